Source: an optimization exercise on an open RTL-to-GDS flow (aim: small area). Production flows keep margins and buffers that such runs may drop. At most, simulation tests tie the RTL to the original design; equivalence was not proved. Runs are listed by start time; runs that overlapped did not see each other's results, and the first one shown may already differ from the original design. The series may have gaps, and a smaller design here may also do less where the tests do not look. The RTL of run 3 was laid out without a check of its function. The clock cells of runs 10 to 20 come from the design's own scripts or RTL, not from TritonCTS. The clock input has no modelled driver; a real chip could not lean on it and would need a root buffer or a full tree.

### run.sh
#!/bin/bash
# synth_recipe.tcl (not shown) runs the flow's synth.tcl, then flattens the netlist and writes it again
# the make line also repeats each setting of config.mk as NAME=value (left out here)
make -C /OpenROAD-flow-scripts/flow DESIGN_CONFIG=/design/flow/config.mk WORK_HOME=/design/flow/orfs CLKGATE_MAP_FILE= SYNTH_SCRIPT=/design/flow/synth_recipe.tcl finish
### config.mk
export PLATFORM = sky130hd
export DESIGN_NAME = latency
export DESIGN_NICKNAME = latency
export VERILOG_FILES = /design/flow/design.v
export SDC_FILE = /design/flow/constraint.sdc
export NUM_CORES = 4
export LEC_CHECK = 0
export CAP_MARGIN = 20
export CORE_MARGIN = 2
export CORE_UTILIZATION = 40
export SLEW_MARGIN = 20
### constraint.sdc
create_clock -name core_clock -period 10.0 [get_ports {clk}]
set_input_delay 2.0000 -clock core_clock [delete_from_list [all_inputs] [get_ports {clk}]]
set_output_delay 2.0000 -clock core_clock [all_outputs]
set_load 0.01 [all_outputs]
### design.v
`timescale 1ns / 1ps
module single_pulse(clk, rst_l, ub, ubsing);
input clk, rst_l;
input ub;
output ubsing;
reg next_state, state;
reg ubsing_reg, next_ubsing_reg;
assign ubsing = ubsing_reg;
always @(posedge clk or negedge rst_l)
begin
	if (~rst_l) begin
			state <= 0;
			ubsing_reg <= 0;
	end else begin
			state <= next_state;
			ubsing_reg <= next_ubsing_reg;
	end
end
always @(*)
begin
		next_state = state;
		next_ubsing_reg = 0;
		case (state)
		0: if (ub == 1) begin
				next_state = 1;
				next_ubsing_reg = 1;
			end
		1: if (ub == 0)
				next_state = 0;
		endcase
end
endmodule
`timescale 1ns / 1ps
module spi_slave_lcd(clk, rst, SCK, SSEL, MOSI, MISO, output_valid, byte_data_received, byte_data_send);
input clk, rst, SCK, SSEL, MOSI;
output MISO;
output [7:0] byte_data_received;
input [7:0] byte_data_send;
output output_valid;
reg MISO;
reg [2:0] i;
reg output_valid;
reg [7:0]  
	byte_data_received;
reg [2:0] SCK_vec;
always @(posedge clk or posedge rst)
	if (rst)
		SCK_vec <= 3'b000;
	else
		SCK_vec <= {SCK_vec[1:0], SCK};
wire SCK_rise=(SCK_vec[2:1]==2'b01);
always @(posedge clk or posedge rst) begin
	if (rst) begin
		MISO <= 0;
		i <= 7;
		output_valid <= 0;
		byte_data_received <= 0;
	end else if (~SSEL) begin
		if(SCK_rise) begin
			byte_data_received[i] <= MOSI;
			if(i == 0) begin
				i <= 7;
				output_valid <= 1;
			end
			else begin
				output_valid <= 0;
				i <= i-1;
			end
		end
		if (SCK_vec[1] == 0) begin
			MISO <= byte_data_send[i];
		end
	end else begin
		i <= 7;
		output_valid <= 0;
	end
end
endmodule
`timescale 1ns / 1ps
module latency(clk, rst, SCK, SSEL, MOSI, MISO, leds, interrupt, interrupt_ack, btn2);  
input clk, rst, btn2;
input SCK, SSEL, MOSI;
output MISO;
output [7:0] leds;
output interrupt;
input interrupt_ack;
wire spi_output_valid, spi_output_valid_sing;
wire [7:0] byte_data_received;
reg [7:0] byte_data_send, next_byte_data_send;
reg [31:0] int_ack_latency_cnt, next_int_ack_latency_cnt,
	spi_latency_cnt, next_spi_latency_cnt;
reg [3:0] state, next_state;
reg interrupt, next_interrupt;
reg [31:0] cnt, next_cnt;
parameter delay=(2*5*10*1000);  
reg sck_deb;
reg [10-1:0] sck_pipe;
always @(posedge clk or posedge rst) begin
  if (rst) begin
    sck_pipe <= {10{1'b0}};
    sck_deb <= 1'b0;
  end else begin
    sck_pipe <= {sck_pipe[10-2:0], SCK};
    if (&sck_pipe[10-1:1] == 1'b1)
      sck_deb <= 1'b1;
    else if (|sck_pipe[10-1:1] == 1'b0)
      sck_deb <= 1'b0;
  end
end
reg ssel_deb;
reg [10-1:0] ssel_pipe;
always @(posedge clk or posedge rst) begin
  if (rst) begin
    ssel_pipe <= {10{1'b1}};
    ssel_deb <= 1'b1;
  end else begin
    ssel_pipe <= {ssel_pipe[10-2:0], SSEL};
    if (&ssel_pipe[10-1:1] == 1'b1)
      ssel_deb <= 1'b1;
    else if (|ssel_pipe[10-1:1] == 1'b0)
      ssel_deb <= 1'b0;
  end
end
reg int_ack_deb;
reg [10-1:0] int_ack_pipe;
always @(posedge clk or posedge rst) begin
  if (rst) begin
    int_ack_pipe <= {10{1'b1}};
    int_ack_deb <= 1'b1;
  end else begin
    int_ack_pipe <= {int_ack_pipe[10-2:0], interrupt_ack};
    if (&int_ack_pipe[10-1:1] == 1'b1)
      int_ack_deb <= 1'b1;
    else if (|int_ack_pipe[10-1:1] == 1'b0)
      int_ack_deb <= 1'b0;
  end
end
spi_slave_lcd si (.clk(clk), .rst(rst), .SCK(sck_deb), .SSEL(ssel_deb), .MOSI(MOSI), .MISO(MISO), 
	.output_valid(spi_output_valid), .byte_data_received(byte_data_received), .byte_data_send(byte_data_send));
single_pulse sp (.clk(clk), .rst_l(!rst), .ub(spi_output_valid), .ubsing(spi_output_valid_sing));
assign leds=
	(btn2 == 0)
		? {sck_deb, interrupt, int_ack_deb, ssel_deb, state[3], state[2], state[1], state[0]}
		: {^byte_data_received, cnt[6:0]};
always @(posedge clk or posedge rst)
	if(rst) begin
		state <= 7;
		int_ack_latency_cnt <= 0;
		spi_latency_cnt <= 0;
		interrupt <= 0;
		cnt <= 0;
		byte_data_send <= 0;
	end else begin
		state <= next_state;
		int_ack_latency_cnt <= next_int_ack_latency_cnt;
		spi_latency_cnt <= next_spi_latency_cnt;
		interrupt <= next_interrupt;
		cnt <= next_cnt;
		byte_data_send <= next_byte_data_send;
	end
always @(*) begin
	next_cnt = cnt;
	next_int_ack_latency_cnt = int_ack_latency_cnt;
	next_spi_latency_cnt = spi_latency_cnt;
	next_state = state;
	next_byte_data_send = byte_data_send;
	next_interrupt = interrupt;
	case(state)
	7: begin
		if(spi_output_valid_sing)
			next_state = 0;
	end
	0: begin
		if(!int_ack_deb) begin
			if (cnt >= delay) begin
				next_interrupt = 1;
				next_state = 1;
				next_int_ack_latency_cnt = 0;
				next_cnt = 0;
			end else
				next_cnt = cnt + 1;
		end
	end
	1: begin
		if(!int_ack_deb) begin
			next_int_ack_latency_cnt = int_ack_latency_cnt + 1;
		end else begin
			next_int_ack_latency_cnt = int_ack_latency_cnt - (10 - 1);
			next_spi_latency_cnt = 0;
			next_interrupt = 0;
			next_state = 2;
		end
	end
	2: begin
		if(ssel_deb) begin
			next_spi_latency_cnt = spi_latency_cnt + 1;
		end else begin
			next_byte_data_send = int_ack_latency_cnt[7:0];
			next_state = 3;
			next_cnt = 1;
		end
	end
	3: begin
		if(spi_output_valid_sing) begin
			if(cnt == 1)
				next_byte_data_send = int_ack_latency_cnt[15:8];
			else if(cnt == 2)
				next_byte_data_send = int_ack_latency_cnt[23:16];
			else if(cnt == 3)
				next_byte_data_send = int_ack_latency_cnt[31:24];
			else if(cnt == 4)
				next_byte_data_send = spi_latency_cnt[7:0];
			else if(cnt == 5)
				next_byte_data_send = spi_latency_cnt[15:8];
			else if(cnt == 6)
				next_byte_data_send = spi_latency_cnt[23:16];
			else if(cnt == 7)
				next_byte_data_send = spi_latency_cnt[31:24];
			if(cnt < 9)
				next_cnt = cnt + 1;
		end else if((cnt >= 9) && (sck_deb == 0)) begin
			next_cnt = 0;
			next_state = 0;
		end
	end
	endcase
end
endmodule
==> results.py, run 1 <==
metrics = {
    "timing": {
        "max_slew_margin_pct": 33.3,
        "post-route-min-period_ns": 5.57,
        "slew_violations": 0,
        "worstMarginPinSlew_ns": 0.998,
        "fmax_mhz": 180,
        "rsz0062_at_grt": "no",
        "finClkSkew_ns": 0.0163,
        "setup_violations": 0,
        "final.period_utilization_pct": 55.7,
        "finalSetupTns_ns": 0,
        "hold_violations": 0,
    },
    "synth": {
        "synth_nets": 1026,
        "synth_warnings": 3,
        "synth_top_area_cell": "dfrtp_1",
        "synth.area.top_cells": "dfrtp_1 (36%), dfstp_2 (8.2%), o21ai_0 (5.7%)",
        "avgSynthCellArea_sq_um": 9.18,
        "synth-seq-cells": 159,
        "yosys.cell_types.count": 67,
        "synthCells": 979,
        "ys_dominant_reg_cell": "dfrtp_1",
        "ys_top_cells_by_count": "dfrtp_1 (131), nand2_1 (110), o21ai_0 (103), nor2_1 (93), a21oi_1 (49)",
        "async_flop_share_pct": 100,
        "ys_seq_area_share_pct": 44.6,
        "synth_area_sq_um": 8990,
        "yosys.cell_count.top_type": "dfrtp_1",
        "synth_edf_count": 0,
        "yosysTopAreaCellShare_pct": 36.5,
    },
    "floorplan": {
        "dieArea_sq_um": 23700,
        "ios": 17,
        "die_width_um": 154,
        "row_count": 54,
        "core-area_sq_um": 22000,
        "start_util_pct": 40.9,
        "die_y_um": 154,
    },
    "routing": {
        "route.detailed.drc": 0,
        "routed_wl_um": 20600,
        "final_antenna_net_count": 0,
        "highest_layer": "met4",
        "first_pass_iters": 5,
        "drtIter0Drc": 471,
        "wl_met3_um": 473,
        "wire_per_inst_um": 16.2,
        "num_vias": 7126,
        "viasPerCell": 5.61,
        "met1Wirelength_um": 10700,
        "wl_met2_um": 9210,
    },
    "clocking": {
        "cts_hold_buf": 0,
        "cts.sinks": 159,
        "cts_setup_buffers": 0,
        "cts_max_level": 4,
        "worst_skew_pair.late_latency_ns": 0.43,
        "clk_pin_slew_ns": 0.07,
        "cts_made_buffers": 17,
        "cts-root-buf": "clkbuf_16",
        "cts_tree": "yes",
        "clockBufferDepth": 2,
        "post_cts_resized": 0,
    },
    "setup_path": {
        "crit_type": "in2out",
        "critPathCaptureType": "output pin",
        "cp_max_fo": 13,
        "crit_arrival_ns": 3.57,
        "crit_path_start_kind": "primary input",
        "critPathRequiredTime_ns": 8.00,
    },
    "min_path": {
        "hold_path_class": "reg2reg",
    },
    "placement": {
        "hpwl_um": 14200,
        "finalWeightedCongestion": 0.817,
        "io_buffers": 16,
    },
    "final_layout": {
        "drive_gt1_share_pct": 8.79,
        "fin_nets": 1024,
        "area_growth_syn_to_layout_pct": 10.7,
        "largestRegisters": "cnt: 32 flops, int_ack_latency_cnt: 32 flops, spi_latency_cnt: 32 flops",
        "n_antenna_cell": 0,
        "nFillCells": 2074,
    },
    "global_route": {
        "grtUsageTotal_pct": 18.3,
        "grt_pass1_wl_um": 35200,
        "grt_max_degree": 89,
        "grt_overflow": 0,
        "antenna_found_initial": 0,
        "grt_pass1_vias": 6835,
    },
    "run_status": {
        "outcome": "timing/DRC/antenna clean",
    },
    "flow_run": {
        "drv_cap": 0,
    },
}
-- path summary, 6_finish.rpt --
| check | from | to | slack [ns] | depth (start not counted) |
|---|---|---|---|---|
| max reg2reg | int_ack_deb | int_ack_latency_cnt[31] | 6.20 | 9 |
| max in group asynchronous | rst | spi_latency_cnt[31] | 6.45 | 3 |
| min in group asynchronous | rst | sck_pipe[0] | 2.10 | 2 |
| max | btn2 | leds[0] | 4.43 | 3 |
| min | sck_pipe[0] | sck_pipe[1] | 0.35 | 0 |
| min reg2reg | sck_pipe[0] | sck_pipe[1] | 0.35 | 0 |
-- cell families after synthesis --
logic type | after synthesis | synth area share [%]
buffers and inverters | 66 | 2.80
adder cells (fa/ha/maj) | 40 | 5.65
XOR/XNOR | 53 | 5.16
AND/OR/NAND/NOR | 370 | 20.4
multiplexers | 13 | 1.81
flip-flops | 159 | 44.6
AO/OA/AOI/OAI | 278 | 19.5
-- layer usage --
layer  up-vias  GRT usage, %
li1       3553             -
met1      3471          26.6
met2        85          28.5
met3        17          3.18
met4         0          4.27
met5         -             0
-- per-stage QoR --
step                cell area [sq um]  hold slack (ns)  cells  worst slack, ns  utilization, %
finish                           9950            0.355   1270             4.43            45.3
global route                     9950            0.359   1270             4.36            45.3
CTS                              9950            0.352   1270             4.42            45.3
detailed placement               9390            0.336   1238             4.42            42.8
global placement                 9390            0.335   1238             4.47            42.8
floorplan                        8990            0.331    979             3.75               -
-- cell type report --
class | instances | area (sq um) | area share (%)
Sequential cell | 159 | 4010 | 40.3
Inverter | 25 | 98.8 | 0.993
Clock buffer | 20 | 467 | 4.69
Clock inverter | 12 | 97.6 | 0.981
Tap cell | 280 | 350 | 3.52
Timing Repair Buffer | 20 | 190 | 1.91
Multi-Input combinational cell | 754 | 4740 | 47.6
-- critical path, cell delays in order --
cell             delay, ns
clkdlybuf4s50_1       0.70
mux2_2                0.39
clkdlybuf4s50_1       0.48
-- cell usage in the layout, fill, tap and decap left out, types with 9 or more instances in the layout --
cell,netlist,routed
a211oi_1,19,19
a21o_1,15,15
a21oi_1,49,49
and2_1,10,10
and3_1,21,21
clkbuf_16,0,17
clkdlybuf4s50_1,0,16
dfrtp_1,131,131
dfstp_2,28,28
ha_1,39,39
inv_1,25,24
nand2_1,110,110
nand3_1,27,27
nand4_1,19,19
nor2_1,93,93
nor2b_1,16,16
nor3_1,15,15
nor4_1,14,14
o21ai_0,103,103
or3_1,9,9
xnor2_1,25,25
xor2_1,28,28
Power of run 1 is not shown: the default activity estimate is doubtful for this run.
==> run 2: changes to the inputs <==
==> design.v (replaced) <==
`timescale 1ns / 1ps
module single_pulse(clk, rst, x, deb);
parameter INIT = 1'b0;
input clk, rst, x;
output deb;
reg deb;
reg p0;
reg [3:0] c;
wire flip = (c == 4'd9);
wire deb_n = deb ^ flip;
wire d = p0 ^ deb_n;
always @(posedge clk or posedge rst)
	if (rst) begin
		p0 <= INIT;
		c <= 4'd0;
		deb <= INIT;
	end else begin
		p0 <= x;
		deb <= deb_n;
		c <= d ? (flip ? 4'd1 : c + 4'd1) : 4'd0;
	end
endmodule
`timescale 1ns / 1ps
module spi_slave_lcd(clk, rst, SCK, SSEL, MOSI, MISO, pulse, parity, byte_data_send);
input clk, rst, SCK, SSEL, MOSI;
output MISO;
output pulse;
output parity;
input [7:0] byte_data_send;
reg MISO;
reg [2:0] i;
reg [7:0] byte_data_received;
reg [2:0] SCK_vec;
reg done, pulse;
wire SCK_rise = ~SCK_vec[2] & SCK_vec[1];
assign parity = ^byte_data_received;
always @(posedge clk or posedge rst)
	if (rst) begin
		SCK_vec <= 3'b000;
		MISO <= 1'b0;
		i <= 3'd7;
		byte_data_received <= 8'd0;
		done <= 1'b0;
		pulse <= 1'b0;
	end else begin
		SCK_vec <= {SCK_vec[1:0], SCK};
		done <= ~SSEL & SCK_rise & (i == 3'd0);
		pulse <= done;
		if (~SSEL) begin
			if (SCK_rise) begin
				byte_data_received[i] <= MOSI;
				i <= i - 3'd1;
			end
			if (~SCK_vec[1])
				MISO <= byte_data_send[i];
		end else
			i <= 3'd7;
	end
endmodule
`timescale 1ns / 1ps
module latency(clk, rst, SCK, SSEL, MOSI, MISO, leds, interrupt, interrupt_ack, btn2);
input clk, rst, btn2;
input SCK, SSEL, MOSI;
output MISO;
output [7:0] leds;
output interrupt;
input interrupt_ack;
wire sck_deb, ssel_deb, int_ack_deb;
wire pulse, parity;
reg [7:0] byte_data_send;
reg [2:0] state;
reg [31:0] a, b;
single_pulse #(.INIT(1'b0)) db_sck (.clk(clk), .rst(rst), .x(SCK), .deb(sck_deb));
single_pulse #(.INIT(1'b1)) db_ssel (.clk(clk), .rst(rst), .x(SSEL), .deb(ssel_deb));
single_pulse #(.INIT(1'b1)) db_ack (.clk(clk), .rst(rst), .x(interrupt_ack), .deb(int_ack_deb));
spi_slave_lcd si (.clk(clk), .rst(rst), .SCK(sck_deb), .SSEL(ssel_deb), .MOSI(MOSI), .MISO(MISO),
	.pulse(pulse), .parity(parity), .byte_data_send(byte_data_send));
wire st7 = (state == 3'd7);
wire st0 = (state == 3'd0);
wire st1 = (state == 3'd1);
wire st2 = (state == 3'd2);
wire st3 = (state == 3'd3);
assign interrupt = st1;
wire delay_done = b[16] & b[15] & b[10] & b[9] & b[7] & b[5];  
wire [3:0] bc = a[3:0];
wire bc_ge9 = bc[3] & bc[0];
wire [6:0] cnt7 = st0 ? b[6:0] : st3 ? a[6:0] : 7'd0;
assign leds = btn2 ? {parity, cnt7}
                   : {sck_deb, interrupt, int_ack_deb, ssel_deb, 1'b0, state};
always @(posedge clk or posedge rst)
	if (rst) begin
		state <= 3'd7;
		byte_data_send <= 8'd0;
	end else begin
		case (state)
		3'd7: if (pulse) state <= 3'd0;
		3'd0: if (~int_ack_deb & delay_done) state <= 3'd1;
		3'd1: if (int_ack_deb) state <= 3'd2;
		3'd2: if (~ssel_deb) begin
			state <= 3'd3;
			byte_data_send <= a[7:0];
		end
		3'd3: if (pulse) begin
			if (~bc[3])
				case (bc[2:0])
				3'd1: byte_data_send <= a[15:8];
				3'd2: byte_data_send <= a[23:16];
				3'd3: byte_data_send <= a[31:24];
				3'd4: byte_data_send <= b[7:0];
				3'd5: byte_data_send <= b[15:8];
				3'd6: byte_data_send <= b[23:16];
				3'd7: byte_data_send <= b[31:24];
				default: ;
				endcase
		end else if (bc_ge9 & ~sck_deb)
			state <= 3'd0;
		default: ;
		endcase
	end
always @(posedge clk) begin
	case (state)
	3'd7, 3'd0: a <= 32'hFFFFFFF7;
	3'd1: if (~int_ack_deb) a <= a + 32'd1;
	3'd2: if (~ssel_deb) a[7:0] <= 8'd1;
	3'd3: if (pulse & ~bc_ge9) a[3:0] <= bc + 4'd1;
	default: ;
	endcase
	case (state)
	3'd7, 3'd1: b <= 32'd0;
	3'd0: if (~int_ack_deb) b <= b + 32'd1;
	3'd2: if (ssel_deb) b <= b + 32'd1;
	3'd3: if (bc[3]) b <= 32'd0;
	default: ;
	endcase
end
endmodule
==> run 2 against run 1 <==
Worst setup slack got worse by 0.15 ns. Synthesized cell count down 30%. Highest routed layer unchanged. Critical path depth up 3. Hold slack improved by 0.011 ns. Routed wire length shrank 22%. Clock-buffer cell count is 11 lower. First-iteration DRC count down 16%. Critical endpoint is now leds[6]. Synthesized area shrank 26%.
==> results.py, run 2 <==
metrics = {
    "timing": {
        "finalSetupTns_ns": 0,
        "final.period_utilization_pct": 57.2,
        "rsz0062_at_grt": "no",
        "fin_ws_ns": 4.28,
        "fmax_mhz": 175,
        "post-route-min-period_ns": 5.72,
        "setup_violations": 0,
        "finClkSkew_ns": 0.00964,
        "max_slew_margin_pct": 40.5,
        "hold_violations": 0,
        "worstMarginPinSlew_ns": 0.891,
        "whs_ns": 0.366,
        "slew_violations": 0,
    },
    "synth": {
        "synth_warnings": 4,
        "ys_top_cells_by_count": "nand2_1 (70), edfxtp_1 (64), nor2_1 (55), nand3_1 (45)",
        "synth_edf_count": 64,
        "synthCells": 689,
        "synth_area_sq_um": 6680,
        "avgSynthCellArea_sq_um": 9.70,
        "synth_nets": 708,
        "yosysTopAreaCellShare_pct": 28.8,
        "synth.area.top_cells": "edfxtp_1 (29%), dfrtp_1 (13%), dfstp_2 (3.9%)",
        "ys_dominant_reg_cell": "edfxtp_1",
        "async_flop_share_pct": 41.8,
        "yosys.cell_count.top_type": "nand2_1",
        "synth_top_area_cell": "edfxtp_1",
        "yosys.cell_types.count": 60,
        "ys_seq_area_share_pct": 46.2,
        "synth-seq-cells": 110,
    },
    "floorplan": {
        "core-area_sq_um": 16500,
        "die_width_um": 133,
        "die_y_um": 133,
        "start_util_pct": 40.6,
        "ios": 17,
        "row_count": 47,
        "dieArea_sq_um": 17800,
    },
    "setup_path": {
        "critPathCaptureType": "output pin",
        "crit_type": "in2out",
        "path_delay_family": "buffers and inverters",
        "cp_slowest_stage_delay_ns": 0.77,
        "crit_top_cell": "clkdlybuf4s50_1",
        "crit_path_start_kind": "primary input",
        "critPathBufInv": 2,
        "cp_max_fo": 15,
        "critPathRequiredTime_ns": 8.00,
        "crit_slowest_cell": "clkdlybuf4s50_1",
        "crit_arrival_ns": 3.72,
        "path_cells": "clkdlybuf4s50_1, nand3_1, o21ai_0, a32oi_1, nor2_1, clkdlybuf4s50_1",
    },
    "placement": {
        "hpwl_um": 11600,
        "dp_cells": 885,
        "finalWeightedCongestion": 0.902,
        "dp_slack_ns": 4.29,
        "io_buffers": 16,
    },
    "final_layout": {
        "drive_gt1_share_pct": 8.37,
        "fin_nets": 695,
        "n_antenna_cell": 0,
        "fin_cells": 901,
        "mostFrequentLayoutCell": "nand2_1",
        "most-common-layout-cells": "nand2_1 (69), edfxtp_1 (64), nor2_1 (55), nand3_1 (45), dfrtp_1 (36)",
        "area_growth_syn_to_layout_pct": 9.04,
        "largestRegisters": "a: 32 flops, b: 32 flops",
    },
    "global_route": {
        "grt_overflow": 0,
        "antenna_found_initial": 0,
        "grt_pass1_vias": 5111,
        "grt_pass1_wl_um": 26500,
        "grt_max_degree": 47,
        "grtUsageTotal_pct": 18.6,
    },
    "clocking": {
        "cts_made_buffers": 9,
        "cts_setup_buffers": 0,
        "clk_pin_slew_ns": 0.08,
        "cts.sinks": 110,
        "cts_hold_buf": 0,
        "cts-root-buf": "clkbuf_16",
        "clockBufferDepth": 2,
        "worst_skew_pair.late_latency_ns": 0.36,
        "cts_max_level": 3,
        "cts_tree": "yes",
        "post_cts_resized": 0,
    },
    "routing": {
        "route.detailed.drc": 0,
        "drtIter0Drc": 395,
        "routed_wl_um": 16100,
        "first_pass_iters": 5,
        "final_antenna_net_count": 0,
        "num_vias": 5357,
        "wire_per_inst_um": 17.9,
        "viasPerCell": 5.95,
    },
    "run_status": {
        "outcome": "timing/DRC/antenna clean",
    },
    "flow_run": {
        "drv_cap": 0,
    },
    "min_path": {
        "hold_path_class": "reg2reg",
    },
}
[run 2: worst reg2reg max path, stage by stage (launching register included)]
cell and delay (ns):
edfxtp_1 0.66, clkinv_1 0.41, ha_1 0.45, nor3_2 0.48, a2111oi_0 0.26, a21oi_2 0.40
mux2_2 0.39
[run 2: worst paths after layout]
kind | from | endpoint | slack, ns | depth (start not counted)
worst max-delay path | btn2 | leds[6] | 4.28 | 6
worst min register to register | si.SCK_vec[0] | si.SCK_vec[1] | 0.37 | 0
min in group asynchronous | rst | si.byte_data_received[4] | 2.15 | 2
worst max register to register | a[2] | byte_data_send[7] | 6.84 | 6
max in group asynchronous | rst | db_ack.c[0] | 7.30 | 2
worst min-delay path | si.SCK_vec[0] | si.SCK_vec[1] | 0.37 | 0
[run 2: final cells by class]
type	instances	area [sq um]
Timing Repair Buffer	17	168
Clock buffer	9	225
Fill cell	1610	9180
Sequential cell	110	3090
Tap cell	220	275
Clock inverter	7	91.3
Inverter	21	78.8
Multi-Input combinational cell	517	3360
[run 2: per-stage QoR]
stage / area [sq um] / util, %
CTS: 7280 / 44.2
global placement: 6970 / 42.3
finish: 7290 / 44.3
global route: 7290 / 44.3
detailed placement: 6970 / 42.3
floorplan: 6680 / -
[run 2: cells by family after synthesis]
family,Yosys count,synth area share (%)
DFF,110,46.2
buffers and inverters,62,3.59
and+or+nand+nor,298,23.6
AOI/OAI and AO/OA,138,14.0
muxes,30,5.20
adders and majority gates,12,2.25
xor gates and xnor gates,39,5.11
[run 2: metal layers]
metal | global-route usage, % | vias to the layer above | part of all wire, %
met5 | 0 | - | 0
met2 | 31.2 | 134 | 49
met3 | 3.50 | 21 | 4.2
li1 | - | 2571 | -
met4 | 5.67 | 0 | 1.8
met1 | 24.7 | 2631 | 45
Power of run 2 is not shown: the default activity estimate is doubtful for this run.
==> run 3: changes to the inputs <==
--- a/design.v
+++ b/design.v
@@ -119,17 +119,16 @@
 	end
 always @(posedge clk) begin
 	case (state)
-	3'd7, 3'd0: a <= 32'hFFFFFFF7;
-	3'd1: if (~int_ack_deb) a <= a + 32'd1;
-	3'd2: if (~ssel_deb) a[7:0] <= 8'd1;
-	3'd3: if (pulse & ~bc_ge9) a[3:0] <= bc + 4'd1;
-	default: ;
-	endcase
-	case (state)
-	3'd7, 3'd1: b <= 32'd0;
-	3'd0: if (~int_ack_deb) b <= b + 32'd1;
+	3'd7: b <= 32'd0;
+	3'd0: if (~int_ack_deb) b <= delay_done ? 32'hFFFFFFF7 : b + 32'd1;
+	3'd1: if (~int_ack_deb) b <= b + 32'd1;
+	      else begin b <= 32'd0; a <= b; end
 	3'd2: if (ssel_deb) b <= b + 32'd1;
-	3'd3: if (bc[3]) b <= 32'd0;
+	      else a[7:0] <= 8'd1;
+	3'd3: begin
+		if (bc[3]) b <= 32'd0;
+		if (pulse & ~bc_ge9) a[3:0] <= bc + 4'd1;
+	end
 	default: ;
 	endcase
 end
--- a/config.mk
+++ b/config.mk
@@ -8,4 +8,5 @@
 export CAP_MARGIN = 20
 export CORE_MARGIN = 2
 export CORE_UTILIZATION = 40
+export CTS_BUF_LIST = sky130_fd_sc_hd__clkbuf_8
 export SLEW_MARGIN = 20
==> run 3 against run 2 <==
Via count down 23%. Non-clock buffer count up 4. Routed wire length down 20%. Critical path depth down 2. Critical path type unchanged. Largest cell class is now flip-flops and latches.
==> results.py, run 3 <==
metrics = {
    "run_status": {
        "outcome": "timing/DRC/antenna clean",
    },
    "final_layout": {
        "n_antenna_cell": 0,
        "multi_input_area_sq_um": 2560,
        "nFillCells": 1328,
        "fin_nets": 566,
        "area_growth_syn_to_layout_pct": 7.87,
        "mostFrequentLayoutCell": "edfxtp_1",
        "most-common-layout-cells": "edfxtp_1 (64), nand2_1 (52), nor2_1 (48), a21oi_1 (40)",
        "largestRegisters": "a: 32 flops, b: 32 flops",
        "drive_gt1_share_pct": 10.4,
        "seq_area_sq_um": 3090,
        "fin_util_pct": 43.8,
    },
    "clocking": {
        "worst_skew_pair.late_latency_ns": 0.39,
        "clockBufferDepth": 2,
        "cts_tree": "yes",
        "cts_max_level": 3,
        "cts_setup_buffers": 0,
        "cts.sinks": 110,
        "cts-root-buf": "clkbuf_8",
        "post_cts_resized": 0,
        "cts_hold_buf": 0,
        "cts_made_buffers": 9,
        "clk_pin_slew_ns": 0.10,
    },
    "setup_path": {
        "critPathCaptureType": "output pin",
        "crit_type": "in2out",
        "timing.rr.start": "a[0]",
        "startpoint": "btn2",
        "critPathRequiredTime_ns": 8.00,
        "cp_max_fo": 16,
        "crit_arrival_ns": 3.82,
        "crit_path_start_kind": "primary input",
    },
    "synth": {
        "synthCells": 545,
        "yosys.cell_types.count": 62,
        "synth_nets": 564,
        "yosysTopAreaCellShare_pct": 32.9,
        "avgSynthCellArea_sq_um": 10.7,
        "ys_dominant_reg_cell": "edfxtp_1",
        "async_flop_share_pct": 41.8,
        "synth_area_sq_um": 5830,
        "synth_edf_count": 64,
        "ys_top_cells_by_count": "edfxtp_1 (64), nand2_1 (52), nor2_1 (49), a21oi_1 (40)",
        "synth_top_area_cell": "edfxtp_1",
        "yosys.cell_count.top_type": "edfxtp_1",
        "synth_warnings": 4,
        "ys_seq_area_share_pct": 52.9,
        "synth-seq-cells": 110,
        "synth.area.top_cells": "edfxtp_1 (33%), dfrtp_1 (15%), dfstp_2 (4.5%)",
    },
    "timing": {
        "post-route-min-period_ns": 5.82,
        "hold_violations": 0,
        "finClkSkew_ns": 0.0118,
        "finalSetupTns_ns": 0,
        "slew_violations": 0,
        "setup_violations": 0,
        "rsz0062_at_grt": "no",
        "whs_ns": 0.369,
        "fmax_mhz": 172,
        "worstMarginPinSlew_ns": 0.926,
        "fin_ws_ns": 4.18,
        "final.period_utilization_pct": 58.2,
        "max_slew_margin_pct": 38.0,
    },
    "routing": {
        "drtIter0Drc": 336,
        "route.detailed.drc": 0,
        "wire_per_inst_um": 17.6,
        "viasPerCell": 5.59,
        "routed_wl_um": 12900,
        "final_antenna_net_count": 0,
        "first_pass_iters": 6,
        "num_vias": 4101,
    },
    "global_route": {
        "grt_pass1_vias": 4028,
        "grt_overflow": 0,
        "grtUsageTotal_pct": 17.0,
        "grt_pass1_wl_um": 21100,
        "grt_max_degree": 47,
        "antenna_found_initial": 0,
    },
    "floorplan": {
        "core-area_sq_um": 14400,
        "die_y_um": 125,
        "die_width_um": 125,
        "row_count": 44,
        "ios": 17,
        "start_util_pct": 40.6,
        "dieArea_sq_um": 15600,
    },
    "min_path": {
        "worstHoldStart": "si.SCK_vec[0]",
        "hold_path_class": "reg2reg",
    },
    "placement": {
        "hpwl_um": 8770,
        "finalWeightedCongestion": 0.840,
        "io_buffers": 16,
        "dp_slack_ns": 4.21,
    },
    "flow_run": {
        "drv_cap": 0,
    },
}
[run 3: cell count changes in the layout (fill, tap and decap cells not counted), sizes merged, moves of 6 or more]
cell	previous run	this run
nand2	70	52
or4	18	0
nand3	45	21
xor2	13	23
mux2	18	10
and2	11	5
and4	12	4
or3	11	0
o21ai	26	37
o31ai	17	1
nor4	12	5
a221oi	8	0
[run 3: through the flow]
step / cells / area [sq um]
5_1_grt: 734 / 6290
2_1_floorplan: 545 / 5830
6_report: 734 / 6290
3_5_place_dp: 720 / 6140
3_3_place_gp: 720 / 6140
4_1_cts: 734 / 6290
[run 3: cells by family (layout without fill, tap and decap cells)]
kind of cell               after synthesis  count (layout)  share of synthesized area (%)
and+or+nand+nor                        186             186                           16.7
AOI/OAI and AO/OA                      127             127                           14.0
DFF                                    110             110                           52.9
buffers and inverters                   48              53                           3.50
xor gates and xnor gates                44              44                           6.61
muxes                                   18              18                           3.73
adders and majority gates               12              12                           2.57
[run 3: worst max-delay path: stages]
cell and delay (ns):
clkdlybuf4s50_1 0.83, o21ai_0 0.24, a32o_1 0.27, clkdlybuf4s50_1 0.48
[run 3: per-layer routing]
metal	track usage [%]	vias to the layer above	wire, um
met1	23.1	2000	5950
met2	26.8	92	6210
met3	3.87	17	514
met4	6.28	0	244
met5	0	-	0
li1	-	1992	-
[run 3: layout make-up]
class / count / area share [%]
repair buffers: 21 / 3.14
well taps: 184 / 3.66
multi-input cells: 387 / 40.7
clock inverters: 5 / 0.457
flip-flops and latches: 110 / 49.0
clock buffers: 9 / 1.97
inverters: 18 / 1.07
[run 3: final timing paths]
| path | to | slack [ns] | cells past startpoint |
|---|---|---|---|
| setup / recovery | leds[1] | 4.18 | 4 |
| hold / removal | si.SCK_vec[1] | 0.37 | 0 |
| hold reg to reg | si.SCK_vec[1] | 0.37 | 0 |
| setup reg to reg | byte_data_send[5] | 7.32 | 6 |
| max in group asynchronous | si.byte_data_received[3] | 7.29 | 2 |
| min in group asynchronous | db_ack.c[1] | 2.14 | 2 |
Power of run 3 is not shown: the default activity estimate is doubtful for this run.
==> run 4: changes to the inputs <==
--- a/design.v
+++ b/design.v
@@ -5,19 +5,20 @@
 output deb;
 reg deb;
 reg p0;
-reg [3:0] c;
-wire flip = (c == 4'd9);
+reg [3:0] s;
+wire flip = s[3] & ~s[2] & ~s[0];            
 wire deb_n = deb ^ flip;
 wire d = p0 ^ deb_n;
+wire f = s[0] ? (s[2] ^ s[3]) : ~s[2];
 always @(posedge clk or posedge rst)
 	if (rst) begin
 		p0 <= INIT;
-		c <= 4'd0;
+		s <= 4'b0000;
 		deb <= INIT;
 	end else begin
 		p0 <= x;
 		deb <= deb_n;
-		c <= d ? (flip ? 4'd1 : c + 4'd1) : 4'd0;
+		s <= d ? {s[2:0], f} : 4'b0000;
 	end
 endmodule
 `timescale 1ns / 1ps
@@ -34,27 +35,29 @@
 reg done, pulse;
 wire SCK_rise = ~SCK_vec[2] & SCK_vec[1];
 assign parity = ^byte_data_received;
+always @(posedge clk) begin
+	SCK_vec <= {SCK_vec[1:0], SCK};
+	if (~SSEL) begin
+		if (SCK_rise)
+			i <= i - 3'd1;
+	end else
+		i <= 3'd7;
+end
 always @(posedge clk or posedge rst)
 	if (rst) begin
-		SCK_vec <= 3'b000;
 		MISO <= 1'b0;
-		i <= 3'd7;
 		byte_data_received <= 8'd0;
 		done <= 1'b0;
 		pulse <= 1'b0;
 	end else begin
-		SCK_vec <= {SCK_vec[1:0], SCK};
 		done <= ~SSEL & SCK_rise & (i == 3'd0);
 		pulse <= done;
 		if (~SSEL) begin
-			if (SCK_rise) begin
+			if (SCK_rise)
 				byte_data_received[i] <= MOSI;
-				i <= i - 3'd1;
-			end
 			if (~SCK_vec[1])
 				MISO <= byte_data_send[i];
-		end else
-			i <= 3'd7;
+		end
 	end
 endmodule
 `timescale 1ns / 1ps
@@ -117,18 +120,22 @@
 		default: ;
 		endcase
 	end
+wire b_inc = ~st3 & ((~state[1] & ~int_ack_deb) | (st2 & ssel_deb));
+wire b_clr = st7 | (st1 & int_ack_deb) | (st3 & bc[3]);
+wire b_ld9 = st0 & ~int_ack_deb & delay_done;
+wire [32:0] b_cy;
+assign b_cy[0] = b_inc;
+genvar g;
+generate for (g = 0; g < 32; g = g + 1) begin : inc
+	assign b_cy[g+1] = b_cy[g] & b[g];
+end endgenerate
+wire [31:0] b_sum = b ^ b_cy[31:0];
 always @(posedge clk) begin
+	b <= b_clr ? 32'd0 : b_ld9 ? 32'hFFFFFFF7 : b_sum;
 	case (state)
-	3'd7: b <= 32'd0;
-	3'd0: if (~int_ack_deb) b <= delay_done ? 32'hFFFFFFF7 : b + 32'd1;
-	3'd1: if (~int_ack_deb) b <= b + 32'd1;
-	      else begin b <= 32'd0; a <= b; end
-	3'd2: if (ssel_deb) b <= b + 32'd1;
-	      else a[7:0] <= 8'd1;
-	3'd3: begin
-		if (bc[3]) b <= 32'd0;
-		if (pulse & ~bc_ge9) a[3:0] <= bc + 4'd1;
-	end
+	3'd1: if (int_ack_deb) a <= b;
+	3'd2: if (~ssel_deb) a[7:0] <= 8'd1;
+	3'd3: if (pulse & ~bc_ge9) a[3:0] <= bc + 4'd1;
 	default: ;
 	endcase
 end
--- a/config.mk
+++ b/config.mk
@@ -7,6 +7,7 @@
 export LEC_CHECK = 0
 export CAP_MARGIN = 20
 export CORE_MARGIN = 2
-export CORE_UTILIZATION = 40
-export CTS_BUF_LIST = sky130_fd_sc_hd__clkbuf_8
+export CORE_UTILIZATION = 60
+export CTS_BUF_LIST = sky130_fd_sc_hd__clkbuf_4 sky130_fd_sc_hd__clkbuf_8
+export PLACE_DENSITY = 0.75
 export SLEW_MARGIN = 20
==> run 4 against run 3 <==
Still clean. Utilization rose by 21 points. Design area fell by 11%. Global-route usage rose by 5.6 points. Critical path depth rose by 32. Flip-flop and latch count did not move. Non-clock buffer count fell by 3. Hold slack got worse by 0.023 ns. Synthesized area fell by 9.8%. Clock skew rose by 0.00086 ns. Synthesized cell count fell by 17%. Largest cell class unchanged.
==> results.py, run 4 <==
metrics = {
    "synth": {
        "ys_dominant_reg_cell": "dfxtp_1",
        "synth_nets": 502,
        "ys_seq_area_share_pct": 51.9,
        "synth_area_sq_um": 5260,
        "async_flop_share_pct": 36.4,
        "avgSynthCellArea_sq_um": 11.7,
        "yosys.cell_count.top_type": "ha_1",
        "synthCells": 450,
        "synth_edf_count": 32,
        "synth-seq-cells": 110,
        "synth_top_area_cell": "edfxtp_1",
        "ys_top_cells_by_count": "ha_1 (45), dfxtp_1 (38), nor2_1 (36), dfrtp_1 (33), edfxtp_1 (32)",
        "yosysTopAreaCellShare_pct": 18.3,
        "synth.area.top_cells": "edfxtp_1 (18%), dfrtp_1 (16%), dfxtp_1 (14%)",
        "yosys.cell_types.count": 56,
        "synth_warnings": 4,
    },
    "setup_path": {
        "crit_top_cell": "ha_1",
        "cp_slowest_stage_delay_ns": 0.67,
        "critPathBufInv": 0,
        "crit_path_start_kind": "flop",
        "critPathRequiredTime_ns": 10.27,
        "crit_type": "reg2reg",
        "crit_arrival_ns": 7.48,
        "cp_max_fo": 14,
        "crit_slowest_cell": "dfstp_2",
        "path_delay_family": "adder cells",
        "regToRegSetupSlack_ns": 2.79,
        "critPathCaptureType": "flop",
    },
    "timing": {
        "finClkSkew_ns": 0.0127,
        "setup_violations": 0,
        "final.period_utilization_pct": 72.1,
        "post-route-min-period_ns": 7.21,
        "finalSetupTns_ns": 0,
        "fmax_mhz": 139,
        "rsz0062_at_grt": "no",
        "hold_violations": 0,
        "slew_violations": 0,
        "max_slew_margin_pct": 39.9,
        "worstMarginPinSlew_ns": 0.889,
    },
    "global_route": {
        "grt_pass1_wl_um": 17100,
        "grt_pass1_vias": 3395,
        "grt_max_degree": 41,
        "antenna_found_initial": 0,
        "grt_overflow": 0,
        "grtUsageTotal_pct": 22.6,
    },
    "clocking": {
        "cts_hold_buf": 0,
        "cts_tree": "yes",
        "cts-root-buf": "clkbuf_8",
        "worst_skew_pair.late_latency_ns": 0.37,
        "cts.sinks": 110,
        "clk_pin_slew_ns": 0.10,
        "cts_made_buffers": 9,
        "clockBufferDepth": 2,
        "cts_setup_buffers": 0,
        "post_cts_resized": 0,
        "cts_max_level": 3,
    },
    "final_layout": {
        "largestRegisters": "a: 32 flops, b: 32 flops",
        "drive_gt1_share_pct": 9.87,
        "mostFrequentLayoutCell": "ha_1",
        "area_growth_syn_to_layout_pct": 6.59,
        "n_antenna_cell": 0,
        "fin_nets": 503,
        "nFillCells": 673,
        "most-common-layout-cells": "ha_1 (45), dfxtp_1 (38), nor2_1 (36), dfrtp_1 (33), edfxtp_1 (32)",
    },
    "flow_run": {
        "drv_cap": 0,
    },
    "placement": {
        "finalWeightedCongestion": 0.889,
        "hpwl_um": 7220,
        "io_buffers": 16,
    },
    "min_path": {
        "hold_path_class": "reg2reg",
    },
    "floorplan": {
        "die_width_um": 97.6,
        "start_util_pct": 61.2,
        "core-area_sq_um": 8590,
        "die_y_um": 97.6,
        "ios": 17,
        "dieArea_sq_um": 9530,
        "row_count": 34,
    },
    "routing": {
        "route.detailed.drc": 0,
        "routed_wl_um": 10000,
        "final_antenna_net_count": 0,
        "wire_per_inst_um": 17.7,
        "num_vias": 3405,
        "viasPerCell": 6.04,
        "first_pass_iters": 5,
        "drtIter0Drc": 196,
    },
    "run_status": {
        "outcome": "timing/DRC/antenna clean",
    },
}
[run 4: cell types whose count changed after synthesis, sizes merged, moves of 14 or more]
cell    previous run  this run
nor2              50        36
nand4             17         1
a21oi             40         8
xor2              23         5
o21ai             37        20
nand2             52        17
o21a               1        31
dfxtp              0        38
nand3             21         6
ha                12        45
edfxtp            64        32
[run 4: kinds of logic (layout without fill, tap and decap cells)]
kind of cell | Yosys count | count (layout) | synth area share, %
flip-flops | 110 | 110 | 51.9
XOR/XNOR | 19 | 19 | 3.16
multiplexers | 10 | 10 | 2.52
adder cells (fa/ha/maj) | 45 | 45 | 10.7
buffers and inverters | 44 | 50 | 3.83
AND/OR/NAND/NOR | 99 | 99 | 9.70
AO/OA/AOI/OAI | 123 | 123 | 18.2
[run 4: cell type report]
type	instances	area, sq um	share of cell area [%]
flip-flops and latches	110	2730	48.7
multi-input cells	296	2330	41.5
repair buffers	18	175	3.12
well taps	108	135	2.41
clock buffers	10	131	2.34
inverters	16	60.1	1.07
clock inverters	6	45.0	0.803
[run 4: worst paths after layout]
path | from | endpoint | depth (start not counted)
setup / recovery | state[2] | b[31] | 36
hold / removal | si.SCK_vec[0] | si.SCK_vec[1] | 0
setup reg to reg | state[2] | b[31] | 36
hold reg to reg | si.SCK_vec[0] | si.SCK_vec[1] | 0
max in group asynchronous | rst | state[2] | 3
min in group asynchronous | rst | db_ssel.s[2] | 3
[run 4: layer usage]
metal / global-route usage [%] / share of wire (%) / routed length [um] / vias up
met5: 0 / 0 / 0 / -
met1: 29.5 / 44 / 4420 / 1657
met2: 36.9 / 49 / 4900 / 91
li1: - / - / - / 1641
met4: 8.55 / 2.3 / 232 / 0
met3: 5.25 / 4.5 / 452 / 16
[run 4: per-stage QoR]
step	hold WS [ns]	instance area, sq um	worst slack [ns]	util [%]	std cells
2_1_floorplan	0.310	5260	3.01	-	450
3_3_place_gp	0.311	5430	2.94	63.2	548
3_5_place_dp	0.325	5430	2.79	63.2	548
4_1_cts	0.350	5610	2.77	65.2	564
5_1_grt	0.351	5610	2.32	65.3	564
6_report	0.346	5610	2.79	65.3	564
Power of run 4 is not shown: the default activity estimate is doubtful for this run.
==> run 5: changes to the inputs <==
--- a/config.mk
+++ b/config.mk
@@ -7,7 +7,8 @@
 export LEC_CHECK = 0
 export CAP_MARGIN = 20
 export CORE_MARGIN = 2
-export CORE_UTILIZATION = 60
-export CTS_BUF_LIST = sky130_fd_sc_hd__clkbuf_4 sky130_fd_sc_hd__clkbuf_8
-export PLACE_DENSITY = 0.75
+export CORE_UTILIZATION = 40
+export CTS_BUF_LIST = sky130_fd_sc_hd__clkbuf_8
+export CTS_CLUSTER_DIAMETER = 100
+export CTS_CLUSTER_SIZE = 30
 export SLEW_MARGIN = 20
==> run 5 against run 4 <==
Non-clock buffer count is 1 lower. Still clean. Largest cell class unchanged. Sequential share of layout area decreased by 0.66 points. Synthesized cell count is the same. Cell count up 11%. Clock skew down 0.0056 ns. Utilization is 21 points lower. Hold slack lost 0.0077 ns. Maximum frequency up 0.50%. Routed wire length increased by 3.9%. Via count decreased by 1.2%. First-iteration DRC count is 56% higher. Die area rose by 48%.
==> results.py, run 5 <==
metrics = {
    "synth": {
        "avgSynthCellArea_sq_um": 11.7,
        "synth_top_area_cell": "edfxtp_1",
        "synth-seq-cells": 110,
        "yosys.cell_count.top_type": "ha_1",
        "ys_seq_area_share_pct": 51.9,
        "synth_edf_count": 32,
        "yosysTopAreaCellShare_pct": 18.3,
        "synth_nets": 502,
        "synth.area.top_cells": "edfxtp_1 (18%), dfrtp_1 (16%), dfxtp_1 (14%)",
        "synthCells": 450,
        "ys_dominant_reg_cell": "dfxtp_1",
        "synth_warnings": 4,
        "yosys.cell_types.count": 56,
        "async_flop_share_pct": 36.4,
        "synth_area_sq_um": 5260,
        "ys_top_cells_by_count": "ha_1 (45), dfxtp_1 (38), nor2_1 (36), dfrtp_1 (33), edfxtp_1 (32)",
    },
    "timing": {
        "final.period_utilization_pct": 71.7,
        "fmax_mhz": 139,
        "slew_violations": 0,
        "hold_violations": 0,
        "rsz0062_at_grt": "no",
        "setup_violations": 0,
        "finalSetupTns_ns": 0,
        "max_slew_margin_pct": 40.3,
        "finClkSkew_ns": 0.00708,
        "post-route-min-period_ns": 7.17,
        "worstMarginPinSlew_ns": 0.883,
    },
    "routing": {
        "first_pass_iters": 4,
        "drtIter0Drc": 306,
        "num_vias": 3365,
        "viasPerCell": 5.37,
        "route.detailed.drc": 0,
        "routed_wl_um": 10400,
        "wire_per_inst_um": 16.6,
        "final_antenna_net_count": 0,
    },
    "setup_path": {
        "timing.rr.start": "state[2]",
        "path_delay_family": "adder cells",
        "regToRegSetupSlack_ns": 2.83,
        "crit_path_start_kind": "flop",
        "crit_top_cell": "ha_1",
        "critPathRequiredTime_ns": 10.29,
        "cp_slowest_stage_delay_ns": 0.66,
        "cp.depth": 36,
        "crit_type": "reg2reg",
        "crit_slowest_cell": "dfstp_2",
        "cp_max_fo": 14,
        "critPathCaptureType": "flop",
        "critPathBufInv": 0,
        "crit_arrival_ns": 7.46,
        "reg2regPathDepth": 36,
        "reg2reg_to": "b[31]",
    },
    "clocking": {
        "cts.sinks": 110,
        "cts_setup_buffers": 0,
        "post_cts_resized": 0,
        "cts_hold_buf": 0,
        "cts_max_level": 3,
        "worst_skew_pair.late_latency_ns": 0.38,
        "cts-root-buf": "clkbuf_8",
        "cts_tree": "yes",
        "clockBufferDepth": 2,
        "clk_pin_slew_ns": 0.11,
        "cts_made_buffers": 9,
    },
    "global_route": {
        "grt_overflow": 0,
        "grt_pass1_vias": 3381,
        "antenna_found_initial": 0,
        "grt_max_degree": 41,
        "grtUsageTotal_pct": 15.7,
        "grt_pass1_wl_um": 17500,
    },
    "run_status": {
        "outcome": "timing/DRC/antenna clean",
    },
    "floorplan": {
        "ios": 17,
        "dieArea_sq_um": 14100,
        "die_width_um": 119,
        "row_count": 41,
        "die_y_um": 119,
        "core-area_sq_um": 12700,
        "start_util_pct": 41.4,
    },
    "final_layout": {
        "mostFrequentLayoutCell": "ha_1",
        "nFillCells": 1233,
        "n_antenna_cell": 0,
        "area_growth_syn_to_layout_pct": 8.06,
        "drive_gt1_share_pct": 9.89,
        "fin_nets": 502,
        "most-common-layout-cells": "ha_1 (45), dfxtp_1 (38), nor2_1 (36), dfrtp_1 (33), edfxtp_1 (32)",
        "largestRegisters": "a: 32 flops, b: 32 flops",
    },
    "placement": {
        "hpwl_um": 7510,
        "io_buffers": 16,
        "finalWeightedCongestion": 0.826,
    },
    "flow_run": {
        "drv_cap": 0,
    },
    "min_path": {
        "hold_path_class": "reg2reg",
        "hold_path_depth": 0,
        "worstHoldStart": "si.SCK_vec[0]",
        "min_to": "si.SCK_vec[1]",
    },
}
## run 5: cell counts after synthesis
No cell type changed its count.
## run 5: worst register-to-register path: cells and delay by family (launching register included)
kind            cells  cell delay (ns)
flops               1             0.66
xor+xnor            1             0.14
simple gates        2             0.36
compound gates      2             0.38
fa+ha+maj          31             5.54
## run 5: layout make-up
| type | instances | area, sq um | area share, % |
|---|---|---|---|
| well taps | 172 | 215 | 3.79 |
| flip-flops and latches | 110 | 2730 | 48.0 |
| clock inverters | 7 | 56.3 | 0.990 |
| inverters | 16 | 60.1 | 1.06 |
| repair buffers | 17 | 168 | 2.95 |
| multi-input cells | 296 | 2330 | 41.0 |
| clock buffers | 9 | 124 | 2.18 |
## run 5: worst max path at each step
stage / startpoint / endpoint / slack [ns]
finish: state[2] / b[31] / 2.83
global route: state[2] / b[31] / 2.36
CTS: state[2] / b[31] / 2.77
detailed placement: state[2] / b[31] / 2.78
global placement: state[2] / b[31] / 2.91
floorplan: state[2] / b[31] / 3.01
## run 5: logic make-up after synthesis
family | after synthesis | share of synthesized area (%)
compound gates | 123 | 18.2
xor+xnor | 19 | 3.16
fa+ha+maj | 45 | 10.7
buf+inv | 44 | 3.83
flops | 110 | 51.9
mux | 10 | 2.52
simple gates | 99 | 9.70
## run 5: per-layer routing
metal	track usage (%)	up-vias	wire, um
met4	2.68	0	70
met2	25.6	53	5060
met3	4.49	7	462
li1	-	1645	-
met5	0	-	0
met1	21.1	1660	4790
## run 5: per-stage QoR
step                      util, %  cells  hold slack [ns]  instance area (sq um)  setup slack (ns)
after floorplan                 -    450            0.310                   5260              3.01
after global placement       43.3    611            0.314                   5500              2.91
after detailed placement     43.3    611            0.312                   5500              2.78
after CTS                    44.7    627            0.341                   5680              2.77
after global routing         44.7    627            0.354                   5690              2.36
final                        44.7    627            0.338                   5690              2.83
Power of run 5 is not shown: the default activity estimate is doubtful for this run.
==> run 6: changes to the inputs <==
==> flow/run.sh (new file) <==
#!/bin/bash
# Standard layout with smaller port buffers and no CTS dummy loads.
bash standard.sh \
  'BUFFER_PORTS_ARGS=-buffer_cell sky130_fd_sc_hd__buf_1' \
  'CTS_ARGS=-sink_clustering_enable -repair_clock_nets -buf_list sky130_fd_sc_hd__clkbuf_8 -sink_clustering_size 30 -sink_clustering_max_diameter 100 -dont_use_dummy_load' \
  finish > standard.log 2>&1
==> standard.sh (new file) <==
#!/bin/bash
# synth_recipe.tcl (not shown) runs the flow's synth.tcl, then flattens the netlist and writes it again
# the make line also repeats each setting of config.mk as NAME=value (left out here)
make -C /OpenROAD-flow-scripts/flow DESIGN_CONFIG=/design/flow/config.mk WORK_HOME=/design/flow/orfs CLKGATE_MAP_FILE= SYNTH_SCRIPT=/design/flow/synth_recipe.tcl "${@:-finish}"
removed: run.sh
==> run 6 against run 5 <==
Clock skew rose by 0.018 ns. Utilization fell by 1.2 points. Via count fell by 0.48%. Critical path depth did not move. Synthesized cell count did not move. Hold slack got worse by 0.0034 ns. Maximum frequency fell by 0.64%. Design area fell by 2.8%. Cell count fell by 1.1%. Flip-flop and latch count did not move. Global-route usage fell by 0.59 points. Routed wire length fell by 1.6%. Critical endpoint unchanged.
==> results.py, run 6 <==
metrics = {
    "min_path": {
        "min_to": "si.SCK_vec[1]",
        "hold_path_class": "reg2reg",
        "hold_path_depth": 0,
        "worstHoldStart": "si.SCK_vec[0]",
    },
    "clocking": {
        "cts_hold_buf": 0,
        "cts_tree": "yes",
        "cts_setup_buffers": 0,
        "cts.sinks": 110,
        "cts_max_level": 3,
        "clk_pin_slew_ns": 0.09,
        "cts_made_buffers": 9,
        "worst_skew_pair.late_latency_ns": 0.38,
        "post_cts_resized": 0,
        "cts-root-buf": "clkbuf_8",
        "clockBufferDepth": 2,
    },
    "routing": {
        "num_vias": 3349,
        "final_antenna_net_count": 0,
        "viasPerCell": 5.40,
        "wire_per_inst_um": 16.5,
        "routed_wl_um": 10200,
        "drtIter0Drc": 315,
        "route.detailed.drc": 0,
        "first_pass_iters": 5,
    },
    "floorplan": {
        "ios": 17,
        "dieArea_sq_um": 14100,
        "core-area_sq_um": 12700,
        "start_util_pct": 41.4,
        "row_count": 41,
        "die_width_um": 119,
        "die_y_um": 119,
    },
    "global_route": {
        "grt_overflow": 0,
        "antenna_found_initial": 0,
        "grtUsageTotal_pct": 15.1,
        "grt_pass1_vias": 3239,
        "grt_pass1_wl_um": 16900,
        "grt_max_degree": 41,
    },
    "timing": {
        "slew_violations": 0,
        "finalSetupTns_ns": 0,
        "rsz0062_at_grt": "no",
        "hold_violations": 0,
        "post-route-min-period_ns": 7.22,
        "fmax_mhz": 138,
        "max_slew_margin_pct": 42.9,
        "fin_ws_ns": 2.78,
        "finClkSkew_ns": 0.0247,
        "setup_violations": 0,
        "final.period_utilization_pct": 72.2,
        "worstMarginPinSlew_ns": 0.845,
    },
    "synth": {
        "yosys.cell_count.top_type": "ha_1",
        "synth_warnings": 4,
        "synth_top_area_cell": "edfxtp_1",
        "async_flop_share_pct": 36.4,
        "synthCells": 450,
        "synth_nets": 502,
        "synth-seq-cells": 110,
        "yosysTopAreaCellShare_pct": 18.3,
        "ys_dominant_reg_cell": "dfxtp_1",
        "synth_area_sq_um": 5260,
        "synth.area.top_cells": "edfxtp_1 (18%), dfrtp_1 (16%), dfxtp_1 (14%)",
        "avgSynthCellArea_sq_um": 11.7,
        "yosys.cell_types.count": 56,
        "ys_top_cells_by_count": "ha_1 (45), dfxtp_1 (38), nor2_1 (36), dfrtp_1 (33), edfxtp_1 (32)",
        "synth_edf_count": 32,
        "ys_seq_area_share_pct": 51.9,
    },
    "placement": {
        "dp_slack_ns": 2.78,
        "io_buffers": 16,
        "finalWeightedCongestion": 0.893,
        "hpwl_um": 7400,
        "dpl_cell_area_sq_um": 5400,
    },
    "setup_path": {
        "crit_top_cell": "ha_1",
        "critPathCaptureType": "flop",
        "reg2reg_to": "b[31]",
        "timing.rr.start": "state[2]",
        "reg2regPathDepth": 36,
        "crit_arrival_ns": 7.49,
        "cp_slowest_stage_delay_ns": 0.66,
        "regToRegSetupSlack_ns": 2.78,
        "crit_type": "reg2reg",
        "critPathRequiredTime_ns": 10.27,
        "crit_path_start_kind": "flop",
        "crit_slowest_cell": "dfstp_2",
        "cp_max_fo": 14,
    },
    "final_layout": {
        "nFillCells": 1250,
        "n_antenna_cell": 0,
        "fin_nets": 502,
        "area_growth_syn_to_layout_pct": 5.09,
        "most-common-layout-cells": "ha_1 (45), dfxtp_1 (38), nor2_1 (36), dfrtp_1 (33), edfxtp_1 (32)",
        "final_cell_area_sq_um": 5530,
        "mostFrequentLayoutCell": "ha_1",
        "seq_area_sq_um": 2730,
        "largestRegisters": "a: 32 flops, b: 32 flops",
        "multi_input_area_sq_um": 2330,
        "drive_gt1_share_pct": 8.48,
    },
    "flow_run": {
        "drv_cap": 0,
    },
    "run_status": {
        "outcome": "timing/DRC/antenna clean",
    },
}
[run 6: cell types whose count changed in the layout (fill, tap and decap cells not counted), sizes merged]
cell	delta
inv	-4
clkinvlp	-1
clkinv	-2
clkdlybuf4s50	-16
buf	+16
[run 6: worst max-delay path by stage]
| stage | slack, ns | from | cells past startpoint | to |
|---|---|---|---|---|
| final | 2.78 | state[2] | 36 | b[31] |
| after global routing | 2.39 | state[2] | 36 | b[31] |
| after detailed placement | 2.78 | state[2] | 36 | b[31] |
| after global placement | 2.91 | state[2] | 36 | b[31] |
| after CTS | 2.78 | state[2] | 36 | b[31] |
| after floorplan | 3.01 | state[2] | 37 | b[31] |
[run 6: per-layer routing]
layer / global-route usage (%) / wire length [um] / vias up
met5: 0 / 0 / -
met4: 4.32 / 129 / 0
met3: 3.47 / 364 / 13
met2: 24.0 / 4970 / 61
met1: 20.7 / 4760 / 1643
li1: - / - / 1632
[run 6: cell families (layout without fill, tap and decap cells)]
group,after synthesis,after routing,share of synthesized area (%)
AOI/OAI and AO/OA,123,123,18.2
DFF,110,110,51.9
and+or+nand+nor,99,99,9.70
adders and majority gates,45,45,10.7
buffers and inverters,44,42,3.83
xor gates and xnor gates,19,19,3.16
muxes,10,10,2.52
[run 6: critical path: cells and delay by family (launching register included)]
family	cells	cell delay [ns]
fa+ha+maj	31	5.58
compound gates	2	0.38
simple gates	2	0.36
xor+xnor	1	0.14
flops	1	0.66
[run 6: layout make-up]
class / count / share of cell area [%]
well taps: 172 / 3.89
inverters: 16 / 1.09
clock buffers: 9 / 2.24
repair buffers: 17 / 1.22
multi-input cells: 296 / 42.2
flip-flops and latches: 110 / 49.4
[run 6: metrics by stage]
step / hold WS (ns) / utilization [%] / cells
final: 0.334 / 43.5 / 620
after global routing: 0.355 / 43.5 / 620
after CTS: 0.343 / 43.4 / 620
after global placement: 0.312 / 42.5 / 611
after floorplan: 0.310 / - / 450
after detailed placement: 0.326 / 42.5 / 611
Power of run 6 is not shown: the default activity estimate is doubtful for this run.
==> run 7: changes to the inputs <==
--- a/design.v
+++ b/design.v
@@ -30,34 +30,34 @@
 input [7:0] byte_data_send;
 reg MISO;
 reg [2:0] i;
-reg [7:0] byte_data_received;
+reg [7:0] rxr;
+reg parity;
 reg [2:0] SCK_vec;
 reg done, pulse;
 wire SCK_rise = ~SCK_vec[2] & SCK_vec[1];
-assign parity = ^byte_data_received;
+wire step = SSEL ? (i != 3'd7) : SCK_rise;
+wire rx_in = SSEL ? rxr[0] : MOSI;
 always @(posedge clk) begin
 	SCK_vec <= {SCK_vec[1:0], SCK};
-	if (~SSEL) begin
-		if (SCK_rise)
-			i <= i - 3'd1;
-	end else
-		i <= 3'd7;
+	if (step)
+		i <= i - 3'd1;
 end
 always @(posedge clk or posedge rst)
 	if (rst) begin
 		MISO <= 1'b0;
-		byte_data_received <= 8'd0;
+		rxr <= 8'd0;
+		parity <= 1'b0;
 		done <= 1'b0;
 		pulse <= 1'b0;
 	end else begin
 		done <= ~SSEL & SCK_rise & (i == 3'd0);
 		pulse <= done;
-		if (~SSEL) begin
-			if (SCK_rise)
-				byte_data_received[i] <= MOSI;
-			if (~SCK_vec[1])
-				MISO <= byte_data_send[i];
+		if (step) begin
+			rxr <= {rx_in, rxr[7:1]};
+			parity <= parity ^ rxr[0] ^ rx_in;
 		end
+		if (~SSEL & ~SCK_vec[1])
+			MISO <= byte_data_send[i];
 	end
 endmodule
 `timescale 1ns / 1ps
@@ -72,6 +72,7 @@
 wire pulse, parity;
 reg [7:0] byte_data_send;
 reg [2:0] state;
+reg [3:0] cnt;         
 reg [31:0] a, b;
 single_pulse #(.INIT(1'b0)) db_sck (.clk(clk), .rst(rst), .x(SCK), .deb(sck_deb));
 single_pulse #(.INIT(1'b1)) db_ssel (.clk(clk), .rst(rst), .x(SSEL), .deb(ssel_deb));
@@ -85,43 +86,41 @@
 wire st3 = (state == 3'd3);
 assign interrupt = st1;
 wire delay_done = b[16] & b[15] & b[10] & b[9] & b[7] & b[5];  
-wire [3:0] bc = a[3:0];
-wire bc_ge9 = bc[3] & bc[0];
-wire [6:0] cnt7 = st0 ? b[6:0] : st3 ? a[6:0] : 7'd0;
+wire cnt_ge9 = cnt[3] & cnt[0];
+wire byte_pulse = st3 & pulse & ~cnt[3];       
+wire [6:0] cnt7 = st0 ? b[6:0] : {3'd0, cnt};
 assign leds = btn2 ? {parity, cnt7}
                    : {sck_deb, interrupt, int_ack_deb, ssel_deb, 1'b0, state};
 always @(posedge clk or posedge rst)
 	if (rst) begin
 		state <= 3'd7;
 		byte_data_send <= 8'd0;
+		cnt <= 4'd0;
 	end else begin
 		case (state)
 		3'd7: if (pulse) state <= 3'd0;
 		3'd0: if (~int_ack_deb & delay_done) state <= 3'd1;
 		3'd1: if (int_ack_deb) state <= 3'd2;
-		3'd2: if (~ssel_deb) begin
-			state <= 3'd3;
-			byte_data_send <= a[7:0];
-		end
-		3'd3: if (pulse) begin
-			if (~bc[3])
-				case (bc[2:0])
-				3'd1: byte_data_send <= a[15:8];
-				3'd2: byte_data_send <= a[23:16];
-				3'd3: byte_data_send <= a[31:24];
-				3'd4: byte_data_send <= b[7:0];
-				3'd5: byte_data_send <= b[15:8];
-				3'd6: byte_data_send <= b[23:16];
-				3'd7: byte_data_send <= b[31:24];
-				default: ;
-				endcase
-		end else if (bc_ge9 & ~sck_deb)
-			state <= 3'd0;
+		3'd2: if (~ssel_deb) state <= 3'd3;
+		3'd3: if (~pulse & cnt_ge9 & ~sck_deb) state <= 3'd0;
 		default: ;
 		endcase
+		if (st3) begin
+			if (pulse & ~cnt_ge9)
+				cnt <= cnt + 4'd1;
+		end else
+			cnt <= {3'd0, st2 & ~ssel_deb};
+		if ((st2 & ~ssel_deb) | byte_pulse)
+			case (cnt[1:0])
+			2'd0: byte_data_send <= a[7:0];
+			2'd1: byte_data_send <= a[15:8];
+			2'd2: byte_data_send <= a[23:16];
+			2'd3: byte_data_send <= a[31:24];
+			endcase
 	end
+wire a_ld = (st1 & int_ack_deb) | (byte_pulse & (cnt[1:0] == 2'd3));
 wire b_inc = ~st3 & ((~state[1] & ~int_ack_deb) | (st2 & ssel_deb));
-wire b_clr = st7 | (st1 & int_ack_deb) | (st3 & bc[3]);
+wire b_clr = st7 | a_ld;
 wire b_ld9 = st0 & ~int_ack_deb & delay_done;
 wire [32:0] b_cy;
 assign b_cy[0] = b_inc;
@@ -132,11 +131,7 @@
 wire [31:0] b_sum = b ^ b_cy[31:0];
 always @(posedge clk) begin
 	b <= b_clr ? 32'd0 : b_ld9 ? 32'hFFFFFFF7 : b_sum;
-	case (state)
-	3'd1: if (int_ack_deb) a <= b;
-	3'd2: if (~ssel_deb) a[7:0] <= 8'd1;
-	3'd3: if (pulse & ~bc_ge9) a[3:0] <= bc + 4'd1;
-	default: ;
-	endcase
+	if (a_ld)
+		a <= b;
 end
 endmodule
==> run.sh (new file) <==
#!/bin/bash
# synth_recipe.tcl (not shown) runs the flow's synth.tcl, then flattens the netlist and writes it again
# the make line also repeats each setting of config.mk as NAME=value (left out here)
make -C /OpenROAD-flow-scripts/flow DESIGN_CONFIG=/design/flow/config.mk WORK_HOME=/design/flow/orfs CLKGATE_MAP_FILE= SYNTH_SCRIPT=/design/flow/synth_recipe.tcl finish
removed: flow/run.sh
removed: standard.sh
==> run 7 against run 6 <==
Register-to-register slack gained 0.28 ns. Sequential share of layout area is 2.4 points higher. Critical path depth unchanged. Synthesized area shrank 8.1%. Cell count fell by 12%. Die area fell by 7.8%. Routed wire length shrank 22%. Non-clock buffer count grew 1. Via count decreased by 19%. Highest routed layer unchanged.
==> results.py, run 7 <==
metrics = {
    "timing": {
        "slew_violations": 0,
        "hold_violations": 0,
        "rsz0062_at_grt": "no",
        "post-route-min-period_ns": 6.94,
        "setup_violations": 0,
        "worstMarginPinSlew_ns": 0.715,
        "finalSetupTns_ns": 0,
        "final.period_utilization_pct": 69.4,
        "fmax_mhz": 144,
        "max_slew_margin_pct": 52.2,
        "finClkSkew_ns": 0.00798,
    },
    "run_status": {
        "outcome": "timing/DRC/antenna clean",
    },
    "placement": {
        "finalWeightedCongestion": 0.820,
        "io_buffers": 16,
        "hpwl_um": 5550,
    },
    "setup_path": {
        "crit_type": "reg2reg",
        "critPathRequiredTime_ns": 10.32,
        "cp_slowest_stage_delay_ns": 0.67,
        "critPathCaptureType": "flop",
        "crit_slowest_cell": "dfstp_2",
        "crit_top_cell": "ha_1",
        "crit_arrival_ns": 7.26,
        "timing.rr.start": "state[0]",
        "crit_path_start_kind": "flop",
        "cp_max_fo": 13,
        "startpoint": "state[0]",
    },
    "global_route": {
        "busiest_layer": "met2",
        "grt_max_degree": 46,
        "grt_pass1_wl_um": 13400,
        "grtUsageTotal_pct": 13.7,
        "grtUsageMet1_pct": 17.6,
        "grt_overflow": 0,
        "grtUsageMet3_pct": 5.42,
        "use_met2_pct": 20.8,
        "antenna_found_initial": 0,
        "grt_pass1_vias": 2749,
    },
    "synth": {
        "synth_nets": 415,
        "synth_warnings": 4,
        "ys_dominant_reg_cell": "dfrtp_1",
        "avgSynthCellArea_sq_um": 13.2,
        "ys_top_cells_by_count": "ha_1 (41), dfrtp_1 (38), dfxtp_1 (35), edfxtp_1 (35), o21a_1 (32)",
        "yosysTopAreaCellShare_pct": 21.7,
        "synthCells": 367,
        "synth_edf_count": 35,
        "synth_area_sq_um": 4840,
        "synth-seq-cells": 115,
        "yosys.cell_types.count": 50,
        "yosys.cell_count.top_type": "ha_1",
        "synth_top_area_cell": "edfxtp_1",
        "synth.area.top_cells": "edfxtp_1 (22%), dfrtp_1 (20%), dfxtp_1 (14%)",
        "ys_seq_area_share_pct": 59.7,
        "async_flop_share_pct": 39.1,
    },
    "routing": {
        "route.detailed.drc": 0,
        "num_vias": 2713,
        "routed_wl_um": 7970,
        "final_antenna_net_count": 0,
        "wire_per_inst_um": 14.5,
        "drtIter0Drc": 217,
        "first_pass_iters": 5,
        "viasPerCell": 4.95,
    },
    "floorplan": {
        "row_count": 40,
        "die_y_um": 114,
        "ios": 17,
        "start_util_pct": 40.6,
        "dieArea_sq_um": 13000,
        "die_width_um": 114,
        "core-area_sq_um": 11900,
    },
    "final_layout": {
        "most-common-layout-cells": "ha_1 (41), dfrtp_1 (38), edfxtp_1 (35), dfxtp_1 (35), o21a_1 (32)",
        "largestRegisters": "a: 32 flops, b: 32 flops",
        "seq_area_sq_um": 2890,
        "drive_gt1_share_pct": 15.5,
        "mostFrequentLayoutCell": "ha_1",
        "n_antenna_cell": 0,
        "area_growth_syn_to_layout_pct": 15.1,
        "multi_input_area_sq_um": 1820,
        "fin_nets": 436,
        "nFillCells": 1068,
    },
    "clocking": {
        "cts_hold_buf": 0,
        "cts-root-buf": "clkbuf_8",
        "worst_skew_pair.late_latency_ns": 0.43,
        "cts_setup_buffers": 0,
        "clk_pin_slew_ns": 0.07,
        "post_cts_resized": 0,
        "cts.sinks": 115,
        "cts_made_buffers": 17,
        "cts_tree": "yes",
        "cts_max_level": 4,
        "clockBufferDepth": 2,
    },
    "min_path": {
        "hold_path_class": "reg2reg",
        "worstHoldStart": "si.SCK_vec[0]",
    },
    "flow_run": {
        "drv_cap": 0,
    },
}
run 7: cells by family (layout without fill, tap and decap cells):
logic type	after synthesis	after routing	share of synthesized area, %
xor+xnor	14	14	2.53
compound gates	72	72	10.7
fa+ha+maj	41	41	10.6
simple gates	68	68	7.01
mux	24	24	6.52
flops	115	115	59.7
buf+inv	33	67	2.95
run 7: worst max-delay path, delay by kind of cell (launching register included):
kind / cells / cell delay (ns)
compound gates: 2 / 0.25
fa+ha+maj: 31 / 5.55
xor+xnor: 1 / 0.16
simple gates: 2 / 0.20
flops: 1 / 0.67
run 7: final cells by class:
type | count | area share (%)
flip-flops and latches | 115 | 51.8
multi-input cells | 219 | 32.7
clock buffers | 20 | 4.94
well taps | 147 | 3.30
repair buffers | 18 | 3.15
clock inverters | 12 | 2.92
inverters | 17 | 1.15
run 7: routing by layer:
layer	wire, um	vias to the layer above
met5	0	-
li1	-	1368
met2	3670	55
met3	323	11
met1	3850	1279
met4	130	0
run 7: worst paths after layout:
check / endpoint / slack, ns / depth (start not counted)
setup / recovery: b[31] / 3.06 / 36
hold / removal: si.SCK_vec[1] / 0.34 / 0
setup reg to reg: b[31] / 3.06 / 36
hold reg to reg: si.SCK_vec[1] / 0.34 / 0
max in group asynchronous: cnt[0] / 7.61 / 3
min in group asynchronous: si.parity / 2.01 / 3
run 7: through the flow:
step                hold WS [ns]  util [%]  area [sq um]  setup WS [ns]  cells
floorplan                  0.310         -          4840           3.19    367
global placement           0.313      43.0          5130           3.16    516
detailed placement         0.314      43.1          5130           3.07    516
CTS                        0.330      46.8          5570           3.03    548
global route               0.351      46.8          5570           2.70    548
finish                     0.335      46.8          5570           3.06    548
Power of run 7 is not shown: the default activity estimate is doubtful for this run.
==> run 8: changes to the inputs <==
==> design.v: back to that of run 4 <==
==> flow/run.sh (new file) <==
#!/bin/bash
# Standard layout with smaller port buffers and a flat clock tree of big buffers.
bash standard.sh \
  'BUFFER_PORTS_ARGS=-buffer_cell sky130_fd_sc_hd__buf_1' \
  'CTS_ARGS=-sink_clustering_enable -repair_clock_nets -buf_list sky130_fd_sc_hd__clkbuf_16 -root_buf sky130_fd_sc_hd__clkbuf_16 -sink_clustering_size 60 -sink_clustering_max_diameter 300 -dont_use_dummy_load' \
  finish > standard.log 2>&1
==> standard.sh (new file) <==
#!/bin/bash
# synth_recipe.tcl (not shown) runs the flow's synth.tcl, then flattens the netlist and writes it again
# the make line also repeats each setting of config.mk as NAME=value (left out here)
make -C /OpenROAD-flow-scripts/flow DESIGN_CONFIG=/design/flow/config.mk WORK_HOME=/design/flow/orfs CLKGATE_MAP_FILE= SYNTH_SCRIPT=/design/flow/synth_recipe.tcl "${@:-finish}"
removed: run.sh
==> run 8 against run 7 <==
Hold slack got worse by 0.0044 ns. Utilization fell by 2.5 points. Maximum frequency fell by 3.9%. Via count rose by 23%. Design area rose by 1.1%. Flip-flop and latch count fell by 5. Critical path depth did not move.
==> results.py, run 8 <==
metrics = {
    "setup_path": {
        "crit_arrival_ns": 7.45,
        "path_delay_family": "adder cells",
        "critPathRequiredTime_ns": 10.23,
        "crit_slowest_cell": "dfstp_2",
        "crit_path_start_kind": "flop",
        "crit_top_cell": "ha_1",
        "critPathCaptureType": "flop",
        "cp_max_fo": 14,
        "cp_slowest_stage_delay_ns": 0.65,
        "critPathBufInv": 0,
        "crit_type": "reg2reg",
    },
    "routing": {
        "wire_per_inst_um": 16.5,
        "first_pass_iters": 4,
        "viasPerCell": 5.37,
        "routed_wl_um": 10200,
        "route.detailed.drc": 0,
        "drtIter0Drc": 278,
        "num_vias": 3331,
        "final_antenna_net_count": 0,
    },
    "floorplan": {
        "dieArea_sq_um": 14100,
        "core-area_sq_um": 12700,
        "die_width_um": 119,
        "start_util_pct": 41.4,
        "ios": 17,
        "row_count": 41,
        "die_y_um": 119,
    },
    "timing": {
        "worstMarginPinSlew_ns": 0.854,
        "setup_violations": 0,
        "hold_violations": 0,
        "whs_ns": 0.331,
        "slew_violations": 0,
        "fmax_mhz": 139,
        "finClkSkew_ns": 0.0157,
        "post-route-min-period_ns": 7.22,
        "final.period_utilization_pct": 72.2,
        "rsz0062_at_grt": "no",
        "finalSetupTns_ns": 0,
        "max_slew_margin_pct": 42.3,
    },
    "synth": {
        "synth_warnings": 4,
        "yosysTopAreaCellShare_pct": 18.3,
        "avgSynthCellArea_sq_um": 11.7,
        "synth_area_sq_um": 5260,
        "ys_top_cells_by_count": "ha_1 (45), dfxtp_1 (38), nor2_1 (36), dfrtp_1 (33), edfxtp_1 (32)",
        "yosys.cell_count.top_type": "ha_1",
        "yosys.cell_types.count": 56,
        "synth.area.top_cells": "edfxtp_1 (18%), dfrtp_1 (16%), dfxtp_1 (14%)",
        "ys_seq_area_share_pct": 51.9,
        "synthCells": 450,
        "synth_nets": 502,
        "ys_dominant_reg_cell": "dfxtp_1",
        "synth-seq-cells": 110,
        "synth_edf_count": 32,
        "async_flop_share_pct": 36.4,
        "synth_top_area_cell": "edfxtp_1",
    },
    "clocking": {
        "cts_setup_buffers": 0,
        "cts_made_buffers": 9,
        "cts-root-buf": "clkbuf_16",
        "worst_skew_pair.late_latency_ns": 0.35,
        "cts_tree": "yes",
        "cts_hold_buf": 0,
        "post_cts_resized": 0,
        "clk_pin_slew_ns": 0.06,
        "cts.sinks": 110,
        "cts_max_level": 3,
        "clockBufferDepth": 2,
    },
    "run_status": {
        "outcome": "timing/DRC/antenna clean",
    },
    "final_layout": {
        "n_antenna_cell": 0,
        "nFillCells": 1234,
        "drive_gt1_share_pct": 8.48,
        "mostFrequentLayoutCell": "ha_1",
        "area_growth_syn_to_layout_pct": 7.02,
        "most-common-layout-cells": "ha_1 (45), dfxtp_1 (38), nor2_1 (36), dfrtp_1 (33), edfxtp_1 (32)",
        "fin_nets": 502,
        "largestRegisters": "a: 32 flops, b: 32 flops",
    },
    "placement": {
        "hpwl_um": 7400,
        "finalWeightedCongestion": 0.893,
        "io_buffers": 16,
    },
    "flow_run": {
        "drv_cap": 0,
    },
    "global_route": {
        "grtUsageTotal_pct": 15.2,
        "grt_pass1_wl_um": 17000,
        "grt_pass1_vias": 3231,
        "grt_overflow": 0,
        "antenna_found_initial": 0,
        "grt_max_degree": 41,
    },
    "min_path": {
        "hold_path_class": "reg2reg",
    },
}
-- run 8: changes by cell type in the layout (fill, tap and decap cells not counted), sizes merged, moves of 5 or more --
cell and change:
nand3b +5, mux2 -10, nor2 +14, a22oi +9, a22o +8, buf +15
nand2b +5, o31ai +7, xnor2 +7, clkbuf -11, dfrtp -5, clkdlybuf4s50 -16
-- run 8: worst paths after layout --
kind	startpoint	endpoint	slack, ns	depth (start not counted)
min in group asynchronous	rst	si.MISO	1.76	3
max in group asynchronous	rst	state[1]	7.87	3
worst max-delay path	state[2]	b[31]	2.78	36
worst min-delay path	si.SCK_vec[0]	si.SCK_vec[1]	0.33	0
worst max register to register	state[2]	b[31]	2.78	36
worst min register to register	si.SCK_vec[0]	si.SCK_vec[1]	0.33	0
-- run 8: layout make-up --
class | count | area, sq um | area share [%]
well taps | 172 | 215 | 3.82
multi-input cells | 296 | 2330 | 41.4
flip-flops and latches | 110 | 2730 | 48.5
clock buffers | 9 | 225 | 4.00
inverters | 16 | 60.1 | 1.07
repair buffers | 17 | 67.6 | 1.20
-- run 8: kinds of logic after synthesis --
logic type | after synthesis | synth area share [%]
xor gates and xnor gates | 19 | 3.16
AOI/OAI and AO/OA | 123 | 18.2
DFF | 110 | 51.9
and+or+nand+nor | 99 | 9.70
buffers and inverters | 44 | 3.83
adders and majority gates | 45 | 10.7
muxes | 10 | 2.52
-- run 8: per-stage QoR --
| stage | std cells | setup slack (ns) | utilization [%] | area, sq um |
|---|---|---|---|---|
| after floorplan | 450 | 3.01 | - | 5260 |
| after global placement | 611 | 2.91 | 42.5 | 5400 |
| after detailed placement | 611 | 2.78 | 42.5 | 5400 |
| after CTS | 620 | 2.77 | 44.2 | 5630 |
| after global routing | 620 | 2.39 | 44.3 | 5630 |
| final | 620 | 2.78 | 44.3 | 5630 |
-- run 8: routing by layer --
layer | share of wire, % | global-route usage [%]
met1 | 46 | 20.8
met2 | 50 | 24.1
met4 | 0.65 | 4.09
met5 | 0 | 0
met3 | 3.6 | 3.47
Power of run 8 is not shown: the default activity estimate is doubtful for this run.
==> run 9: changes to the inputs <==
==> design.v: back to that of run 7 <==
==> flow/run.sh (replaced) <==
#!/bin/bash
# Standard layout with smaller port buffers and no CTS dummy loads.
bash standard.sh \
  'BUFFER_PORTS_ARGS=-buffer_cell sky130_fd_sc_hd__buf_1' \
  'CTS_ARGS=-sink_clustering_enable -repair_clock_nets -buf_list sky130_fd_sc_hd__clkbuf_8 -sink_clustering_size 30 -sink_clustering_max_diameter 100 -dont_use_dummy_load' \
  finish > standard.log 2>&1
--- a/config.mk
+++ b/config.mk
@@ -8,7 +8,4 @@
 export CAP_MARGIN = 20
 export CORE_MARGIN = 2
 export CORE_UTILIZATION = 40
-export CTS_BUF_LIST = sky130_fd_sc_hd__clkbuf_8
-export CTS_CLUSTER_DIAMETER = 100
-export CTS_CLUSTER_SIZE = 30
 export SLEW_MARGIN = 20
==> run 9 against run 8 <==
Non-clock buffer count grew 1. Global-route usage shrank 1.4 points. Utilization shrank 0.055 points. Sequential share of layout area grew 6.3 points.
==> results.py, run 9 <==
metrics = {
    "setup_path": {
        "critPathCaptureType": "flop",
        "startpoint": "state[0]",
        "crit_top_cell": "ha_1",
        "cp_slowest_stage_delay_ns": 0.67,
        "reg2regPathDepth": 36,
        "reg2reg_to": "b[31]",
        "crit_slowest_cell": "dfstp_2",
        "crit_path_start_kind": "flop",
        "crit_type": "reg2reg",
        "timing.rr.start": "state[0]",
        "regToRegSetupSlack_ns": 3.12,
        "crit_arrival_ns": 7.18,
        "critPathRequiredTime_ns": 10.30,
        "cp_max_fo": 13,
    },
    "synth": {
        "yosys.cell_count.top_type": "ha_1",
        "synth_nets": 415,
        "yosysTopAreaCellShare_pct": 21.7,
        "ys_top_cells_by_count": "ha_1 (41), dfrtp_1 (38), dfxtp_1 (35), edfxtp_1 (35), o21a_1 (32)",
        "ys_seq_area_share_pct": 59.7,
        "synth_edf_count": 35,
        "synth_top_area_cell": "edfxtp_1",
        "synth_area_sq_um": 4840,
        "yosys.cell_types.count": 50,
        "avgSynthCellArea_sq_um": 13.2,
        "ys_dominant_reg_cell": "dfrtp_1",
        "synth.area.top_cells": "edfxtp_1 (22%), dfrtp_1 (20%), dfxtp_1 (14%)",
        "async_flop_share_pct": 39.1,
        "synth_warnings": 4,
        "synth-seq-cells": 115,
        "synthCells": 367,
    },
    "floorplan": {
        "ios": 17,
        "die_width_um": 114,
        "start_util_pct": 40.6,
        "die_y_um": 114,
        "dieArea_sq_um": 13000,
        "core-area_sq_um": 11900,
        "row_count": 40,
    },
    "flow_run": {
        "drv_cap": 0,
    },
    "placement": {
        "hpwl_um": 5700,
        "dp_slack_ns": 3.09,
        "dp_cells": 516,
        "finalWeightedCongestion": 0.830,
        "io_buffers": 16,
    },
    "min_path": {
        "min_to": "si.SCK_vec[1]",
        "worstHoldStart": "si.SCK_vec[0]",
        "hold_path_depth": 0,
        "hold_path_class": "reg2reg",
    },
    "global_route": {
        "grt_overflow": 0,
        "grtUsageTotal_pct": 13.7,
        "grt_pass1_wl_um": 13500,
        "antenna_found_initial": 0,
        "grt_pass1_vias": 2658,
        "grt_max_degree": 46,
    },
    "timing": {
        "hold_violations": 0,
        "worstMarginPinSlew_ns": 0.682,
        "fmax_mhz": 145,
        "slew_violations": 0,
        "rsz0062_at_grt": "no",
        "setup_violations": 0,
        "post-route-min-period_ns": 6.88,
        "finClkSkew_ns": 0.0222,
        "max_slew_margin_pct": 54.5,
        "final.period_utilization_pct": 68.8,
        "finalSetupTns_ns": 0,
        "fin_ws_ns": 3.12,
    },
    "clocking": {
        "clockBufferDepth": 2,
        "cts-root-buf": "clkbuf_8",
        "cts_setup_buffers": 0,
        "worst_skew_pair.late_latency_ns": 0.42,
        "post_cts_resized": 0,
        "cts_max_level": 4,
        "clk_pin_slew_ns": 0.06,
        "cts_tree": "yes",
        "cts_made_buffers": 17,
        "cts.sinks": 115,
        "cts_hold_buf": 0,
    },
    "routing": {
        "route.detailed.drc": 0,
        "final_antenna_net_count": 0,
        "num_vias": 2706,
        "first_pass_iters": 4,
        "wire_per_inst_um": 15.0,
        "routed_wl_um": 7990,
        "drtIter0Drc": 169,
        "viasPerCell": 5.08,
    },
    "final_layout": {
        "fin_cells": 533,
        "n_antenna_cell": 0,
        "largestRegisters": "a: 32 flops, b: 32 flops",
        "mostFrequentLayoutCell": "ha_1",
        "fin_nets": 436,
        "fin_util_pct": 44.2,
        "nFillCells": 1118,
        "area_growth_syn_to_layout_pct": 8.85,
        "drive_gt1_share_pct": 13.0,
        "most-common-layout-cells": "ha_1 (41), dfrtp_1 (38), edfxtp_1 (35), dfxtp_1 (35), o21a_1 (32)",
    },
    "run_status": {
        "outcome": "timing/DRC/antenna clean",
    },
}
-- run 9: cell count changes after synthesis, moves of 5 or more --
cell	change
a22o_1	-8
a22oi_1	-9
clkbuf_1	-8
dfrtp_1	+5
mux2_4	+8
nand2b_1	-5
nand3b_1	-5
nor2_1	-14
o21ai_0	-5
o31ai_2	-7
xnor2_1	-7
-- run 9: through the flow --
stage	hold WS [ns]	area, sq um
after floorplan	0.310	4840
after global placement	0.312	5030
after detailed placement	0.314	5030
after CTS	0.329	5270
after global routing	0.331	5270
final	0.326	5270
-- run 9: routing by layer --
layer / GRT usage, % / vias to the layer above / wire (um)
met5: 0 / - / 0
met1: 18.4 / 1293 / 3950
met3: 4.46 / 13 / 286
li1: - / 1353 / -
met4: 6.10 / 0 / 112
met2: 20.4 / 47 / 3640
-- run 9: cells by family after synthesis --
family          Yosys count  synth area share (%)
buf+inv                  33                  2.95
mux                      24                  6.52
xor+xnor                 14                  2.53
fa+ha+maj                41                  10.6
flops                   115                  59.7
simple gates             68                  7.01
compound gates           72                  10.7
-- run 9: area by class of cell --
cell class / count / area [sq um] / share of cell area (%)
Multi-Input combinational cell: 219 / 1820 / 34.6
Timing Repair Buffer: 18 / 75.1 / 1.43
Clock buffer: 17 / 234 / 4.44
Tap cell: 147 / 184 / 3.49
Sequential cell: 115 / 2890 / 54.8
Inverter: 17 / 63.8 / 1.21
-- run 9: worst max-delay path by stage --
stage	end	slack [ns]	depth (start not counted)
6_report	b[31]	3.12	36
5_1_grt	b[31]	2.67	36
4_1_cts	b[31]	3.07	36
3_5_place_dp	b[31]	3.09	36
3_3_place_gp	b[31]	3.17	36
2_1_floorplan	b[31]	3.19	37
-- run 9: worst max-delay path: cells and delay by family, from the launching register on --
| kind | cells | cell delay, ns |
|---|---|---|
| AND/OR/NAND/NOR | 2 | 0.20 |
| XOR/XNOR | 1 | 0.16 |
| adder cells (fa/ha/maj) | 31 | 5.48 |
| AO/OA/AOI/OAI | 2 | 0.25 |
| flip-flops | 1 | 0.67 |
Power of run 9 is not shown: the default activity estimate is doubtful for this run.
==> run 10: changes to the inputs <==
==> flow/run.sh (replaced) <==
#!/bin/bash
# Standard layout, except: port buffers are buf_1 cells, and the clock tree
# is a fixed root buffer plus 8 leaf buffers (flow/mycts.tcl).
export MYCTS_NBUF=8
export MYCTS_LEAF=sky130_fd_sc_hd__clkbuf_8
export MYCTS_ROOT=sky130_fd_sc_hd__clkbuf_8
bash standard.sh \
  'BUFFER_PORTS_ARGS=-buffer_cell sky130_fd_sc_hd__buf_1' \
  "PRE_CTS_TCL=$(pwd)/flow/mycts.tcl" \
  finish > standard.log 2>&1
==> flow/mycts.tcl (new file) <==
# Sourced by ORFS's cts.tcl before clock tree synthesis (PRE_CTS_TCL). It
# replaces clock_tree_synthesis with a fixed two-level tree: the clock port
# drives one root buffer, which drives MYCTS_NBUF leaf buffers, each placed
# at the centre of the group of registers it drives. The groups are formed by
# splitting the registers in half at the median y, then each half at the
# median x, and so on. All registers see the same two buffers, so the tree
# is balanced; cts.tcl then legalises the placement and repairs timing.
proc mytree_build {nbuf bufcell rootcell} {
  set block [ord::get_db_block]
  set master [[ord::get_db] findMaster $bufcell]
  set rm [[ord::get_db] findMaster $rootcell]
  set clk [$block findNet clk]
  set sinks {}
  foreach it [$clk getITerms] {
    set inst [$it getInst]
    set loc [$inst getLocation]
    set m [$inst getMaster]
    set cx [expr {[lindex $loc 0] + [$m getWidth] / 2}]
    set cy [expr {[lindex $loc 1] + [$m getHeight] / 2}]
    lappend sinks [list $it $cx $cy]
  }
  set groups [list $sinks]
  set axis 2
  while {[llength $groups] < $nbuf} {
    set ng {}
    foreach g $groups {
      set s [lsort -integer -index $axis $g]
      set h [expr {[llength $s] / 2}]
      lappend ng [lrange $s 0 [expr {$h - 1}]] [lrange $s $h end]
    }
    set groups $ng
    set axis [expr {3 - $axis}]
  }
  set sx 0; set sy 0
  foreach s $sinks { incr sx [lindex $s 1]; incr sy [lindex $s 2] }
  set n [llength $sinks]
  set rinst [odb::dbInst_create $block $rm "clkbuf_root"]
  set drv [odb::dbNet_create $block "clk_root"]
  $drv setSigType CLOCK
  $clk setSigType CLOCK
  [$rinst findITerm A] connect $clk
  [$rinst findITerm X] connect $drv
  $rinst setLocation [expr {$sx / $n - [$rm getWidth] / 2}] [expr {$sy / $n - [$rm getHeight] / 2}]
  $rinst setPlacementStatus PLACED
  set k 0
  foreach g $groups {
    set sx 0; set sy 0
    foreach s $g { incr sx [lindex $s 1]; incr sy [lindex $s 2] }
    set n [llength $g]
    set inst [odb::dbInst_create $block $master "clkbuf_leaf_$k"]
    set net [odb::dbNet_create $block "clk_leaf_$k"]
    $net setSigType CLOCK
    foreach s $g {
      set it [lindex $s 0]
      $it disconnect
      $it connect $net
    }
    [$inst findITerm A] connect $drv
    [$inst findITerm X] connect $net
    $inst setLocation [expr {$sx / $n - [$master getWidth] / 2}] [expr {$sy / $n - [$master getHeight] / 2}]
    $inst setPlacementStatus PLACED
    incr k
  }
  puts "mycts: root $rootcell, $nbuf leaves of $bufcell"
}

rename clock_tree_synthesis orfs_clock_tree_synthesis
proc clock_tree_synthesis {args} {
  mytree_build $::env(MYCTS_NBUF) $::env(MYCTS_LEAF) $::env(MYCTS_ROOT)
}
==> run 10 against run 9 <==
Synthesized area unchanged. Critical endpoint unchanged. Worst setup slack got worse by 0.026 ns. Die area unchanged. Flip-flop and latch count unchanged. First-iteration DRC count increased by 17%. Maximum frequency decreased by 0.38%. Still clean. Register-to-register slack got worse by 0.03 ns. Synthesized cell count unchanged. Critical path type unchanged. Utilization decreased by 0.92 points. Sequential share of layout area increased by 1.2 points. Critical path depth unchanged.
==> results.py, run 10 <==
metrics = {
    "routing": {
        "route.detailed.drc": 0,
        "wl_met2_um": 3590,
        "routed_wl_um": 7960,
        "final_antenna_net_count": 0,
        "met1Wirelength_um": 3880,
        "num_vias": 2679,
        "highest_layer": "met4",
        "wl_met3_um": 304,
        "viasPerCell": 5.10,
        "drtIter0Drc": 198,
        "wire_per_inst_um": 15.2,
        "first_pass_iters": 4,
    },
    "synth": {
        "ys_top_cells_by_count": "ha_1 (41), dfrtp_1 (38), dfxtp_1 (35), edfxtp_1 (35), o21a_1 (32)",
        "synth.area.top_cells": "edfxtp_1 (22%), dfrtp_1 (20%), dfxtp_1 (14%)",
        "yosys.cell_types.count": 50,
        "synth_area_sq_um": 4840,
        "synth_top_area_cell": "edfxtp_1",
        "async_flop_share_pct": 39.1,
        "yosysTopAreaCellShare_pct": 21.7,
        "synthCells": 367,
        "synth_warnings": 4,
        "yosys.cell_count.top_type": "ha_1",
        "avgSynthCellArea_sq_um": 13.2,
        "ys_dominant_reg_cell": "dfrtp_1",
        "synth-seq-cells": 115,
        "synth_nets": 415,
        "synth_edf_count": 35,
        "ys_seq_area_share_pct": 59.7,
    },
    "min_path": {
        "hold_path_class": "reg2reg",
        "hold_path_depth": 0,
    },
    "final_layout": {
        "drive_gt1_share_pct": 11.1,
        "n_antenna_cell": 0,
        "final_cell_area_sq_um": 5150,
        "most-common-layout-cells": "ha_1 (41), dfrtp_1 (38), edfxtp_1 (35), dfxtp_1 (35), o21a_1 (32)",
        "mostFrequentLayoutCell": "ha_1",
        "fin_nets": 428,
        "seq_area_sq_um": 2890,
        "nFillCells": 1130,
        "multi_input_area_sq_um": 1820,
        "area_growth_syn_to_layout_pct": 6.57,
        "largestRegisters": "a: 32 flops, b: 32 flops",
    },
    "global_route": {
        "grt_pass1_vias": 2604,
        "grt_pass1_wl_um": 13400,
        "grtUsageTotal_pct": 12.5,
        "grt_max_degree": 46,
        "grt_overflow": 0,
        "antenna_found_initial": 0,
    },
    "setup_path": {
        "regToRegSetupSlack_ns": 3.09,
        "crit_arrival_ns": 7.18,
        "startpoint": "state[0]",
        "reg2reg_to": "b[31]",
        "crit_top_cell": "ha_1",
        "critPathRequiredTime_ns": 10.27,
        "crit_path_start_kind": "flop",
        "cp_slowest_stage_delay_ns": 0.68,
        "timing.rr.start": "state[0]",
        "critPathCapture": "b[31]",
        "cp_max_fo": 13,
        "crit_type": "reg2reg",
        "reg2regPathDepth": 36,
        "critPathCaptureType": "flop",
        "crit_slowest_cell": "dfstp_2",
    },
    "timing": {
        "worstMarginPinSlew_ns": 0.680,
        "final.period_utilization_pct": 69.1,
        "finalSetupTns_ns": 0,
        "finClkSkew_ns": 0.0106,
        "max_slew_margin_pct": 54.6,
        "hold_violations": 0,
        "setup_violations": 0,
        "post-route-min-period_ns": 6.91,
        "fmax_mhz": 145,
        "slew_violations": 0,
        "rsz0062_at_grt": "no",
    },
    "floorplan": {
        "row_count": 40,
        "die_y_um": 114,
        "die_width_um": 114,
        "start_util_pct": 40.6,
        "ios": 17,
        "dieArea_sq_um": 13000,
        "core-area_sq_um": 11900,
    },
    "clocking": {
        "post_cts_resized": 0,
        "worst_skew_pair.late_latency_ns": 0.37,
        "cts_hold_buf": 0,
        "clk_pin_slew_ns": 0.09,
        "cts_setup_buffers": 0,
    },
    "flow_run": {
        "drv_cap": 0,
    },
    "placement": {
        "dpl_cell_area_sq_um": 5030,
        "hpwl_um": 5700,
        "finalWeightedCongestion": 0.830,
        "io_buffers": 16,
    },
    "run_status": {
        "outcome": "timing/DRC/antenna clean",
    },
}
## run 10: cell counts after synthesis
Identical to the previous run, type by type.
## run 10: cells by family (layout without fill, tap and decap cells)
family	Yosys count	in the layout	synth area share (%)
AO/OA/AOI/OAI	72	72	10.7
XOR/XNOR	14	14	2.53
adder cells (fa/ha/maj)	41	41	10.6
buffers and inverters	33	44	2.95
flip-flops	115	115	59.7
multiplexers	24	24	6.52
AND/OR/NAND/NOR	68	68	7.01
## run 10: metrics by stage
stage	std cells	hold WS (ns)	util [%]	setup WS, ns
3_3_place_gp	516	0.312	42.2	3.17
4_1_cts	525	0.314	43.3	3.06
6_report	525	0.335	43.3	3.09
3_5_place_dp	516	0.314	42.2	3.09
2_1_floorplan	367	0.310	-	3.19
5_1_grt	525	0.341	43.3	2.64
## run 10: worst min-delay path by stage
stage	startpoint	endpoint	slack (ns)
floorplan	si.SCK_vec[0]	si.SCK_vec[1]	0.31
global placement	si.SCK_vec[0]	si.SCK_vec[1]	0.31
detailed placement	si.SCK_vec[0]	si.SCK_vec[1]	0.31
CTS	si.SCK_vec[0]	si.SCK_vec[1]	0.31
global route	si.SCK_vec[0]	si.SCK_vec[1]	0.34
finish	si.SCK_vec[0]	si.SCK_vec[1]	0.34
## run 10: final cells by class
type                       count  area share (%)
sequential                   115            56.0
multi-input combinational    219            35.3
tap                          147            3.57
buffer                         9            2.40
timing repair buffer          18            1.46
inverter                      17            1.24
## run 10: layer usage
metal	global-route usage, %	up-vias
met1	18.9	1274
met2	20.2	51
met4	2.20	0
met3	0.903	12
li1	-	1342
met5	0	-
## run 10: critical path: cells and delay by family (launching register included)
kind | cells | cell delay (ns)
flops | 1 | 0.68
simple gates | 2 | 0.20
xor+xnor | 1 | 0.16
fa+ha+maj | 31 | 5.50
compound gates | 2 | 0.25
Power of run 10 is not shown: the default activity estimate is doubtful for this run.
==> run 11: changes to the inputs <==
--- a/flow/run.sh
+++ b/flow/run.sh
@@ -7,4 +7,5 @@
 bash standard.sh \
   'BUFFER_PORTS_ARGS=-buffer_cell sky130_fd_sc_hd__buf_1' \
   "PRE_CTS_TCL=$(pwd)/flow/mycts.tcl" \
+  RECOVER_POWER=100 \
   finish > standard.log 2>&1
--- a/config.mk
+++ b/config.mk
@@ -7,5 +7,6 @@
 export LEC_CHECK = 0
 export CAP_MARGIN = 20
 export CORE_MARGIN = 2
-export CORE_UTILIZATION = 40
+export CORE_UTILIZATION = 65
+export PLACE_DENSITY = 0.8
 export SLEW_MARGIN = 20
==> run 11 against run 10 <==
Design area down 1.9%. Now fails the layout checks on capacitance limit, slew limit. Cell count fell by 9.1%. Worst setup slack lost 0.24 ns. First-iteration DRC count rose by 16%. Synthesized area is the same. Highest routed layer unchanged.
==> results.py, run 11 <==
metrics = {
    "run_status": {
        "outcome": "failed layout checks",
        "violations": "capacitance limit, slew limit",
    },
    "global_route": {
        "grt_overflow": 0,
        "grt_pass1_vias": 2740,
        "antenna_found_initial": 0,
        "grt_max_degree": 46,
        "grtUsageTotal_pct": 19.7,
        "grt_pass1_wl_um": 13200,
    },
    "placement": {
        "io_buffers": 16,
        "finalWeightedCongestion": 0.840,
        "hpwl_um": 5630,
        "dp_slack_ns": 3.01,
        "dpl_cell_area_sq_um": 4970,
    },
    "floorplan": {
        "start_util_pct": 67.0,
        "die_y_um": 90.3,
        "die_width_um": 90.3,
        "core-area_sq_um": 7210,
        "ios": 17,
        "dieArea_sq_um": 8150,
        "row_count": 31,
    },
    "routing": {
        "num_vias": 2697,
        "final_antenna_net_count": 0,
        "viasPerCell": 5.65,
        "routed_wl_um": 7760,
        "route.detailed.drc": 0,
        "drtIter0Drc": 229,
        "first_pass_iters": 8,
        "wire_per_inst_um": 16.3,
    },
    "synth": {
        "synthCells": 367,
        "async_flop_share_pct": 39.1,
        "synth-seq-cells": 115,
        "synth_edf_count": 35,
        "yosys.cell_count.top_type": "ha_1",
        "ys_seq_area_share_pct": 59.7,
        "synth_top_area_cell": "edfxtp_1",
        "ys_dominant_reg_cell": "dfrtp_1",
        "avgSynthCellArea_sq_um": 13.2,
        "yosysTopAreaCellShare_pct": 21.7,
        "yosys.cell_types.count": 50,
        "synth_area_sq_um": 4840,
        "ys_top_cells_by_count": "ha_1 (41), dfrtp_1 (38), dfxtp_1 (35), edfxtp_1 (35), o21a_1 (32)",
        "synth_warnings": 4,
        "synth.area.top_cells": "edfxtp_1 (22%), dfrtp_1 (20%), dfxtp_1 (14%)",
        "synth_nets": 415,
    },
    "final_layout": {
        "area_growth_syn_to_layout_pct": 4.53,
        "fin_nets": 428,
        "mostFrequentLayoutCell": "ha_1",
        "nFillCells": 531,
        "largestRegisters": "a: 32 flops, b: 32 flops",
        "final_cell_area_sq_um": 5060,
        "n_antenna_cell": 0,
        "most-common-layout-cells": "ha_1 (41), dfrtp_1 (38), edfxtp_1 (35), dfxtp_1 (35), o21a_1 (32)",
        "drive_gt1_share_pct": 6.88,
    },
    "timing": {
        "max_slew_margin_pct": -10.0,
        "slew_violations": 79,
        "final.period_utilization_pct": 71.5,
        "whs_ns": 0.333,
        "fmax_mhz": 140,
        "post-route-min-period_ns": 7.15,
        "finalSetupTns_ns": 0,
        "worstMarginPinSlew_ns": 1.65,
        "rsz0062_at_grt": "no",
        "finClkSkew_ns": 0.00822,
        "fin_ws_ns": 2.85,
        "setup_violations": 0,
        "hold_violations": 0,
    },
    "setup_path": {
        "crit_arrival_ns": 7.41,
        "crit_type": "reg2reg",
        "critPathRequiredTime_ns": 10.27,
        "crit_top_cell": "ha_1",
        "path_delay_family": "adder cells",
        "crit_slowest_cell": "dfstp_1",
        "cp_slowest_stage_delay_ns": 0.79,
        "critPathBufInv": 0,
        "critPathCaptureType": "flop",
        "cp_max_fo": 13,
        "crit_path_start_kind": "flop",
    },
    "clocking": {
        "clk_pin_slew_ns": 0.09,
        "post_cts_resized": 0,
        "cts_setup_buffers": 0,
        "cts_hold_buf": 0,
        "worst_skew_pair.late_latency_ns": 0.37,
    },
    "min_path": {
        "hold_path_class": "reg2reg",
    },
    "flow_run": {
        "drv_cap": 2,
    },
}
==> run 11: changes by cell type in the layout (fill, tap and decap cells not counted), moves of 2 or more <==
cell	delta
mux2_1	+8
mux2_4	-8
dfstp_1	+4
dfstp_2	-4
o21ai_0	+3
buf_4	-2
clkbuf_1	+2
inv_1	+2
o21ai_1	-2
==> run 11: worst paths after layout <==
kind                       depth (start not counted)           from            end  slack [ns]
setup / recovery                                  36       state[0]          b[31]        2.85
hold / removal                                     0  si.SCK_vec[0]  si.SCK_vec[1]        0.33
setup reg to reg                                  36       state[0]          b[31]        2.85
hold reg to reg                                    0  si.SCK_vec[0]  si.SCK_vec[1]        0.33
max in group asynchronous                          2            rst      si.rxr[2]        6.95
min in group asynchronous                          2            rst   db_ssel.s[0]        2.10
==> run 11: worst register-to-register path, delay by kind of cell (launching register included) <==
kind / cells / cell delay, ns
xor+xnor: 1 / 0.15
fa+ha+maj: 31 / 5.63
flops: 1 / 0.79
compound gates: 2 / 0.25
simple gates: 2 / 0.23
==> run 11: kinds of logic after synthesis <==
kind of cell | count (synthesis) | share of synthesized area [%]
AOI/OAI and AO/OA | 72 | 10.7
muxes | 24 | 6.52
buffers and inverters | 33 | 2.95
DFF | 115 | 59.7
xor gates and xnor gates | 14 | 2.53
and+or+nand+nor | 68 | 7.01
adders and majority gates | 41 | 10.6
==> run 11: metrics by stage <==
stage / util (%) / cells
floorplan: - / 367
global placement: 68.7 / 467
detailed placement: 68.9 / 468
CTS: 70.6 / 477
global route: 70.1 / 477
finish: 70.1 / 477
==> run 11: area by class of cell <==
| type | count | area (sq um) | share of cell area [%] |
|---|---|---|---|
| sequential | 115 | 2890 | 57.1 |
| buffer | 9 | 124 | 2.45 |
| inverter | 17 | 63.8 | 1.26 |
| tap | 99 | 124 | 2.45 |
| multi-input combinational | 219 | 1780 | 35.3 |
| timing repair buffer | 18 | 75.1 | 1.48 |
==> run 11: routing by layer <==
| layer | GRT usage, % | wire length (um) |
|---|---|---|
| met5 | 0 | 0 |
| met4 | 4.10 | 153 |
| met3 | 1.42 | 257 |
| met2 | 32.7 | 3710 |
| met1 | 29.1 | 3650 |
Power of run 11 is not shown: the default activity estimate is doubtful for this run.
==> run 12: changes to the inputs <==
==> design.v (replaced) <==
`timescale 1ns / 1ps
module single_pulse(clk, rst, x, deb, deb_n);
parameter INIT = 1'b0;
input clk, rst, x;
output deb;
output deb_n;     
reg deb;
reg p0;
reg [3:0] s;
wire flip = s[3] & ~s[2] & ~s[0];            
wire deb_n = deb ^ flip;
wire d = p0 ^ deb_n;
wire f = s[0] ? (s[2] ^ s[3]) : ~s[2];
always @(posedge clk or posedge rst)
	if (rst) begin
		p0 <= INIT;
		s <= 4'b0000;
		deb <= INIT;
	end else begin
		p0 <= x;
		deb <= deb_n;
		s <= d ? {s[2:0], f} : 4'b0000;
	end
endmodule
`timescale 1ns / 1ps
module spi_slave_lcd(clk, rst, SCK, SSEL, SSEL_n, MOSI, MISO, pulse, parity, byte_data_send, a_top, keep, keep_old);
input clk, rst, SCK, SSEL, MOSI;
input SSEL_n;      
input keep;        
input keep_old;    
output MISO;
output pulse;
output parity;
input [7:0] byte_data_send;
input [7:0] a_top;       
reg MISO;
reg [2:0] i;
reg [7:0] rxr;
reg parity;
reg [2:0] SCK_vec;
reg done, pulse;
reg old_bit;
wire SCK_rise = ~SCK_vec[2] & SCK_vec[1];
wire step = SSEL ? (i != 3'd7) : SCK_rise;
wire rx_in = SSEL ? rxr[0] : MOSI;
wire [2:0] i_n = step ? i - 3'd1 : i;
wire [2:0] i_keep = SSEL_n ? 3'd7 : i_n;
always @(posedge clk) begin
	SCK_vec <= {SCK_vec[1:0], SCK};
	if (keep)
		old_bit <= a_top[i_keep];
end
always @(posedge clk or posedge rst)
	if (rst) begin
		MISO <= 1'b0;
		i <= 3'd7;
		rxr <= 8'd0;
		parity <= 1'b0;
		done <= 1'b0;
		pulse <= 1'b0;
	end else begin
		i <= i_n;
		done <= ~SSEL & SCK_rise & (i == 3'd0);
		pulse <= done;
		if (step) begin
			rxr <= {rx_in, rxr[7:1]};
			parity <= parity ^ rxr[0] ^ rx_in;
		end
		if (~SSEL & ~SCK_vec[1])
			MISO <= keep_old ? old_bit : byte_data_send[i];
	end
endmodule
`timescale 1ns / 1ps
module latency(clk, rst, SCK, SSEL, MOSI, MISO, leds, interrupt, interrupt_ack, btn2);
input clk, rst, btn2;
input SCK, SSEL, MOSI;
output MISO;
output [7:0] leds;
output interrupt;
input interrupt_ack;
wire sck_deb, ssel_deb, int_ack_deb, ssel_deb_n;
wire pulse, parity;
reg [2:0] state;
reg [3:0] cnt;         
reg [31:0] a;
reg [31:0] b;
single_pulse #(.INIT(1'b0)) db_sck (.clk(clk), .rst(rst), .x(SCK), .deb(sck_deb), .deb_n());
single_pulse #(.INIT(1'b1)) db_ssel (.clk(clk), .rst(rst), .x(SSEL), .deb(ssel_deb), .deb_n(ssel_deb_n));
single_pulse #(.INIT(1'b1)) db_ack (.clk(clk), .rst(rst), .x(interrupt_ack), .deb(int_ack_deb), .deb_n());
wire st7 = (state == 3'd7);
wire st0 = (state == 3'd0);
wire st1 = (state == 3'd1);
wire st2 = (state == 3'd2);
wire st3 = (state == 3'd3);
assign interrupt = st1;
wire delay_done = b[16] & b[15] & b[10] & b[9] & b[7] & b[5];  
wire cnt_ge9 = cnt[3] & cnt[0];
wire ack_in = st1 & int_ack_deb;
wire [1:0] idx = cnt_ge9 ? 2'd3 : cnt[1:0] - 2'd1;
wire [3:0] sel = {idx == 2'd3, idx == 2'd2, idx == 2'd1, idx == 2'd0};
wire [7:0] byte_data_send = (a[7:0] & {8{sel[0]}}) | (a[15:8] & {8{sel[1]}})
                          | (a[23:16] & {8{sel[2]}}) | (a[31:24] & {8{sel[3]}});
spi_slave_lcd si (.clk(clk), .rst(rst), .SCK(sck_deb), .SSEL(ssel_deb), .SSEL_n(ssel_deb_n), .MOSI(MOSI), .MISO(MISO),
	.pulse(pulse), .parity(parity), .byte_data_send(byte_data_send), .a_top(a[31:24]),
	.keep(ack_in), .keep_old(st2));
wire [6:0] cnt7 = st0 ? b[6:0] : {3'd0, cnt};
assign leds = btn2 ? {parity, cnt7}
                   : {sck_deb, interrupt, int_ack_deb, ssel_deb, 1'b0, state};
always @(posedge clk or posedge rst)
	if (rst) begin
		state <= 3'd7;
		cnt <= 4'd0;
	end else begin
		case (state)
		3'd7: if (pulse) state <= 3'd0;
		3'd0: if (~int_ack_deb & delay_done) state <= 3'd1;
		3'd1: if (int_ack_deb) state <= 3'd2;
		3'd2: if (~ssel_deb) state <= 3'd3;
		3'd3: if (~pulse & cnt_ge9 & ~sck_deb) state <= 3'd0;
		default: ;
		endcase
		if (st3) begin
			if (pulse & ~cnt_ge9)
				cnt <= cnt + 4'd1;
		end else
			cnt <= {3'd0, st2 & ~ssel_deb};
	end
wire a_ld = st7 | ack_in | (st3 & pulse & (cnt == 4'd4));
wire b_inc = ~st3 & ((~state[1] & ~int_ack_deb) | (st2 & ssel_deb));
wire b_clr = a_ld;
wire b_ld9 = st0 & ~int_ack_deb & delay_done;
wire [32:0] b_cy;
assign b_cy[0] = b_inc;
genvar g;
generate for (g = 0; g < 32; g = g + 1) begin : inc
	assign b_cy[g+1] = b_cy[g] & b[g];
end endgenerate
wire [31:0] b_sum = b ^ b_cy[31:0];
always @(posedge clk) begin
	b <= b_clr ? 32'd0 : b_ld9 ? 32'hFFFFFFF7 : b_sum;
	if (a_ld)
		a <= b;
end
endmodule
--- a/flow/run.sh
+++ b/flow/run.sh
@@ -7,5 +7,4 @@
 bash standard.sh \
   'BUFFER_PORTS_ARGS=-buffer_cell sky130_fd_sc_hd__buf_1' \
   "PRE_CTS_TCL=$(pwd)/flow/mycts.tcl" \
-  RECOVER_POWER=100 \
   finish > standard.log 2>&1
--- a/config.mk
+++ b/config.mk
@@ -7,6 +7,5 @@
 export LEC_CHECK = 0
 export CAP_MARGIN = 20
 export CORE_MARGIN = 2
-export CORE_UTILIZATION = 65
-export PLACE_DENSITY = 0.8
+export CORE_UTILIZATION = 40
 export SLEW_MARGIN = 20
==> run 12 against run 11 <==
The run now finishes clean. Hold slack hardly changed. Routed wire length grew 3.7%. Worst setup slack better by 0.15 ns. Global-route usage shrank 6.8 points. Flip-flop and latch count shrank 7. Register-to-register slack gained 0.15 ns. Synthesized area decreased by 1.8%. Clock skew rose by 0.0080 ns. Via count up 6.7%. Cell count up 19%. Sequential share of layout area fell by 3.4 points. Critical path type unchanged. Largest cell class unchanged. Highest routed layer unchanged.
==> results.py, run 12 <==
metrics = {
    "global_route": {
        "antenna_found_initial": 0,
        "grt_pass1_wl_um": 13900,
        "grt_max_degree": 65,
        "grt_pass1_vias": 2822,
        "grtUsageMet1_pct": 18.9,
        "grtUsageTotal_pct": 12.9,
        "grtUsageMet3_pct": 0.911,
        "busiest_layer": "met2",
        "grt_overflow": 0,
        "use_met2_pct": 21.4,
    },
    "clocking": {
        "worst_skew_pair.late_latency_ns": 0.37,
        "cts_setup_buffers": 0,
        "cts_hold_buf": 0,
        "post_cts_resized": 0,
        "clk_pin_slew_ns": 0.10,
    },
    "placement": {
        "finalWeightedCongestion": 0.865,
        "io_buffers": 16,
        "dp_slack_ns": 2.99,
        "hpwl_um": 5880,
    },
    "final_layout": {
        "drive_gt1_share_pct": 10.6,
        "seq_area_sq_um": 2710,
        "mostFrequentLayoutCell": "nor2_1",
        "largestRegisters": "a: 32 flops, b: 32 flops, si.rxr: 8 flops",
        "fin_nets": 474,
        "area_growth_syn_to_layout_pct": 6.11,
        "n_antenna_cell": 0,
        "multi_input_area_sq_um": 1890,
        "nFillCells": 1118,
        "most-common-layout-cells": "nor2_1 (90), ha_1 (39), dfxtp_1 (35), edfxtp_1 (33), dfrtp_1 (30)",
    },
    "setup_path": {
        "crit_slowest_cell": "dfstp_2",
        "timing.rr.start": "state[0]",
        "critPathRequiredTime_ns": 10.22,
        "crit_top_cell": "ha_1",
        "cp_slowest_stage_delay_ns": 0.64,
        "crit_arrival_ns": 7.22,
        "reg2regPathDepth": 37,
        "crit_path_start_kind": "flop",
        "regToRegSetupSlack_ns": 3.00,
        "cp_max_fo": 10,
        "critPathCaptureType": "flop",
        "startpoint": "state[0]",
        "crit_type": "reg2reg",
    },
    "synth": {
        "synthCells": 420,
        "synth_area_sq_um": 4750,
        "yosysTopAreaCellShare_pct": 20.9,
        "yosys.cell_types.count": 55,
        "avgSynthCellArea_sq_um": 11.3,
        "ys_seq_area_share_pct": 56.9,
        "synth.area.top_cells": "edfxtp_1 (21%), dfrtp_1 (16%), dfxtp_1 (15%)",
        "synth_edf_count": 33,
        "synth_top_area_cell": "edfxtp_1",
        "yosys.cell_count.top_type": "nor2_1",
        "synth_warnings": 4,
        "async_flop_share_pct": 37.0,
        "synth_nets": 466,
        "ys_top_cells_by_count": "nor2_1 (90), ha_1 (39), dfxtp_1 (35), edfxtp_1 (33), dfrtp_1 (30)",
        "ys_dominant_reg_cell": "dfxtp_1",
        "synth-seq-cells": 108,
    },
    "floorplan": {
        "start_util_pct": 41.3,
        "ios": 17,
        "dieArea_sq_um": 12800,
        "die_y_um": 113,
        "die_width_um": 113,
        "core-area_sq_um": 11500,
        "row_count": 39,
    },
    "min_path": {
        "hold_path_class": "reg2reg",
        "worstHoldStart": "si.SCK_vec[0]",
        "hold_path_depth": 0,
    },
    "routing": {
        "first_pass_iters": 16,
        "routed_wl_um": 8050,
        "route.detailed.drc": 0,
        "final_antenna_net_count": 0,
        "wire_per_inst_um": 14.1,
        "viasPerCell": 5.06,
        "num_vias": 2879,
        "drtIter0Drc": 166,
    },
    "timing": {
        "hold_violations": 0,
        "fin_ws_ns": 3.00,
        "slew_violations": 0,
        "setup_violations": 0,
        "rsz0062_at_grt": "no",
        "finalSetupTns_ns": 0,
        "fmax_mhz": 143,
        "post-route-min-period_ns": 7.00,
        "worstMarginPinSlew_ns": 0.920,
        "max_slew_margin_pct": 38.7,
        "final.period_utilization_pct": 70.0,
        "finClkSkew_ns": 0.0162,
    },
    "run_status": {
        "outcome": "timing/DRC/antenna clean",
    },
    "flow_run": {
        "drv_cap": 0,
    },
}
## run 12: changes by cell type after synthesis, moves of 4 or more
cell / change
nor3_1: +4
a222oi_1: -8
nor2_1: +68
o21ai_0: -4
o21a_1: -32
mux2_4: -6
a21oi_1: +10
clkbuf_1: +4
dfrtp_1: -8
## run 12: cells by family (layout without fill, tap and decap cells)
kind of cell	after synthesis	in the layout	share of synthesized area, %
AO/OA/AOI/OAI	55	55	8.08
XOR/XNOR	14	14	2.74
adder cells (fa/ha/maj)	39	39	10.3
buffers and inverters	39	45	3.42
flip-flops	108	108	56.9
multiplexers	24	24	5.61
AND/OR/NAND/NOR	141	141	13.0
## run 12: routing by layer
| layer | part of all wire, % | wire length (um) |
|---|---|---|
| met1 | 49 | 3940 |
| met2 | 46 | 3730 |
| met3 | 2.9 | 235 |
| met4 | 1.7 | 137 |
| met5 | 0 | 0 |
## run 12: cell type report
cell class,count,area share (%)
plain buffers,9,2.46
inverters,19,1.44
multi-input cells,273,37.6
flip-flops and latches,108,53.6
well taps,143,3.55
repair buffers,17,1.34
## run 12: final timing paths
kind / end
min in group asynchronous: si.rxr[1]
max reg2reg: b[31]
min reg2reg: si.SCK_vec[1]
min: si.SCK_vec[1]
max in group asynchronous: db_ack.deb
max: b[31]
## run 12: through the flow
step / instances / instance area [sq um] / hold slack (ns) / utilization [%]
6_report: 569 / 5040 / 0.333 / 43.8
2_1_floorplan: 420 / 4750 / 0.310 / -
3_3_place_gp: 560 / 4910 / 0.317 / 42.6
4_1_cts: 569 / 5030 / 0.314 / 43.7
5_1_grt: 569 / 5040 / 0.341 / 43.8
3_5_place_dp: 560 / 4910 / 0.320 / 42.6
## run 12: critical path, delay by kind of cell (launching register included)
| family | cells | cell delay [ns] |
|---|---|---|
| AOI/OAI and AO/OA | 1 | 0.12 |
| adders and majority gates | 31 | 5.62 |
| xor gates and xnor gates | 1 | 0.16 |
| and+or+nand+nor | 4 | 0.32 |
| DFF | 1 | 0.64 |
Power of run 12 is not shown: the default activity estimate is doubtful for this run.
==> run 13: changes to the inputs <==
==> flow/run.sh (replaced) <==
#!/bin/bash
# Standard layout, except: port buffers are buf_1 cells, and the clock tree
# is a fixed root buffer plus 4 leaf buffers (flow/mycts.tcl).
export MYCTS_NBUF=4
export MYCTS_LEAF=sky130_fd_sc_hd__clkbuf_16
export MYCTS_ROOT=sky130_fd_sc_hd__clkbuf_4
bash standard.sh \
  'BUFFER_PORTS_ARGS=-buffer_cell sky130_fd_sc_hd__buf_1' \
  "PRE_CTS_TCL=$(pwd)/flow/mycts.tcl" \
  finish > standard.log 2>&1
==> run 13 against run 12 <==
Still clean. Via count decreased by 0.73%. Utilization decreased by 0.12 points. First-iteration DRC count decreased by 6.6%. Global-route usage decreased by 0.13 points. Sequential share of layout area increased by 0.15 points. Design area decreased by 0.27%. Synthesized area unchanged. Worst setup slack improved by 0.0036 ns. Flip-flop and latch count unchanged. Critical path type unchanged. Largest cell class unchanged.
==> results.py, run 13 <==
metrics = {
    "routing": {
        "final_antenna_net_count": 0,
        "routed_wl_um": 7920,
        "route.detailed.drc": 0,
        "drtIter0Drc": 155,
        "viasPerCell": 5.05,
        "first_pass_iters": 16,
        "wire_per_inst_um": 14.0,
        "num_vias": 2858,
    },
    "setup_path": {
        "reg2regPathDepth": 37,
        "reg2reg_to": "b[31]",
        "crit_type": "reg2reg",
        "crit_top_cell": "ha_1",
        "regToRegSetupSlack_ns": 3.00,
        "crit_path_start_kind": "flop",
        "timing.rr.start": "state[0]",
        "path_delay_family": "adder cells",
        "critPathRequiredTime_ns": 10.30,
        "critPathBufInv": 0,
        "cp_max_fo": 10,
        "crit_arrival_ns": 7.30,
        "cp_slowest_stage_delay_ns": 0.65,
        "crit_slowest_cell": "dfstp_2",
        "critPathCaptureType": "flop",
    },
    "synth": {
        "avgSynthCellArea_sq_um": 11.3,
        "yosysTopAreaCellShare_pct": 20.9,
        "synthCells": 420,
        "yosys.cell_count.top_type": "nor2_1",
        "ys_top_cells_by_count": "nor2_1 (90), ha_1 (39), dfxtp_1 (35), edfxtp_1 (33), dfrtp_1 (30)",
        "synth_warnings": 4,
        "synth_top_area_cell": "edfxtp_1",
        "synth_area_sq_um": 4750,
        "synth.area.top_cells": "edfxtp_1 (21%), dfrtp_1 (16%), dfxtp_1 (15%)",
        "synth_edf_count": 33,
        "ys_dominant_reg_cell": "dfxtp_1",
        "synth_nets": 466,
        "synth-seq-cells": 108,
        "ys_seq_area_share_pct": 56.9,
        "async_flop_share_pct": 37.0,
        "yosys.cell_types.count": 55,
    },
    "final_layout": {
        "seq_area_sq_um": 2710,
        "drive_gt1_share_pct": 9.72,
        "mostFrequentLayoutCell": "nor2_1",
        "fin_cells": 566,
        "largestRegisters": "a: 32 flops, b: 32 flops, si.rxr: 8 flops",
        "final_cell_area_sq_um": 5030,
        "fin_nets": 470,
        "fin_util_pct": 43.7,
        "most-common-layout-cells": "nor2_1 (90), ha_1 (39), dfxtp_1 (35), edfxtp_1 (33), dfrtp_1 (30)",
        "area_growth_syn_to_layout_pct": 5.82,
        "nFillCells": 1122,
        "multi_input_area_sq_um": 1890,
    },
    "global_route": {
        "antenna_found_initial": 0,
        "grt_max_degree": 65,
        "grtUsageTotal_pct": 12.7,
        "grt_pass1_vias": 2785,
        "grt_pass1_wl_um": 13800,
        "grt_overflow": 0,
    },
    "floorplan": {
        "dieArea_sq_um": 12800,
        "core-area_sq_um": 11500,
        "row_count": 39,
        "start_util_pct": 41.3,
        "die_width_um": 113,
        "ios": 17,
        "die_y_um": 113,
    },
    "flow_run": {
        "drv_cap": 0,
    },
    "clocking": {
        "cts_hold_buf": 0,
        "worst_skew_pair.late_latency_ns": 0.44,
        "post_cts_resized": 0,
        "clk_pin_slew_ns": 0.11,
        "cts_setup_buffers": 0,
    },
    "timing": {
        "post-route-min-period_ns": 7.00,
        "setup_violations": 0,
        "worstMarginPinSlew_ns": 0.908,
        "rsz0062_at_grt": "no",
        "fmax_mhz": 143,
        "final.period_utilization_pct": 70.0,
        "finClkSkew_ns": 0.0149,
        "hold_violations": 0,
        "slew_violations": 0,
        "max_slew_margin_pct": 39.5,
        "finalSetupTns_ns": 0,
    },
    "run_status": {
        "outcome": "timing/DRC/antenna clean",
    },
    "min_path": {
        "hold_path_depth": 0,
        "hold_path_class": "reg2reg",
        "worstHoldStart": "si.SCK_vec[0]",
        "min_to": "si.SCK_vec[1]",
    },
    "placement": {
        "hpwl_um": 5880,
        "finalWeightedCongestion": 0.865,
        "io_buffers": 16,
        "dp_cells": 560,
        "dpl_cell_area_sq_um": 4910,
    },
}
run 13: cell types whose count changed in the layout (fill, tap and decap cells not counted):
| cell | change |
|---|---|
| diode_2 | +1 |
| clkbuf_4 | +1 |
| clkbuf_8 | -9 |
| clkbuf_16 | +4 |
run 13: worst max path at each step:
stage | start | end | depth (start not counted)
5_1_grt | state[0] | b[31] | 37
6_report | state[0] | b[31] | 37
3_3_place_gp | state[0] | b[31] | 37
2_1_floorplan | state[0] | b[30] | 37
3_5_place_dp | state[0] | b[31] | 37
4_1_cts | state[0] | b[31] | 37
run 13: final cells by class:
| type | count | share of cell area [%] |
|---|---|---|
| inverter | 19 | 1.44 |
| buffer | 5 | 2.14 |
| tap | 143 | 3.56 |
| timing repair buffer | 17 | 1.34 |
| antenna | 1 | 0.0498 |
| multi-input combinational | 273 | 37.7 |
| sequential | 108 | 53.8 |
run 13: cell families after synthesis:
group                    share of synthesized area (%)
buffers and inverters                             3.42
flip-flops                                        56.9
AND/OR/NAND/NOR                                   13.0
adder cells (fa/ha/maj)                           10.3
AO/OA/AOI/OAI                                     8.08
multiplexers                                      5.61
XOR/XNOR                                          2.74
run 13: worst reg2reg max path, delay by kind of cell (launching register included):
kind                     cells  cell delay, ns
adder cells (fa/ha/maj)     31            5.62
AO/OA/AOI/OAI                1            0.12
flip-flops                   1            0.65
AND/OR/NAND/NOR              4            0.32
XOR/XNOR                     1            0.16
run 13: routing by layer:
layer  wire, um  GRT usage (%)  vias up
met2       3740           21.4       35
met1       3790           18.7     1360
met3        241          0.803       11
met4        148           1.95        0
met5          0              0        -
li1           -              -     1452
run 13: through the flow:
| step | hold WS (ns) | worst slack, ns |
|---|---|---|
| 6_report | 0.339 | 3.00 |
| 5_1_grt | 0.346 | 2.49 |
| 4_1_cts | 0.314 | 2.98 |
| 3_5_place_dp | 0.320 | 2.99 |
| 3_3_place_gp | 0.317 | 3.13 |
| 2_1_floorplan | 0.310 | 3.27 |
Power of run 13 is not shown: the default activity estimate is doubtful for this run.
==> run 14: changes to the inputs <==
--- a/design.v
+++ b/design.v
@@ -5,21 +5,24 @@
 output deb;
 output deb_n;     
 reg deb;
-reg p0;
 reg [3:0] s;
-wire flip = s[3] & ~s[2] & ~s[0];            
-wire deb_n = deb ^ flip;
-wire d = p0 ^ deb_n;
-wire f = s[0] ? (s[2] ^ s[3]) : ~s[2];
+wire u = x ^ deb;
+wire flip = s[3] & ~s[2] & ~s[1];            
+wire [3:0] sn;
+assign sn[0] = (u & s[0] & ~s[1] & s[2]) | (u & s[2] & ~s[3]) | (~u & ~s[0] & ~s[1] & s[2])
+             | (u & s[1] & ~s[2] & s[3]) | (~u & ~s[1] & ~s[2] & s[3]) | (u & ~s[1] & ~s[3]);
+assign sn[1] = (u & s[0] & s[2]) | (u & s[0] & ~s[3]) | (~u & s[0] & ~s[1] & ~s[2] & s[3])
+             | (u & s[0] & s[1]);
+assign sn[2] = u & s[1];
+assign sn[3] = (~s[0] & ~s[1] & s[2]) | (u & s[2]);
+assign deb_n = deb ^ flip;
 always @(posedge clk or posedge rst)
 	if (rst) begin
-		p0 <= INIT;
 		s <= 4'b0000;
 		deb <= INIT;
 	end else begin
-		p0 <= x;
+		s <= sn;
 		deb <= deb_n;
-		s <= d ? {s[2:0], f} : 4'b0000;
 	end
 endmodule
 `timescale 1ns / 1ps
==> run 14 against run 13 <==
First-iteration DRC count up 48%. Maximum frequency shrank 0.24%. Routed wire length is 4.9% higher. Cell count increased by 0.71%. Synthesized area rose by 0.11%.
==> results.py, run 14 <==
metrics = {
    "min_path": {
        "worstHoldStart": "si.SCK_vec[0]",
        "hold_path_depth": 0,
        "hold_path_class": "reg2reg",
        "min_to": "si.SCK_vec[1]",
    },
    "floorplan": {
        "die_y_um": 113,
        "die_width_um": 113,
        "core-area_sq_um": 11500,
        "dieArea_sq_um": 12800,
        "start_util_pct": 41.3,
        "ios": 17,
        "row_count": 39,
    },
    "global_route": {
        "antenna_found_initial": 0,
        "grt_max_degree": 65,
        "grt_pass1_vias": 2848,
        "grtUsageMet3_pct": 0.857,
        "grt_pass1_wl_um": 14500,
        "grtUsageTotal_pct": 13.4,
        "grt_overflow": 0,
        "use_met2_pct": 22.8,
        "grtUsageMet1_pct": 19.6,
        "busiest_layer": "met2",
    },
    "timing": {
        "fmax_mhz": 143,
        "post-route-min-period_ns": 7.01,
        "slew_violations": 0,
        "hold_violations": 0,
        "setup_violations": 0,
        "max_slew_margin_pct": 39.1,
        "finalSetupTns_ns": 0,
        "final.period_utilization_pct": 70.1,
        "rsz0062_at_grt": "no",
        "worstMarginPinSlew_ns": 0.913,
        "finClkSkew_ns": 0.00966,
    },
    "synth": {
        "synth_warnings": 4,
        "synth_area_sq_um": 4760,
        "ys_dominant_reg_cell": "dfxtp_1",
        "synth.area.top_cells": "edfxtp_1 (21%), dfrtp_1 (15%), dfxtp_1 (15%)",
        "avgSynthCellArea_sq_um": 11.2,
        "ys_seq_area_share_pct": 55.2,
        "synth_simple_gate_area_share_pct": 14.4,
        "synthCells": 423,
        "synth_top_family_by_area": "simple AND/OR/NAND/NOR gates",
        "synth_nets": 466,
        "yosys.cell_count.top_type": "nor2_1",
        "synth_compound_area_share_pct": 10.6,
        "synthAdderAreaFrac_pct": 9.47,
        "yosysTopAreaCellShare_pct": 20.8,
        "yosys.cell_types.count": 58,
        "synth-seq-cells": 105,
        "ys_top_cells_by_count": "nor2_1 (78), ha_1 (36), dfxtp_1 (35), edfxtp_1 (33), dfrtp_1 (29)",
        "muxShareOfSynthArea_pct": 4.13,
        "synth_edf_count": 33,
        "async_flop_share_pct": 35.2,
        "synth_top_area_cell": "edfxtp_1",
        "synthXorXnorAreaFrac_pct": 3.08,
    },
    "routing": {
        "first_pass_iters": 16,
        "viasPerCell": 5.26,
        "wire_per_inst_um": 14.6,
        "route.detailed.drc": 0,
        "final_antenna_net_count": 0,
        "drtIter0Drc": 230,
        "routed_wl_um": 8300,
        "num_vias": 2996,
    },
    "clocking": {
        "worst_skew_pair.late_latency_ns": 0.43,
        "clk_pin_slew_ns": 0.10,
        "cts_setup_buffers": 0,
        "cts_hold_buf": 0,
        "post_cts_resized": 0,
    },
    "setup_path": {
        "reg2reg_to": "b[31]",
        "critPathRequiredTime_ns": 10.29,
        "cp_slowest_stage_delay_ns": 0.66,
        "startpoint": "state[0]",
        "critPathCaptureType": "flop",
        "crit_arrival_ns": 7.31,
        "crit_slowest_cell": "dfstp_2",
        "crit_top_cell": "ha_1",
        "reg2regPathDepth": 37,
        "critPathBufInv": 0,
        "timing.rr.start": "state[0]",
        "path_delay_family": "adder cells",
        "regToRegSetupSlack_ns": 2.99,
        "crit_type": "reg2reg",
        "cp_max_fo": 12,
        "crit_path_start_kind": "flop",
    },
    "run_status": {
        "outcome": "timing/DRC/antenna clean",
    },
    "placement": {
        "io_buffers": 16,
        "hpwl_um": 5950,
        "finalWeightedCongestion": 0.792,
        "dp_cells": 565,
    },
    "flow_run": {
        "drv_cap": 0,
    },
    "final_layout": {
        "seq_area_sq_um": 2630,
        "mostFrequentLayoutCell": "nor2_1",
        "drive_gt1_share_pct": 9.37,
        "fin_nets": 472,
        "multi_input_area_sq_um": 1980,
        "most-common-layout-cells": "nor2_1 (78), ha_1 (36), dfxtp_1 (35), edfxtp_1 (33), dfrtp_1 (29)",
        "fin_cells": 570,
        "n_antenna_cell": 0,
        "largestRegisters": "a: 32 flops, b: 32 flops, si.rxr: 8 flops",
        "area_growth_syn_to_layout_pct": 5.58,
        "nFillCells": 1079,
    },
}
run 14: cell families after synthesis:
group | count (synthesis)
compound gates | 71
xor+xnor | 15
fa+ha+maj | 36
buf+inv | 32
flops | 105
mux | 17
simple gates | 147
run 14: worst max-delay path by stage:
stage | slack, ns | to | depth (start not counted)
after global placement | 3.05 | b[31] | 37
after floorplan | 3.19 | b[30] | 37
after global routing | 2.54 | b[31] | 37
after CTS | 2.94 | b[31] | 37
final | 2.99 | b[31] | 37
after detailed placement | 2.96 | b[31] | 37
run 14: metrics by stage:
stage               hold WS (ns)  instance area, sq um  util [%]  setup slack [ns]
floorplan                  0.310                  4760         -              3.19
global placement           0.314                  4910      42.7              3.05
detailed placement         0.315                  4910      42.7              2.96
CTS                        0.315                  5020      43.6              2.94
global route               0.347                  5020      43.6              2.54
finish                     0.340                  5020      43.6              2.99
run 14: final cells by class:
| class | instances | area share [%] |
|---|---|---|
| buffer | 5 | 2.14 |
| inverter | 13 | 0.997 |
| multi-input combinational | 286 | 39.5 |
| sequential | 105 | 52.3 |
| tap | 143 | 3.56 |
| timing repair buffer | 18 | 1.49 |
run 14: metal layers:
| layer | share of wire [%] | up-vias |
|---|---|---|
| met2 | 48 | 43 |
| met4 | 1.1 | 0 |
| met3 | 2.9 | 8 |
| met5 | 0 | - |
| met1 | 48 | 1436 |
| li1 | - | 1509 |
run 14: worst register-to-register path: cells and delay by family, from the launching register on:
| family | cells | cell delay (ns) |
|---|---|---|
| compound gates | 1 | 0.10 |
| fa+ha+maj | 31 | 5.61 |
| flops | 1 | 0.66 |
| xor+xnor | 1 | 0.15 |
| simple gates | 4 | 0.37 |
Power of run 14 is not shown: the default activity estimate is doubtful for this run.
==> run 15: changes to the inputs <==
--- a/design.v
+++ b/design.v
@@ -5,24 +5,21 @@
 output deb;
 output deb_n;     
 reg deb;
+reg p0;
 reg [3:0] s;
-wire u = x ^ deb;
-wire flip = s[3] & ~s[2] & ~s[1];            
-wire [3:0] sn;
-assign sn[0] = (u & s[0] & ~s[1] & s[2]) | (u & s[2] & ~s[3]) | (~u & ~s[0] & ~s[1] & s[2])
-             | (u & s[1] & ~s[2] & s[3]) | (~u & ~s[1] & ~s[2] & s[3]) | (u & ~s[1] & ~s[3]);
-assign sn[1] = (u & s[0] & s[2]) | (u & s[0] & ~s[3]) | (~u & s[0] & ~s[1] & ~s[2] & s[3])
-             | (u & s[0] & s[1]);
-assign sn[2] = u & s[1];
-assign sn[3] = (~s[0] & ~s[1] & s[2]) | (u & s[2]);
-assign deb_n = deb ^ flip;
+wire flip = s[3] & ~s[2] & ~s[0];            
+wire deb_n = deb ^ flip;
+wire d = p0 ^ deb_n;
+wire f = s[0] ? (s[2] ^ s[3]) : ~s[2];
 always @(posedge clk or posedge rst)
 	if (rst) begin
+		p0 <= INIT;
 		s <= 4'b0000;
 		deb <= INIT;
 	end else begin
-		s <= sn;
+		p0 <= x;
 		deb <= deb_n;
+		s <= d ? {s[2:0], f} : 4'b0000;
 	end
 endmodule
 `timescale 1ns / 1ps
--- a/config.mk
+++ b/config.mk
@@ -7,5 +7,6 @@
 export LEC_CHECK = 0
 export CAP_MARGIN = 20
 export CORE_MARGIN = 2
-export CORE_UTILIZATION = 40
+export CORE_UTILIZATION = 65
+export PLACE_DENSITY = 0.8
 export SLEW_MARGIN = 20
==> run 15 against run 14 <==
Synthesized area decreased by 0.11%. Maximum frequency decreased by 0.70%. Flip-flop and latch count increased by 3. Still clean on timing, DRC and antenna. Worst setup slack got worse by 0.049 ns. Critical path depth unchanged.
==> results.py, run 15 <==
metrics = {
    "routing": {
        "wire_per_inst_um": 15.3,
        "routed_wl_um": 7970,
        "wl_met3_um": 256,
        "viasPerCell": 5.59,
        "final_antenna_net_count": 0,
        "highest_layer": "met4",
        "first_pass_iters": 4,
        "drtIter0Drc": 240,
        "wl_met2_um": 3920,
        "num_vias": 2913,
        "route.detailed.drc": 0,
        "met1Wirelength_um": 3610,
    },
    "final_layout": {
        "drive_gt1_share_pct": 9.72,
        "final_cell_area_sq_um": 4970,
        "fin_cells": 521,
        "mostFrequentLayoutCell": "nor2_1",
        "fin_nets": 470,
        "largestRegisters": "a: 32 flops, b: 32 flops, si.rxr: 8 flops",
        "most-common-layout-cells": "nor2_1 (90), ha_1 (39), dfxtp_1 (35), edfxtp_1 (33), dfrtp_1 (30)",
        "area_growth_syn_to_layout_pct": 4.61,
        "n_antenna_cell": 0,
    },
    "timing": {
        "hold_violations": 0,
        "post-route-min-period_ns": 7.06,
        "fin_ws_ns": 2.94,
        "fmax_mhz": 142,
        "finClkSkew_ns": 0.00999,
        "slew_violations": 0,
        "worstMarginPinSlew_ns": 0.889,
        "final.period_utilization_pct": 70.6,
        "setup_violations": 0,
        "max_slew_margin_pct": 40.7,
        "rsz0062_at_grt": "no",
        "finalSetupTns_ns": 0,
    },
    "min_path": {
        "hold_path_depth": 0,
        "hold_path_class": "reg2reg",
    },
    "setup_path": {
        "reg2regPathDepth": 37,
        "critPathBufInv": 0,
        "cp_slowest_stage_delay_ns": 0.64,
        "path_delay_family": "adder cells",
        "crit_arrival_ns": 7.36,
        "crit_top_cell": "ha_1",
        "crit_type": "reg2reg",
        "crit_slowest_cell": "dfstp_2",
        "crit_path_start_kind": "flop",
        "cp.depth": 37,
        "critPathRequiredTime_ns": 10.30,
        "cp_max_fo": 10,
        "critPathCaptureType": "flop",
    },
    "clocking": {
        "cts_setup_buffers": 0,
        "worst_skew_pair.late_latency_ns": 0.44,
        "cts_hold_buf": 0,
        "clk_pin_slew_ns": 0.10,
        "post_cts_resized": 0,
    },
    "synth": {
        "synth_edf_count": 33,
        "ys_top_cells_by_count": "nor2_1 (90), ha_1 (39), dfxtp_1 (35), edfxtp_1 (33), dfrtp_1 (30)",
        "avgSynthCellArea_sq_um": 11.3,
        "synth.area.top_cells": "edfxtp_1 (21%), dfrtp_1 (16%), dfxtp_1 (15%)",
        "synth_top_area_cell": "edfxtp_1",
        "ys_dominant_reg_cell": "dfxtp_1",
        "synth-seq-cells": 108,
        "yosys.cell_count.top_type": "nor2_1",
        "synthCells": 420,
        "yosys.cell_types.count": 55,
        "synth_area_sq_um": 4750,
        "async_flop_share_pct": 37.0,
        "synth_warnings": 4,
        "yosysTopAreaCellShare_pct": 20.9,
        "ys_seq_area_share_pct": 56.9,
        "synth_nets": 466,
    },
    "floorplan": {
        "core-area_sq_um": 7180,
        "start_util_pct": 66.2,
        "dieArea_sq_um": 8010,
        "ios": 17,
        "die_y_um": 89.5,
        "die_width_um": 89.5,
        "row_count": 31,
    },
    "placement": {
        "dpl_cell_area_sq_um": 4850,
        "io_buffers": 16,
        "dp_cells": 516,
        "hpwl_um": 5790,
        "dp_slack_ns": 2.94,
        "finalWeightedCongestion": 0.936,
    },
    "flow_run": {
        "drv_cap": 0,
    },
    "global_route": {
        "grt_pass1_vias": 2646,
        "grtUsageTotal_pct": 20.0,
        "grt_max_degree": 65,
        "grt_pass1_wl_um": 12600,
        "grt_overflow": 0,
        "antenna_found_initial": 0,
    },
    "run_status": {
        "outcome": "timing/DRC/antenna clean",
    },
}
-- run 15: metal layers --
metal / GRT usage, % / vias up
met5: 0 / -
met4: 4.21 / 0
met3: 2.03 / 13
met2: 34.9 / 48
met1: 27.3 / 1395
li1: - / 1457
-- run 15: worst register-to-register path, delay by kind of cell, from the launching register on --
| kind | cells | cell delay [ns] |
|---|---|---|
| DFF | 1 | 0.64 |
| xor gates and xnor gates | 1 | 0.16 |
| adders and majority gates | 31 | 5.67 |
| AOI/OAI and AO/OA | 1 | 0.13 |
| and+or+nand+nor | 4 | 0.32 |
-- run 15: cells by family after synthesis --
| logic type | after synthesis | share of synthesized area (%) |
|---|---|---|
| AO/OA/AOI/OAI | 55 | 8.08 |
| XOR/XNOR | 14 | 2.74 |
| adder cells (fa/ha/maj) | 39 | 10.3 |
| buffers and inverters | 39 | 3.42 |
| flip-flops | 108 | 56.9 |
| multiplexers | 24 | 5.61 |
| AND/OR/NAND/NOR | 141 | 13.0 |
-- run 15: through the flow --
step / utilization (%) / hold slack (ns)
finish: 69.3 / 0.340
global route: 69.3 / 0.354
CTS: 69.1 / 0.318
detailed placement: 67.6 / 0.318
global placement: 67.6 / 0.315
floorplan: - / 0.310
-- run 15: final timing paths --
path                          startpoint             to  slack (ns)
hold / removal             si.SCK_vec[0]  si.SCK_vec[1]        0.34
setup / recovery                state[0]          b[31]        2.94
max in group asynchronous            rst        si.i[2]        7.99
setup reg to reg                state[0]          b[31]        2.94
hold reg to reg            si.SCK_vec[0]  si.SCK_vec[1]        0.34
min in group asynchronous            rst    db_ack.s[2]        1.64
-- run 15: layout make-up --
cell class | instances | area, sq um
multi-input combinational | 273 | 1890
fill | 535 | 2200
tap | 99 | 124
buffer | 5 | 108
sequential | 108 | 2710
timing repair buffer | 17 | 67.6
inverter | 19 | 72.6
Power of run 15 is not shown: the default activity estimate is doubtful for this run.
==> run 16: changes to the inputs <==
--- a/design.v
+++ b/design.v
@@ -5,21 +5,24 @@
 output deb;
 output deb_n;     
 reg deb;
-reg p0;
 reg [3:0] s;
-wire flip = s[3] & ~s[2] & ~s[0];            
-wire deb_n = deb ^ flip;
-wire d = p0 ^ deb_n;
-wire f = s[0] ? (s[2] ^ s[3]) : ~s[2];
+wire u = x ^ deb;
+wire flip = s[3] & ~s[2] & ~s[1];            
+wire [3:0] sn;
+assign sn[0] = (u & s[0] & ~s[1] & s[2]) | (u & s[2] & ~s[3]) | (~u & ~s[0] & ~s[1] & s[2])
+             | (u & s[1] & ~s[2] & s[3]) | (~u & ~s[1] & ~s[2] & s[3]) | (u & ~s[1] & ~s[3]);
+assign sn[1] = (u & s[0] & s[2]) | (u & s[0] & ~s[3]) | (~u & s[0] & ~s[1] & ~s[2] & s[3])
+             | (u & s[0] & s[1]);
+assign sn[2] = u & s[1];
+assign sn[3] = (~s[0] & ~s[1] & s[2]) | (u & s[2]);
+assign deb_n = deb ^ flip;
 always @(posedge clk or posedge rst)
 	if (rst) begin
-		p0 <= INIT;
 		s <= 4'b0000;
 		deb <= INIT;
 	end else begin
-		p0 <= x;
+		s <= sn;
 		deb <= deb_n;
-		s <= d ? {s[2:0], f} : 4'b0000;
 	end
 endmodule
 `timescale 1ns / 1ps
==> flow/run.sh (replaced) <==
#!/bin/bash
# Standard layout (bash standard.sh, standard synthesis), except:
#  - port buffers are buf_1 cells;
#  - before repair_design, combinational cells go back to their smallest
#    drive strength (flow/downsize.tcl);
#  - the clock tree is a fixed root buffer plus 4 leaf buffers, each driving
#    a quarter of the registers (flow/mycts.tcl).
export MYCTS_NBUF=4
export MYCTS_LEAF=sky130_fd_sc_hd__clkbuf_16
export MYCTS_ROOT=sky130_fd_sc_hd__clkbuf_4
bash standard.sh \
  'BUFFER_PORTS_ARGS=-buffer_cell sky130_fd_sc_hd__buf_1' \
  "PRE_RESIZE_TCL=$(pwd)/flow/downsize.tcl" \
  "PRE_CTS_TCL=$(pwd)/flow/mycts.tcl" \
  finish > standard.log 2>&1
==> flow/downsize.tcl (new file) <==
# Sourced by ORFS's resize.tcl before repair_design (PRE_RESIZE_TCL). It puts
# every combinational cell that synthesis gave more than the smallest drive
# strength back to the smallest variant of the same cell; repair_design, which
# follows, upsizes again only where slew or capacitance needs it, and the
# later timing repairs only where timing needs it.
set n_downsized 0
foreach inst [get_cells *] {
  set ref [get_property $inst ref_name]
  if {![regexp {^(sky130_fd_sc_hd__[a-z0-9]+)_([0-9]+)$} $ref -> base drv]} { continue }
  if {[regexp {clk|dly|__buf|__inv|__df|__edf|__sdf|conb|tap|fill|decap|diode} $base]} { continue }
  foreach d {0 1} {
    if {$d >= $drv} { break }
    set cand "${base}_$d"
    if {[get_lib_cells -quiet */$cand] eq ""} { continue }
    replace_cell $inst $cand
    incr n_downsized
    break
  }
}
puts "downsize: $n_downsized cells set to their smallest drive strength"
==> run 16 against run 15 <==
Routed wire length is 2.1% higher. Synthesized area is 0.11% higher. Flip-flop and latch count fell by 3. Critical path depth unchanged. Utilization shrank 0.44 points. Worst setup slack better by 0.0082 ns. Register-to-register slack is essentially flat. Synthesized cell count grew 0.71%. Hold slack improved by 0.0015 ns. Die area increased by 0.10%. Global-route usage up 0.76 points. Sequential share of layout area shrank 1.2 points. Highest routed layer unchanged.
==> results.py, run 16 <==
metrics = {
    "run_status": {
        "outcome": "timing/DRC/antenna clean",
    },
    "setup_path": {
        "crit_slowest_cell": "dfstp_2",
        "critPathCaptureType": "flop",
        "reg2regPathDepth": 37,
        "regToRegSetupSlack_ns": 2.95,
        "crit_arrival_ns": 7.37,
        "path_delay_family": "adder cells",
        "timing.rr.start": "state[0]",
        "critPathCapture": "b[31]",
        "cp_slowest_stage_delay_ns": 0.66,
        "startpoint": "state[0]",
        "critPathBufInv": 0,
        "cp.depth": 37,
        "crit_path_start_kind": "flop",
        "crit_type": "reg2reg",
        "reg2reg_to": "b[31]",
        "critPathRequiredTime_ns": 10.31,
        "crit_top_cell": "ha_1",
        "cp_max_fo": 12,
    },
    "clocking": {
        "worst_skew_pair.late_latency_ns": 0.45,
        "cts_hold_buf": 0,
        "post_cts_resized": 0,
        "cts_setup_buffers": 0,
        "clk_pin_slew_ns": 0.10,
    },
    "final_layout": {
        "largestRegisters": "a: 32 flops, b: 32 flops, si.rxr: 8 flops",
        "mostFrequentLayoutCell": "nor2_1",
        "area_growth_syn_to_layout_pct": 3.84,
        "n_antenna_cell": 0,
        "drive_gt1_share_pct": 4.44,
        "nFillCells": 560,
        "most-common-layout-cells": "nor2_1 (79), ha_1 (36), dfxtp_1 (35), edfxtp_1 (33), dfrtp_1 (29)",
        "fin_nets": 473,
    },
    "routing": {
        "viasPerCell": 5.78,
        "first_pass_iters": 4,
        "num_vias": 3044,
        "wire_per_inst_um": 15.4,
        "route.detailed.drc": 0,
        "drtIter0Drc": 177,
        "final_antenna_net_count": 0,
        "routed_wl_um": 8140,
    },
    "synth": {
        "synth_edf_count": 33,
        "synth.area.top_cells": "edfxtp_1 (21%), dfrtp_1 (15%), dfxtp_1 (15%)",
        "ys_top_cells_by_count": "nor2_1 (78), ha_1 (36), dfxtp_1 (35), edfxtp_1 (33), dfrtp_1 (29)",
        "synth_top_area_cell": "edfxtp_1",
        "synth_nets": 466,
        "ys_seq_area_share_pct": 55.2,
        "avgSynthCellArea_sq_um": 11.2,
        "ys_dominant_reg_cell": "dfxtp_1",
        "synthCells": 423,
        "yosys.cell_count.top_type": "nor2_1",
        "async_flop_share_pct": 35.2,
        "yosys.cell_types.count": 58,
        "synth_warnings": 4,
        "synth-seq-cells": 105,
        "yosysTopAreaCellShare_pct": 20.8,
        "synth_area_sq_um": 4760,
    },
    "floorplan": {
        "core-area_sq_um": 7180,
        "die_y_um": 89.6,
        "start_util_pct": 66.3,
        "row_count": 31,
        "ios": 17,
        "die_width_um": 89.6,
        "dieArea_sq_um": 8020,
    },
    "timing": {
        "post-route-min-period_ns": 7.05,
        "max_slew_margin_pct": 27.5,
        "rsz0062_at_grt": "no",
        "slew_violations": 0,
        "hold_violations": 0,
        "worstMarginPinSlew_ns": 1.08,
        "finClkSkew_ns": 0.0135,
        "fmax_mhz": 142,
        "finalSetupTns_ns": 0,
        "final.period_utilization_pct": 70.5,
        "setup_violations": 0,
    },
    "global_route": {
        "grt_overflow": 0,
        "grt_pass1_wl_um": 13200,
        "grtUsageTotal_pct": 20.8,
        "grt_pass1_vias": 2755,
        "antenna_found_initial": 0,
        "grt_max_degree": 65,
    },
    "flow_run": {
        "drv_cap": 0,
    },
    "placement": {
        "io_buffers": 16,
        "finalWeightedCongestion": 0.918,
        "hpwl_um": 5720,
    },
    "min_path": {
        "worstHoldStart": "si.SCK_vec[0]",
        "hold_path_class": "reg2reg",
    },
}
## run 16: cells by family after synthesis
logic type	share of synthesized area (%)
AND/OR/NAND/NOR	14.4
flip-flops	55.2
AO/OA/AOI/OAI	10.6
adder cells (fa/ha/maj)	9.47
buffers and inverters	3.08
multiplexers	4.13
XOR/XNOR	3.08
## run 16: area by class of cell
cell class	count	area, sq um	share of cell area, %
multi-input combinational	286	1950	39.4
timing repair buffer	19	82.6	1.67
buffer	5	108	2.18
tap	99	124	2.51
sequential	105	2630	53.2
inverter	13	50.0	1.01
## run 16: worst reg2reg max path: cells and delay by family (launching register included)
kind | cells | cell delay (ns)
compound gates | 1 | 0.10
xor+xnor | 1 | 0.16
fa+ha+maj | 31 | 5.63
flops | 1 | 0.66
simple gates | 4 | 0.37
## run 16: stage by stage
stage	setup WS (ns)	util, %	hold WS, ns	area [sq um]	instances
6_report	2.95	68.8	0.342	4940	527
5_1_grt	2.47	68.8	0.350	4940	527
3_3_place_gp	3.07	67.7	0.315	4860	521
2_1_floorplan	3.19	-	0.310	4760	423
3_5_place_dp	2.98	67.3	0.328	4830	522
4_1_cts	2.93	68.8	0.321	4940	527
## run 16: metal layers
metal | wire (um) | track usage (%) | part of all wire [%] | vias to the layer above
li1 | - | - | - | 1508
met1 | 3640 | 30.4 | 45 | 1465
met2 | 3980 | 34.0 | 49 | 56
met3 | 326 | 1.94 | 4.0 | 15
met4 | 189 | 4.34 | 2.3 | 0
met5 | 0 | 0 | 0 | -
## run 16: how the worst min path moves through the flow
stage	endpoint	slack, ns	cells after the start
6_report	si.SCK_vec[1]	0.34	0
5_1_grt	si.SCK_vec[1]	0.35	0
4_1_cts	si.SCK_vec[1]	0.32	0
3_5_place_dp	si.SCK_vec[1]	0.33	0
3_3_place_gp	si.SCK_vec[1]	0.32	0
2_1_floorplan	si.SCK_vec[1]	0.31	0
Power of run 16 is not shown: the default activity estimate is doubtful for this run.
==> run 17: changes to the inputs <==
--- a/config.mk
+++ b/config.mk
@@ -8,5 +8,6 @@
 export CAP_MARGIN = 20
 export CORE_MARGIN = 2
 export CORE_UTILIZATION = 65
+export GPL_TIMING_DRIVEN = 0
 export PLACE_DENSITY = 0.8
 export SLEW_MARGIN = 20
==> run 17 against run 16 <==
Flip-flop and latch count unchanged. Critical path depth up 1. Maximum frequency down 5.0%. Cell count up 3.4%. Worst setup slack worse by 0.37 ns. Clock skew down 0.0033 ns. Critical endpoint unchanged.
==> results.py, run 17 <==
metrics = {
    "run_status": {
        "outcome": "timing/DRC/antenna clean",
    },
    "timing": {
        "hold_violations": 0,
        "max_slew_margin_pct": 49.5,
        "fmax_mhz": 135,
        "setup_violations": 0,
        "final.period_utilization_pct": 74.2,
        "worstMarginPinSlew_ns": 0.756,
        "finalSetupTns_ns": 0,
        "post-route-min-period_ns": 7.42,
        "rsz0062_at_grt": "no",
        "finClkSkew_ns": 0.0102,
        "slew_violations": 0,
    },
    "final_layout": {
        "most-common-layout-cells": "nor2_1 (79), ha_1 (36), dfxtp_1 (35), edfxtp_1 (33), dfrtp_1 (29)",
        "largestRegisters": "a: 32 flops, b: 32 flops, si.rxr: 8 flops",
        "nFillCells": 527,
        "multi_input_area_sq_um": 1950,
        "drive_gt1_share_pct": 6.50,
        "area_growth_syn_to_layout_pct": 6.10,
        "seq_area_sq_um": 2630,
        "n_antenna_cell": 0,
        "fin_cells": 545,
        "fin_nets": 491,
        "mostFrequentLayoutCell": "nor2_1",
    },
    "routing": {
        "routed_wl_um": 8600,
        "final_antenna_net_count": 0,
        "num_vias": 3133,
        "viasPerCell": 5.75,
        "first_pass_iters": 5,
        "route.detailed.drc": 0,
        "drtIter0Drc": 175,
        "wire_per_inst_um": 15.8,
    },
    "synth": {
        "ys_seq_area_share_pct": 55.2,
        "synth_nets": 466,
        "avgSynthCellArea_sq_um": 11.2,
        "synth.area.top_cells": "edfxtp_1 (21%), dfrtp_1 (15%), dfxtp_1 (15%)",
        "ys_top_cells_by_count": "nor2_1 (78), ha_1 (36), dfxtp_1 (35), edfxtp_1 (33), dfrtp_1 (29)",
        "async_flop_share_pct": 35.2,
        "synth-seq-cells": 105,
        "ys_dominant_reg_cell": "dfxtp_1",
        "yosysTopAreaCellShare_pct": 20.8,
        "synth_warnings": 4,
        "yosys.cell_types.count": 58,
        "synth_edf_count": 33,
        "synth_top_area_cell": "edfxtp_1",
        "synthCells": 423,
        "synth_area_sq_um": 4760,
        "yosys.cell_count.top_type": "nor2_1",
    },
    "setup_path": {
        "crit_arrival_ns": 7.76,
        "critPathCaptureType": "flop",
        "crit_path_start_kind": "flop",
        "cp_max_fo": 10,
        "regToRegSetupSlack_ns": 2.58,
        "crit_slowest_cell": "dfstp_2",
        "timing.rr.start": "state[0]",
        "critPathRequiredTime_ns": 10.34,
        "crit_top_cell": "ha_1",
        "cp_slowest_stage_delay_ns": 0.56,
        "crit_type": "reg2reg",
        "reg2regPathDepth": 38,
        "reg2reg_to": "b[31]",
    },
    "min_path": {
        "hold_path_depth": 0,
        "worstHoldStart": "si.SCK_vec[0]",
        "hold_path_class": "reg2reg",
        "min_to": "si.SCK_vec[1]",
    },
    "placement": {
        "io_buffers": 16,
        "dp_cells": 539,
        "finalWeightedCongestion": 0.870,
        "hpwl_um": 6250,
    },
    "floorplan": {
        "core-area_sq_um": 7180,
        "start_util_pct": 66.3,
        "die_width_um": 89.6,
        "dieArea_sq_um": 8020,
        "row_count": 31,
        "die_y_um": 89.6,
        "ios": 17,
    },
    "clocking": {
        "cts_setup_buffers": 0,
        "cts_hold_buf": 0,
        "clk_pin_slew_ns": 0.10,
        "post_cts_resized": 0,
        "worst_skew_pair.late_latency_ns": 0.44,
    },
    "flow_run": {
        "drv_cap": 0,
    },
    "global_route": {
        "grtUsageTotal_pct": 21.7,
        "grt_max_degree": 38,
        "grt_overflow": 0,
        "grt_pass1_wl_um": 13700,
        "antenna_found_initial": 0,
        "grt_pass1_vias": 2813,
    },
}
## run 17: cell counts after synthesis
Identical to the previous run, type by type.
## run 17: how the worst max path moves through the flow
stage	from	end	slack, ns	cells past startpoint
global route	state[0]	b[31]	2.14	38
floorplan	state[0]	b[30]	3.19	37
CTS	state[0]	b[31]	2.55	38
global placement	state[0]	b[31]	2.68	38
finish	state[0]	b[31]	2.58	38
detailed placement	state[0]	b[31]	2.58	38
## run 17: area by class of cell
class / instances / share of cell area, %
inverters: 13 / 0.967
repair buffers: 18 / 1.83
multi-input cells: 286 / 38.6
well taps: 99 / 2.45
plain buffers: 24 / 4.09
flip-flops and latches: 105 / 52.1
## run 17: routing by layer
| layer | vias up | share of wire (%) | global-route usage, % |
|---|---|---|---|
| met3 | 16 | 4.4 | 1.48 |
| met2 | 75 | 48 | 35.6 |
| met4 | 0 | 2.3 | 4.48 |
| li1 | 1548 | - | - |
| met5 | - | 0 | 0 |
| met1 | 1494 | 46 | 32.0 |
## run 17: critical path: cells and delay by family (launching register included)
kind	cells	cell delay, ns
simple gates	4	0.43
compound gates	1	0.10
fa+ha+maj	31	5.73
flops	1	0.56
buf+inv	1	0.31
xor+xnor	1	0.17
## run 17: stage by stage
stage	instance area [sq um]	setup WS [ns]	util (%)	hold WS (ns)
2_1_floorplan	4760	3.19	-	0.310
3_3_place_gp	4940	2.68	68.9	0.313
3_5_place_dp	4930	2.58	68.8	0.313
4_1_cts	5040	2.55	70.3	0.313
5_1_grt	5050	2.14	70.3	0.341
6_report	5050	2.58	70.3	0.336
## run 17: cells by family (layout without fill, tap and decap cells)
group	after synthesis	count (layout)	synth area share (%)
simple gates	147	147	14.4
buf+inv	32	55	3.08
fa+ha+maj	36	36	9.47
xor+xnor	15	15	3.08
flops	105	105	55.2
compound gates	71	71	10.6
mux	17	17	4.13
Power of run 17 is not shown: the default activity estimate is doubtful for this run.
==> run 18: changes to the inputs <==
--- a/flow/run.sh
+++ b/flow/run.sh
@@ -1,5 +1,7 @@
 #!/bin/bash
 # Standard layout (bash standard.sh, standard synthesis), except:
+#  - after floorplanning, the combinational logic is re-mapped for area with
+#    OpenROAD's restructure (flow/restructure.tcl); registers are untouched;
 #  - port buffers are buf_1 cells;
 #  - before repair_design, combinational cells go back to their smallest
 #    drive strength (flow/downsize.tcl);
@@ -9,6 +11,7 @@
 export MYCTS_LEAF=sky130_fd_sc_hd__clkbuf_16
 export MYCTS_ROOT=sky130_fd_sc_hd__clkbuf_4
 bash standard.sh \
+  "POST_FLOORPLAN_TCL=$(pwd)/flow/restructure.tcl" \
   'BUFFER_PORTS_ARGS=-buffer_cell sky130_fd_sc_hd__buf_1' \
   "PRE_RESIZE_TCL=$(pwd)/flow/downsize.tcl" \
   "PRE_CTS_TCL=$(pwd)/flow/mycts.tcl" \
==> flow/restructure.tcl (new file) <==
# Sourced by ORFS's floorplan.tcl at its end (POST_FLOORPLAN_TCL), before
# placement. It re-maps the combinational logic between the registers and
# ports for area with OpenROAD's restructure (ABC); registers are untouched.
set rs_dir [file join $::env(RESULTS_DIR) restructure]
file mkdir $rs_dir
set rs_lib [lindex $::env(LIB_FILES) 0]
set tielo [lindex $::env(TIELO_CELL_AND_PORT) 0]/[lindex $::env(TIELO_CELL_AND_PORT) 1]
set tiehi [lindex $::env(TIEHI_CELL_AND_PORT) 0]/[lindex $::env(TIEHI_CELL_AND_PORT) 1]
log_cmd restructure -liberty_file $rs_lib -target area \
  -tielo_port $tielo -tiehi_port $tiehi -work_dir $rs_dir
--- a/config.mk
+++ b/config.mk
@@ -8,6 +8,5 @@
 export CAP_MARGIN = 20
 export CORE_MARGIN = 2
 export CORE_UTILIZATION = 65
-export GPL_TIMING_DRIVEN = 0
 export PLACE_DENSITY = 0.8
 export SLEW_MARGIN = 20
==> run 18 against run 17 <==
Critical path type unchanged. Hold slack better by 0.010 ns. Maximum frequency is 29% higher. Sequential share of layout area is 2.1 points higher.
==> results.py, run 18 <==
metrics = {
    "routing": {
        "viasPerCell": 5.99,
        "routed_wl_um": 9010,
        "first_pass_iters": 4,
        "drtIter0Drc": 247,
        "num_vias": 3363,
        "route.detailed.drc": 0,
        "final_antenna_net_count": 0,
        "wire_per_inst_um": 16.1,
    },
    "global_route": {
        "grt_pass1_wl_um": 14200,
        "grtUsageTotal_pct": 22.2,
        "antenna_found_initial": 0,
        "grt_pass1_vias": 2993,
        "grt_max_degree": 38,
        "grt_overflow": 0,
    },
    "final_layout": {
        "drive_gt1_share_pct": 3.68,
        "area_growth_syn_to_layout_pct": 2.03,
        "fin_nets": 471,
        "largestRegisters": "a: 32 flops, b: 32 flops, si.rxr: 8 flops",
        "fin_util_pct": 67.6,
        "n_antenna_cell": 0,
        "nFillCells": 553,
        "mostFrequentLayoutCell": "nor2_1",
        "most-common-layout-cells": "nor2_1 (70), clkinv_1 (56), o21a_1 (41), dfxtp_1 (35), edfxtp_1 (33)",
    },
    "run_status": {
        "outcome": "timing/DRC/antenna clean",
    },
    "min_path": {
        "worstHoldStart": "si.SCK_vec[0]",
        "hold_path_class": "reg2reg",
    },
    "placement": {
        "finalWeightedCongestion": 0.905,
        "io_buffers": 16,
        "hpwl_um": 6430,
    },
    "synth": {
        "synth_edf_count": 33,
        "avgSynthCellArea_sq_um": 11.2,
        "ys_dominant_reg_cell": "dfxtp_1",
        "async_flop_share_pct": 35.2,
        "synth-seq-cells": 105,
        "synth_warnings": 4,
        "ys_top_cells_by_count": "nor2_1 (78), ha_1 (36), dfxtp_1 (35), edfxtp_1 (33), dfrtp_1 (29)",
        "synth.area.top_cells": "edfxtp_1 (21%), dfrtp_1 (15%), dfxtp_1 (15%)",
        "synthCells": 423,
        "yosys.cell_count.top_type": "nor2_1",
        "yosys.cell_types.count": 58,
        "synth_nets": 466,
        "synth_top_area_cell": "edfxtp_1",
        "synth_area_sq_um": 4760,
        "ys_seq_area_share_pct": 55.2,
        "yosysTopAreaCellShare_pct": 20.8,
    },
    "timing": {
        "rsz0062_at_grt": "no",
        "post-route-min-period_ns": 5.74,
        "hold_violations": 0,
        "finalSetupTns_ns": 0,
        "max_slew_margin_pct": 45.6,
        "fmax_mhz": 174,
        "worstMarginPinSlew_ns": 0.811,
        "slew_violations": 0,
        "setup_violations": 0,
        "finClkSkew_ns": 0.0141,
        "final.period_utilization_pct": 57.4,
    },
    "clocking": {
        "cts_setup_buffers": 0,
        "worst_skew_pair.late_latency_ns": 0.43,
        "clk_pin_slew_ns": 0.10,
        "cts_hold_buf": 0,
        "post_cts_resized": 0,
    },
    "setup_path": {
        "cp_slowest_stage_delay_ns": 0.58,
        "crit_arrival_ns": 6.10,
        "path_delay_family": "simple AND/OR/NAND/NOR gates",
        "crit_slowest_cell": "dfstp_2",
        "timing.rr.start": "db_ssel.deb",
        "crit_top_cell": "and3_1",
        "startpoint": "db_ssel.deb",
        "crit_path_start_kind": "flop",
        "cp_max_fo": 9,
        "critPathCaptureType": "flop",
        "critPathRequiredTime_ns": 10.36,
        "critPathBufInv": 4,
        "crit_type": "reg2reg",
    },
    "floorplan": {
        "ios": 17,
        "start_util_pct": 66.3,
        "die_width_um": 89.6,
        "die_y_um": 89.6,
        "dieArea_sq_um": 8020,
        "core-area_sq_um": 7180,
        "row_count": 31,
    },
    "flow_run": {
        "drv_cap": 0,
    },
}
==> run 18: cell counts after synthesis <==
No cell type changed its count.
==> run 18: metal layers <==
| layer | routed length (um) | GRT usage (%) |
|---|---|---|
| met1 | 4050 | 30.7 |
| met2 | 4480 | 37.8 |
| met3 | 321 | 1.85 |
| met4 | 167 | 5.83 |
| met5 | 0 | 0 |
==> run 18: final timing paths <==
| check | cells after the start | slack [ns] | endpoint |
|---|---|---|---|
| setup reg to reg | 29 | 4.26 | b[31] |
| hold reg to reg | 0 | 0.35 | si.SCK_vec[1] |
| min in group asynchronous | 3 | 1.63 | db_sck.s[2] |
| max in group asynchronous | 3 | 8.00 | si.i[0] |
| setup / recovery | 29 | 4.26 | b[31] |
| hold / removal | 0 | 0.35 | si.SCK_vec[1] |
==> run 18: kinds of logic (layout without fill, tap and decap cells) <==
| kind of cell | Yosys count | count (layout) | synth area share, % |
|---|---|---|---|
| AND/OR/NAND/NOR | 147 | 119 | 14.4 |
| AO/OA/AOI/OAI | 71 | 156 | 10.6 |
| XOR/XNOR | 15 | 1 | 3.08 |
| flip-flops | 105 | 105 | 55.2 |
| adder cells (fa/ha/maj) | 36 | 0 | 9.47 |
| multiplexers | 17 | 0 | 4.13 |
| buffers and inverters | 32 | 81 | 3.08 |
==> run 18: cell type report <==
class                      instances  area [sq um]  area share [%]
buffer                             5           108            2.22
multi-input combinational        276          1700            35.0
sequential                       105          2630            54.1
tap                               99           124            2.55
timing repair buffer              19          82.6            1.70
inverter                          57           214            4.41
==> run 18: per-stage QoR <==
| stage | setup WS, ns | hold WS (ns) | instances | instance area [sq um] |
|---|---|---|---|---|
| floorplan | 3.19 | 0.310 | 423 | 4760 |
| finish | 4.26 | 0.347 | 561 | 4850 |
| detailed placement | 4.37 | 0.325 | 556 | 4750 |
| CTS | 4.32 | 0.325 | 561 | 4850 |
| global placement | 4.65 | 0.315 | 556 | 4750 |
| global route | 3.64 | 0.361 | 561 | 4850 |
Power of run 18 is not shown: the default activity estimate is doubtful for this run.
==> run 19: changes to the inputs <==
==> flow/run.sh (replaced) <==
#!/bin/bash
# Standard layout (bash standard.sh, standard synthesis), except:
#  - the combinational logic of the standard synthesis netlist is mapped again
#    for area (flow/remap.sh, ABC script flow/remap.abc); the registers stay
#    exactly as the standard synthesis made them;
#  - port buffers are buf_1 cells;
#  - before repair_design, combinational cells go back to their smallest
#    drive strength (flow/downsize.tcl);
#  - the clock tree is a fixed root buffer plus 4 leaf buffers, each driving
#    a quarter of the registers (flow/mycts.tcl).
set -e
export MYCTS_NBUF=4
export MYCTS_LEAF=sky130_fd_sc_hd__clkbuf_16
export MYCTS_ROOT=sky130_fd_sc_hd__clkbuf_4
ARGS=(
  'BUFFER_PORTS_ARGS=-buffer_cell sky130_fd_sc_hd__buf_1'
  "PRE_RESIZE_TCL=$(pwd)/flow/downsize.tcl"
  "PRE_CTS_TCL=$(pwd)/flow/mycts.tcl"
)
RES=$(pwd)/orfs/results/sky130hd/latency/base
LIB=$FLOW_HOME/platforms/sky130hd/lib/sky130_fd_sc_hd__tt_025C_1v80.lib
bash standard.sh "${ARGS[@]}" "$RES/1_2_yosys.v" > synth.log 2>&1
cp "$RES/1_2_yosys.v" "$RES/1_2_yosys_standard.v"
bash flow/remap.sh "$RES/1_2_yosys_standard.v" "$RES/1_2_yosys.v" "$LIB" "$(pwd)/flow/remap.abc" > remap.log 2>&1
bash standard.sh "${ARGS[@]}" finish > standard.log 2>&1
==> flow/remap.abc (new file) <==
strash
&get -n
&st
&dc2
&dch
&nf -R 1000
&put
==> flow/remap.sh (new file) <==
#!/bin/bash
# Re-map the combinational logic of the standard synthesis netlist for area.
# usage: remap.sh NETLIST_IN NETLIST_OUT LIBERTY ABC_SCRIPT
# The registers stay as they are (the same instances, names and cells): the
# flip-flop cells are kept as black boxes, every other cell is read as its
# liberty function, and ABC maps that logic again with ABC_SCRIPT.
set -euo pipefail
IN=$1; OUT=$2; LIB=$3; SCRIPT=$4
cat > remap.ys <<EOT
read_liberty -ignore_miss_func $LIB
setattr -mod -set blackbox 1 sky130_fd_sc_hd__*df* sky130_fd_sc_hd__*dl*
read_verilog $IN
hierarchy -top latency
flatten
opt_clean -purge
abc -liberty $LIB -dont_use *probe* -dont_use *lpflow* -dont_use *clk* -dont_use *dlygate* -script $SCRIPT
splitnets
opt_clean -purge
hilomap -singleton -hicell sky130_fd_sc_hd__conb_1 HI -locell sky130_fd_sc_hd__conb_1 LO
insbuf -buf sky130_fd_sc_hd__buf_1 A X
opt_clean -purge
read_liberty -lib -overwrite -ignore_miss_func $LIB
check -assert
stat -liberty $LIB
write_verilog -noattr -nohex -nodec $OUT
EOT
yosys -s remap.ys
removed: flow/restructure.tcl
==> run 19 against run 18 <==
Synthesized cell count down 5.9%. Hold slack worse by 0.012 ns. Die area down 8.0%. Critical path type unchanged. Design area down 4.1%. Worst setup slack better by 0.32 ns. First-iteration DRC count up 13%. Via count down 8.2%. Synthesized area down 8.3%. Register-to-register slack better by 0.32 ns. Critical endpoint unchanged. Maximum frequency up 5.9%.
==> results.py, run 19 <==
metrics = {
    "setup_path": {
        "cp_slowest_stage_delay_ns": 0.67,
        "critPathBufInv": 0,
        "cp_max_fo": 14,
        "timing.rr.start": "state[1]",
        "path_cells": "nand2_1, o22a_1, nor2b_1, and4_1, nand3_1, nor2_1, nand3_1, nor2_1, nand3_1, nor2_1, nand3_1, nor2_1, nand3_1, nor2_1, nand3_1, nor2_1, nand3_1, nor2_1, nand3_1, nor2_1, nand4_1, xor2_1, a21oi_1",
        "crit_type": "reg2reg",
        "crit_path_start_kind": "flop",
        "reg2regPathDepth": 23,
        "regToRegSetupSlack_ns": 4.58,
        "path_delay_family": "simple AND/OR/NAND/NOR gates",
        "cp.depth": 23,
        "crit_slowest_cell": "dfstp_2",
        "crit_arrival_ns": 5.70,
        "critPathRequiredTime_ns": 10.28,
        "reg2reg_to": "b[31]",
        "critPathCaptureType": "flop",
    },
    "final_layout": {
        "mostFrequentLayoutCell": "a21oi_1",
        "n_antenna_cell": 0,
        "final_cell_area_sq_um": 4650,
        "most-common-layout-cells": "a21oi_1 (50), nand2_1 (35), dfxtp_1 (35), edfxtp_1 (33), dfrtp_1 (29)",
        "largestRegisters": "a: 32 flops, b: 32 flops, si.rxr: 8 flops",
        "area_growth_syn_to_layout_pct": 6.74,
        "nFillCells": 473,
        "drive_gt1_share_pct": 3.79,
        "fin_cells": 499,
        "fin_nets": 431,
    },
    "floorplan": {
        "start_util_pct": 67.9,
        "die_y_um": 85.9,
        "die_width_um": 85.9,
        "ios": 17,
        "dieArea_sq_um": 7380,
        "row_count": 29,
        "core-area_sq_um": 6420,
    },
    "routing": {
        "viasPerCell": 6.19,
        "num_vias": 3087,
        "final_antenna_net_count": 0,
        "route.detailed.drc": 0,
        "drtIter0Drc": 278,
        "routed_wl_um": 7850,
        "wl_met2_um": 3870,
        "wire_per_inst_um": 15.7,
        "wl_met3_um": 373,
        "met1Wirelength_um": 3480,
        "highest_layer": "met4",
        "first_pass_iters": 5,
    },
    "min_path": {
        "worstHoldStart": "si.SCK_vec[0]",
        "hold_path_depth": 0,
        "hold_path_class": "reg2reg",
        "min_to": "si.SCK_vec[1]",
    },
    "clocking": {
        "worst_skew_pair.late_latency_ns": 0.42,
        "post_cts_resized": 0,
        "clk_pin_slew_ns": 0.10,
        "cts_hold_buf": 0,
        "cts_setup_buffers": 0,
    },
    "placement": {
        "finalWeightedCongestion": 0.896,
        "io_buffers": 16,
        "dpl_cell_area_sq_um": 4530,
        "dp_cells": 493,
        "hpwl_um": 5570,
    },
    "timing": {
        "hold_violations": 0,
        "finClkSkew_ns": 0.0141,
        "setup_violations": 0,
        "post-route-min-period_ns": 5.42,
        "slew_violations": 0,
        "fmax_mhz": 184,
        "worstMarginPinSlew_ns": 0.998,
        "max_slew_margin_pct": 33.4,
        "final.period_utilization_pct": 54.2,
        "rsz0062_at_grt": "no",
        "finalSetupTns_ns": 0,
    },
    "run_status": {
        "outcome": "timing/DRC/antenna clean",
    },
    "global_route": {
        "grtUsageTotal_pct": 21.8,
        "grt_max_degree": 65,
        "antenna_found_initial": 0,
        "grt_pass1_vias": 2956,
        "grt_overflow": 0,
        "grt_pass1_wl_um": 13400,
    },
    "synth": {
        "synth_warnings": 4,
        "avgSynthCellArea_sq_um": 11.0,
        "synth_area_sq_um": 4360,
        "synthCells": 398,
        "synth_nets": 405,
    },
    "flow_run": {
        "drv_cap": 0,
    },
}
==> run 19: worst max-delay path by stage <==
stage | slack (ns) | start | endpoint
final | 4.58 | state[1] | b[31]
after global placement | 4.90 | state[1] | b[31]
after global routing | 3.97 | state[1] | b[31]
after detailed placement | 4.63 | state[1] | b[31]
after floorplan | 4.71 | cnt[0] | a[0]
after CTS | 4.62 | state[1] | b[31]
==> run 19: layout make-up <==
class / count / area [sq um] / share of cell area, %
inverters: 17 / 63.8 / 1.37
multi-input cells: 276 / 1670 / 35.9
plain buffers: 5 / 108 / 2.31
flip-flops and latches: 105 / 2630 / 56.5
well taps: 77 / 96.3 / 2.07
repair buffers: 19 / 90.1 / 1.94
==> run 19: worst register-to-register path: cells and delay by family (launching register included) <==
kind                      cells  cell delay [ns]
and+or+nand+nor              20             4.09
DFF                           1             0.67
AOI/OAI and AO/OA             2             0.32
xor gates and xnor gates      1             0.17
==> run 19: stage by stage <==
stage	setup WS, ns	hold slack (ns)	util [%]
floorplan	4.71	0.310	-
global placement	4.90	0.312	70.7
detailed placement	4.63	0.320	70.6
CTS	4.62	0.313	72.2
global route	3.97	0.352	72.5
finish	4.58	0.334	72.5
==> run 19: routing by layer <==
layer	up-vias	track usage, %
met5	-	0
met4	0	4.04
met3	14	1.83
met2	88	37.5
met1	1475	30.9
li1	1510	-
Power of run 19 is not shown: the default activity estimate is doubtful for this run.
==> run 20: changes to the inputs <==
--- a/flow/run.sh
+++ b/flow/run.sh
@@ -1,7 +1,8 @@
 #!/bin/bash
 # Standard layout (bash standard.sh, standard synthesis), except:
 #  - the combinational logic of the standard synthesis netlist is mapped again
-#    for area (flow/remap.sh, ABC script flow/remap.abc); the registers stay
+#    for area with several ABC scripts, keeping the smallest result
+#    (flow/remap_best.sh, flow/remap.sh, flow/remap_*.abc); the registers stay
 #    exactly as the standard synthesis made them;
 #  - port buffers are buf_1 cells;
 #  - before repair_design, combinational cells go back to their smallest
@@ -21,5 +22,5 @@
 LIB=$FLOW_HOME/platforms/sky130hd/lib/sky130_fd_sc_hd__tt_025C_1v80.lib
 bash standard.sh "${ARGS[@]}" "$RES/1_2_yosys.v" > synth.log 2>&1
 cp "$RES/1_2_yosys.v" "$RES/1_2_yosys_standard.v"
-bash flow/remap.sh "$RES/1_2_yosys_standard.v" "$RES/1_2_yosys.v" "$LIB" "$(pwd)/flow/remap.abc" > remap.log 2>&1
+bash flow/remap_best.sh "$RES/1_2_yosys_standard.v" "$RES/1_2_yosys.v" "$LIB" > remap.log 2>&1
 bash standard.sh "${ARGS[@]}" finish > standard.log 2>&1
==> flow/remap_base.abc (new file) <==
strash
&get -n
&st
&dc2
&dch
&nf -R 1000
&put
==> flow/remap_best.sh (new file) <==
#!/bin/bash
# Re-map the combinational logic of the standard synthesis netlist for area
# with each ABC script flow/remap_*.abc (in parallel, each in its own folder
# remap_<name>/ with its log), and keep the smallest result.
# usage: remap_best.sh NETLIST_IN NETLIST_OUT LIBERTY
set -uo pipefail
IN=$1; OUT=$2; LIB=$3
HERE=$(pwd)
for s in flow/remap_*.abc; do
  n=$(basename "$s" .abc)
  mkdir -p "$n"
  ( cd "$n" && bash "$HERE/flow/remap.sh" "$IN" "$HERE/$n/netlist.v" "$LIB" "$HERE/$s" > remap.log 2>&1 ) &
done
wait
best=""; best_area=""
for s in flow/remap_*.abc; do
  n=$(basename "$s" .abc)
  a=$(grep "Chip area for module" "$n/remap.log" | tail -1 | awk '{print $NF}')
  [[ -n "$a" && -s "$n/netlist.v" ]] || continue
  echo "$n: $a"
  if [[ -z "$best" ]] || awk -v a="$a" -v b="$best_area" 'BEGIN{exit !(a < b)}'; then
    best=$n; best_area=$a
  fi
done
[[ -n "$best" ]] || { echo "no remap result"; exit 1; }
echo "best: $best ($best_area)"
cp "$best/netlist.v" "$OUT"
==> flow/remap_s0.abc (new file) <==
strash
&get -n
&st
&dc2
&deepsyn -T 60 -S 0
&dc2
&dch
&nf -R 1000
&put
==> flow/remap_s1.abc (new file) <==
strash
&get -n
&st
&dc2
&deepsyn -T 60 -S 1
&dc2
&dch
&nf -R 1000
&put
==> flow/remap_s2.abc (new file) <==
strash
&get -n
&st
&dc2
&deepsyn -T 60 -S 2
&dc2
&dch
&nf -R 1000
&put
==> flow/remap_s3.abc (new file) <==
strash
&get -n
&st
&dc2
&deepsyn -T 60 -S 3
&dc2
&dch
&nf -R 1000
&put
removed: flow/remap.abc
==> run 20 against run 19 <==
Still clean on timing, DRC and antenna. Die area shrank 2.2%. First-iteration DRC count down 37%. Via count down 5.6%. Design area shrank 2.2%. Hold slack improved by 0.013 ns. Maximum frequency up 4.9%. Worst setup slack better by 0.25 ns. Critical path type unchanged. Highest routed layer unchanged.
==> results.py, run 20 <==
metrics = {
    "setup_path": {
        "timing.rr.start": "state[1]",
        "reg2regPathDepth": 22,
        "critPathCaptureType": "flop",
        "regToRegSetupSlack_ns": 4.83,
        "reg2reg_to": "b[31]",
        "crit_arrival_ns": 5.52,
        "crit_path_start_kind": "flop",
        "startpoint": "state[1]",
        "critPathRequiredTime_ns": 10.35,
        "crit_type": "reg2reg",
        "cp_max_fo": 13,
    },
    "placement": {
        "io_buffers": 16,
        "hpwl_um": 5300,
        "finalWeightedCongestion": 0.863,
    },
    "synth": {
        "synthCells": 381,
        "synth_warnings": 4,
        "synth_nets": 388,
        "avgSynthCellArea_sq_um": 11.2,
        "synth_area_sq_um": 4260,
    },
    "global_route": {
        "antenna_found_initial": 0,
        "grt_pass1_vias": 2770,
        "grt_overflow": 0,
        "grtUsageTotal_pct": 21.7,
        "grt_max_degree": 65,
        "grt_pass1_wl_um": 13100,
    },
    "flow_run": {
        "drv_cap": 0,
    },
    "min_path": {
        "hold_path_depth": 0,
        "min_to": "si.SCK_vec[1]",
        "hold_path_class": "reg2reg",
        "worstHoldStart": "si.SCK_vec[0]",
    },
    "floorplan": {
        "row_count": 29,
        "die_y_um": 85.0,
        "dieArea_sq_um": 7220,
        "core-area_sq_um": 6350,
        "ios": 17,
        "die_width_um": 85.0,
        "start_util_pct": 67.1,
    },
    "timing": {
        "rsz0062_at_grt": "no",
        "final.period_utilization_pct": 51.7,
        "post-route-min-period_ns": 5.17,
        "finalSetupTns_ns": 0,
        "worstMarginPinSlew_ns": 0.845,
        "setup_violations": 0,
        "max_slew_margin_pct": 43.7,
        "finClkSkew_ns": 0.0142,
        "slew_violations": 0,
        "hold_violations": 0,
        "fmax_mhz": 194,
    },
    "final_layout": {
        "fin_nets": 414,
        "area_growth_syn_to_layout_pct": 6.81,
        "most-common-layout-cells": "a21oi_1 (43), nor2_1 (42), dfxtp_1 (35), edfxtp_1 (33), dfrtp_1 (29)",
        "drive_gt1_share_pct": 3.95,
        "largestRegisters": "a: 32 flops, b: 32 flops, si.rxr: 8 flops",
        "nFillCells": 457,
        "n_antenna_cell": 0,
        "mostFrequentLayoutCell": "a21oi_1",
    },
    "routing": {
        "num_vias": 2914,
        "first_pass_iters": 4,
        "drtIter0Drc": 176,
        "routed_wl_um": 7680,
        "viasPerCell": 6.05,
        "final_antenna_net_count": 0,
        "wire_per_inst_um": 15.9,
        "route.detailed.drc": 0,
    },
    "run_status": {
        "outcome": "timing/DRC/antenna clean",
    },
    "clocking": {
        "clk_pin_slew_ns": 0.10,
        "worst_skew_pair.late_latency_ns": 0.43,
        "post_cts_resized": 0,
        "cts_hold_buf": 0,
        "cts_setup_buffers": 0,
    },
}
-- run 20: routing by layer --
| metal | global-route usage (%) | up-vias | routed length, um |
|---|---|---|---|
| met5 | 0 | - | 0 |
| met4 | 2.89 | 0 | 113 |
| met3 | 1.46 | 10 | 348 |
| met2 | 36.7 | 78 | 3690 |
| met1 | 32.1 | 1405 | 3530 |
| li1 | - | 1421 | - |
-- run 20: stage by stage --
stage          area (sq um)  cells  hold WS (ns)  setup WS, ns  util, %
2_1_floorplan          4260    381         0.310          5.45        -
3_3_place_gp           4440    477         0.315          5.08     70.0
3_5_place_dp           4440    477         0.319          4.93     70.0
4_1_cts                4550    482         0.324          4.91     71.7
5_1_grt                4550    482         0.350          4.27     71.7
6_report               4550    482         0.347          4.83     71.7
-- run 20: worst max-delay path by stage --
stage	to	slack [ns]
after floorplan	b[31]	5.45
after global placement	b[31]	5.08
after detailed placement	b[31]	4.93
after CTS	b[31]	4.91
after global routing	b[31]	4.27
final	b[31]	4.83
-- run 20: layout make-up --
| cell class | count | area [sq um] | area share (%) |
|---|---|---|---|
| well taps | 77 | 96.3 | 2.12 |
| multi-input cells | 260 | 1580 | 34.6 |
| flip-flops and latches | 105 | 2630 | 57.7 |
| inverters | 16 | 60.1 | 1.32 |
| plain buffers | 5 | 108 | 2.36 |
| repair buffers | 19 | 82.6 | 1.81 |
-- run 20: worst max-delay path, cell delays in order, from the launching register on --
cell and delay, ns:
dfstp_2 0.66, a31oi_1 0.16, nor2b_1 0.28, and4_1 0.32, nand3_1 0.15, nor2_1 0.21
nand3_1 0.17, nor2_1 0.22, nand3_1 0.16, nor2_1 0.21, nand3_1 0.16, nor2_1 0.21
nand3_1 0.16, nor2_1 0.24, nand3_1 0.18, nor2_1 0.23, nand3_1 0.17, nor2_1 0.23
nand3_1 0.16, nor2_1 0.26, nand4_1 0.17, or2_0 0.23, a21oi_1 0.11
Power of run 20 is not shown: the default activity estimate is doubtful for this run.

## what the ideal ports hide
The flow's constraints put no driver on any port. The routed layouts listed below were extracted and timed again, unchanged, in two steps.
Step 1 assumes that a clkbuf_16 drives the clock port and a buf_2 every other input.
Step 2 times the ports against the registers' clock, not the clock port: input delays grow and output delays shrink by t, the midpoint of the rising clock arrivals with the driver on.
a / b / c = no drivers / after step 1 / after step 2; a / b = the first two.
run | shift t [ns] | slack for setup (ns) | worst setup path at the end | worst register clock-pin slew, ns
run 1 | 0.469 | 4.430 / 4.403 / 4.403 | input to output | 0.07 / 0.07
run 2 | 0.398 | 4.282 / 4.259 / 4.259 | input to output | 0.08 / 0.08
run 3 | 0.417 | 4.180 / 4.157 / 4.157 | input to output | 0.10 / 0.10
run 4 | 0.401 | 2.790 / 2.790 / 2.790 | register to register | 0.11 / 0.11
run 5 | 0.407 | 2.826 / 2.826 / 2.826 | register to register | 0.11 / 0.11
run 6 | 0.399 | 2.779 / 2.779 / 2.779 | register to register | 0.10 / 0.10
run 7 | 0.463 | 3.059 / 3.059 / 3.059 | register to register | 0.07 / 0.07
run 8 | 0.377 | 2.780 / 2.780 / 2.780 | register to register | 0.07 / 0.07
run 9 | 0.438 | 3.121 / 3.121 / 3.121 | register to register | 0.07 / 0.07
run 10 | 0.401 | 3.095 / 3.095 / 3.095 | register to register | 0.09 / 0.09
run 11 | 0.394 | 2.853 / 2.853 / 2.853 | register to register | 0.09 / 0.09
run 12 | 0.399 | 3.000 / 3.000 / 3.000 | register to register | 0.10 / 0.10
run 13 | 0.469 | 3.004 / 3.004 / 3.004 | register to register | 0.11 / 0.11
run 14 | 0.454 | 2.987 / 2.987 / 2.987 | register to register | 0.10 / 0.10
run 15 | 0.458 | 2.938 / 2.938 / 2.938 | register to register | 0.10 / 0.10
run 16 | 0.470 | 2.946 / 2.946 / 2.946 | register to register | 0.10 / 0.10
run 17 | 0.466 | 2.576 / 2.576 / 2.576 | register to register | 0.10 / 0.10
run 18 | 0.446 | 4.261 / 4.261 / 4.261 | register to register | 0.10 / 0.10
run 19 | 0.441 | 4.580 / 4.580 / 4.580 | register to register | 0.10 / 0.10
run 20 | 0.447 | 4.832 / 4.832 / 4.832 | register to register | 0.10 / 0.10
The setup slack of run 1, which loses most, moves by -0.027 ns with the drivers and by -0.027 ns with both steps.
